From an optimization exercise on the open Yosys and OpenROAD flow, aimed at small area, a short achievable clock period and few clock cycles per item; shortcuts taken in it are not production practice. In this exercise RTL edits were held to simulation tests only and were not proved equivalent to the original. The runs stand in the order in which they began. Some may have run side by side, so a run need not build on the results above it, and the first need not be the original design. Some runs may be left out. An edit can pass the tests and still lose a function that they never use.

<file path="flow/design.v">
`timescale 1ns / 1ps
module addkeyancon(data_in,k1,k,data_out);
 input[63:0] data_in,k1,k;
 output[63:0] data_out;
 assign data_out = data_in ^ k1 ^ k;
endmodule
`timescale 1ns / 1ps
module linear_mprime(data_in,data_out);
	input [63:0] data_in;
	output [63:0] data_out;
	wire [31:0] ims;
    		  assign ims[0] = data_in[59] ^ data_in[55];
		  assign ims[1] = data_in[54] ^ data_in[50];		  
		  assign ims[2] = data_in[61] ^ data_in[49];
		  assign ims[3] = data_in[60] ^ data_in[56];
        assign data_out[63] = ims[0] ^ data_in[51];
        assign data_out[62] = data_in[62] ^ ims[1];
        assign data_out[61] = data_in[57] ^ ims[2];
        assign data_out[60] = ims[3] ^ data_in[52];
        assign data_out[59] = data_in[63] ^ ims[0];
        assign data_out[58] = data_in[58] ^ ims[1];
        assign data_out[57] = data_in[53] ^ ims[2];
        assign data_out[56] = ims[3] ^ data_in[48];
		  assign ims[4] = data_in[63] ^ data_in[51];
		  assign ims[5] = data_in[62] ^ data_in[58];		  
		  assign ims[6] = data_in[57] ^ data_in[53];
		  assign ims[7] = data_in[52] ^ data_in[48];
        assign data_out[55] = data_in[59] ^ ims[4];
        assign data_out[54] = ims[5] ^ data_in[54];
        assign data_out[53] = ims[6] ^ data_in[49];
        assign data_out[52] = data_in[60] ^ ims[7];
        assign data_out[51] = data_in[55] ^ ims[4];
        assign data_out[50] = ims[5] ^ data_in[50];
        assign data_out[49] = data_in[61] ^ ims[6];
        assign data_out[48] = data_in[56] ^ ims[7];
		  assign ims[8] = data_in[47] ^ data_in[43];
		  assign ims[9] = data_in[42] ^ data_in[38];		  
		  assign ims[10] = data_in[37] ^ data_in[33];
		  assign ims[11] = data_in[44] ^ data_in[32];
        assign data_out[47] = ims[8] ^ data_in[39];
        assign data_out[46] = ims[9] ^ data_in[34];
        assign data_out[45] = data_in[45] ^ ims[10];
        assign data_out[44] = ims[11] ^ data_in[40];
        assign data_out[43] = ims[8] ^ data_in[35];
        assign data_out[42] = data_in[46] ^ ims[9];
        assign data_out[41] = data_in[41] ^ ims[10];
        assign data_out[40] = ims[11] ^ data_in[36];
		  assign ims[12] = data_in[39] ^ data_in[35];
		  assign ims[13] = data_in[46] ^ data_in[34];		  
		  assign ims[14] = data_in[45] ^ data_in[41];
		  assign ims[15] = data_in[40] ^ data_in[36];
		  assign data_out[39] = data_in[47] ^ ims[12];
        assign data_out[38] = ims[13] ^ data_in[42];
        assign data_out[37] = ims[14] ^ data_in[37];
        assign data_out[36] = ims[15] ^ data_in[32];
        assign data_out[35] = data_in[43] ^ ims[12];
        assign data_out[34] = ims[13] ^ data_in[38];
        assign data_out[33] = ims[14] ^ data_in[33];
        assign data_out[32] = data_in[44] ^ ims[15];
		  assign ims[16] = data_in[31] ^ data_in[27];
		  assign ims[17] = data_in[26] ^ data_in[22];		  
		  assign ims[18] = data_in[21] ^ data_in[17];
		  assign ims[19] = data_in[28] ^ data_in[16];
        assign data_out[31] = ims[16] ^ data_in[23];
        assign data_out[30] = ims[17] ^ data_in[18];
        assign data_out[29] = data_in[29] ^ ims[18];
        assign data_out[28] = ims[19] ^ data_in[24];
        assign data_out[27] = ims[16] ^ data_in[19];
        assign data_out[26] = data_in[30] ^ ims[17];
        assign data_out[25] = data_in[25] ^ ims[18];
        assign data_out[24] = ims[19] ^ data_in[20];
		  assign ims[20] = data_in[23] ^ data_in[19];
		  assign ims[21] = data_in[30] ^ data_in[18];		  
		  assign ims[22] = data_in[29] ^ data_in[25];
		  assign ims[23] = data_in[24] ^ data_in[20];
        assign data_out[23] = data_in[31] ^ ims[20];
        assign data_out[22] = ims[21] ^ data_in[26];
        assign data_out[21] = ims[22] ^ data_in[21];
        assign data_out[20] = ims[23] ^ data_in[16];
        assign data_out[19] = data_in[27] ^ ims[20];
        assign data_out[18] = ims[21] ^ data_in[22];
        assign data_out[17] = ims[22] ^ data_in[17];
        assign data_out[16] = data_in[28] ^ ims[23];
		  assign ims[24] = data_in[11] ^ data_in[7];
		  assign ims[25] = data_in[6]  ^ data_in[2];		  
		  assign ims[26] = data_in[13] ^ data_in[1];
		  assign ims[27] = data_in[12] ^ data_in[8];
        assign data_out[15] = ims[24] ^ data_in[3];
        assign data_out[14] = data_in[14] ^ ims[25];
        assign data_out[13] = ims[26] ^ data_in[9];
        assign data_out[12] = ims[27] ^ data_in[4];
        assign data_out[11] = data_in[15] ^ ims[24];
        assign data_out[10] = data_in[10] ^ ims[25];
        assign data_out[9]  = ims[26] ^ data_in[5];
        assign data_out[8]  = ims[27] ^ data_in[0];
		  assign ims[28] = data_in[15] ^ data_in[3];
		  assign ims[29] = data_in[14] ^ data_in[10];		  
		  assign ims[30] = data_in[9] ^ data_in[5];
		  assign ims[31] = data_in[4] ^ data_in[0];
        assign data_out[7]  = ims[28] ^ data_in[11];
        assign data_out[6]  = ims[29] ^ data_in[6];
        assign data_out[5]  = ims[30] ^ data_in[1];
        assign data_out[4]  = data_in[12] ^ ims[31];
        assign data_out[3]  = ims[28] ^ data_in[7];
        assign data_out[2]  = ims[29] ^ data_in[2];
        assign data_out[1]  = ims[30] ^ data_in[13];
        assign data_out[0]  = data_in[8] ^ ims[31];
endmodule
`timescale 1ns / 1ps
module linear_m(data_in,data_out);
	input [63:0] data_in;
	output [63:0] data_out;
	wire [63:0] mp;
   linear_mprime mp1(data_in, mp);
	assign data_out[63:60] = mp[63:60];
	assign data_out[59:56] = mp[43:40];
	assign data_out[55:52] = mp[23:20];
	assign data_out[51:48] = mp[3:0];
	assign data_out[47:44] = mp[47:44];
	assign data_out[43:40] = mp[27:24];
	assign data_out[39:36] = mp[7:4];
	assign data_out[35:32] = mp[51:48];
	assign data_out[31:28] = mp[31:28];
	assign data_out[27:24] = mp[11:8];
	assign data_out[23:20] = mp[55:52];
	assign data_out[19:16] = mp[35:32];
	assign data_out[15:12] = mp[15:12];
	assign data_out[11:8]  = mp[59:56];
	assign data_out[7:4]   = mp[39:36];
	assign data_out[3:0]   = mp[19:16];
endmodule
`timescale 1ns / 1ps
module linear_m_inv(data_in,data_out);
	input [63:0] data_in;
	output [63:0] data_out;
	wire [63:0] mp;
	assign mp[63:60] = data_in[63:60];
	assign mp[59:56] = data_in[11:8];
	assign mp[55:52] = data_in[23:20];
	assign mp[51:48] = data_in[35:32];
	assign mp[47:44] = data_in[47:44];
	assign mp[43:40] = data_in[59:56];
	assign mp[39:36] = data_in[7:4];
	assign mp[35:32] = data_in[19:16];
	assign mp[31:28] = data_in[31:28];
	assign mp[27:24] = data_in[43:40];
	assign mp[23:20] = data_in[55:52];
	assign mp[19:16] = data_in[3:0];
	assign mp[15:12] = data_in[15:12];
	assign mp[11:8]  = data_in[27:24];
	assign mp[7:4]   = data_in[39:36];
	assign mp[3:0]   = data_in[51:48];
	linear_mprime mp0(mp,data_out);
endmodule
`timescale 1ns / 1ps
module prince_core(data_in,key,rc,data_out);
	input[63:0] data_in,key,rc;
	output [63:0] data_out;
	wire [63:0] sb_out,m_out,m_out0,xor_out;
	sbox s1(data_in,sb_out);
	linear_m m_0(sb_out,m_out);
	addkeyancon akc1(m_out,key,rc,data_out);
endmodule
module prince_core1(data_in,key,rc,data_out);
	input[63:0] data_in,key,rc;
	output [63:0] data_out;
	wire [63:0] m_out,xor_out;
	addkeyancon akc2(data_in,key,rc,xor_out);
	linear_m_inv m_1(xor_out,m_out);
	invsbox s1(m_out,data_out);
endmodule
module sbox(data_in,data_out);
	input [63:0] data_in;
	output [63:0] data_out;
	function [3:0] sb;
		input [3:0] x;
		case (x)
			4'h0: sb = 4'd11; 4'h1: sb = 4'd15; 4'h2: sb = 4'd3;  4'h3: sb = 4'd2;
			4'h4: sb = 4'd10; 4'h5: sb = 4'd12; 4'h6: sb = 4'd9;  4'h7: sb = 4'd1;
			4'h8: sb = 4'd6;  4'h9: sb = 4'd7;  4'ha: sb = 4'd8;  4'hb: sb = 4'd0;
			4'hc: sb = 4'd14; 4'hd: sb = 4'd5;  4'he: sb = 4'd13; default: sb = 4'd4;
		endcase
	endfunction
	assign data_out={
	  sb(data_in[63:60]),sb(data_in[59:56]),sb(data_in[55:52]),sb(data_in[51:48]),
	  sb(data_in[47:44]),sb(data_in[43:40]),sb(data_in[39:36]),sb(data_in[35:32]),
	  sb(data_in[31:28]),sb(data_in[27:24]),sb(data_in[23:20]),sb(data_in[19:16]),
	  sb(data_in[15:12]),sb(data_in[11: 8]),sb(data_in[ 7: 4]),sb(data_in[ 3: 0])
	};
endmodule
module invsbox(data_in,data_out);
	input [63:0] data_in;
	output [63:0] data_out;
	function [3:0] isb;
		input [3:0] x;
		case (x)
			4'h0: isb = 4'd11; 4'h1: isb = 4'd7;  4'h2: isb = 4'd3;  4'h3: isb = 4'd2;
			4'h4: isb = 4'd15; 4'h5: isb = 4'd13; 4'h6: isb = 4'd8;  4'h7: isb = 4'd9;
			4'h8: isb = 4'd10; 4'h9: isb = 4'd6;  4'ha: isb = 4'd4;  4'hb: isb = 4'd0;
			4'hc: isb = 4'd5;  4'hd: isb = 4'd14; 4'he: isb = 4'd12; default: isb = 4'd1;
		endcase
	endfunction
	assign data_out={
	  isb(data_in[63:60]),isb(data_in[59:56]),isb(data_in[55:52]),isb(data_in[51:48]),
	  isb(data_in[47:44]),isb(data_in[43:40]),isb(data_in[39:36]),isb(data_in[35:32]),
	  isb(data_in[31:28]),isb(data_in[27:24]),isb(data_in[23:20]),isb(data_in[19:16]),
	  isb(data_in[15:12]),isb(data_in[11: 8]),isb(data_in[ 7: 4]),isb(data_in[ 3: 0])
	};
endmodule
`timescale 1ns / 1ps
module prince_top(plaintext,key,ciphertext);
	input [63:0] plaintext;
	input [127:0] key;
	output [63:0] ciphertext;	
	wire [63:0] m[0:11],m1,m2,subkey;
	wire [63:0] ai[1:5];
	assign ai[1]=64'h13198A2E03707344;
	assign ai[2]=64'hA4093822299F31D0;
	assign ai[3]=64'h082EFA98EC4E6C89;
	assign ai[4]=64'h452821E638D01377;
	assign ai[5]=64'hBE5466CF34E90C6C;
	addkeyancon akc1(plaintext,key[127:64],key[63:0],m[0]);
	prince_core p001(m[0],key[63:0],ai[1],m[1]);
	prince_core p011(m[1],key[63:0],ai[2],m[2]);
	prince_core p021(m[2],key[63:0],ai[3],m[3]);
	prince_core p031(m[3],key[63:0],ai[4],m[4]);
	prince_core p041(m[4],key[63:0],ai[5],m[5]);
	sbox s1(m[5],m1);
	linear_mprime mm1(m1,m2);
	invsbox ss1(m2,m[6]);
	getk11 k11(key[63:0],subkey);
	prince_core1 p101(m[6],subkey,ai[5],m[7]);	
	prince_core1 p111(m[7],subkey,ai[4],m[8]);	
	prince_core1 p121(m[8],subkey,ai[3],m[9]);
	prince_core1 p131(m[9],subkey,ai[2],m[10]);
	prince_core1 p141(m[10],subkey,ai[1],m[11]);
   addkeyancon akc31(m[11],subkey,{key[64],key[127:66],key[65]^ key[127]},ciphertext);	
endmodule
module getk11(key,wk);
   input  [63:0] key;
   output [63:0] wk;
	assign wk = {~key[63:62],key[61:56],~key[55],key[54],~key[53],
		key[52],~key[51:50],key[49:46],~key[45],key[44],
		~key[43],key[42:41],~key[40:39],key[38],~key[37:36],
		key[35],~key[34:30],key[29:28],~key[27],key[26:25],
		~key[24],key[23],~key[22:18],key[17:15],~key[14],
		key[13],~key[12],key[11:8],~key[7:6],key[5],
		~key[4:2],key[1],~key[0]};
endmodule
module prince_enc (
    input  wire         clk,
    input  wire         rst,         
    input  wire         in_valid,
    output wire         in_ready,
    input  wire [63:0]  plaintext,
    input  wire [127:0] key,         
    output reg          out_valid,
    output reg  [63:0]  ciphertext
);
    reg         v1;
    reg [63:0]  pt_r;
    reg [127:0] key_r;
    wire [63:0] ct;
    assign in_ready = 1'b1;
    always @(posedge clk) begin
        if (rst) begin
            v1        <= 1'b0;
            out_valid <= 1'b0;
        end else begin
            v1        <= in_valid;
            out_valid <= v1;
        end
    end
    always @(posedge clk) begin
        if (in_valid) begin
            pt_r  <= plaintext;
            key_r <= key;
        end
        if (v1)
            ciphertext <= ct;
    end
    prince_top u_prince (
        .plaintext  (pt_r),
        .key        (key_r),
        .ciphertext (ct)
    );
endmodule
</file>
<file path="flow/config.mk">
export PLATFORM = sky130hd
export DESIGN_NAME = prince_enc
export DESIGN_NICKNAME = prince_enc
export VERILOG_FILES = /design/flow/design.v
export SDC_FILE = /design/flow/constraint.sdc
export NUM_CORES = 4
export LEC_CHECK = 0
export CAP_MARGIN = 20
export CORE_MARGIN = 2
export CORE_UTILIZATION = 40
export PLACE_DENSITY = 0.6
export SLEW_MARGIN = 20
</file>
<file path="flow/run.sh">
#!/bin/bash
# synth_recipe.tcl (not shown) runs the flow's synth.tcl, then flattens the netlist and writes it again
# the make line also repeats each setting of config.mk as NAME=value (left out here)
make -C /OpenROAD-flow-scripts/flow DESIGN_CONFIG=/design/flow/config.mk WORK_HOME=/design/flow/orfs CLKGATE_MAP_FILE= SYNTH_SCRIPT=/design/flow/synth_recipe.tcl finish
</file>
<file path="flow/constraint.sdc">
create_clock -name core_clock -period 22.0 [get_ports {clk}]
set_input_delay 4.4000 -clock core_clock [delete_from_list [all_inputs] [get_ports {clk}]]
set_output_delay 4.4000 -clock core_clock [all_outputs]
set_load 0.01 [all_outputs]
</file>
==> impl_metrics.tcl, run 1 <==
set metrics [dict create \
    r2r_slack_ps 1100 \
    synth_ff_type "edfxtp_1" \
    synth_edf_count 256 \
    syn_area_per_cell_um2 9.53 \
    slew_violations 0 \
    start_util 0.404 \
    reg2reg_to "ciphertext[52]$_DFFE_PP_" \
    cts_tree "yes" \
    worst_path_largest_cell_delay_ps 830 \
    synth_common_cells "xnor2_1 (911), ha_1 (630), inv_1 (542), mux2i_1 (389), xor2_1 (369)" \
    rsz0062_at_grt "no" \
    synth.top_cell.area_share 0.126 \
    num_vias 53515 \
    synth_fp_nets 7461 \
    finalSetupViolCount 0 \
    drive_gt1_frac 0.0994 \
    synthTopCellsByArea "xnor2_1 (13%), ha_1 (12%), edfxtp_1 (12%), xnor3_1 (9.5%), mux2i_1 (6.2%)" \
    crit_top_cell "xnor2_1" \
    startpoint_type "flop" \
    grt_pass1_wl_mm 342 \
    clkTransAtPathRegs_ps 80 \
    coreArea_mm2 0.157 \
    drt_wl_total_mm 246 \
    vias_per_cell 5.91 \
    worstRegToRegCells 72 \
    htreeDepth 1 \
    fillers 14889 \
    cp_max_fo 7 \
    cp_slowest_cell "edfxtp_1" \
    gp_congestion 0.984 \
    finalCriticalPeriod_ps 20900 \
    critical_path_class "reg -> reg" \
    place_area_mm2 0.0692 \
    whs_endpoint "ciphertext[51]$_DFFE_PP_" \
    antenna_found_initial 11 \
    dr.pass1.iters 6 \
    cp-startpoint "key_r[23]$_DFFE_PP_" \
    synth_seq_cells 258 \
    hold_viol 0 \
    layout_setup_ws_ps 1100 \
    fin_area_mm2 0.0702 \
    ys_warn_count 4 \
    required_ps 22340 \
    drtAntennaViolNets 0 \
    hpwl_mm 199 \
    final_nets 7802 \
    status "complete, no violations" \
    yosysMostFrequentCell "xnor2_1" \
    wl_per_cell_um 27.1 \
    die_h_um 402 \
    worst_slew_pin_slew_ps 1190 \
    path_buf_inv 8 \
    min_period_over_period 0.950 \
    dieWidth_um 402 \
    maxCapViolCount 0 \
    grt.overflow.total 0 \
    grt_max_degree 90 \
    hp-start "v1$_SDFF_PP0_" \
    holdPathStages 0 \
    synth_top_area_cell "xnor2_1" \
    clockBufferDepth 3 \
    pre_cts_slack_ps 1380 \
    yosysSeqAreaShare 0.122 \
    max_freq_mhz 47.9 \
    drc_errors 0 \
    synthArstFlopShare 0 \
    cts_sinks 258 \
    grt_usage 0.291 \
    synthCells 6636 \
    die_area_mm2 0.161 \
    min_path_type "reg -> reg" \
    r2r-start "key_r[23]$_DFFE_PP_" \
    finClkSkew_ps 26.1 \
    ios 261 \
    root_buffer "clkbuf_16" \
    drtIter0Drc 5426 \
    area_growth_pct 10.9 \
    critPathTopFamily "XOR/XNOR gates" \
    rows 145 \
    insertion_delay_ps 610 \
    cts_buffers 26 \
    synthDistinctLibCells 145 \
    slew_headroom 0.200 \
    grt_pass1_vias 49267 \
    worstSetupEndpointType "flop" \
    setup_tns_ps 0 \
    ctsHoldBuffers 0 \
    port_buffers 259 \
    netlist_area_mm2 0.0633 \
    cp_data_arrival_time_ps 21240 \
]
[what timing repair did]
item / in CTS / in global routing
gates resized for setup: 0 / 9
endpoints found under the setup margin: 0 / 47
buffers inserted: 0 / 3
[final cells by class]
class | count | area (µm²) | area share
Multi-Input combinational cell | 5663 | 52800 | 0.752
Sequential cell | 258 | 7730 | 0.110
Timing Repair Buffer | 443 | 3990 | 0.0569
Tap cell | 2058 | 2570 | 0.0367
Inverter | 585 | 2200 | 0.0313
Clock buffer | 30 | 666 | 0.00949
Clock inverter | 16 | 190 | 0.00271
Antenna cell | 7 | 17.5 | 0.000250
[worst max-delay path by stage]
stage,slack [ps],cells past startpoint,end
2_1_floorplan,4290,77,ciphertext[16]$_DFFE_PP_
3_3_place_gp,1690,67,ciphertext[46]$_DFFE_PP_
3_5_place_dp,1380,74,ciphertext[52]$_DFFE_PP_
4_1_cts,1260,74,ciphertext[52]$_DFFE_PP_
5_1_grt,30,80,ciphertext[4]$_DFFE_PP_
6_report,1100,72,ciphertext[52]$_DFFE_PP_
[state kept, by name (all words and copies together) (netlist names)]
register and count:
ciphertext 64, v1 1, out_valid 1, pt_r 64, key_r 128
[routing by layer]
metal	vias to the layer above	share of wire	routed length (µm)	GRT usage
met5	-	0.00028	68	0
met2	2383	0.43	106000	0.454
li1	24662	-	-	-
met1	25917	0.41	99900	0.376
met3	543	0.080	19700	0.0378
met4	10	0.082	20100	0.198
[kinds of logic after synthesis]
logic type               count (synthesis)  share of synthesized area
other                                    1                  0.0000593
buffers and inverters                  715                     0.0441
AO/OA/AOI/OAI                         1420                      0.166
XOR/XNOR                              1740                      0.334
flip-flops                             258                      0.122
multiplexers                           533                     0.0929
AND/OR/NAND/NOR                       1339                      0.116
adder cells (fa/ha/maj)                630                      0.125
[placed cells by master (no fill, tap or decap), types with 79 or more instances in the layout]
master,instances
nor2_1,269
o211ai_1,126
edfxtp_1,256
xor2_1,367
mux2i_1,389
a21oi_1,235
buf_4,183
nand2_1,212
a211oi_1,115
nand3_1,134
nor3_1,113
clkdlybuf4s50_1,258
xnor3_1,267
inv_1,542
ha_1,630
o21ai_0,183
mux2_2,84
xnor2_2,79
and3_1,79
xnor2_1,908
[stage by stage]
step | hold WS (ps) | instances | utilization
floorplan | 640 | 6636 | -
global placement | 670 | 9004 | 0.442
detailed placement | 677 | 9004 | 0.442
CTS | 683 | 9050 | 0.448
global route | 699 | 9057 | 0.448
finish | 676 | 9060 | 0.448
Testbench counts, summed over its fixed seeds: cycles 2,064, items 2,048.
Power of run 1 is not shown: default switching activity piles up to over one toggle a cycle in this logic, so the estimate is an artifact.
## Run 2: large edit since run 1, in outline
flow/design.v: 287 -> 1563 lines; modules unchanged: 0
  prince_enc: edited, 38 -> 1563 lines, shown in part
  removed: addkeyancon, linear_mprime, linear_m, linear_m_inv, prince_core, prince_core1, sbox, invsbox, prince_top, getk11
  code outside the modules changed too, not shown
==> module prince_enc, changes in run 2, first 50 of 1582 lines <==
@@ -7,32 +7,1557 @@
     input  wire [127:0] key,         
-    output reg          out_valid,
-    output reg  [63:0]  ciphertext
+    output wire         out_valid,
+    output wire [63:0]  ciphertext
 );
-    reg         v1;
-    reg [63:0]  pt_r;
-    reg [127:0] key_r;
-    wire [63:0] ct;
     assign in_ready = 1'b1;
+    reg [3:0] vld;
     always @(posedge clk) begin
-        if (rst) begin
-            v1        <= 1'b0;
-            out_valid <= 1'b0;
-        end else begin
-            v1        <= in_valid;
-            out_valid <= v1;
-        end
+        if (rst) vld <= 4'b0;
+        else vld <= {vld[2:0], in_valid};
     end
+    assign out_valid = vld[3];
+    wire [63:0] s0;
+    assign s0 = plaintext ^ key[127:64] ^ key[63:0];
+    reg [63:0] st0;
+    reg [63:0] k0_0, k1_0;
     always @(posedge clk) begin
-        if (in_valid) begin
-            pt_r  <= plaintext;
-            key_r <= key;
-        end
-        if (v1)
-            ciphertext <= ct;
+        st0 <= s0;
+        k0_0 <= key[127:64];
+        k1_0 <= key[63:0];
     end
-    prince_top u_prince (
-        .plaintext  (pt_r),
-        .key        (key_r),
-        .ciphertext (ct)
-    );
+    wire [63:0] s1;
+    assign s1[60] = (~st0[60] & st0[61] & st0[62]) | (~st0[60] & st0[61] & ~st0[63]) | (st0[60] & ~st0[61] & st0[63]) | (~st0[61] & ~st0[62] & ~st0[63]) | (st0[61] & st0[62] & ~st0[63]);
+    assign s1[61] = (~st0[60] & ~st0[61]) | (~st0[61] & ~st0[62]) | (~st0[62] & ~st0[63]);
+    assign s1[62] = (st0[60] & ~st0[61]) | (~st0[61] & st0[63]) | (st0[62] & st0[63]);
+    assign s1[63] = (~st0[60] & st0[61] & st0[63]) | (~st0[60] & st0[62]) | (~st0[61] & ~st0[63]);
--- a/flow/config.mk
+++ b/flow/config.mk
@@ -7,6 +7,7 @@
 export LEC_CHECK = 0
+export ABC_CLOCK_PERIOD_IN_PS = 4500
 export CAP_MARGIN = 20
 export CORE_MARGIN = 2
-export CORE_UTILIZATION = 40
-export PLACE_DENSITY = 0.6
+export CORE_UTILIZATION = 55
+export PLACE_DENSITY = 0.7
 export SLEW_MARGIN = 20
==> run 2 against run 1 <==
Routed wire length is 27% lower. Core utilization is 18 points higher. Worst hold slack worse by 350 ps. Sequential share of layout area is 12 points higher. Clock-buffer cell count is 59 higher. Synthesized cell count is 16% lower. Register-to-register slack better by 14000 ps. Sequential cell count is 386 higher. Final area is 21% lower. Area after synthesis is 22% lower. Critical path type unchanged.
==> impl_metrics.tcl, run 2 <==
set metrics [dict create \
    synthCells 5603 \
    min_period_over_period 0.324 \
    wl_per_cell_um 25.3 \
    slew_headroom 0.243 \
    cts_buffers 68 \
    ios 261 \
    num_vias 42714 \
    root_buffer "clkbuf_16" \
    synth_edf_count 0 \
    clkTransAtPathRegs_ps 60 \
    startpoint_type "flop" \
    synth_common_cells "xnor2_1 (1388), dfxtp_1 (644), xor2_1 (579), nor2_1 (391), a21oi_1 (390)" \
    ctsHoldBuffers 0 \
    ys_warn_count 1 \
    cts_resized 0 \
    final_nets 6092 \
    synth_ff_type "dfxtp_1" \
    drt_wl_total_mm 180 \
    synthArstFlopShare 0 \
    grt_pass1_wl_mm 252 \
    final_cell_mix "xnor2_1 (1387), dfxtp_1 (644), xor2_1 (578)" \
    cts_sinks 644 \
    required_ps 22510 \
    place_area_mm2 0.0532 \
    layoutNonFillerInstCount 7115 \
    finalCoreUtilization 0.626 \
    setup_tns_ps 0 \
    vias_per_cell 6.00 \
    cts_tree "yes" \
    drtIter0Drc 4747 \
    htreeDepth 3 \
    grt_max_degree 16 \
    synthTopCellsByArea "dfxtp_1 (26%), xnor2_1 (25%), xor2_1 (10%), a21oi_1 (4.0%), nor2_1 (3.0%)" \
    start_util 0.556 \
    grt_usage 0.379 \
    grt_pass1_vias 37906 \
    finClkSkew_ps 33.7 \
    cp_data_arrival_time_ps 7640 \
    finalCriticalPeriod_ps 7140 \
    synthDistinctLibCells 124 \
    yosysSeqAreaShare 0.262 \
    yosysMostFrequentCell "xnor2_1" \
    gp_congestion 1.03 \
    clockBufferDepth 3 \
    netlist_area_mm2 0.0493 \
    min_path_type "reg -> reg" \
    synth_fp_nets 5798 \
    worst_slew_pin_slew_ps 1130 \
    status "complete, no violations" \
    die_area_mm2 0.0920 \
    maxCapViolCount 0 \
    cp_max_fo 11 \
    critical_path_class "reg -> reg" \
    port_buffers 259 \
    drc_errors 0 \
    coreArea_mm2 0.0886 \
    finalSetupViolCount 0 \
    rsz0062_at_grt "no" \
    max_freq_mhz 140 \
    syn_area_per_cell_um2 8.80 \
    area_growth_pct 12.6 \
    synth_top_area_cell "dfxtp_1" \
    dpl.cell_count 6992 \
    dieWidth_um 303 \
    hpwl_mm 149 \
    rows 109 \
    synth.top_cell.area_share 0.262 \
    grt.overflow.total 0 \
    hold_viol 0 \
    worstSetupEndpointType "flop" \
    drtAntennaViolNets 0 \
    dr.pass1.iters 6 \
    cts_setup_buffers 0 \
    layout_commonest_cell "xnor2_1" \
    fin_area_mm2 0.0555 \
    slew_violations 0 \
    drive_gt1_frac 0.0565 \
    synth_seq_cells 644 \
    die_h_um 303 \
    insertion_delay_ps 640 \
    antenna_found_initial 11 \
]
run 2: changes by cell type after synthesis, moves of 92 or more:
cell	delta
mux2i_1	-354
xor2_1	+210
dfxtp_1	+642
a21oi_1	+155
nor2_1	+122
ha_1	-630
nand2_1	+100
edfxtp_1	-256
o211ai_1	-96
o21ai_0	+92
xnor2_1	+477
inv_1	-427
xnor3_1	-224
run 2: logic make-up after synthesis:
logic type / count (synthesis) / synth area share
xor gates and xnor gates: 2113 / 0.406
AOI/OAI and AO/OA: 1417 / 0.189
adders and majority gates: 18 / 0.00368
other: 1 / 0.0000761
and+or+nand+nor: 1200 / 0.116
muxes: 49 / 0.0108
DFF: 644 / 0.262
buffers and inverters: 161 / 0.0126
run 2: cell type report:
type	count	area (µm²)
Multi-Input combinational cell	4798	35800
Fill cell	7777	33200
Sequential cell	644	12900
Timing Repair Buffer	270	2680
Clock buffer	89	1930
Tap cell	1165	1460
Inverter	115	432
Clock inverter	30	299
Antenna cell	4	10.0
run 2: worst paths after layout:
kind	from	end	slack [ps]	depth (start not counted)
min reg2reg	k0_1[8]$_DFF_P_	k0_2[8]$_DFF_P_	320	0
max	st1[37]$_DFF_P_	st2[27]$_DFF_P_	14860	19
max reg2reg	st1[37]$_DFF_P_	st2[27]$_DFF_P_	14860	19
min	k0_1[8]$_DFF_P_	k0_2[8]$_DFF_P_	320	0
run 2: critical path, stage by stage (launching register included):
cell,delay [ps]
dfxtp_1,450
a21oi_1,120
o22ai_2,270
xor2_1,540
xnor2_1,330
mux2i_1,330
mux2i_4,140
xnor2_2,350
xor2_1,680
a21oi_1,200
o31a_1,330
or4_1,580
a21o_1,290
nor4bb_1,150
o32ai_1,610
xnor2_1,320
xnor2_1,250
xor2_1,580
nor3_1,130
a311oi_1,340
run 2: stage by stage:
stage	setup slack (ps)	hold slack (ps)
floorplan	16470	310
global placement	15240	310
detailed placement	15120	312
CTS	15030	321
global route	14460	326
finish	14860	322
run 2: layer usage:
layer / routed length, µm / GRT usage
met2: 78600 / 0.591
met1: 72700 / 0.490
met3: 16500 / 0.0720
met5: 12 / 0
met4: 12400 / 0.216
Testbench counts for the RTL of run 2, summed over its fixed seeds: cycles 2,080, items 2,048.
Power of run 2 is left out for the same reason.
==> inputs of run 3 (changes only) <==
--- a/flow/design.v
+++ b/flow/design.v
@@ -19,74 +19,67 @@
     assign s0 = plaintext ^ key[127:64] ^ key[63:0];
-    reg [63:0] st0;
-    reg [63:0] k0_0, k1_0;
-    always @(posedge clk) begin
-        st0 <= s0;
-        k0_0 <= key[127:64];
-        k1_0 <= key[63:0];
-    end
     wire [63:0] s1;
-    assign s1[60] = (~st0[60] & st0[61] & st0[62]) | (~st0[60] & st0[61] & ~st0[63]) | (st0[60] & ~st0[61] & st0[63]) | (~st0[61] & ~st0[62] & ~st0[63]) | (st0[61] & st0[62] & ~st0[63]);
-    assign s1[61] = (~st0[60] & ~st0[61]) | (~st0[61] & ~st0[62]) | (~st0[62] & ~st0[63]);
-    assign s1[62] = (st0[60] & ~st0[61]) | (~st0[61] & st0[63]) | (st0[62] & st0[63]);
-    assign s1[63] = (~st0[60] & st0[61] & st0[63]) | (~st0[60] & st0[62]) | (~st0[61] & ~st0[63]);
-    assign s1[56] = (~st0[56] & st0[57] & st0[58]) | (~st0[56] & st0[57] & ~st0[59]) | (st0[56] & ~st0[57] & st0[59]) | (~st0[57] & ~st0[58] & ~st0[59]) | (st0[57] & st0[58] & ~st0[59]);
-    assign s1[57] = (~st0[56] & ~st0[57]) | (~st0[57] & ~st0[58]) | (~st0[58] & ~st0[59]);
-    assign s1[58] = (st0[56] & ~st0[57]) | (~st0[57] & st0[59]) | (st0[58] & st0[59]);
-    assign s1[59] = (~st0[56] & st0[57] & st0[59]) | (~st0[56] & st0[58]) | (~st0[57] & ~st0[59]);
-    assign s1[52] = (~st0[52] & st0[53] & st0[54]) | (~st0[52] & st0[53] & ~st0[55]) | (st0[52] & ~st0[53] & st0[55]) | (~st0[53] & ~st0[54] & ~st0[55]) | (st0[53] & st0[54] & ~st0[55]);
-    assign s1[53] = (~st0[52] & ~st0[53]) | (~st0[53] & ~st0[54]) | (~st0[54] & ~st0[55]);
-    assign s1[54] = (st0[52] & ~st0[53]) | (~st0[53] & st0[55]) | (st0[54] & st0[55]);
-    assign s1[55] = (~st0[52] & st0[53] & st0[55]) | (~st0[52] & st0[54]) | (~st0[53] & ~st0[55]);
-    assign s1[48] = (~st0[48] & st0[49] & st0[50]) | (~st0[48] & st0[49] & ~st0[51]) | (st0[48] & ~st0[49] & st0[51]) | (~st0[49] & ~st0[50] & ~st0[51]) | (st0[49] & st0[50] & ~st0[51]);
-    assign s1[49] = (~st0[48] & ~st0[49]) | (~st0[49] & ~st0[50]) | (~st0[50] & ~st0[51]);
-    assign s1[50] = (st0[48] & ~st0[49]) | (~st0[49] & st0[51]) | (st0[50] & st0[51]);
-    assign s1[51] = (~st0[48] & st0[49] & st0[51]) | (~st0[48] & st0[50]) | (~st0[49] & ~st0[51]);
-    assign s1[44] = (~st0[44] & st0[45] & st0[46]) | (~st0[44] & st0[45] & ~st0[47]) | (st0[44] & ~st0[45] & st0[47]) | (~st0[45] & ~st0[46] & ~st0[47]) | (st0[45] & st0[46] & ~st0[47]);
-    assign s1[45] = (~st0[44] & ~st0[45]) | (~st0[45] & ~st0[46]) | (~st0[46] & ~st0[47]);
-    assign s1[46] = (st0[44] & ~st0[45]) | (~st0[45] & st0[47]) | (st0[46] & st0[47]);
-    assign s1[47] = (~st0[44] & st0[45] & st0[47]) | (~st0[44] & st0[46]) | (~st0[45] & ~st0[47]);
-    assign s1[40] = (~st0[40] & st0[41] & st0[42]) | (~st0[40] & st0[41] & ~st0[43]) | (st0[40] & ~st0[41] & st0[43]) | (~st0[41] & ~st0[42] & ~st0[43]) | (st0[41] & st0[42] & ~st0[43]);
-    assign s1[41] = (~st0[40] & ~st0[41]) | (~st0[41] & ~st0[42]) | (~st0[42] & ~st0[43]);
-    assign s1[42] = (st0[40] & ~st0[41]) | (~st0[41] & st0[43]) | (st0[42] & st0[43]);
-    assign s1[43] = (~st0[40] & st0[41] & st0[43]) | (~st0[40] & st0[42]) | (~st0[41] & ~st0[43]);
-    assign s1[36] = (~st0[36] & st0[37] & st0[38]) | (~st0[36] & st0[37] & ~st0[39]) | (st0[36] & ~st0[37] & st0[39]) | (~st0[37] & ~st0[38] & ~st0[39]) | (st0[37] & st0[38] & ~st0[39]);
-    assign s1[37] = (~st0[36] & ~st0[37]) | (~st0[37] & ~st0[38]) | (~st0[38] & ~st0[39]);
-    assign s1[38] = (st0[36] & ~st0[37]) | (~st0[37] & st0[39]) | (st0[38] & st0[39]);
-    assign s1[39] = (~st0[36] & st0[37] & st0[39]) | (~st0[36] & st0[38]) | (~st0[37] & ~st0[39]);
-    assign s1[32] = (~st0[32] & st0[33] & st0[34]) | (~st0[32] & st0[33] & ~st0[35]) | (st0[32] & ~st0[33] & st0[35]) | (~st0[33] & ~st0[34] & ~st0[35]) | (st0[33] & st0[34] & ~st0[35]);
-    assign s1[33] = (~st0[32] & ~st0[33]) | (~st0[33] & ~st0[34]) | (~st0[34] & ~st0[35]);
-    assign s1[34] = (st0[32] & ~st0[33]) | (~st0[33] & st0[35]) | (st0[34] & st0[35]);
-    assign s1[35] = (~st0[32] & st0[33] & st0[35]) | (~st0[32] & st0[34]) | (~st0[33] & ~st0[35]);
-    assign s1[28] = (~st0[28] & st0[29] & st0[30]) | (~st0[28] & st0[29] & ~st0[31]) | (st0[28] & ~st0[29] & st0[31]) | (~st0[29] & ~st0[30] & ~st0[31]) | (st0[29] & st0[30] & ~st0[31]);
-    assign s1[29] = (~st0[28] & ~st0[29]) | (~st0[29] & ~st0[30]) | (~st0[30] & ~st0[31]);
-    assign s1[30] = (st0[28] & ~st0[29]) | (~st0[29] & st0[31]) | (st0[30] & st0[31]);
-    assign s1[31] = (~st0[28] & st0[29] & st0[31]) | (~st0[28] & st0[30]) | (~st0[29] & ~st0[31]);
-    assign s1[24] = (~st0[24] & st0[25] & st0[26]) | (~st0[24] & st0[25] & ~st0[27]) | (st0[24] & ~st0[25] & st0[27]) | (~st0[25] & ~st0[26] & ~st0[27]) | (st0[25] & st0[26] & ~st0[27]);
-    assign s1[25] = (~st0[24] & ~st0[25]) | (~st0[25] & ~st0[26]) | (~st0[26] & ~st0[27]);
-    assign s1[26] = (st0[24] & ~st0[25]) | (~st0[25] & st0[27]) | (st0[26] & st0[27]);
-    assign s1[27] = (~st0[24] & st0[25] & st0[27]) | (~st0[24] & st0[26]) | (~st0[25] & ~st0[27]);
-    assign s1[20] = (~st0[20] & st0[21] & st0[22]) | (~st0[20] & st0[21] & ~st0[23]) | (st0[20] & ~st0[21] & st0[23]) | (~st0[21] & ~st0[22] & ~st0[23]) | (st0[21] & st0[22] & ~st0[23]);
-    assign s1[21] = (~st0[20] & ~st0[21]) | (~st0[21] & ~st0[22]) | (~st0[22] & ~st0[23]);
-    assign s1[22] = (st0[20] & ~st0[21]) | (~st0[21] & st0[23]) | (st0[22] & st0[23]);
-    assign s1[23] = (~st0[20] & st0[21] & st0[23]) | (~st0[20] & st0[22]) | (~st0[21] & ~st0[23]);
-    assign s1[16] = (~st0[16] & st0[17] & st0[18]) | (~st0[16] & st0[17] & ~st0[19]) | (st0[16] & ~st0[17] & st0[19]) | (~st0[17] & ~st0[18] & ~st0[19]) | (st0[17] & st0[18] & ~st0[19]);
-    assign s1[17] = (~st0[16] & ~st0[17]) | (~st0[17] & ~st0[18]) | (~st0[18] & ~st0[19]);
-    assign s1[18] = (st0[16] & ~st0[17]) | (~st0[17] & st0[19]) | (st0[18] & st0[19]);
-    assign s1[19] = (~st0[16] & st0[17] & st0[19]) | (~st0[16] & st0[18]) | (~st0[17] & ~st0[19]);
-    assign s1[12] = (~st0[12] & st0[13] & st0[14]) | (~st0[12] & st0[13] & ~st0[15]) | (st0[12] & ~st0[13] & st0[15]) | (~st0[13] & ~st0[14] & ~st0[15]) | (st0[13] & st0[14] & ~st0[15]);
-    assign s1[13] = (~st0[12] & ~st0[13]) | (~st0[13] & ~st0[14]) | (~st0[14] & ~st0[15]);
-    assign s1[14] = (st0[12] & ~st0[13]) | (~st0[13] & st0[15]) | (st0[14] & st0[15]);
-    assign s1[15] = (~st0[12] & st0[13] & st0[15]) | (~st0[12] & st0[14]) | (~st0[13] & ~st0[15]);
-    assign s1[8] = (~st0[8] & st0[9] & st0[10]) | (~st0[8] & st0[9] & ~st0[11]) | (st0[8] & ~st0[9] & st0[11]) | (~st0[9] & ~st0[10] & ~st0[11]) | (st0[9] & st0[10] & ~st0[11]);
-    assign s1[9] = (~st0[8] & ~st0[9]) | (~st0[9] & ~st0[10]) | (~st0[10] & ~st0[11]);
-    assign s1[10] = (st0[8] & ~st0[9]) | (~st0[9] & st0[11]) | (st0[10] & st0[11]);
-    assign s1[11] = (~st0[8] & st0[9] & st0[11]) | (~st0[8] & st0[10]) | (~st0[9] & ~st0[11]);
-    assign s1[4] = (~st0[4] & st0[5] & st0[6]) | (~st0[4] & st0[5] & ~st0[7]) | (st0[4] & ~st0[5] & st0[7]) | (~st0[5] & ~st0[6] & ~st0[7]) | (st0[5] & st0[6] & ~st0[7]);
-    assign s1[5] = (~st0[4] & ~st0[5]) | (~st0[5] & ~st0[6]) | (~st0[6] & ~st0[7]);
-    assign s1[6] = (st0[4] & ~st0[5]) | (~st0[5] & st0[7]) | (st0[6] & st0[7]);
-    assign s1[7] = (~st0[4] & st0[5] & st0[7]) | (~st0[4] & st0[6]) | (~st0[5] & ~st0[7]);
-    assign s1[0] = (~st0[0] & st0[1] & st0[2]) | (~st0[0] & st0[1] & ~st0[3]) | (st0[0] & ~st0[1] & st0[3]) | (~st0[1] & ~st0[2] & ~st0[3]) | (st0[1] & st0[2] & ~st0[3]);
-    assign s1[1] = (~st0[0] & ~st0[1]) | (~st0[1] & ~st0[2]) | (~st0[2] & ~st0[3]);
-    assign s1[2] = (st0[0] & ~st0[1]) | (~st0[1] & st0[3]) | (st0[2] & st0[3]);
-    assign s1[3] = (~st0[0] & st0[1] & st0[3]) | (~st0[0] & st0[2]) | (~st0[1] & ~st0[3]);
+    assign s1[60] = (~s0[60] & s0[61] & s0[62]) | (~s0[60] & s0[61] & ~s0[63]) | (s0[60] & ~s0[61] & s0[63]) | (~s0[61] & ~s0[62] & ~s0[63]) | (s0[61] & s0[62] & ~s0[63]);
+    assign s1[61] = (~s0[60] & ~s0[61]) | (~s0[61] & ~s0[62]) | (~s0[62] & ~s0[63]);
+    assign s1[62] = (s0[60] & ~s0[61]) | (~s0[61] & s0[63]) | (s0[62] & s0[63]);
+    assign s1[63] = (~s0[60] & s0[61] & s0[63]) | (~s0[60] & s0[62]) | (~s0[61] & ~s0[63]);
+    assign s1[56] = (~s0[56] & s0[57] & s0[58]) | (~s0[56] & s0[57] & ~s0[59]) | (s0[56] & ~s0[57] & s0[59]) | (~s0[57] & ~s0[58] & ~s0[59]) | (s0[57] & s0[58] & ~s0[59]);
+    assign s1[57] = (~s0[56] & ~s0[57]) | (~s0[57] & ~s0[58]) | (~s0[58] & ~s0[59]);
+    assign s1[58] = (s0[56] & ~s0[57]) | (~s0[57] & s0[59]) | (s0[58] & s0[59]);
+    assign s1[59] = (~s0[56] & s0[57] & s0[59]) | (~s0[56] & s0[58]) | (~s0[57] & ~s0[59]);
+    assign s1[52] = (~s0[52] & s0[53] & s0[54]) | (~s0[52] & s0[53] & ~s0[55]) | (s0[52] & ~s0[53] & s0[55]) | (~s0[53] & ~s0[54] & ~s0[55]) | (s0[53] & s0[54] & ~s0[55]);
+    assign s1[53] = (~s0[52] & ~s0[53]) | (~s0[53] & ~s0[54]) | (~s0[54] & ~s0[55]);
+    assign s1[54] = (s0[52] & ~s0[53]) | (~s0[53] & s0[55]) | (s0[54] & s0[55]);
+    assign s1[55] = (~s0[52] & s0[53] & s0[55]) | (~s0[52] & s0[54]) | (~s0[53] & ~s0[55]);
+    assign s1[48] = (~s0[48] & s0[49] & s0[50]) | (~s0[48] & s0[49] & ~s0[51]) | (s0[48] & ~s0[49] & s0[51]) | (~s0[49] & ~s0[50] & ~s0[51]) | (s0[49] & s0[50] & ~s0[51]);
+    assign s1[49] = (~s0[48] & ~s0[49]) | (~s0[49] & ~s0[50]) | (~s0[50] & ~s0[51]);
+    assign s1[50] = (s0[48] & ~s0[49]) | (~s0[49] & s0[51]) | (s0[50] & s0[51]);
+    assign s1[51] = (~s0[48] & s0[49] & s0[51]) | (~s0[48] & s0[50]) | (~s0[49] & ~s0[51]);
+    assign s1[44] = (~s0[44] & s0[45] & s0[46]) | (~s0[44] & s0[45] & ~s0[47]) | (s0[44] & ~s0[45] & s0[47]) | (~s0[45] & ~s0[46] & ~s0[47]) | (s0[45] & s0[46] & ~s0[47]);
+    assign s1[45] = (~s0[44] & ~s0[45]) | (~s0[45] & ~s0[46]) | (~s0[46] & ~s0[47]);
+    assign s1[46] = (s0[44] & ~s0[45]) | (~s0[45] & s0[47]) | (s0[46] & s0[47]);
+    assign s1[47] = (~s0[44] & s0[45] & s0[47]) | (~s0[44] & s0[46]) | (~s0[45] & ~s0[47]);
+    assign s1[40] = (~s0[40] & s0[41] & s0[42]) | (~s0[40] & s0[41] & ~s0[43]) | (s0[40] & ~s0[41] & s0[43]) | (~s0[41] & ~s0[42] & ~s0[43]) | (s0[41] & s0[42] & ~s0[43]);
+    assign s1[41] = (~s0[40] & ~s0[41]) | (~s0[41] & ~s0[42]) | (~s0[42] & ~s0[43]);
+    assign s1[42] = (s0[40] & ~s0[41]) | (~s0[41] & s0[43]) | (s0[42] & s0[43]);
+    assign s1[43] = (~s0[40] & s0[41] & s0[43]) | (~s0[40] & s0[42]) | (~s0[41] & ~s0[43]);
+    assign s1[36] = (~s0[36] & s0[37] & s0[38]) | (~s0[36] & s0[37] & ~s0[39]) | (s0[36] & ~s0[37] & s0[39]) | (~s0[37] & ~s0[38] & ~s0[39]) | (s0[37] & s0[38] & ~s0[39]);
+    assign s1[37] = (~s0[36] & ~s0[37]) | (~s0[37] & ~s0[38]) | (~s0[38] & ~s0[39]);
+    assign s1[38] = (s0[36] & ~s0[37]) | (~s0[37] & s0[39]) | (s0[38] & s0[39]);
+    assign s1[39] = (~s0[36] & s0[37] & s0[39]) | (~s0[36] & s0[38]) | (~s0[37] & ~s0[39]);
+    assign s1[32] = (~s0[32] & s0[33] & s0[34]) | (~s0[32] & s0[33] & ~s0[35]) | (s0[32] & ~s0[33] & s0[35]) | (~s0[33] & ~s0[34] & ~s0[35]) | (s0[33] & s0[34] & ~s0[35]);
+    assign s1[33] = (~s0[32] & ~s0[33]) | (~s0[33] & ~s0[34]) | (~s0[34] & ~s0[35]);
+    assign s1[34] = (s0[32] & ~s0[33]) | (~s0[33] & s0[35]) | (s0[34] & s0[35]);
+    assign s1[35] = (~s0[32] & s0[33] & s0[35]) | (~s0[32] & s0[34]) | (~s0[33] & ~s0[35]);
+    assign s1[28] = (~s0[28] & s0[29] & s0[30]) | (~s0[28] & s0[29] & ~s0[31]) | (s0[28] & ~s0[29] & s0[31]) | (~s0[29] & ~s0[30] & ~s0[31]) | (s0[29] & s0[30] & ~s0[31]);
+    assign s1[29] = (~s0[28] & ~s0[29]) | (~s0[29] & ~s0[30]) | (~s0[30] & ~s0[31]);
+    assign s1[30] = (s0[28] & ~s0[29]) | (~s0[29] & s0[31]) | (s0[30] & s0[31]);
+    assign s1[31] = (~s0[28] & s0[29] & s0[31]) | (~s0[28] & s0[30]) | (~s0[29] & ~s0[31]);
+    assign s1[24] = (~s0[24] & s0[25] & s0[26]) | (~s0[24] & s0[25] & ~s0[27]) | (s0[24] & ~s0[25] & s0[27]) | (~s0[25] & ~s0[26] & ~s0[27]) | (s0[25] & s0[26] & ~s0[27]);
+    assign s1[25] = (~s0[24] & ~s0[25]) | (~s0[25] & ~s0[26]) | (~s0[26] & ~s0[27]);
+    assign s1[26] = (s0[24] & ~s0[25]) | (~s0[25] & s0[27]) | (s0[26] & s0[27]);
+    assign s1[27] = (~s0[24] & s0[25] & s0[27]) | (~s0[24] & s0[26]) | (~s0[25] & ~s0[27]);
+    assign s1[20] = (~s0[20] & s0[21] & s0[22]) | (~s0[20] & s0[21] & ~s0[23]) | (s0[20] & ~s0[21] & s0[23]) | (~s0[21] & ~s0[22] & ~s0[23]) | (s0[21] & s0[22] & ~s0[23]);
+    assign s1[21] = (~s0[20] & ~s0[21]) | (~s0[21] & ~s0[22]) | (~s0[22] & ~s0[23]);
+    assign s1[22] = (s0[20] & ~s0[21]) | (~s0[21] & s0[23]) | (s0[22] & s0[23]);
+    assign s1[23] = (~s0[20] & s0[21] & s0[23]) | (~s0[20] & s0[22]) | (~s0[21] & ~s0[23]);
+    assign s1[16] = (~s0[16] & s0[17] & s0[18]) | (~s0[16] & s0[17] & ~s0[19]) | (s0[16] & ~s0[17] & s0[19]) | (~s0[17] & ~s0[18] & ~s0[19]) | (s0[17] & s0[18] & ~s0[19]);
+    assign s1[17] = (~s0[16] & ~s0[17]) | (~s0[17] & ~s0[18]) | (~s0[18] & ~s0[19]);
+    assign s1[18] = (s0[16] & ~s0[17]) | (~s0[17] & s0[19]) | (s0[18] & s0[19]);
+    assign s1[19] = (~s0[16] & s0[17] & s0[19]) | (~s0[16] & s0[18]) | (~s0[17] & ~s0[19]);
+    assign s1[12] = (~s0[12] & s0[13] & s0[14]) | (~s0[12] & s0[13] & ~s0[15]) | (s0[12] & ~s0[13] & s0[15]) | (~s0[13] & ~s0[14] & ~s0[15]) | (s0[13] & s0[14] & ~s0[15]);
+    assign s1[13] = (~s0[12] & ~s0[13]) | (~s0[13] & ~s0[14]) | (~s0[14] & ~s0[15]);
+    assign s1[14] = (s0[12] & ~s0[13]) | (~s0[13] & s0[15]) | (s0[14] & s0[15]);
+    assign s1[15] = (~s0[12] & s0[13] & s0[15]) | (~s0[12] & s0[14]) | (~s0[13] & ~s0[15]);
+    assign s1[8] = (~s0[8] & s0[9] & s0[10]) | (~s0[8] & s0[9] & ~s0[11]) | (s0[8] & ~s0[9] & s0[11]) | (~s0[9] & ~s0[10] & ~s0[11]) | (s0[9] & s0[10] & ~s0[11]);
+    assign s1[9] = (~s0[8] & ~s0[9]) | (~s0[9] & ~s0[10]) | (~s0[10] & ~s0[11]);
+    assign s1[10] = (s0[8] & ~s0[9]) | (~s0[9] & s0[11]) | (s0[10] & s0[11]);
+    assign s1[11] = (~s0[8] & s0[9] & s0[11]) | (~s0[8] & s0[10]) | (~s0[9] & ~s0[11]);
+    assign s1[4] = (~s0[4] & s0[5] & s0[6]) | (~s0[4] & s0[5] & ~s0[7]) | (s0[4] & ~s0[5] & s0[7]) | (~s0[5] & ~s0[6] & ~s0[7]) | (s0[5] & s0[6] & ~s0[7]);
+    assign s1[5] = (~s0[4] & ~s0[5]) | (~s0[5] & ~s0[6]) | (~s0[6] & ~s0[7]);
+    assign s1[6] = (s0[4] & ~s0[5]) | (~s0[5] & s0[7]) | (s0[6] & s0[7]);
+    assign s1[7] = (~s0[4] & s0[5] & s0[7]) | (~s0[4] & s0[6]) | (~s0[5] & ~s0[7]);
+    assign s1[0] = (~s0[0] & s0[1] & s0[2]) | (~s0[0] & s0[1] & ~s0[3]) | (s0[0] & ~s0[1] & s0[3]) | (~s0[1] & ~s0[2] & ~s0[3]) | (s0[1] & s0[2] & ~s0[3]);
+    assign s1[1] = (~s0[0] & ~s0[1]) | (~s0[1] & ~s0[2]) | (~s0[2] & ~s0[3]);
+    assign s1[2] = (s0[0] & ~s0[1]) | (~s0[1] & s0[3]) | (s0[2] & s0[3]);
+    assign s1[3] = (~s0[0] & s0[1] & s0[3]) | (~s0[0] & s0[2]) | (~s0[1] & ~s0[3]);
     wire [63:0] s2;
@@ -156,4 +149,11 @@
     assign s2[0] = s1[28] ^ s1[24] ^ s1[20];
+    reg [63:0] st0;
+    reg [63:0] k0_0, k1_0;
+    always @(posedge clk) begin
+        st0 <= s2;
+        k0_0 <= key[127:64];
+        k1_0 <= key[63:0];
+    end
     wire [63:0] s3;
-    assign s3 = s2 ^ k1_0 ^ 64'h13198a2e03707344;
+    assign s3 = st0 ^ k1_0 ^ 64'h13198a2e03707344;
     wire [63:0] s4;
@@ -554,2 +554,67 @@
     assign s12 = s11 ^ k1_0 ^ 64'h452821e638d01377;
+    wire [63:0] s13;
+    assign s13[60] = (~s12[60] & s12[61] & s12[62]) | (~s12[60] & s12[61] & ~s12[63]) | (s12[60] & ~s12[61] & s12[63]) | (~s12[61] & ~s12[62] & ~s12[63]) | (s12[61] & s12[62] & ~s12[63]);
+    assign s13[61] = (~s12[60] & ~s12[61]) | (~s12[61] & ~s12[62]) | (~s12[62] & ~s12[63]);
+    assign s13[62] = (s12[60] & ~s12[61]) | (~s12[61] & s12[63]) | (s12[62] & s12[63]);
+    assign s13[63] = (~s12[60] & s12[61] & s12[63]) | (~s12[60] & s12[62]) | (~s12[61] & ~s12[63]);
+    assign s13[56] = (~s12[56] & s12[57] & s12[58]) | (~s12[56] & s12[57] & ~s12[59]) | (s12[56] & ~s12[57] & s12[59]) | (~s12[57] & ~s12[58] & ~s12[59]) | (s12[57] & s12[58] & ~s12[59]);
+    assign s13[57] = (~s12[56] & ~s12[57]) | (~s12[57] & ~s12[58]) | (~s12[58] & ~s12[59]);
+    assign s13[58] = (s12[56] & ~s12[57]) | (~s12[57] & s12[59]) | (s12[58] & s12[59]);
+    assign s13[59] = (~s12[56] & s12[57] & s12[59]) | (~s12[56] & s12[58]) | (~s12[57] & ~s12[59]);
+    assign s13[52] = (~s12[52] & s12[53] & s12[54]) | (~s12[52] & s12[53] & ~s12[55]) | (s12[52] & ~s12[53] & s12[55]) | (~s12[53] & ~s12[54] & ~s12[55]) | (s12[53] & s12[54] & ~s12[55]);
+    assign s13[53] = (~s12[52] & ~s12[53]) | (~s12[53] & ~s12[54]) | (~s12[54] & ~s12[55]);
+    assign s13[54] = (s12[52] & ~s12[53]) | (~s12[53] & s12[55]) | (s12[54] & s12[55]);
+    assign s13[55] = (~s12[52] & s12[53] & s12[55]) | (~s12[52] & s12[54]) | (~s12[53] & ~s12[55]);
+    assign s13[48] = (~s12[48] & s12[49] & s12[50]) | (~s12[48] & s12[49] & ~s12[51]) | (s12[48] & ~s12[49] & s12[51]) | (~s12[49] & ~s12[50] & ~s12[51]) | (s12[49] & s12[50] & ~s12[51]);
+    assign s13[49] = (~s12[48] & ~s12[49]) | (~s12[49] & ~s12[50]) | (~s12[50] & ~s12[51]);
+    assign s13[50] = (s12[48] & ~s12[49]) | (~s12[49] & s12[51]) | (s12[50] & s12[51]);
+    assign s13[51] = (~s12[48] & s12[49] & s12[51]) | (~s12[48] & s12[50]) | (~s12[49] & ~s12[51]);
+    assign s13[44] = (~s12[44] & s12[45] & s12[46]) | (~s12[44] & s12[45] & ~s12[47]) | (s12[44] & ~s12[45] & s12[47]) | (~s12[45] & ~s12[46] & ~s12[47]) | (s12[45] & s12[46] & ~s12[47]);
+    assign s13[45] = (~s12[44] & ~s12[45]) | (~s12[45] & ~s12[46]) | (~s12[46] & ~s12[47]);
+    assign s13[46] = (s12[44] & ~s12[45]) | (~s12[45] & s12[47]) | (s12[46] & s12[47]);
+    assign s13[47] = (~s12[44] & s12[45] & s12[47]) | (~s12[44] & s12[46]) | (~s12[45] & ~s12[47]);
+    assign s13[40] = (~s12[40] & s12[41] & s12[42]) | (~s12[40] & s12[41] & ~s12[43]) | (s12[40] & ~s12[41] & s12[43]) | (~s12[41] & ~s12[42] & ~s12[43]) | (s12[41] & s12[42] & ~s12[43]);
+    assign s13[41] = (~s12[40] & ~s12[41]) | (~s12[41] & ~s12[42]) | (~s12[42] & ~s12[43]);
+    assign s13[42] = (s12[40] & ~s12[41]) | (~s12[41] & s12[43]) | (s12[42] & s12[43]);
+    assign s13[43] = (~s12[40] & s12[41] & s12[43]) | (~s12[40] & s12[42]) | (~s12[41] & ~s12[43]);
+    assign s13[36] = (~s12[36] & s12[37] & s12[38]) | (~s12[36] & s12[37] & ~s12[39]) | (s12[36] & ~s12[37] & s12[39]) | (~s12[37] & ~s12[38] & ~s12[39]) | (s12[37] & s12[38] & ~s12[39]);
+    assign s13[37] = (~s12[36] & ~s12[37]) | (~s12[37] & ~s12[38]) | (~s12[38] & ~s12[39]);
+    assign s13[38] = (s12[36] & ~s12[37]) | (~s12[37] & s12[39]) | (s12[38] & s12[39]);
+    assign s13[39] = (~s12[36] & s12[37] & s12[39]) | (~s12[36] & s12[38]) | (~s12[37] & ~s12[39]);
+    assign s13[32] = (~s12[32] & s12[33] & s12[34]) | (~s12[32] & s12[33] & ~s12[35]) | (s12[32] & ~s12[33] & s12[35]) | (~s12[33] & ~s12[34] & ~s12[35]) | (s12[33] & s12[34] & ~s12[35]);
+    assign s13[33] = (~s12[32] & ~s12[33]) | (~s12[33] & ~s12[34]) | (~s12[34] & ~s12[35]);
+    assign s13[34] = (s12[32] & ~s12[33]) | (~s12[33] & s12[35]) | (s12[34] & s12[35]);
+    assign s13[35] = (~s12[32] & s12[33] & s12[35]) | (~s12[32] & s12[34]) | (~s12[33] & ~s12[35]);
+    assign s13[28] = (~s12[28] & s12[29] & s12[30]) | (~s12[28] & s12[29] & ~s12[31]) | (s12[28] & ~s12[29] & s12[31]) | (~s12[29] & ~s12[30] & ~s12[31]) | (s12[29] & s12[30] & ~s12[31]);
+    assign s13[29] = (~s12[28] & ~s12[29]) | (~s12[29] & ~s12[30]) | (~s12[30] & ~s12[31]);
+    assign s13[30] = (s12[28] & ~s12[29]) | (~s12[29] & s12[31]) | (s12[30] & s12[31]);
+    assign s13[31] = (~s12[28] & s12[29] & s12[31]) | (~s12[28] & s12[30]) | (~s12[29] & ~s12[31]);
+    assign s13[24] = (~s12[24] & s12[25] & s12[26]) | (~s12[24] & s12[25] & ~s12[27]) | (s12[24] & ~s12[25] & s12[27]) | (~s12[25] & ~s12[26] & ~s12[27]) | (s12[25] & s12[26] & ~s12[27]);
+    assign s13[25] = (~s12[24] & ~s12[25]) | (~s12[25] & ~s12[26]) | (~s12[26] & ~s12[27]);
+    assign s13[26] = (s12[24] & ~s12[25]) | (~s12[25] & s12[27]) | (s12[26] & s12[27]);
+    assign s13[27] = (~s12[24] & s12[25] & s12[27]) | (~s12[24] & s12[26]) | (~s12[25] & ~s12[27]);
+    assign s13[20] = (~s12[20] & s12[21] & s12[22]) | (~s12[20] & s12[21] & ~s12[23]) | (s12[20] & ~s12[21] & s12[23]) | (~s12[21] & ~s12[22] & ~s12[23]) | (s12[21] & s12[22] & ~s12[23]);
+    assign s13[21] = (~s12[20] & ~s12[21]) | (~s12[21] & ~s12[22]) | (~s12[22] & ~s12[23]);
+    assign s13[22] = (s12[20] & ~s12[21]) | (~s12[21] & s12[23]) | (s12[22] & s12[23]);
+    assign s13[23] = (~s12[20] & s12[21] & s12[23]) | (~s12[20] & s12[22]) | (~s12[21] & ~s12[23]);
+    assign s13[16] = (~s12[16] & s12[17] & s12[18]) | (~s12[16] & s12[17] & ~s12[19]) | (s12[16] & ~s12[17] & s12[19]) | (~s12[17] & ~s12[18] & ~s12[19]) | (s12[17] & s12[18] & ~s12[19]);
+    assign s13[17] = (~s12[16] & ~s12[17]) | (~s12[17] & ~s12[18]) | (~s12[18] & ~s12[19]);
+    assign s13[18] = (s12[16] & ~s12[17]) | (~s12[17] & s12[19]) | (s12[18] & s12[19]);
+    assign s13[19] = (~s12[16] & s12[17] & s12[19]) | (~s12[16] & s12[18]) | (~s12[17] & ~s12[19]);
+    assign s13[12] = (~s12[12] & s12[13] & s12[14]) | (~s12[12] & s12[13] & ~s12[15]) | (s12[12] & ~s12[13] & s12[15]) | (~s12[13] & ~s12[14] & ~s12[15]) | (s12[13] & s12[14] & ~s12[15]);
+    assign s13[13] = (~s12[12] & ~s12[13]) | (~s12[13] & ~s12[14]) | (~s12[14] & ~s12[15]);
+    assign s13[14] = (s12[12] & ~s12[13]) | (~s12[13] & s12[15]) | (s12[14] & s12[15]);
+    assign s13[15] = (~s12[12] & s12[13] & s12[15]) | (~s12[12] & s12[14]) | (~s12[13] & ~s12[15]);
+    assign s13[8] = (~s12[8] & s12[9] & s12[10]) | (~s12[8] & s12[9] & ~s12[11]) | (s12[8] & ~s12[9] & s12[11]) | (~s12[9] & ~s12[10] & ~s12[11]) | (s12[9] & s12[10] & ~s12[11]);
+    assign s13[9] = (~s12[8] & ~s12[9]) | (~s12[9] & ~s12[10]) | (~s12[10] & ~s12[11]);
+    assign s13[10] = (s12[8] & ~s12[9]) | (~s12[9] & s12[11]) | (s12[10] & s12[11]);
+    assign s13[11] = (~s12[8] & s12[9] & s12[11]) | (~s12[8] & s12[10]) | (~s12[9] & ~s12[11]);
+    assign s13[4] = (~s12[4] & s12[5] & s12[6]) | (~s12[4] & s12[5] & ~s12[7]) | (s12[4] & ~s12[5] & s12[7]) | (~s12[5] & ~s12[6] & ~s12[7]) | (s12[5] & s12[6] & ~s12[7]);
+    assign s13[5] = (~s12[4] & ~s12[5]) | (~s12[5] & ~s12[6]) | (~s12[6] & ~s12[7]);
+    assign s13[6] = (s12[4] & ~s12[5]) | (~s12[5] & s12[7]) | (s12[6] & s12[7]);
+    assign s13[7] = (~s12[4] & s12[5] & s12[7]) | (~s12[4] & s12[6]) | (~s12[5] & ~s12[7]);
+    assign s13[0] = (~s12[0] & s12[1] & s12[2]) | (~s12[0] & s12[1] & ~s12[3]) | (s12[0] & ~s12[1] & s12[3]) | (~s12[1] & ~s12[2] & ~s12[3]) | (s12[1] & s12[2] & ~s12[3]);
+    assign s13[1] = (~s12[0] & ~s12[1]) | (~s12[1] & ~s12[2]) | (~s12[2] & ~s12[3]);
+    assign s13[2] = (s12[0] & ~s12[1]) | (~s12[1] & s12[3]) | (s12[2] & s12[3]);
+    assign s13[3] = (~s12[0] & s12[1] & s12[3]) | (~s12[0] & s12[2]) | (~s12[1] & ~s12[3]);
     reg [63:0] st1;
@@ -557,3 +622,3 @@
     always @(posedge clk) begin
-        st1 <= s12;
+        st1 <= s13;
         k0_1 <= k0_0;
@@ -561,132 +626,67 @@
     end
-    wire [63:0] s13;
-    assign s13[60] = (~st1[60] & st1[61] & st1[62]) | (~st1[60] & st1[61] & ~st1[63]) | (st1[60] & ~st1[61] & st1[63]) | (~st1[61] & ~st1[62] & ~st1[63]) | (st1[61] & st1[62] & ~st1[63]);
-    assign s13[61] = (~st1[60] & ~st1[61]) | (~st1[61] & ~st1[62]) | (~st1[62] & ~st1[63]);
-    assign s13[62] = (st1[60] & ~st1[61]) | (~st1[61] & st1[63]) | (st1[62] & st1[63]);
-    assign s13[63] = (~st1[60] & st1[61] & st1[63]) | (~st1[60] & st1[62]) | (~st1[61] & ~st1[63]);
-    assign s13[56] = (~st1[56] & st1[57] & st1[58]) | (~st1[56] & st1[57] & ~st1[59]) | (st1[56] & ~st1[57] & st1[59]) | (~st1[57] & ~st1[58] & ~st1[59]) | (st1[57] & st1[58] & ~st1[59]);
-    assign s13[57] = (~st1[56] & ~st1[57]) | (~st1[57] & ~st1[58]) | (~st1[58] & ~st1[59]);
-    assign s13[58] = (st1[56] & ~st1[57]) | (~st1[57] & st1[59]) | (st1[58] & st1[59]);
-    assign s13[59] = (~st1[56] & st1[57] & st1[59]) | (~st1[56] & st1[58]) | (~st1[57] & ~st1[59]);
-    assign s13[52] = (~st1[52] & st1[53] & st1[54]) | (~st1[52] & st1[53] & ~st1[55]) | (st1[52] & ~st1[53] & st1[55]) | (~st1[53] & ~st1[54] & ~st1[55]) | (st1[53] & st1[54] & ~st1[55]);
-    assign s13[53] = (~st1[52] & ~st1[53]) | (~st1[53] & ~st1[54]) | (~st1[54] & ~st1[55]);
-    assign s13[54] = (st1[52] & ~st1[53]) | (~st1[53] & st1[55]) | (st1[54] & st1[55]);
-    assign s13[55] = (~st1[52] & st1[53] & st1[55]) | (~st1[52] & st1[54]) | (~st1[53] & ~st1[55]);
-    assign s13[48] = (~st1[48] & st1[49] & st1[50]) | (~st1[48] & st1[49] & ~st1[51]) | (st1[48] & ~st1[49] & st1[51]) | (~st1[49] & ~st1[50] & ~st1[51]) | (st1[49] & st1[50] & ~st1[51]);
-    assign s13[49] = (~st1[48] & ~st1[49]) | (~st1[49] & ~st1[50]) | (~st1[50] & ~st1[51]);
-    assign s13[50] = (st1[48] & ~st1[49]) | (~st1[49] & st1[51]) | (st1[50] & st1[51]);
-    assign s13[51] = (~st1[48] & st1[49] & st1[51]) | (~st1[48] & st1[50]) | (~st1[49] & ~st1[51]);
-    assign s13[44] = (~st1[44] & st1[45] & st1[46]) | (~st1[44] & st1[45] & ~st1[47]) | (st1[44] & ~st1[45] & st1[47]) | (~st1[45] & ~st1[46] & ~st1[47]) | (st1[45] & st1[46] & ~st1[47]);
-    assign s13[45] = (~st1[44] & ~st1[45]) | (~st1[45] & ~st1[46]) | (~st1[46] & ~st1[47]);
-    assign s13[46] = (st1[44] & ~st1[45]) | (~st1[45] & st1[47]) | (st1[46] & st1[47]);
-    assign s13[47] = (~st1[44] & st1[45] & st1[47]) | (~st1[44] & st1[46]) | (~st1[45] & ~st1[47]);
-    assign s13[40] = (~st1[40] & st1[41] & st1[42]) | (~st1[40] & st1[41] & ~st1[43]) | (st1[40] & ~st1[41] & st1[43]) | (~st1[41] & ~st1[42] & ~st1[43]) | (st1[41] & st1[42] & ~st1[43]);
-    assign s13[41] = (~st1[40] & ~st1[41]) | (~st1[41] & ~st1[42]) | (~st1[42] & ~st1[43]);
-    assign s13[42] = (st1[40] & ~st1[41]) | (~st1[41] & st1[43]) | (st1[42] & st1[43]);
-    assign s13[43] = (~st1[40] & st1[41] & st1[43]) | (~st1[40] & st1[42]) | (~st1[41] & ~st1[43]);
-    assign s13[36] = (~st1[36] & st1[37] & st1[38]) | (~st1[36] & st1[37] & ~st1[39]) | (st1[36] & ~st1[37] & st1[39]) | (~st1[37] & ~st1[38] & ~st1[39]) | (st1[37] & st1[38] & ~st1[39]);
-    assign s13[37] = (~st1[36] & ~st1[37]) | (~st1[37] & ~st1[38]) | (~st1[38] & ~st1[39]);
-    assign s13[38] = (st1[36] & ~st1[37]) | (~st1[37] & st1[39]) | (st1[38] & st1[39]);
-    assign s13[39] = (~st1[36] & st1[37] & st1[39]) | (~st1[36] & st1[38]) | (~st1[37] & ~st1[39]);
-    assign s13[32] = (~st1[32] & st1[33] & st1[34]) | (~st1[32] & st1[33] & ~st1[35]) | (st1[32] & ~st1[33] & st1[35]) | (~st1[33] & ~st1[34] & ~st1[35]) | (st1[33] & st1[34] & ~st1[35]);
-    assign s13[33] = (~st1[32] & ~st1[33]) | (~st1[33] & ~st1[34]) | (~st1[34] & ~st1[35]);
-    assign s13[34] = (st1[32] & ~st1[33]) | (~st1[33] & st1[35]) | (st1[34] & st1[35]);
-    assign s13[35] = (~st1[32] & st1[33] & st1[35]) | (~st1[32] & st1[34]) | (~st1[33] & ~st1[35]);
-    assign s13[28] = (~st1[28] & st1[29] & st1[30]) | (~st1[28] & st1[29] & ~st1[31]) | (st1[28] & ~st1[29] & st1[31]) | (~st1[29] & ~st1[30] & ~st1[31]) | (st1[29] & st1[30] & ~st1[31]);
-    assign s13[29] = (~st1[28] & ~st1[29]) | (~st1[29] & ~st1[30]) | (~st1[30] & ~st1[31]);
-    assign s13[30] = (st1[28] & ~st1[29]) | (~st1[29] & st1[31]) | (st1[30] & st1[31]);
-    assign s13[31] = (~st1[28] & st1[29] & st1[31]) | (~st1[28] & st1[30]) | (~st1[29] & ~st1[31]);
-    assign s13[24] = (~st1[24] & st1[25] & st1[26]) | (~st1[24] & st1[25] & ~st1[27]) | (st1[24] & ~st1[25] & st1[27]) | (~st1[25] & ~st1[26] & ~st1[27]) | (st1[25] & st1[26] & ~st1[27]);
-    assign s13[25] = (~st1[24] & ~st1[25]) | (~st1[25] & ~st1[26]) | (~st1[26] & ~st1[27]);
-    assign s13[26] = (st1[24] & ~st1[25]) | (~st1[25] & st1[27]) | (st1[26] & st1[27]);
-    assign s13[27] = (~st1[24] & st1[25] & st1[27]) | (~st1[24] & st1[26]) | (~st1[25] & ~st1[27]);
-    assign s13[20] = (~st1[20] & st1[21] & st1[22]) | (~st1[20] & st1[21] & ~st1[23]) | (st1[20] & ~st1[21] & st1[23]) | (~st1[21] & ~st1[22] & ~st1[23]) | (st1[21] & st1[22] & ~st1[23]);
-    assign s13[21] = (~st1[20] & ~st1[21]) | (~st1[21] & ~st1[22]) | (~st1[22] & ~st1[23]);
-    assign s13[22] = (st1[20] & ~st1[21]) | (~st1[21] & st1[23]) | (st1[22] & st1[23]);
-    assign s13[23] = (~st1[20] & st1[21] & st1[23]) | (~st1[20] & st1[22]) | (~st1[21] & ~st1[23]);
-    assign s13[16] = (~st1[16] & st1[17] & st1[18]) | (~st1[16] & st1[17] & ~st1[19]) | (st1[16] & ~st1[17] & st1[19]) | (~st1[17] & ~st1[18] & ~st1[19]) | (st1[17] & st1[18] & ~st1[19]);
-    assign s13[17] = (~st1[16] & ~st1[17]) | (~st1[17] & ~st1[18]) | (~st1[18] & ~st1[19]);
-    assign s13[18] = (st1[16] & ~st1[17]) | (~st1[17] & st1[19]) | (st1[18] & st1[19]);
-    assign s13[19] = (~st1[16] & st1[17] & st1[19]) | (~st1[16] & st1[18]) | (~st1[17] & ~st1[19]);
-    assign s13[12] = (~st1[12] & st1[13] & st1[14]) | (~st1[12] & st1[13] & ~st1[15]) | (st1[12] & ~st1[13] & st1[15]) | (~st1[13] & ~st1[14] & ~st1[15]) | (st1[13] & st1[14] & ~st1[15]);
-    assign s13[13] = (~st1[12] & ~st1[13]) | (~st1[13] & ~st1[14]) | (~st1[14] & ~st1[15]);
-    assign s13[14] = (st1[12] & ~st1[13]) | (~st1[13] & st1[15]) | (st1[14] & st1[15]);
-    assign s13[15] = (~st1[12] & st1[13] & st1[15]) | (~st1[12] & st1[14]) | (~st1[13] & ~st1[15]);
-    assign s13[8] = (~st1[8] & st1[9] & st1[10]) | (~st1[8] & st1[9] & ~st1[11]) | (st1[8] & ~st1[9] & st1[11]) | (~st1[9] & ~st1[10] & ~st1[11]) | (st1[9] & st1[10] & ~st1[11]);
-    assign s13[9] = (~st1[8] & ~st1[9]) | (~st1[9] & ~st1[10]) | (~st1[10] & ~st1[11]);
-    assign s13[10] = (st1[8] & ~st1[9]) | (~st1[9] & st1[11]) | (st1[10] & st1[11]);
-    assign s13[11] = (~st1[8] & st1[9] & st1[11]) | (~st1[8] & st1[10]) | (~st1[9] & ~st1[11]);
-    assign s13[4] = (~st1[4] & st1[5] & st1[6]) | (~st1[4] & st1[5] & ~st1[7]) | (st1[4] & ~st1[5] & st1[7]) | (~st1[5] & ~st1[6] & ~st1[7]) | (st1[5] & st1[6] & ~st1[7]);
-    assign s13[5] = (~st1[4] & ~st1[5]) | (~st1[5] & ~st1[6]) | (~st1[6] & ~st1[7]);
-    assign s13[6] = (st1[4] & ~st1[5]) | (~st1[5] & st1[7]) | (st1[6] & st1[7]);
-    assign s13[7] = (~st1[4] & st1[5] & st1[7]) | (~st1[4] & st1[6]) | (~st1[5] & ~st1[7]);
-    assign s13[0] = (~st1[0] & st1[1] & st1[2]) | (~st1[0] & st1[1] & ~st1[3]) | (st1[0] & ~st1[1] & st1[3]) | (~st1[1] & ~st1[2] & ~st1[3]) | (st1[1] & st1[2] & ~st1[3]);
-    assign s13[1] = (~st1[0] & ~st1[1]) | (~st1[1] & ~st1[2]) | (~st1[2] & ~st1[3]);
-    assign s13[2] = (st1[0] & ~st1[1]) | (~st1[1] & st1[3]) | (st1[2] & st1[3]);
-    assign s13[3] = (~st1[0] & st1[1] & st1[3]) | (~st1[0] & st1[2]) | (~st1[1] & ~st1[3]);
     wire [63:0] s14;
-    assign s14[63] = s13[59] ^ s13[55] ^ s13[51];
-    assign s14[62] = s13[62] ^ s13[54] ^ s13[50];
-    assign s14[61] = s13[61] ^ s13[57] ^ s13[49];
-    assign s14[60] = s13[60] ^ s13[56] ^ s13[52];
-    assign s14[59] = s13[47] ^ s13[43] ^ s13[35];
-    assign s14[58] = s13[46] ^ s13[42] ^ s13[38];
-    assign s14[57] = s13[41] ^ s13[37] ^ s13[33];
-    assign s14[56] = s13[44] ^ s13[36] ^ s13[32];
-    assign s14[55] = s13[31] ^ s13[23] ^ s13[19];
-    assign s14[54] = s13[30] ^ s13[26] ^ s13[18];
-    assign s14[53] = s13[29] ^ s13[25] ^ s13[21];
-    assign s14[52] = s13[24] ^ s13[20] ^ s13[16];
-    assign s14[51] = s13[15] ^ s13[7] ^ s13[3];
-    assign s14[50] = s13[14] ^ s13[10] ^ s13[2];
-    assign s14[49] = s13[13] ^ s13[9] ^ s13[5];
-    assign s14[48] = s13[8] ^ s13[4] ^ s13[0];
-    assign s14[47] = s13[47] ^ s13[43] ^ s13[39];
-    assign s14[46] = s13[42] ^ s13[38] ^ s13[34];
-    assign s14[45] = s13[45] ^ s13[37] ^ s13[33];
-    assign s14[44] = s13[44] ^ s13[40] ^ s13[32];
-    assign s14[43] = s13[31] ^ s13[27] ^ s13[19];
-    assign s14[42] = s13[30] ^ s13[26] ^ s13[22];
-    assign s14[41] = s13[25] ^ s13[21] ^ s13[17];
-    assign s14[40] = s13[28] ^ s13[20] ^ s13[16];
-    assign s14[39] = s13[15] ^ s13[11] ^ s13[3];
-    assign s14[38] = s13[14] ^ s13[10] ^ s13[6];
-    assign s14[37] = s13[9] ^ s13[5] ^ s13[1];
-    assign s14[36] = s13[12] ^ s13[4] ^ s13[0];
-    assign s14[35] = s13[63] ^ s13[55] ^ s13[51];
-    assign s14[34] = s13[62] ^ s13[58] ^ s13[50];
-    assign s14[33] = s13[61] ^ s13[57] ^ s13[53];
-    assign s14[32] = s13[56] ^ s13[52] ^ s13[48];
-    assign s14[31] = s13[31] ^ s13[27] ^ s13[23];
-    assign s14[30] = s13[26] ^ s13[22] ^ s13[18];
-    assign s14[29] = s13[29] ^ s13[21] ^ s13[17];
-    assign s14[28] = s13[28] ^ s13[24] ^ s13[16];
-    assign s14[27] = s13[15] ^ s13[11] ^ s13[7];
-    assign s14[26] = s13[10] ^ s13[6] ^ s13[2];
-    assign s14[25] = s13[13] ^ s13[5] ^ s13[1];
-    assign s14[24] = s13[12] ^ s13[8] ^ s13[0];
-    assign s14[23] = s13[63] ^ s13[59] ^ s13[51];
-    assign s14[22] = s13[62] ^ s13[58] ^ s13[54];
-    assign s14[21] = s13[57] ^ s13[53] ^ s13[49];
-    assign s14[20] = s13[60] ^ s13[52] ^ s13[48];
-    assign s14[19] = s13[43] ^ s13[39] ^ s13[35];
-    assign s14[18] = s13[46] ^ s13[38] ^ s13[34];
-    assign s14[17] = s13[45] ^ s13[41] ^ s13[33];
-    assign s14[16] = s13[44] ^ s13[40] ^ s13[36];
-    assign s14[15] = s13[11] ^ s13[7] ^ s13[3];
-    assign s14[14] = s13[14] ^ s13[6] ^ s13[2];
-    assign s14[13] = s13[13] ^ s13[9] ^ s13[1];
-    assign s14[12] = s13[12] ^ s13[8] ^ s13[4];
-    assign s14[11] = s13[63] ^ s13[59] ^ s13[55];
-    assign s14[10] = s13[58] ^ s13[54] ^ s13[50];
-    assign s14[9] = s13[61] ^ s13[53] ^ s13[49];
-    assign s14[8] = s13[60] ^ s13[56] ^ s13[48];
-    assign s14[7] = s13[47] ^ s13[39] ^ s13[35];
-    assign s14[6] = s13[46] ^ s13[42] ^ s13[34];
-    assign s14[5] = s13[45] ^ s13[41] ^ s13[37];
-    assign s14[4] = s13[40] ^ s13[36] ^ s13[32];
-    assign s14[3] = s13[27] ^ s13[23] ^ s13[19];
-    assign s14[2] = s13[30] ^ s13[22] ^ s13[18];
-    assign s14[1] = s13[29] ^ s13[25] ^ s13[17];
-    assign s14[0] = s13[28] ^ s13[24] ^ s13[20];
+    assign s14[63] = st1[59] ^ st1[55] ^ st1[51];
+    assign s14[62] = st1[62] ^ st1[54] ^ st1[50];
+    assign s14[61] = st1[61] ^ st1[57] ^ st1[49];
+    assign s14[60] = st1[60] ^ st1[56] ^ st1[52];
+    assign s14[59] = st1[47] ^ st1[43] ^ st1[35];
+    assign s14[58] = st1[46] ^ st1[42] ^ st1[38];
+    assign s14[57] = st1[41] ^ st1[37] ^ st1[33];
+    assign s14[56] = st1[44] ^ st1[36] ^ st1[32];
+    assign s14[55] = st1[31] ^ st1[23] ^ st1[19];
+    assign s14[54] = st1[30] ^ st1[26] ^ st1[18];
+    assign s14[53] = st1[29] ^ st1[25] ^ st1[21];
+    assign s14[52] = st1[24] ^ st1[20] ^ st1[16];
+    assign s14[51] = st1[15] ^ st1[7] ^ st1[3];
+    assign s14[50] = st1[14] ^ st1[10] ^ st1[2];
+    assign s14[49] = st1[13] ^ st1[9] ^ st1[5];
+    assign s14[48] = st1[8] ^ st1[4] ^ st1[0];
+    assign s14[47] = st1[47] ^ st1[43] ^ st1[39];
+    assign s14[46] = st1[42] ^ st1[38] ^ st1[34];
+    assign s14[45] = st1[45] ^ st1[37] ^ st1[33];
+    assign s14[44] = st1[44] ^ st1[40] ^ st1[32];
+    assign s14[43] = st1[31] ^ st1[27] ^ st1[19];
+    assign s14[42] = st1[30] ^ st1[26] ^ st1[22];
+    assign s14[41] = st1[25] ^ st1[21] ^ st1[17];
+    assign s14[40] = st1[28] ^ st1[20] ^ st1[16];
+    assign s14[39] = st1[15] ^ st1[11] ^ st1[3];
+    assign s14[38] = st1[14] ^ st1[10] ^ st1[6];
+    assign s14[37] = st1[9] ^ st1[5] ^ st1[1];
+    assign s14[36] = st1[12] ^ st1[4] ^ st1[0];
+    assign s14[35] = st1[63] ^ st1[55] ^ st1[51];
+    assign s14[34] = st1[62] ^ st1[58] ^ st1[50];
+    assign s14[33] = st1[61] ^ st1[57] ^ st1[53];
+    assign s14[32] = st1[56] ^ st1[52] ^ st1[48];
+    assign s14[31] = st1[31] ^ st1[27] ^ st1[23];
+    assign s14[30] = st1[26] ^ st1[22] ^ st1[18];
+    assign s14[29] = st1[29] ^ st1[21] ^ st1[17];
+    assign s14[28] = st1[28] ^ st1[24] ^ st1[16];
+    assign s14[27] = st1[15] ^ st1[11] ^ st1[7];
+    assign s14[26] = st1[10] ^ st1[6] ^ st1[2];
+    assign s14[25] = st1[13] ^ st1[5] ^ st1[1];
+    assign s14[24] = st1[12] ^ st1[8] ^ st1[0];
+    assign s14[23] = st1[63] ^ st1[59] ^ st1[51];
+    assign s14[22] = st1[62] ^ st1[58] ^ st1[54];
+    assign s14[21] = st1[57] ^ st1[53] ^ st1[49];
+    assign s14[20] = st1[60] ^ st1[52] ^ st1[48];
+    assign s14[19] = st1[43] ^ st1[39] ^ st1[35];
+    assign s14[18] = st1[46] ^ st1[38] ^ st1[34];
+    assign s14[17] = st1[45] ^ st1[41] ^ st1[33];
+    assign s14[16] = st1[44] ^ st1[40] ^ st1[36];
+    assign s14[15] = st1[11] ^ st1[7] ^ st1[3];
+    assign s14[14] = st1[14] ^ st1[6] ^ st1[2];
+    assign s14[13] = st1[13] ^ st1[9] ^ st1[1];
+    assign s14[12] = st1[12] ^ st1[8] ^ st1[4];
+    assign s14[11] = st1[63] ^ st1[59] ^ st1[55];
+    assign s14[10] = st1[58] ^ st1[54] ^ st1[50];
+    assign s14[9] = st1[61] ^ st1[53] ^ st1[49];
+    assign s14[8] = st1[60] ^ st1[56] ^ st1[48];
+    assign s14[7] = st1[47] ^ st1[39] ^ st1[35];
+    assign s14[6] = st1[46] ^ st1[42] ^ st1[34];
+    assign s14[5] = st1[45] ^ st1[41] ^ st1[37];
+    assign s14[4] = st1[40] ^ st1[36] ^ st1[32];
+    assign s14[3] = st1[27] ^ st1[23] ^ st1[19];
+    assign s14[2] = st1[30] ^ st1[22] ^ st1[18];
+    assign s14[1] = st1[29] ^ st1[25] ^ st1[17];
+    assign s14[0] = st1[28] ^ st1[24] ^ st1[20];
     wire [63:0] s15;
@@ -1087,67 +1087,2 @@
     assign s23[0] = s22[24] ^ s22[36] ^ s22[48];
-    wire [63:0] s24;
-    assign s24[60] = (~s23[60] & ~s23[61] & s23[62]) | (~s23[60] & ~s23[62] & ~s23[63]) | (s23[60] & s23[61] & s23[62]) | (~s23[61] & ~s23[63]);
-    assign s24[61] = (~s23[60] & ~s23[61] & ~s23[63]) | (s23[60] & ~s23[61] & s23[63]) | (~s23[61] & ~s23[62]) | (~s23[62] & ~s23[63]);
-    assign s24[62] = (~s23[60] & s23[61] & s23[63]) | (s23[60] & ~s23[61]) | (~s23[61] & s23[62]);
-    assign s24[63] = (~s23[60] & ~s23[61] & ~s23[62]) | (~s23[60] & s23[61] & s23[62]) | (s23[60] & ~s23[61] & s23[62]) | (s23[62] & ~s23[63]);
-    assign s24[56] = (~s23[56] & ~s23[57] & s23[58]) | (~s23[56] & ~s23[58] & ~s23[59]) | (s23[56] & s23[57] & s23[58]) | (~s23[57] & ~s23[59]);
-    assign s24[57] = (~s23[56] & ~s23[57] & ~s23[59]) | (s23[56] & ~s23[57] & s23[59]) | (~s23[57] & ~s23[58]) | (~s23[58] & ~s23[59]);
-    assign s24[58] = (~s23[56] & s23[57] & s23[59]) | (s23[56] & ~s23[57]) | (~s23[57] & s23[58]);
-    assign s24[59] = (~s23[56] & ~s23[57] & ~s23[58]) | (~s23[56] & s23[57] & s23[58]) | (s23[56] & ~s23[57] & s23[58]) | (s23[58] & ~s23[59]);
-    assign s24[52] = (~s23[52] & ~s23[53] & s23[54]) | (~s23[52] & ~s23[54] & ~s23[55]) | (s23[52] & s23[53] & s23[54]) | (~s23[53] & ~s23[55]);
-    assign s24[53] = (~s23[52] & ~s23[53] & ~s23[55]) | (s23[52] & ~s23[53] & s23[55]) | (~s23[53] & ~s23[54]) | (~s23[54] & ~s23[55]);
-    assign s24[54] = (~s23[52] & s23[53] & s23[55]) | (s23[52] & ~s23[53]) | (~s23[53] & s23[54]);
-    assign s24[55] = (~s23[52] & ~s23[53] & ~s23[54]) | (~s23[52] & s23[53] & s23[54]) | (s23[52] & ~s23[53] & s23[54]) | (s23[54] & ~s23[55]);
-    assign s24[48] = (~s23[48] & ~s23[49] & s23[50]) | (~s23[48] & ~s23[50] & ~s23[51]) | (s23[48] & s23[49] & s23[50]) | (~s23[49] & ~s23[51]);
-    assign s24[49] = (~s23[48] & ~s23[49] & ~s23[51]) | (s23[48] & ~s23[49] & s23[51]) | (~s23[49] & ~s23[50]) | (~s23[50] & ~s23[51]);
-    assign s24[50] = (~s23[48] & s23[49] & s23[51]) | (s23[48] & ~s23[49]) | (~s23[49] & s23[50]);
-    assign s24[51] = (~s23[48] & ~s23[49] & ~s23[50]) | (~s23[48] & s23[49] & s23[50]) | (s23[48] & ~s23[49] & s23[50]) | (s23[50] & ~s23[51]);
-    assign s24[44] = (~s23[44] & ~s23[45] & s23[46]) | (~s23[44] & ~s23[46] & ~s23[47]) | (s23[44] & s23[45] & s23[46]) | (~s23[45] & ~s23[47]);
-    assign s24[45] = (~s23[44] & ~s23[45] & ~s23[47]) | (s23[44] & ~s23[45] & s23[47]) | (~s23[45] & ~s23[46]) | (~s23[46] & ~s23[47]);
-    assign s24[46] = (~s23[44] & s23[45] & s23[47]) | (s23[44] & ~s23[45]) | (~s23[45] & s23[46]);
-    assign s24[47] = (~s23[44] & ~s23[45] & ~s23[46]) | (~s23[44] & s23[45] & s23[46]) | (s23[44] & ~s23[45] & s23[46]) | (s23[46] & ~s23[47]);
-    assign s24[40] = (~s23[40] & ~s23[41] & s23[42]) | (~s23[40] & ~s23[42] & ~s23[43]) | (s23[40] & s23[41] & s23[42]) | (~s23[41] & ~s23[43]);
-    assign s24[41] = (~s23[40] & ~s23[41] & ~s23[43]) | (s23[40] & ~s23[41] & s23[43]) | (~s23[41] & ~s23[42]) | (~s23[42] & ~s23[43]);
-    assign s24[42] = (~s23[40] & s23[41] & s23[43]) | (s23[40] & ~s23[41]) | (~s23[41] & s23[42]);
-    assign s24[43] = (~s23[40] & ~s23[41] & ~s23[42]) | (~s23[40] & s23[41] & s23[42]) | (s23[40] & ~s23[41] & s23[42]) | (s23[42] & ~s23[43]);
-    assign s24[36] = (~s23[36] & ~s23[37] & s23[38]) | (~s23[36] & ~s23[38] & ~s23[39]) | (s23[36] & s23[37] & s23[38]) | (~s23[37] & ~s23[39]);
-    assign s24[37] = (~s23[36] & ~s23[37] & ~s23[39]) | (s23[36] & ~s23[37] & s23[39]) | (~s23[37] & ~s23[38]) | (~s23[38] & ~s23[39]);
-    assign s24[38] = (~s23[36] & s23[37] & s23[39]) | (s23[36] & ~s23[37]) | (~s23[37] & s23[38]);
-    assign s24[39] = (~s23[36] & ~s23[37] & ~s23[38]) | (~s23[36] & s23[37] & s23[38]) | (s23[36] & ~s23[37] & s23[38]) | (s23[38] & ~s23[39]);
-    assign s24[32] = (~s23[32] & ~s23[33] & s23[34]) | (~s23[32] & ~s23[34] & ~s23[35]) | (s23[32] & s23[33] & s23[34]) | (~s23[33] & ~s23[35]);
-    assign s24[33] = (~s23[32] & ~s23[33] & ~s23[35]) | (s23[32] & ~s23[33] & s23[35]) | (~s23[33] & ~s23[34]) | (~s23[34] & ~s23[35]);
-    assign s24[34] = (~s23[32] & s23[33] & s23[35]) | (s23[32] & ~s23[33]) | (~s23[33] & s23[34]);
-    assign s24[35] = (~s23[32] & ~s23[33] & ~s23[34]) | (~s23[32] & s23[33] & s23[34]) | (s23[32] & ~s23[33] & s23[34]) | (s23[34] & ~s23[35]);
-    assign s24[28] = (~s23[28] & ~s23[29] & s23[30]) | (~s23[28] & ~s23[30] & ~s23[31]) | (s23[28] & s23[29] & s23[30]) | (~s23[29] & ~s23[31]);
-    assign s24[29] = (~s23[28] & ~s23[29] & ~s23[31]) | (s23[28] & ~s23[29] & s23[31]) | (~s23[29] & ~s23[30]) | (~s23[30] & ~s23[31]);
-    assign s24[30] = (~s23[28] & s23[29] & s23[31]) | (s23[28] & ~s23[29]) | (~s23[29] & s23[30]);
-    assign s24[31] = (~s23[28] & ~s23[29] & ~s23[30]) | (~s23[28] & s23[29] & s23[30]) | (s23[28] & ~s23[29] & s23[30]) | (s23[30] & ~s23[31]);
-    assign s24[24] = (~s23[24] & ~s23[25] & s23[26]) | (~s23[24] & ~s23[26] & ~s23[27]) | (s23[24] & s23[25] & s23[26]) | (~s23[25] & ~s23[27]);
-    assign s24[25] = (~s23[24] & ~s23[25] & ~s23[27]) | (s23[24] & ~s23[25] & s23[27]) | (~s23[25] & ~s23[26]) | (~s23[26] & ~s23[27]);
-    assign s24[26] = (~s23[24] & s23[25] & s23[27]) | (s23[24] & ~s23[25]) | (~s23[25] & s23[26]);
-    assign s24[27] = (~s23[24] & ~s23[25] & ~s23[26]) | (~s23[24] & s23[25] & s23[26]) | (s23[24] & ~s23[25] & s23[26]) | (s23[26] & ~s23[27]);
-    assign s24[20] = (~s23[20] & ~s23[21] & s23[22]) | (~s23[20] & ~s23[22] & ~s23[23]) | (s23[20] & s23[21] & s23[22]) | (~s23[21] & ~s23[23]);
-    assign s24[21] = (~s23[20] & ~s23[21] & ~s23[23]) | (s23[20] & ~s23[21] & s23[23]) | (~s23[21] & ~s23[22]) | (~s23[22] & ~s23[23]);
-    assign s24[22] = (~s23[20] & s23[21] & s23[23]) | (s23[20] & ~s23[21]) | (~s23[21] & s23[22]);
-    assign s24[23] = (~s23[20] & ~s23[21] & ~s23[22]) | (~s23[20] & s23[21] & s23[22]) | (s23[20] & ~s23[21] & s23[22]) | (s23[22] & ~s23[23]);
-    assign s24[16] = (~s23[16] & ~s23[17] & s23[18]) | (~s23[16] & ~s23[18] & ~s23[19]) | (s23[16] & s23[17] & s23[18]) | (~s23[17] & ~s23[19]);
-    assign s24[17] = (~s23[16] & ~s23[17] & ~s23[19]) | (s23[16] & ~s23[17] & s23[19]) | (~s23[17] & ~s23[18]) | (~s23[18] & ~s23[19]);
-    assign s24[18] = (~s23[16] & s23[17] & s23[19]) | (s23[16] & ~s23[17]) | (~s23[17] & s23[18]);
-    assign s24[19] = (~s23[16] & ~s23[17] & ~s23[18]) | (~s23[16] & s23[17] & s23[18]) | (s23[16] & ~s23[17] & s23[18]) | (s23[18] & ~s23[19]);
-    assign s24[12] = (~s23[12] & ~s23[13] & s23[14]) | (~s23[12] & ~s23[14] & ~s23[15]) | (s23[12] & s23[13] & s23[14]) | (~s23[13] & ~s23[15]);
-    assign s24[13] = (~s23[12] & ~s23[13] & ~s23[15]) | (s23[12] & ~s23[13] & s23[15]) | (~s23[13] & ~s23[14]) | (~s23[14] & ~s23[15]);
-    assign s24[14] = (~s23[12] & s23[13] & s23[15]) | (s23[12] & ~s23[13]) | (~s23[13] & s23[14]);
-    assign s24[15] = (~s23[12] & ~s23[13] & ~s23[14]) | (~s23[12] & s23[13] & s23[14]) | (s23[12] & ~s23[13] & s23[14]) | (s23[14] & ~s23[15]);
-    assign s24[8] = (~s23[8] & ~s23[9] & s23[10]) | (~s23[8] & ~s23[10] & ~s23[11]) | (s23[8] & s23[9] & s23[10]) | (~s23[9] & ~s23[11]);
-    assign s24[9] = (~s23[8] & ~s23[9] & ~s23[11]) | (s23[8] & ~s23[9] & s23[11]) | (~s23[9] & ~s23[10]) | (~s23[10] & ~s23[11]);
-    assign s24[10] = (~s23[8] & s23[9] & s23[11]) | (s23[8] & ~s23[9]) | (~s23[9] & s23[10]);
-    assign s24[11] = (~s23[8] & ~s23[9] & ~s23[10]) | (~s23[8] & s23[9] & s23[10]) | (s23[8] & ~s23[9] & s23[10]) | (s23[10] & ~s23[11]);
-    assign s24[4] = (~s23[4] & ~s23[5] & s23[6]) | (~s23[4] & ~s23[6] & ~s23[7]) | (s23[4] & s23[5] & s23[6]) | (~s23[5] & ~s23[7]);
-    assign s24[5] = (~s23[4] & ~s23[5] & ~s23[7]) | (s23[4] & ~s23[5] & s23[7]) | (~s23[5] & ~s23[6]) | (~s23[6] & ~s23[7]);
-    assign s24[6] = (~s23[4] & s23[5] & s23[7]) | (s23[4] & ~s23[5]) | (~s23[5] & s23[6]);
-    assign s24[7] = (~s23[4] & ~s23[5] & ~s23[6]) | (~s23[4] & s23[5] & s23[6]) | (s23[4] & ~s23[5] & s23[6]) | (s23[6] & ~s23[7]);
-    assign s24[0] = (~s23[0] & ~s23[1] & s23[2]) | (~s23[0] & ~s23[2] & ~s23[3]) | (s23[0] & s23[1] & s23[2]) | (~s23[1] & ~s23[3]);
-    assign s24[1] = (~s23[0] & ~s23[1] & ~s23[3]) | (s23[0] & ~s23[1] & s23[3]) | (~s23[1] & ~s23[2]) | (~s23[2] & ~s23[3]);
-    assign s24[2] = (~s23[0] & s23[1] & s23[3]) | (s23[0] & ~s23[1]) | (~s23[1] & s23[2]);
-    assign s24[3] = (~s23[0] & ~s23[1] & ~s23[2]) | (~s23[0] & s23[1] & s23[2]) | (s23[0] & ~s23[1] & s23[2]) | (s23[2] & ~s23[3]);
     reg [63:0] st2;
@@ -1155,3 +1090,3 @@
     always @(posedge clk) begin
-        st2 <= s24;
+        st2 <= s23;
         k0_2 <= k0_1;
@@ -1159,4 +1094,69 @@
     end
+    wire [63:0] s24;
+    assign s24[60] = (~st2[60] & ~st2[61] & st2[62]) | (~st2[60] & ~st2[62] & ~st2[63]) | (st2[60] & st2[61] & st2[62]) | (~st2[61] & ~st2[63]);
+    assign s24[61] = (~st2[60] & ~st2[61] & ~st2[63]) | (st2[60] & ~st2[61] & st2[63]) | (~st2[61] & ~st2[62]) | (~st2[62] & ~st2[63]);
+    assign s24[62] = (~st2[60] & st2[61] & st2[63]) | (st2[60] & ~st2[61]) | (~st2[61] & st2[62]);
+    assign s24[63] = (~st2[60] & ~st2[61] & ~st2[62]) | (~st2[60] & st2[61] & st2[62]) | (st2[60] & ~st2[61] & st2[62]) | (st2[62] & ~st2[63]);
+    assign s24[56] = (~st2[56] & ~st2[57] & st2[58]) | (~st2[56] & ~st2[58] & ~st2[59]) | (st2[56] & st2[57] & st2[58]) | (~st2[57] & ~st2[59]);
+    assign s24[57] = (~st2[56] & ~st2[57] & ~st2[59]) | (st2[56] & ~st2[57] & st2[59]) | (~st2[57] & ~st2[58]) | (~st2[58] & ~st2[59]);
+    assign s24[58] = (~st2[56] & st2[57] & st2[59]) | (st2[56] & ~st2[57]) | (~st2[57] & st2[58]);
+    assign s24[59] = (~st2[56] & ~st2[57] & ~st2[58]) | (~st2[56] & st2[57] & st2[58]) | (st2[56] & ~st2[57] & st2[58]) | (st2[58] & ~st2[59]);
+    assign s24[52] = (~st2[52] & ~st2[53] & st2[54]) | (~st2[52] & ~st2[54] & ~st2[55]) | (st2[52] & st2[53] & st2[54]) | (~st2[53] & ~st2[55]);
+    assign s24[53] = (~st2[52] & ~st2[53] & ~st2[55]) | (st2[52] & ~st2[53] & st2[55]) | (~st2[53] & ~st2[54]) | (~st2[54] & ~st2[55]);
+    assign s24[54] = (~st2[52] & st2[53] & st2[55]) | (st2[52] & ~st2[53]) | (~st2[53] & st2[54]);
+    assign s24[55] = (~st2[52] & ~st2[53] & ~st2[54]) | (~st2[52] & st2[53] & st2[54]) | (st2[52] & ~st2[53] & st2[54]) | (st2[54] & ~st2[55]);
+    assign s24[48] = (~st2[48] & ~st2[49] & st2[50]) | (~st2[48] & ~st2[50] & ~st2[51]) | (st2[48] & st2[49] & st2[50]) | (~st2[49] & ~st2[51]);
+    assign s24[49] = (~st2[48] & ~st2[49] & ~st2[51]) | (st2[48] & ~st2[49] & st2[51]) | (~st2[49] & ~st2[50]) | (~st2[50] & ~st2[51]);
+    assign s24[50] = (~st2[48] & st2[49] & st2[51]) | (st2[48] & ~st2[49]) | (~st2[49] & st2[50]);
+    assign s24[51] = (~st2[48] & ~st2[49] & ~st2[50]) | (~st2[48] & st2[49] & st2[50]) | (st2[48] & ~st2[49] & st2[50]) | (st2[50] & ~st2[51]);
+    assign s24[44] = (~st2[44] & ~st2[45] & st2[46]) | (~st2[44] & ~st2[46] & ~st2[47]) | (st2[44] & st2[45] & st2[46]) | (~st2[45] & ~st2[47]);
+    assign s24[45] = (~st2[44] & ~st2[45] & ~st2[47]) | (st2[44] & ~st2[45] & st2[47]) | (~st2[45] & ~st2[46]) | (~st2[46] & ~st2[47]);
+    assign s24[46] = (~st2[44] & st2[45] & st2[47]) | (st2[44] & ~st2[45]) | (~st2[45] & st2[46]);
+    assign s24[47] = (~st2[44] & ~st2[45] & ~st2[46]) | (~st2[44] & st2[45] & st2[46]) | (st2[44] & ~st2[45] & st2[46]) | (st2[46] & ~st2[47]);
+    assign s24[40] = (~st2[40] & ~st2[41] & st2[42]) | (~st2[40] & ~st2[42] & ~st2[43]) | (st2[40] & st2[41] & st2[42]) | (~st2[41] & ~st2[43]);
+    assign s24[41] = (~st2[40] & ~st2[41] & ~st2[43]) | (st2[40] & ~st2[41] & st2[43]) | (~st2[41] & ~st2[42]) | (~st2[42] & ~st2[43]);
+    assign s24[42] = (~st2[40] & st2[41] & st2[43]) | (st2[40] & ~st2[41]) | (~st2[41] & st2[42]);
+    assign s24[43] = (~st2[40] & ~st2[41] & ~st2[42]) | (~st2[40] & st2[41] & st2[42]) | (st2[40] & ~st2[41] & st2[42]) | (st2[42] & ~st2[43]);
+    assign s24[36] = (~st2[36] & ~st2[37] & st2[38]) | (~st2[36] & ~st2[38] & ~st2[39]) | (st2[36] & st2[37] & st2[38]) | (~st2[37] & ~st2[39]);
+    assign s24[37] = (~st2[36] & ~st2[37] & ~st2[39]) | (st2[36] & ~st2[37] & st2[39]) | (~st2[37] & ~st2[38]) | (~st2[38] & ~st2[39]);
+    assign s24[38] = (~st2[36] & st2[37] & st2[39]) | (st2[36] & ~st2[37]) | (~st2[37] & st2[38]);
+    assign s24[39] = (~st2[36] & ~st2[37] & ~st2[38]) | (~st2[36] & st2[37] & st2[38]) | (st2[36] & ~st2[37] & st2[38]) | (st2[38] & ~st2[39]);
+    assign s24[32] = (~st2[32] & ~st2[33] & st2[34]) | (~st2[32] & ~st2[34] & ~st2[35]) | (st2[32] & st2[33] & st2[34]) | (~st2[33] & ~st2[35]);
+    assign s24[33] = (~st2[32] & ~st2[33] & ~st2[35]) | (st2[32] & ~st2[33] & st2[35]) | (~st2[33] & ~st2[34]) | (~st2[34] & ~st2[35]);
+    assign s24[34] = (~st2[32] & st2[33] & st2[35]) | (st2[32] & ~st2[33]) | (~st2[33] & st2[34]);
+    assign s24[35] = (~st2[32] & ~st2[33] & ~st2[34]) | (~st2[32] & st2[33] & st2[34]) | (st2[32] & ~st2[33] & st2[34]) | (st2[34] & ~st2[35]);
+    assign s24[28] = (~st2[28] & ~st2[29] & st2[30]) | (~st2[28] & ~st2[30] & ~st2[31]) | (st2[28] & st2[29] & st2[30]) | (~st2[29] & ~st2[31]);
+    assign s24[29] = (~st2[28] & ~st2[29] & ~st2[31]) | (st2[28] & ~st2[29] & st2[31]) | (~st2[29] & ~st2[30]) | (~st2[30] & ~st2[31]);
+    assign s24[30] = (~st2[28] & st2[29] & st2[31]) | (st2[28] & ~st2[29]) | (~st2[29] & st2[30]);
+    assign s24[31] = (~st2[28] & ~st2[29] & ~st2[30]) | (~st2[28] & st2[29] & st2[30]) | (st2[28] & ~st2[29] & st2[30]) | (st2[30] & ~st2[31]);
+    assign s24[24] = (~st2[24] & ~st2[25] & st2[26]) | (~st2[24] & ~st2[26] & ~st2[27]) | (st2[24] & st2[25] & st2[26]) | (~st2[25] & ~st2[27]);
+    assign s24[25] = (~st2[24] & ~st2[25] & ~st2[27]) | (st2[24] & ~st2[25] & st2[27]) | (~st2[25] & ~st2[26]) | (~st2[26] & ~st2[27]);
+    assign s24[26] = (~st2[24] & st2[25] & st2[27]) | (st2[24] & ~st2[25]) | (~st2[25] & st2[26]);
+    assign s24[27] = (~st2[24] & ~st2[25] & ~st2[26]) | (~st2[24] & st2[25] & st2[26]) | (st2[24] & ~st2[25] & st2[26]) | (st2[26] & ~st2[27]);
+    assign s24[20] = (~st2[20] & ~st2[21] & st2[22]) | (~st2[20] & ~st2[22] & ~st2[23]) | (st2[20] & st2[21] & st2[22]) | (~st2[21] & ~st2[23]);
+    assign s24[21] = (~st2[20] & ~st2[21] & ~st2[23]) | (st2[20] & ~st2[21] & st2[23]) | (~st2[21] & ~st2[22]) | (~st2[22] & ~st2[23]);
+    assign s24[22] = (~st2[20] & st2[21] & st2[23]) | (st2[20] & ~st2[21]) | (~st2[21] & st2[22]);
+    assign s24[23] = (~st2[20] & ~st2[21] & ~st2[22]) | (~st2[20] & st2[21] & st2[22]) | (st2[20] & ~st2[21] & st2[22]) | (st2[22] & ~st2[23]);
+    assign s24[16] = (~st2[16] & ~st2[17] & st2[18]) | (~st2[16] & ~st2[18] & ~st2[19]) | (st2[16] & st2[17] & st2[18]) | (~st2[17] & ~st2[19]);
+    assign s24[17] = (~st2[16] & ~st2[17] & ~st2[19]) | (st2[16] & ~st2[17] & st2[19]) | (~st2[17] & ~st2[18]) | (~st2[18] & ~st2[19]);
+    assign s24[18] = (~st2[16] & st2[17] & st2[19]) | (st2[16] & ~st2[17]) | (~st2[17] & st2[18]);
+    assign s24[19] = (~st2[16] & ~st2[17] & ~st2[18]) | (~st2[16] & st2[17] & st2[18]) | (st2[16] & ~st2[17] & st2[18]) | (st2[18] & ~st2[19]);
+    assign s24[12] = (~st2[12] & ~st2[13] & st2[14]) | (~st2[12] & ~st2[14] & ~st2[15]) | (st2[12] & st2[13] & st2[14]) | (~st2[13] & ~st2[15]);
+    assign s24[13] = (~st2[12] & ~st2[13] & ~st2[15]) | (st2[12] & ~st2[13] & st2[15]) | (~st2[13] & ~st2[14]) | (~st2[14] & ~st2[15]);
+    assign s24[14] = (~st2[12] & st2[13] & st2[15]) | (st2[12] & ~st2[13]) | (~st2[13] & st2[14]);
+    assign s24[15] = (~st2[12] & ~st2[13] & ~st2[14]) | (~st2[12] & st2[13] & st2[14]) | (st2[12] & ~st2[13] & st2[14]) | (st2[14] & ~st2[15]);
+    assign s24[8] = (~st2[8] & ~st2[9] & st2[10]) | (~st2[8] & ~st2[10] & ~st2[11]) | (st2[8] & st2[9] & st2[10]) | (~st2[9] & ~st2[11]);
+    assign s24[9] = (~st2[8] & ~st2[9] & ~st2[11]) | (st2[8] & ~st2[9] & st2[11]) | (~st2[9] & ~st2[10]) | (~st2[10] & ~st2[11]);
+    assign s24[10] = (~st2[8] & st2[9] & st2[11]) | (st2[8] & ~st2[9]) | (~st2[9] & st2[10]);
+    assign s24[11] = (~st2[8] & ~st2[9] & ~st2[10]) | (~st2[8] & st2[9] & st2[10]) | (st2[8] & ~st2[9] & st2[10]) | (st2[10] & ~st2[11]);
+    assign s24[4] = (~st2[4] & ~st2[5] & st2[6]) | (~st2[4] & ~st2[6] & ~st2[7]) | (st2[4] & st2[5] & st2[6]) | (~st2[5] & ~st2[7]);
+    assign s24[5] = (~st2[4] & ~st2[5] & ~st2[7]) | (st2[4] & ~st2[5] & st2[7]) | (~st2[5] & ~st2[6]) | (~st2[6] & ~st2[7]);
+    assign s24[6] = (~st2[4] & st2[5] & st2[7]) | (st2[4] & ~st2[5]) | (~st2[5] & st2[6]);
+    assign s24[7] = (~st2[4] & ~st2[5] & ~st2[6]) | (~st2[4] & st2[5] & st2[6]) | (st2[4] & ~st2[5] & st2[6]) | (st2[6] & ~st2[7]);
+    assign s24[0] = (~st2[0] & ~st2[1] & st2[2]) | (~st2[0] & ~st2[2] & ~st2[3]) | (st2[0] & st2[1] & st2[2]) | (~st2[1] & ~st2[3]);
+    assign s24[1] = (~st2[0] & ~st2[1] & ~st2[3]) | (st2[0] & ~st2[1] & st2[3]) | (~st2[1] & ~st2[2]) | (~st2[2] & ~st2[3]);
+    assign s24[2] = (~st2[0] & st2[1] & st2[3]) | (st2[0] & ~st2[1]) | (~st2[1] & st2[2]);
+    assign s24[3] = (~st2[0] & ~st2[1] & ~st2[2]) | (~st2[0] & st2[1] & st2[2]) | (st2[0] & ~st2[1] & st2[2]) | (st2[2] & ~st2[3]);
     wire [63:0] s25;
-    assign s25 = st2 ^ k1_2 ^ 64'hc882d32f25323c54;
+    assign s25 = s24 ^ k1_2 ^ 64'hc882d32f25323c54;
     wire [63:0] s26;
--- a/flow/config.mk
+++ b/flow/config.mk
@@ -7,7 +7,6 @@
 export LEC_CHECK = 0
-export ABC_CLOCK_PERIOD_IN_PS = 4500
 export CAP_MARGIN = 20
 export CORE_MARGIN = 2
-export CORE_UTILIZATION = 55
-export PLACE_DENSITY = 0.7
+export CORE_UTILIZATION = 60
+export PLACE_DENSITY = 0.72
 export SLEW_MARGIN = 20
==> run 3 against run 2 <==
Area after synthesis is 0.14% higher. Worst hold slack worse by 0.50 ps. Final area hardly changed. Clock-buffer cell count is 2 lower. Highest routed layer is now met4. Fmax is 6.2% higher. Final cell count is 7.1% lower. Sequential cell count stayed put. Via count is 9.9% lower. First-iteration DRC count is 36% lower. Core utilization is 5.3 points higher.
==> impl_metrics.tcl, run 3 <==
set metrics [dict create \
    final_cell_mix "xnor2_1 (1253), xor2_1 (672), dfxtp_1 (644)" \
    dr.pass1.iters 7 \
    synthTopCellsByArea "dfxtp_1 (26%), xnor2_1 (22%), xor2_1 (12%), xnor3_1 (5.2%), a21oi_1 (3.2%)" \
    synth_top_area_cell "dfxtp_1" \
    worst_slew_pin_slew_ps 1160 \
    cp_max_fo 7 \
    setup_tns_ps 0 \
    grt.overflow.total 0 \
    antenna_found_initial 3 \
    htreeDepth 3 \
    maxCapViolCount 0 \
    cts_tree "yes" \
    multi_input_area_mm2 0.0357 \
    grt_pass1_wl_mm 237 \
    slew_violations 0 \
    dieWidth_um 291 \
    ctsHoldBuffers 0 \
    synth_common_cells "xnor2_1 (1253), xor2_1 (672), dfxtp_1 (644), a21oi_1 (313), nand2_1 (248)" \
    status "complete, no violations" \
    die_area_mm2 0.0846 \
    finalCoreUtilization 0.679 \
    synth_edf_count 0 \
    seqCellArea_mm2 0.0129 \
    layout_commonest_cell "xnor2_1" \
    synth_top_family_by_area "XOR/XNOR gates" \
    synth_ff_type "dfxtp_1" \
    startpoint_type "flop" \
    fillers 6671 \
    die_h_um 291 \
    ios 261 \
    grt_pass1_vias 35902 \
    clockBufferDepth 3 \
    num_vias 38480 \
    vias_per_cell 5.82 \
    cts_buffers 70 \
    syn_area_per_cell_um2 9.47 \
    cp_data_arrival_time_ps 7170 \
    synthDistinctLibCells 106 \
    grt_max_degree 18 \
    drive_gt1_frac 0.0671 \
    synthArstFlopShare 0 \
    synth_mux_area_frac 0.0222 \
    ys_warn_count 1 \
    cts_sinks 644 \
    finClkSkew_ps 38.0 \
    cp-startpoint "k1_0[7]$_DFF_P_" \
    insertion_delay_ps 630 \
    rows 105 \
    port_buffers 259 \
    synth_fp_nets 5406 \
    hp-start "k0_1[53]$_DFF_P_" \
    coreArea_mm2 0.0817 \
    wl_per_cell_um 25.5 \
    min_period_over_period 0.306 \
    drc_errors 0 \
    yosys.area_share.simple 0.0779 \
    hold_viol 0 \
    r2r-start "k1_0[7]$_DFF_P_" \
    critical_path_class "reg -> reg" \
    start_util 0.604 \
    clkTransAtPathRegs_ps 70 \
    required_ps 22440 \
    yosysMostFrequentCell "xnor2_1" \
    synthCells 5211 \
    grt_usage 0.386 \
    cts_setup_buffers 0 \
    rsz0062_at_grt "no" \
    finalSetupViolCount 0 \
    yosysSeqAreaShare 0.261 \
    final_nets 5680 \
    synth_compound_area_frac 0.160 \
    hpwl_mm 141 \
    netlist_area_mm2 0.0494 \
    slew_headroom 0.219 \
    drt_wl_total_mm 169 \
    cts_resized 0 \
    gp_congestion 1.01 \
    drtIter0Drc 3048 \
    root_buffer "clkbuf_16" \
    worstSetupEndpointType "flop" \
    synth_seq_cells 644 \
    synthAdderAreaFrac 0.00735 \
    area_growth_pct 12.4 \
    synth-xor-area-share 0.455 \
    synth.top_cell.area_share 0.261 \
    finalCriticalPeriod_ps 6720 \
    max_freq_mhz 149 \
    min_path_type "reg -> reg" \
    drtAntennaViolNets 0 \
]
-- run 3: cell types whose count changed after synthesis, sizes merged, moves of 41 or more --
cell | previous run | this run
a21oi | 393 | 320
mux2i | 37 | 90
a22oi | 75 | 116
nand2 | 314 | 249
xnor3 | 45 | 126
xnor2 | 1448 | 1348
xor2 | 615 | 704
nor2 | 393 | 245
-- run 3: final cells by class --
type | instances | share of cell area
Antenna cell | 3 | 0.000135
Clock inverter | 40 | 0.00913
Sequential cell | 644 | 0.232
Clock buffer | 87 | 0.0349
Multi-Input combinational cell | 4379 | 0.643
Tap cell | 1070 | 0.0241
Timing Repair Buffer | 265 | 0.0475
Inverter | 125 | 0.00846
-- run 3: stage by stage --
| stage | hold slack [ps] | setup WS (ps) | cells | area (µm²) |
|---|---|---|---|---|
| after floorplan | 310 | 16040 | 5211 | 49400 |
| after global placement | 311 | 15360 | 6483 | 53000 |
| after detailed placement | 312 | 15340 | 6483 | 53000 |
| after CTS | 323 | 15610 | 6610 | 55500 |
| after global routing | 329 | 15180 | 6610 | 55500 |
| final | 322 | 15280 | 6613 | 55500 |
-- run 3: cells by family after synthesis --
| group | after synthesis |
|---|---|
| flops | 644 |
| mux | 105 |
| simple gates | 817 |
| buf+inv | 188 |
| fa+ha+maj | 36 |
| xor+xnor | 2205 |
| compound gates | 1215 |
| other cells | 1 |
-- run 3: worst paths after layout --
check	slack [ps]	depth (start not counted)	endpoint
min	320	0	k0_2[53]$_DFF_P_
max reg2reg	15280	17	st1[40]$_DFF_P_
min reg2reg	320	0	k0_2[53]$_DFF_P_
max	15280	17	st1[40]$_DFF_P_
-- run 3: worst max-delay path, stage by stage (launching register included) --
cell and delay [ps]:
dfxtp_1 850, xor2_1 270, a21o_1 240, a22oi_1 680, xor2_1 230, xnor2_1 860, mux2i_1 170, mux2i_1 410
xor2_1 310, xor2_1 290, xnor2_1 180, o21ai_0 200, o21ai_0 240, xnor2_1 250, xnor2_1 540, or2_2 220
a21oi_1 60, a211oi_1 500
-- run 3: layer usage --
metal	track usage	wire length, µm	up-vias
li1	-	-	18348
met1	0.443	64800	18264
met2	0.651	78900	1384
met3	0.0428	8610	484
met4	0.320	16600	0
met5	0	0	-
Testbench counts for the RTL of run 3, summed over its fixed seeds: cycles 2,080, items 2,048.
Power of run 3 is left out for the same reason.
--- run 4: outline of the changes from run 3 ---
flow/design.v: 1563 -> 1570 lines; modules unchanged: 0
  prince_enc: edited, 1563 -> 1570 lines, shown in part
==> module prince_enc, changes in run 4, first 32 of 767 lines <==
@@ -11,75 +11,82 @@
     assign in_ready = 1'b1;
-    reg [3:0] vld;
+    reg [4:0] vld;
     always @(posedge clk) begin
-        if (rst) vld <= 4'b0;
-        else vld <= {vld[2:0], in_valid};
+        if (rst) vld <= 5'b0;
+        else vld <= {vld[3:0], in_valid};
     end
-    assign out_valid = vld[3];
+    assign out_valid = vld[4];
     wire [63:0] s0;
     assign s0 = plaintext ^ key[127:64] ^ key[63:0];
+    reg [63:0] st0;
+    reg [63:0] k0_0, k1_0;
+    always @(posedge clk) begin
+        st0 <= s0;
+        k0_0 <= key[127:64];
+        k1_0 <= key[63:0];
+    end
     wire [63:0] s1;
-    assign s1[60] = (~s0[60] & s0[61] & s0[62]) | (~s0[60] & s0[61] & ~s0[63]) | (s0[60] & ~s0[61] & s0[63]) | (~s0[61] & ~s0[62] & ~s0[63]) | (s0[61] & s0[62] & ~s0[63]);
-    assign s1[61] = (~s0[60] & ~s0[61]) | (~s0[61] & ~s0[62]) | (~s0[62] & ~s0[63]);
-    assign s1[62] = (s0[60] & ~s0[61]) | (~s0[61] & s0[63]) | (s0[62] & s0[63]);
-    assign s1[63] = (~s0[60] & s0[61] & s0[63]) | (~s0[60] & s0[62]) | (~s0[61] & ~s0[63]);
-    assign s1[56] = (~s0[56] & s0[57] & s0[58]) | (~s0[56] & s0[57] & ~s0[59]) | (s0[56] & ~s0[57] & s0[59]) | (~s0[57] & ~s0[58] & ~s0[59]) | (s0[57] & s0[58] & ~s0[59]);
-    assign s1[57] = (~s0[56] & ~s0[57]) | (~s0[57] & ~s0[58]) | (~s0[58] & ~s0[59]);
-    assign s1[58] = (s0[56] & ~s0[57]) | (~s0[57] & s0[59]) | (s0[58] & s0[59]);
-    assign s1[59] = (~s0[56] & s0[57] & s0[59]) | (~s0[56] & s0[58]) | (~s0[57] & ~s0[59]);
-    assign s1[52] = (~s0[52] & s0[53] & s0[54]) | (~s0[52] & s0[53] & ~s0[55]) | (s0[52] & ~s0[53] & s0[55]) | (~s0[53] & ~s0[54] & ~s0[55]) | (s0[53] & s0[54] & ~s0[55]);
-    assign s1[53] = (~s0[52] & ~s0[53]) | (~s0[53] & ~s0[54]) | (~s0[54] & ~s0[55]);
==> run 4 against run 3 <==
Final cell count rose by 4.3%. Still clean on timing, DRC and antenna. Fmax rose by 13%. Non-clock buffer count fell by 6. Core utilization rose by 0.27 points. Sequential share of layout area rose by 5.2 points.
==> impl_metrics.tcl, run 4 <==
set metrics [dict create \
    gp_congestion 0.996 \
    cts_buffers 83 \
    die_area_mm2 0.0894 \
    synth_ff_type "dfxtp_1" \
    cp-startpoint "st4[48]$_DFF_P_" \
    cp_slowest_cell "clkdlybuf4s50_1" \
    rsz0062_at_grt "no" \
    synth_common_cells "xnor2_1 (1384), dfxtp_1 (837), xor2_1 (574), a21oi_1 (318), nor2_1 (285)" \
    cp_max_fo 1 \
    htreeDepth 3 \
    clkTransAtPathRegs_ps 60 \
    worstRegToRegCells 13 \
    port_buffers 259 \
    drt_wl_total_mm 168 \
    ios 261 \
    setup_tns_ps 0 \
    synth.top_cell.area_share 0.321 \
    num_vias 39863 \
    finClkSkew_ps 89.5 \
    cts_tree "yes" \
    final_cell_mix "xnor2_1 (1383), dfxtp_1 (837), xor2_1 (574)" \
    reg2reg_to "st2[39]$_DFF_P_" \
    cts_sinks 837 \
    pre_cts_slack_ps 16160 \
    holdWs_ps 303 \
    grt.overflow.total 0 \
    cts_setup_buffers 0 \
    antenna_found_initial 10 \
    layout_setup_ws_ps 16070 \
    final_nets 5869 \
    coreArea_mm2 0.0865 \
    area_growth_pct 12.9 \
    yosysMostFrequentCell "xnor2_1" \
    synthArstFlopShare 0 \
    synthCells 5367 \
    synth_fp_nets 5562 \
    synth_top_area_cell "dfxtp_1" \
    cp.depth 1 \
    critPathTopFamily "buffers and inverters" \
    synth_edf_count 0 \
    path_buf_inv 1 \
    drtAntennaViolNets 0 \
    critical_path_class "reg -> out" \
    insertion_delay_ps 680 \
    ctsHoldBuffers 0 \
    synthDistinctLibCells 105 \
    r2r_slack_ps 16680 \
    hpwl_mm 140 \
    max_freq_mhz 169 \
    drc_errors 0 \
    min_period_over_period 0.269 \
    clockBufferDepth 3 \
    syn_area_per_cell_um2 9.73 \
    cp_data_arrival_time_ps 1530 \
    drive_gt1_frac 0.0530 \
    status "complete, no violations" \
    crit_path_cell_trace "clkdlybuf4s50_1" \
    die_h_um 299 \
    rows 108 \
    r2r-start "k1_1[39]$_DFF_P_" \
    wl_per_cell_um 24.4 \
    slew_headroom 0.278 \
    grt_pass1_wl_mm 239 \
    netlist_area_mm2 0.0522 \
    layout_commonest_cell "xnor2_1" \
    dr.pass1.iters 6 \
    hold_viol 0 \
    maxCapViolCount 0 \
    grt_usage 0.366 \
    root_buffer "clkbuf_16" \
    startpoint_type "flop" \
    slew_violations 0 \
    min_path_type "reg -> reg" \
    finalCriticalPeriod_ps 5930 \
    synthTopCellsByArea "dfxtp_1 (32%), xnor2_1 (23%), xor2_1 (9.6%), xnor3_1 (4.7%), a21oi_1 (3.0%)" \
    finalSetupViolCount 0 \
    layoutNonFillerInstCount 6896 \
    grt_pass1_vias 36430 \
    worstSetupEndpointType "output pin" \
    dieWidth_um 299 \
    drtIter0Drc 3835 \
    dpl.cell_count 6744 \
    yosysSeqAreaShare 0.321 \
    synth_seq_cells 837 \
    required_ps 17600 \
    vias_per_cell 5.78 \
    cts_resized 0 \
    worst_path_largest_cell_delay_ps 550 \
    ys_warn_count 1 \
    grt_max_degree 16 \
    setup.worst_path.end "ciphertext[48]" \
    start_util 0.604 \
    worst_slew_pin_slew_ps 1070 \
]
## run 4: cells by family (layout without fill, tap and decap cells)
logic type               count (synthesis)  after routing  share of synthesized area
AO/OA/AOI/OAI                         1231           1231                      0.151
XOR/XNOR                              2191           2191                      0.421
adder cells (fa/ha/maj)                 27             27                    0.00520
buffers and inverters                  157            525                     0.0121
flip-flops                             837            837                      0.321
multiplexers                            70             70                     0.0138
other                                    1              7                  0.0000718
AND/OR/NAND/NOR                        853            853                     0.0762
## run 4: layout make-up
class | count | area (µm²)
antenna | 6 | 15.0
clock buffer | 114 | 2360
clock inverter | 32 | 492
fill | 6894 | 27500
inverter | 120 | 450
multi-input combinational | 4373 | 34800
sequential | 837 | 16800
tap | 1155 | 1450
timing repair buffer | 259 | 2590
## run 4: layer usage
layer  share of wire  routed length [µm]  global-route usage
met5        0.000071                  12                   0
met2            0.46               77400               0.604
met4           0.057                9650               0.181
met1            0.41               68900               0.472
met3           0.073               12200              0.0512
## run 4: how the worst min path moves through the flow
stage / cells after the start / slack, ps / to / from
after global placement: 0 / 310 / k0_2[26]$_DFF_P_ / k0_1[26]$_DFF_P_
after detailed placement: 0 / 310 / k0_1[50]$_DFF_P_ / k0_0[50]$_DFF_P_
after floorplan: 0 / 310 / k0_1[0]$_DFF_P_ / k0_0[0]$_DFF_P_
after global routing: 0 / 310 / k0_2[10]$_DFF_P_ / k0_1[10]$_DFF_P_
final: 0 / 300 / k0_2[10]$_DFF_P_ / k0_1[10]$_DFF_P_
after CTS: 0 / 290 / k0_2[10]$_DFF_P_ / k0_1[10]$_DFF_P_
## run 4: per-stage QoR
stage	instance area, µm²	util
final	58900	0.682
after global placement	56100	0.648
after global routing	58900	0.681
after detailed placement	56100	0.648
after CTS	58900	0.681
after floorplan	52200	-
Testbench counts for the RTL of run 4, summed over its fixed seeds: cycles 2,088, items 2,048.
Power of run 4 is left out for the same reason.
==> inputs of run 5 (changes only) <==
==> flow/flow/run.sh (new file) <==
#!/bin/bash
# Standard ORFS layout; repair_timing aims for 16.4 ns of setup slack so the
# flow sizes the critical paths instead of stopping at the 22 ns constraint.
set -euo pipefail
bash standard.sh SETUP_SLACK_MARGIN=16.4 finish > standard_finish.log 2>&1
==> flow/standard.sh (new file) <==
#!/bin/bash
# synth_recipe.tcl (not shown) runs the flow's synth.tcl, then flattens the netlist and writes it again
# the make line also repeats each setting of config.mk as NAME=value (left out here)
make -C /OpenROAD-flow-scripts/flow DESIGN_CONFIG=/design/flow/config.mk WORK_HOME=/design/flow/orfs CLKGATE_MAP_FILE= SYNTH_SCRIPT=/design/flow/synth_recipe.tcl "${@:-finish}"
removed: flow/run.sh
==> run 5 against run 4 <==
Worst hold slack better by 2.4 ps. Synthesized cell count stayed put. Critical path depth is the same. Sequential cell count unchanged. Sequential share of layout area is 0.13 points higher. Final cell count is essentially flat.
==> impl_metrics.tcl, run 5 <==
set metrics [dict create \
    insertion_delay_ps 690 \
    critical_path_class "reg -> out" \
    critPathTopFamily "flip-flops" \
    grt_usage 0.367 \
    vias_per_cell 5.76 \
    ios 261 \
    synthArstFlopShare 0 \
    die_h_um 299 \
    min_period_over_period 0.253 \
    ctsHoldBuffers 0 \
    crit_path_cell_trace "clkdlybuf4s15_2" \
    grt_pass1_vias 36430 \
    pre_cts_slack_ps 16160 \
    yosysSeqAreaShare 0.321 \
    rsz0062_at_grt "no" \
    cp_data_arrival_time_ps 1170 \
    setup_tns_ps 0 \
    required_ps 17600 \
    grt_pass1_wl_mm 239 \
    port_buffers 259 \
    cp_slowest_cell "dfxtp_1" \
    yosysMostFrequentCell "xnor2_1" \
    wl_per_cell_um 24.4 \
    grt_max_degree 16 \
    max_freq_mhz 180 \
    synth_ff_type "dfxtp_1" \
    drive_gt1_frac 0.0643 \
    final_nets 5869 \
    cts_tree "yes" \
    worst_path_largest_cell_delay_ps 310 \
    start_util 0.604 \
    antenna_found_initial 11 \
    min_path_type "reg -> reg" \
    finalSetupViolCount 0 \
    cp_max_fo 1 \
    hold_viol 0 \
    drt_wl_total_mm 168 \
    dieWidth_um 299 \
    synth.top_cell.area_share 0.321 \
    syn_area_per_cell_um2 9.73 \
    drc_errors 0 \
    num_vias 39722 \
    path_buf_inv 1 \
    maxCapViolCount 0 \
    layout_commonest_cell "xnor2_1" \
    synth_fp_nets 5562 \
    netlist_area_mm2 0.0522 \
    gp_congestion 0.996 \
    root_buffer "clkbuf_16" \
    finalCriticalPeriod_ps 5570 \
    worst_slew_pin_slew_ps 1120 \
    clockBufferDepth 3 \
    drtAntennaViolNets 0 \
    dr.pass1.iters 6 \
    synth_edf_count 0 \
    synthTopCellsByArea "dfxtp_1 (32%), xnor2_1 (23%), xor2_1 (9.6%), xnor3_1 (4.7%), a21oi_1 (3.0%)" \
    synthCells 5367 \
    finClkSkew_ps 94.1 \
    hpwl_mm 140 \
    layout_setup_ws_ps 16430 \
    synth_common_cells "xnor2_1 (1384), dfxtp_1 (837), xor2_1 (574), a21oi_1 (318), nor2_1 (285)" \
    cts_sinks 837 \
    finalCoreUtilization 0.679 \
    slew_violations 0 \
    final_cell_mix "xnor2_1 (1383), dfxtp_1 (837), xor2_1 (574)" \
    synthDistinctLibCells 105 \
    ys_warn_count 1 \
    die_area_mm2 0.0894 \
    synth_seq_cells 837 \
    synth_top_area_cell "dfxtp_1" \
    slew_headroom 0.242 \
    rows 108 \
    htreeDepth 3 \
    worstSetupEndpointType "output pin" \
    grt.overflow.total 0 \
    drtIter0Drc 3739 \
    status "complete, no violations" \
    startpoint_type "flop" \
    clkTransAtPathRegs_ps 60 \
    coreArea_mm2 0.0865 \
    area_growth_pct 12.4 \
    cts_buffers 83 \
]
## run 5: changes by cell type in the layout (fill, tap and decap cells not counted), sizes merged
cell           delta
buf              +49
clkbuf            +5
clkdlybuf4s15    +11
clkdlybuf4s50    -65
diode             -2
## run 5: cell families (layout without fill, tap and decap cells)
family / count (synthesis) / count (layout) / synth area share
buffers and inverters: 157 / 525 / 0.0121
DFF: 837 / 837 / 0.321
AOI/OAI and AO/OA: 1231 / 1231 / 0.151
adders and majority gates: 27 / 27 / 0.00520
and+or+nand+nor: 853 / 853 / 0.0762
muxes: 70 / 70 / 0.0138
xor gates and xnor gates: 2191 / 2191 / 0.421
other: 1 / 5 / 0.0000718
## run 5: layer usage
metal  part of all wire  vias to the layer above  global-route usage
li1                   -                    18881                   -
met1               0.41                    18841               0.473
met2               0.46                     1590               0.604
met3              0.068                      408              0.0511
met4              0.057                        2               0.181
met5           0.000071                        -                   0
## run 5: final cells by class
cell class / instances / area (µm²)
multi-input cells: 4373 / 34800
fillers: 6932 / 27800
flip-flops and latches: 837 / 16800
clock buffers: 114 / 2360
repair buffers: 259 / 2340
well taps: 1155 / 1450
clock inverters: 32 / 492
inverters: 120 / 450
diodes: 4 / 10.0
## run 5: repair_timing
action | 4_1_cts | 5_1_grt
setup buffers | 0 | 0
hold endpoints to repair | 0 | 0
resized for setup | 216 | 28
endpoints found under the setup margin | 65 | 28
## run 5: worst reg2reg max path, stage by stage, from the launching register on
cell,delay [ps]
dfxtp_1,720
xor2_1,500
a21oi_1,90
a21oi_1,390
xnor2_1,200
xnor2_1,300
mux2_2,370
a221oi_1,750
xnor2_1,270
xnor2_1,560
inv_1,120
a22oi_1,380
xor2_1,290
xnor2_1,190
## run 5: through the flow
stage | hold WS, ps | cell area (µm²) | instances
global placement | 310 | 56100 | 6744
finish | 306 | 58700 | 6894
CTS | 294 | 58800 | 6890
floorplan | 310 | 52200 | 5367
detailed placement | 312 | 56100 | 6744
global route | 307 | 58700 | 6891
## run 5: path summary, 6_finish.rpt
| kind | startpoint | to | slack (ps) | depth (start not counted) |
|---|---|---|---|---|
| max | st4[22]$_DFF_P_ | ciphertext[22] | 16430 | 1 |
| min | k0_1[10]$_DFF_P_ | k0_2[10]$_DFF_P_ | 310 | 0 |
| max reg2reg | k1_1[45]$_DFF_P_ | st2[39]$_DFF_P_ | 16740 | 13 |
| min reg2reg | k0_1[10]$_DFF_P_ | k0_2[10]$_DFF_P_ | 310 | 0 |
Power of run 5 is left out for the same reason.
==> inputs of run 6 (changes only) <==
==> flow/flow/run.sh (replaced) <==
#!/bin/bash
# Standard ORFS layout; repair_timing aims for 16.8 ns of setup slack so the
# flow sizes the critical paths instead of stopping at the 22 ns constraint.
set -euo pipefail
bash standard.sh SETUP_SLACK_MARGIN=16.8 finish > standard_finish.log 2>&1
==> run 6 against run 5 <==
Critical path depth did not move. Critical path type unchanged. Highest routed layer unchanged. First-iteration DRC count shrank 1.4%. Routed wire length is 0.17% higher. Largest cell class unchanged. Final area increased by 0.32%. Sequential cell count did not move.
==> impl_metrics.tcl, run 6 <==
set metrics [dict create \
    slew_violations 0 \
    insertion_delay_ps 680 \
    synthArstFlopShare 0 \
    synth_top_family_by_area "XOR/XNOR gates" \
    gp_congestion 0.996 \
    min_path_type "reg -> reg" \
    layout_commonest_cell "xnor2_1" \
    yosysMostFrequentCell "xnor2_1" \
    grt.overflow.total 0 \
    grt_pass1_wl_mm 239 \
    ctsHoldBuffers 0 \
    critical_path_class "reg -> out" \
    drtIter0Drc 3685 \
    hpwl_mm 140 \
    ys_warn_count 1 \
    grt_max_degree 16 \
    drive_gt1_frac 0.0713 \
    setup_tns_ps 0 \
    path_buf_inv 1 \
    final_cell_mix "xnor2_1 (1377), dfxtp_1 (808), xor2_1 (573)" \
    status "complete, no violations" \
    htreeDepth 3 \
    synth_fp_nets 5562 \
    final_nets 5869 \
    drc_errors 0 \
    wl_per_cell_um 24.5 \
    finalSetupViolCount 0 \
    dieWidth_um 299 \
    port_buffers 259 \
    ios 261 \
    rows 108 \
    synth_ff_type "dfxtp_1" \
    cts_setup_buffers 0 \
    critPathTopFamily "flip-flops" \
    maxCapViolCount 0 \
    synthAdderAreaFrac 0.00520 \
    rsz0062_at_grt "yes" \
    grt_pass1_vias 36459 \
    cts_sinks 837 \
    cts_buffers 83 \
    cp_data_arrival_time_ps 1090 \
    grt_usage 0.367 \
    area_growth_pct 12.7 \
    coreArea_mm2 0.0865 \
    synth_mux_area_frac 0.0138 \
    netlist_area_mm2 0.0522 \
    yosys.area_share.simple 0.0762 \
    finalCriticalPeriod_ps 5490 \
    drtAntennaViolNets 0 \
    synth_top_area_cell "dfxtp_1" \
    clockBufferDepth 3 \
    fillers 6908 \
    required_ps 17600 \
    synth-xor-area-share 0.421 \
    cp_max_fo 1 \
    cts_tree "yes" \
    dr.pass1.iters 6 \
    cp_slowest_cell "dfxtp_2" \
    die_area_mm2 0.0894 \
    synth_compound_area_frac 0.151 \
    synth.top_cell.area_share 0.321 \
    max_freq_mhz 182 \
    finClkSkew_ps 90.1 \
    antenna_found_initial 9 \
    yosysSeqAreaShare 0.321 \
    synth_seq_cells 837 \
    vias_per_cell 5.78 \
    startpoint_type "flop" \
    synth_edf_count 0 \
    slew_headroom 0.311 \
    worstSetupEndpointType "output pin" \
    hold_viol 0 \
    die_h_um 299 \
    start_util 0.604 \
    root_buffer "clkbuf_16" \
    syn_area_per_cell_um2 9.73 \
    clkTransAtPathRegs_ps 70 \
    worst_path_largest_cell_delay_ps 320 \
    worst_slew_pin_slew_ps 1020 \
    synthDistinctLibCells 105 \
    synth_common_cells "xnor2_1 (1384), dfxtp_1 (837), xor2_1 (574), a21oi_1 (318), nor2_1 (285)" \
    synthTopCellsByArea "dfxtp_1 (32%), xnor2_1 (23%), xor2_1 (9.6%), xnor3_1 (4.7%), a21oi_1 (3.0%)" \
    min_period_over_period 0.249 \
    synthCells 5367 \
    drt_wl_total_mm 169 \
    num_vias 39844 \
    crit_path_cell_trace "buf_6" \
]
[run 6: cell counts after synthesis]
Identical to the previous run, type by type.
[run 6: path summary, 6_finish.rpt]
kind / to / slack [ps] / startpoint / cells after the start
worst max-delay path: ciphertext[62] / 16510 / st4[62]$_DFF_P_ / 1
worst min-delay path: k0_2[10]$_DFF_P_ / 300 / k0_1[10]$_DFF_P_ / 0
worst max register to register: st2[49]$_DFF_P_ / 16850 / k1_1[4]$_DFF_P_ / 14
worst min register to register: k0_2[10]$_DFF_P_ / 300 / k0_1[10]$_DFF_P_ / 0
[run 6: area by class of cell]
cell class,instances,area (µm²),area share
timing repair buffer,259,2420,0.0411
multi-input combinational,4373,34900,0.593
clock inverter,32,492,0.00835
clock buffer,114,2360,0.0400
sequential,837,16800,0.285
tap,1155,1450,0.0245
inverter,120,450,0.00765
antenna,4,10.0,0.000170
[run 6: routing by layer]
metal,wire (µm),track usage,vias up,share of wire
li1,-,-,18866,-
met1,68800,0.473,18987,0.41
met2,77800,0.605,1603,0.46
met3,12500,0.0518,386,0.074
met5,12,0,-,0.000071
met4,9490,0.179,2,0.056
[run 6: per-stage QoR]
| step | util | hold slack, ps | setup WS, ps | cell area (µm²) | instances |
|---|---|---|---|---|---|
| detailed placement | 0.648 | 312 | 16160 | 56100 | 6744 |
| CTS | 0.679 | 294 | 16490 | 58700 | 6890 |
| global placement | 0.648 | 310 | 16160 | 56100 | 6744 |
| global route | 0.681 | 307 | 16480 | 58900 | 6891 |
| floorplan | - | 310 | 17250 | 52200 | 5367 |
| finish | 0.681 | 305 | 16510 | 58900 | 6894 |
[run 6: repair_timing]
item,4_1_cts,5_1_grt
setup endpoints to repair,65,115
gates resized for setup,284,44
pin swaps,0,0
gates cloned,0,0
[run 6: kinds of logic after synthesis]
family                   Yosys count
AO/OA/AOI/OAI                   1231
AND/OR/NAND/NOR                  853
flip-flops                       837
XOR/XNOR                        2191
multiplexers                      70
other                              1
adder cells (fa/ha/maj)           27
buffers and inverters            157
Power of run 6 is left out for the same reason.
==> inputs of run 7 (changes only) <==
==> flow/flow/run.sh (replaced) <==
#!/bin/bash
# Standard ORFS layout with two changes: repair_timing aims for 16.8 ns of setup
# slack (so the flow sizes the critical paths instead of stopping at the 22 ns
# constraint), and ports are buffered with buf_1 (repair upsizes where needed).
set -euo pipefail
bash standard.sh SETUP_SLACK_MARGIN=16.8 "BUFFER_PORTS_ARGS=-buffer_cell sky130_fd_sc_hd__buf_1" finish > standard_finish.log 2>&1
==> run 7 against run 6 <==
Clock-buffer cell count unchanged. Largest cell class unchanged. First-iteration DRC count increased by 12%. Register-to-register slack improved by 100 ps. Sequential share of layout area increased by 0.56 points. Global-route usage decreased by 0.16 points. Critical path depth unchanged. Area after synthesis unchanged. Routed wire length about the same. Synthesized cell count unchanged. Die area unchanged. Worst hold slack got worse by 47 ps. Still clean. Sequential cell count unchanged.
==> impl_metrics.tcl, run 7 <==
set metrics [dict create \
    gp_congestion 1.02 \
    grt_max_degree 17 \
    maxCapViolCount 0 \
    cp_max_fo 1 \
    grt.overflow.total 0 \
    htreeDepth 3 \
    clkTransAtPathRegs_ps 60 \
    r2r_slack_ps 16950 \
    synth_fp_nets 5562 \
    grt_usage 0.365 \
    cts_resized 79 \
    synthArstFlopShare 0 \
    finalSetupViolCount 0 \
    setup_tns_ps 0 \
    grt_pass1_wl_mm 238 \
    drtIter0Drc 4130 \
    finClkSkew_ps 75.4 \
    required_ps 17600 \
    fin_area_mm2 0.0577 \
    worstSetupEndpointType "output pin" \
    min_period_over_period 0.252 \
    num_vias 40195 \
    root_buffer "clkbuf_16" \
    synth_top_area_cell "dfxtp_1" \
    reg2reg_to "st2[24]$_DFF_P_" \
    drt_wl_total_mm 169 \
    die_h_um 299 \
    cts_setup_buffers 0 \
    insertion_delay_ps 720 \
    wl_per_cell_um 24.4 \
    dieWidth_um 299 \
    start_util 0.604 \
    grt_pass1_vias 36582 \
    slew_violations 0 \
    rsz0062_at_grt "yes" \
    hp-start "k0_2[46]$_DFF_P_" \
    drtAntennaViolNets 0 \
    port_buffers 259 \
    critical_path_class "reg -> out" \
    worstRegToRegCells 14 \
    min_path_type "reg -> reg" \
    synthDistinctLibCells 105 \
    final_nets 5870 \
    final_cell_mix "xnor2_1 (1381), dfxtp_1 (809), xor2_1 (573)" \
    synth.top_cell.area_share 0.321 \
    worst_slew_pin_slew_ps 1130 \
    vias_per_cell 5.83 \
    layout_commonest_cell "xnor2_1" \
    startpoint_type "flop" \
    dr.pass1.iters 7 \
    slew_headroom 0.241 \
    rows 108 \
    drive_gt1_frac 0.0718 \
    finalCoreUtilization 0.668 \
    yosysSeqAreaShare 0.321 \
    synthCells 5367 \
    ctsHoldBuffers 0 \
    netlist_area_mm2 0.0522 \
    die_area_mm2 0.0894 \
    critPathTopFamily "flip-flops" \
    holdPathStages 0 \
    cts_buffers 84 \
    place_area_mm2 0.0545 \
    r2r-start "k1_1[4]$_DFF_P_" \
    hpwl_mm 139 \
    finalCriticalPeriod_ps 5550 \
    ios 261 \
    hold_viol 0 \
    worst_path_largest_cell_delay_ps 320 \
    path_buf_inv 1 \
    synth_ff_type "dfxtp_1" \
    antenna_found_initial 11 \
    clockBufferDepth 3 \
    coreArea_mm2 0.0865 \
    whs_endpoint "k0_3[46]$_DFF_P_" \
    cp_slowest_cell "dfxtp_2" \
    cts_sinks 837 \
    synth_seq_cells 837 \
    cp_data_arrival_time_ps 1150 \
    status "complete, no violations" \
    holdWs_ps 257 \
    yosysMostFrequentCell "xnor2_1" \
    synth_common_cells "xnor2_1 (1384), dfxtp_1 (837), xor2_1 (574), a21oi_1 (318), nor2_1 (285)" \
    syn_area_per_cell_um2 9.73 \
    cts_tree "yes" \
    ys_warn_count 1 \
    crit_path_cell_trace "buf_6" \
    synth_edf_count 0 \
    drc_errors 0 \
    area_growth_pct 10.6 \
    synthTopCellsByArea "dfxtp_1 (32%), xnor2_1 (23%), xor2_1 (9.6%), xnor3_1 (4.7%), a21oi_1 (3.0%)" \
    max_freq_mhz 180 \
]
==> run 7: worst register-to-register path, delay by kind of cell (launching register included) <==
kind,cells,cell delay [ps]
AND/OR/NAND/NOR,2,290
AO/OA/AOI/OAI,5,1340
XOR/XNOR,7,2490
flip-flops,1,760
==> run 7: cell type report <==
class | count | area [µm²]
diodes | 3 | 7.51
inverters | 120 | 450
multi-input cells | 4373 | 34900
flip-flops and latches | 837 | 16800
repair buffers | 259 | 1220
clock buffers | 114 | 2380
well taps | 1155 | 1450
fillers | 6905 | 28700
clock inverters | 39 | 564
==> run 7: through the flow <==
| stage | std cells | worst slack, ps |
|---|---|---|
| floorplan | 5367 | 17250 |
| global placement | 6744 | 16750 |
| detailed placement | 6744 | 16710 |
| CTS | 6897 | 16420 |
| global route | 6897 | 16410 |
| finish | 6900 | 16450 |
==> run 7: worst max path at each step <==
stage / start / endpoint / slack, ps / cells after the start
after detailed placement: key[8] / st0[8]$_DFF_P_ / 16710 / 3
after floorplan: plaintext[0] / st0[0]$_DFF_P_ / 17250 / 2
final: st4[62]$_DFF_P_ / ciphertext[62] / 16450 / 1
after global routing: st4[59]$_DFF_P_ / ciphertext[59] / 16410 / 1
after CTS: st4[48]$_DFF_P_ / ciphertext[48] / 16420 / 1
after global placement: plaintext[4] / st0[4]$_DFF_P_ / 16750 / 3
==> run 7: kinds of logic (layout without fill, tap and decap cells) <==
| group | Yosys count | in the layout | share of synthesized area |
|---|---|---|---|
| AOI/OAI and AO/OA | 1231 | 1231 | 0.151 |
| xor gates and xnor gates | 2191 | 2191 | 0.421 |
| adders and majority gates | 27 | 27 | 0.00520 |
| buffers and inverters | 157 | 532 | 0.0121 |
| DFF | 837 | 837 | 0.321 |
| muxes | 70 | 70 | 0.0138 |
| other | 1 | 4 | 0.0000718 |
| and+or+nand+nor | 853 | 853 | 0.0762 |
==> run 7: layer usage <==
layer / global-route usage / up-vias / wire length (µm)
li1: - / 18889 / -
met1: 0.468 / 19074 / 67000
met3: 0.0546 / 446 / 14000
met5: 0 / - / 0
met2: 0.596 / 1786 / 77300
met4: 0.194 / 0 / 10300
Power of run 7 is left out for the same reason.
==> inputs of run 8 (changes only) <==
--- a/flow/config.mk
+++ b/flow/config.mk
@@ -10,2 +10,3 @@
 export CORE_UTILIZATION = 60
+export CTS_BUF_LIST = sky130_fd_sc_hd__clkbuf_8
 export PLACE_DENSITY = 0.72
==> run 8 against run 7 <==
Critical path depth stayed put. First-iteration DRC count is 3.4% lower. Final area is 0.13% lower. Routed wire length is 0.15% lower. Register-to-register slack hardly changed.
==> impl_metrics.tcl, run 8 <==
set metrics [dict create \
    status "complete, no violations" \
    min_period_over_period 0.259 \
    worstRegToRegCells 13 \
    slew_headroom 0.217 \
    synthCells 5367 \
    cp_slowest_cell "dfxtp_2" \
    critical_path_class "reg -> out" \
    port_buffers 259 \
    critPathTopFamily "flip-flops" \
    path_buf_inv 1 \
    final_nets 5918 \
    yosysMostFrequentCell "xnor2_1" \
    coreArea_mm2 0.0865 \
    num_vias 40344 \
    synth_ff_type "dfxtp_1" \
    drc_errors 0 \
    cts_tree "yes" \
    whs_endpoint "k0_3[47]$_DFF_P_" \
    grt.overflow.total 0 \
    rsz0062_at_grt "yes" \
    syn_area_per_cell_um2 9.73 \
    root_buffer "clkbuf_8" \
    cp_data_arrival_time_ps 1310 \
    clkTransAtPathRegs_ps 70 \
    synthTopCellsByArea "dfxtp_1 (32%), xnor2_1 (23%), xor2_1 (9.6%), xnor3_1 (4.7%), a21oi_1 (3.0%)" \
    clockBufferDepth 3 \
    grt_usage 0.366 \
    r2r_slack_ps 16950 \
    drtIter0Drc 3988 \
    rows 108 \
    drt_wl_total_mm 168 \
    ios 261 \
    place_area_mm2 0.0545 \
    ys_warn_count 1 \
    synth_common_cells "xnor2_1 (1384), dfxtp_1 (837), xor2_1 (574), a21oi_1 (318), nor2_1 (285)" \
    synth_fp_nets 5562 \
    min_path_type "reg -> reg" \
    cts_buffers 132 \
    pre_cts_slack_ps 16710 \
    yosysSeqAreaShare 0.321 \
    die_h_um 299 \
    wl_per_cell_um 24.1 \
    setup_tns_ps 0 \
    layout_setup_ws_ps 16290 \
    cts_resized 82 \
    hp-start "k0_2[47]$_DFF_P_" \
    synthArstFlopShare 0 \
    hold_viol 0 \
    crit_path_cell_trace "buf_6" \
    area_growth_pct 10.4 \
    layout_commonest_cell "xnor2_1" \
    dr.pass1.iters 6 \
    final_cell_mix "xnor2_1 (1382), dfxtp_1 (808), xor2_1 (573)" \
    hpwl_mm 139 \
    startpoint_type "flop" \
    die_area_mm2 0.0894 \
    dieWidth_um 299 \
    layoutNonFillerInstCount 6974 \
    synth.top_cell.area_share 0.321 \
    start_util 0.604 \
    insertion_delay_ps 860 \
    cp-startpoint "st4[55]$_DFF_P_" \
    dpl.cell_count 6744 \
    netlist_area_mm2 0.0522 \
    holdPathStages 0 \
    gp_congestion 1.02 \
    grt_pass1_wl_mm 238 \
    synth_edf_count 0 \
    finalCriticalPeriod_ps 5710 \
    worst_slew_pin_slew_ps 1160 \
    worst_path_largest_cell_delay_ps 360 \
    synth_top_area_cell "dfxtp_1" \
    finalSetupViolCount 0 \
    cts_setup_buffers 0 \
    vias_per_cell 5.78 \
    ctsHoldBuffers 0 \
    finClkSkew_ps 60.3 \
    synth_seq_cells 837 \
    maxCapViolCount 0 \
    grt_pass1_vias 36820 \
    cts_sinks 837 \
    drtAntennaViolNets 0 \
    required_ps 17600 \
    htreeDepth 4 \
    reg2reg_to "st2[27]$_DFF_P_" \
    cp_max_fo 1 \
    r2r-start "k1_1[6]$_DFF_P_" \
    synthDistinctLibCells 105 \
    worstSetupEndpointType "output pin" \
    slew_violations 0 \
    drive_gt1_frac 0.0800 \
    grt_max_degree 17 \
    max_freq_mhz 175 \
    antenna_found_initial 13 \
    fin_area_mm2 0.0577 \
]
## run 8: cell types whose count changed in the layout (fill, tap and decap cells not counted), moves of 2 or more
cell / delta
inv_1: +29
inv_6: -4
inv_16: +4
clkbuf_1: -13
inv_12: +5
clkbuf_8: +140
clkinvlp_4: -3
bufinv_16: +2
clkbuf_16: -84
clkinv_4: -4
clkinv_16: -4
diode_2: +4
## run 8: metal layers
layer | track usage | share of wire | up-vias
met1 | 0.468 | 0.40 | 19158
met4 | 0.185 | 0.055 | 6
met5 | 0 | 0.00026 | -
li1 | - | - | 18986
met2 | 0.599 | 0.46 | 1764
met3 | 0.0586 | 0.082 | 430
## run 8: how the worst max path moves through the flow
stage | end | cells past startpoint | slack [ps]
3_5_place_dp | st0[8]$_DFF_P_ | 3 | 16710
5_1_grt | ciphertext[55] | 1 | 16250
4_1_cts | ciphertext[55] | 1 | 16240
3_3_place_gp | st0[4]$_DFF_P_ | 3 | 16750
2_1_floorplan | st0[0]$_DFF_P_ | 2 | 17250
6_report | ciphertext[55] | 1 | 16290
## run 8: layout make-up
type	instances	area, µm²
multi-input combinational	4373	34900
fill	6907	28800
sequential	837	16800
clock buffer	157	2160
tap	1155	1450
timing repair buffer	259	1230
clock inverter	66	709
inverter	120	450
antenna	7	17.5
## run 8: cell families (layout without fill, tap and decap cells)
| logic type | count (synthesis) | after routing | share of synthesized area |
|---|---|---|---|
| AND/OR/NAND/NOR | 853 | 853 | 0.0762 |
| AO/OA/AOI/OAI | 1231 | 1231 | 0.151 |
| adder cells (fa/ha/maj) | 27 | 27 | 0.00520 |
| other | 1 | 8 | 0.0000718 |
| flip-flops | 837 | 837 | 0.321 |
| XOR/XNOR | 2191 | 2191 | 0.421 |
| multiplexers | 70 | 70 | 0.0138 |
| buffers and inverters | 157 | 602 | 0.0121 |
## run 8: through the flow
stage | utilization | hold WS, ps
finish | 0.667 | 306
global route | 0.667 | 318
CTS | 0.664 | 314
detailed placement | 0.630 | 312
global placement | 0.630 | 310
floorplan | - | 310
Power of run 8 is left out for the same reason.
==> inputs of run 9 (changes only) <==
==> flow/design.v: back to that of run 3 <==
==> flow/flow/run.sh (replaced) <==
#!/bin/bash
# Standard ORFS layout with two changes: repair_timing aims for 16.6 ns of setup
# slack (so the flow sizes the critical paths instead of stopping at the 22 ns
# constraint), and ports are buffered with buf_1 (repair upsizes where needed).
set -euo pipefail
bash standard.sh SETUP_SLACK_MARGIN=16.6 "BUFFER_PORTS_ARGS=-buffer_cell sky130_fd_sc_hd__buf_1" finish > standard_finish.log 2>&1
--- a/flow/config.mk
+++ b/flow/config.mk
@@ -10,3 +10,2 @@
 export CORE_UTILIZATION = 60
-export CTS_BUF_LIST = sky130_fd_sc_hd__clkbuf_8
 export PLACE_DENSITY = 0.72
==> run 9 against run 8 <==
Still clean on timing, DRC and antenna. Register-to-register slack got worse by 350 ps. Die area decreased by 5.4%. Routed wire length increased by 1.6%. Setup slack improved by 220 ps. Largest cell class unchanged.
==> impl_metrics.tcl, run 9 <==
set metrics [dict create \
    status "complete, no violations" \
    insertion_delay_ps 650 \
    setup_tns_ps 0 \
    dr.pass1.iters 8 \
    synth.top_cell.area_share 0.261 \
    clkTransAtPathRegs_ps 60 \
    dieWidth_um 291 \
    pre_cts_slack_ps 15700 \
    coreArea_mm2 0.0817 \
    synth_top_area_cell "dfxtp_1" \
    vias_per_cell 5.90 \
    min_path_type "reg -> reg" \
    cts_tree "yes" \
    cts_buffers 68 \
    synth_ff_type "dfxtp_1" \
    netlist_area_mm2 0.0494 \
    cp_slowest_cell "dfxtp_2" \
    holdWs_ps 315 \
    start_util 0.604 \
    yosysSeqAreaShare 0.261 \
    clockBufferDepth 3 \
    maxCapViolCount 0 \
    rows 105 \
    grt_pass1_wl_mm 239 \
    grt.overflow.total 0 \
    cp_data_arrival_time_ps 1090 \
    drtAntennaViolNets 0 \
    final_nets 5763 \
    slew_violations 0 \
    critical_path_class "reg -> out" \
    worstSetupEndpointType "output pin" \
    wl_per_cell_um 25.5 \
    required_ps 17600 \
    min_period_over_period 0.249 \
    yosysMostFrequentCell "xnor2_1" \
    max_freq_mhz 182 \
    crit_path_cell_trace "buf_6" \
    num_vias 39469 \
    gp_congestion 1.07 \
    finalCriticalPeriod_ps 5490 \
    drive_gt1_frac 0.216 \
    area_growth_pct 20.9 \
    port_buffers 259 \
    drt_wl_total_mm 171 \
    drtIter0Drc 3353 \
    ctsHoldBuffers 0 \
    synthTopCellsByArea "dfxtp_1 (26%), xnor2_1 (22%), xor2_1 (12%), xnor3_1 (5.2%), a21oi_1 (3.2%)" \
    drc_errors 0 \
    grt_max_degree 17 \
    critPathTopFamily "flip-flops" \
    ios 261 \
    r2r_slack_ps 16600 \
    htreeDepth 3 \
    synthCells 5211 \
    slew_headroom 0.385 \
    grt_usage 0.386 \
    synth_edf_count 0 \
    synthArstFlopShare 0 \
    finClkSkew_ps 20.2 \
    finalSetupViolCount 0 \
    synth_fp_nets 5406 \
    cts_sinks 644 \
    synthDistinctLibCells 106 \
    synth_common_cells "xnor2_1 (1253), xor2_1 (672), dfxtp_1 (644), a21oi_1 (313), nand2_1 (248)" \
    cp_max_fo 1 \
    die_area_mm2 0.0846 \
    worst_slew_pin_slew_ps 922 \
    fillers 5923 \
    layout_setup_ws_ps 16510 \
    hpwl_mm 137 \
    startpoint_type "flop" \
    die_h_um 291 \
    rsz0062_at_grt "yes" \
    layout_commonest_cell "xnor2_1" \
    worst_path_largest_cell_delay_ps 330 \
    ys_warn_count 1 \
    antenna_found_initial 6 \
    hold_viol 0 \
    root_buffer "clkbuf_16" \
    path_buf_inv 1 \
    syn_area_per_cell_um2 9.47 \
    synth_seq_cells 644 \
    final_cell_mix "xnor2_1 (971), dfxtp_1 (557), xor2_1 (512)" \
    grt_pass1_vias 36714 \
]
[run 9: cell count changes after synthesis, sizes merged, moves of 18 or more]
cell	previous run	this run
xnor2	1437	1348
dfxtp	837	644
mux2i	59	90
nor2	286	245
nor2b	41	60
a211o	25	7
nand2b	107	86
xor2	608	704
[run 9: kinds of logic after synthesis]
family          share of synthesized area
compound gates                      0.160
xor+xnor                            0.455
fa+ha+maj                         0.00735
buf+inv                            0.0157
flops                               0.261
mux                                0.0222
other cells                     0.0000760
simple gates                       0.0779
[run 9: final timing paths]
| check | start | end | cells past startpoint |
|---|---|---|---|
| worst max register to register | k1_1[60]$_DFF_P_ | st2[38]$_DFF_P_ | 16 |
| worst min register to register | k0_0[36]$_DFF_P_ | k0_1[36]$_DFF_P_ | 0 |
| worst max-delay path | st3[63]$_DFF_P_ | ciphertext[63] | 1 |
| worst min-delay path | k0_0[36]$_DFF_P_ | k0_1[36]$_DFF_P_ | 0 |
[run 9: final cells by class]
| cell class | instances | area [µm²] | share of cell area |
|---|---|---|---|
| Antenna cell | 3 | 7.51 | 0.000126 |
| Tap cell | 1070 | 1340 | 0.0224 |
| Sequential cell | 644 | 13000 | 0.218 |
| Multi-Input combinational cell | 4380 | 40500 | 0.678 |
| Timing Repair Buffer | 349 | 1970 | 0.0330 |
| Clock inverter | 40 | 557 | 0.00933 |
| Clock buffer | 83 | 1850 | 0.0310 |
| Inverter | 125 | 469 | 0.00786 |
[run 9: repair_timing]
item,in CTS,in global routing
setup endpoints to repair,254,287
gates resized for setup,231,448
gates cloned,0,1
setup buffers,14,75
pin swaps,6,62
[run 9: layer usage]
layer | routed length, µm | share of wire | GRT usage
met1 | 62200 | 0.36 | 0.442
met2 | 78300 | 0.46 | 0.633
met5 | 0 | 0 | 0
met3 | 11100 | 0.065 | 0.0551
met4 | 19300 | 0.11 | 0.341
[run 9: metrics by stage]
| stage | utilization | cell area, µm² | cells |
|---|---|---|---|
| after floorplan | - | 50900 | 5211 |
| after global placement | 0.647 | 52900 | 6478 |
| after detailed placement | 0.647 | 52900 | 6478 |
| after CTS | 0.690 | 56400 | 6615 |
| after global routing | 0.730 | 59700 | 6691 |
| final | 0.730 | 59700 | 6694 |
Testbench counts for the RTL of run 9, summed over its fixed seeds: cycles 2,080, items 2,048.
Power of run 9 is left out for the same reason.
==> inputs of run 10 (changes only) <==
==> flow/design.v: back to that of run 4 <==
==> flow/flow/run.sh (replaced) <==
#!/bin/bash
# Own layout flow: the standard flow, with three changes.
#  1. After the standard synthesis, the combinational logic is re-mapped for
#     area by ABC (flow/resynth.ys.in); registers keep their names and cells.
#  2. repair_timing aims for MARGIN ns of setup slack, so the flow sizes the
#     critical paths instead of stopping at the 22 ns constraint.
#  3. Ports are buffered with buf_1 (repair upsizes where needed).
set -euo pipefail
MARGIN=16.8
VARS=(SETUP_SLACK_MARGIN=$MARGIN "BUFFER_PORTS_ARGS=-buffer_cell sky130_fd_sc_hd__buf_1")
bash standard.sh "${VARS[@]}" synth > standard_synth.log 2>&1
R=orfs/results/${FLOW_PLATFORM:-sky130hd}/prince_enc/base
LIB=$FLOW_HOME/platforms/sky130hd/lib/sky130_fd_sc_hd__tt_025C_1v80.lib
YOSYS=$(command -v yosys || echo "$FLOW_HOME/../tools/install/yosys/bin/yosys")
cp $R/1_2_yosys.v standard_1_2_yosys.v
printf 'set_driving_cell sky130_fd_sc_hd__buf_1\nset_load 5\n' > resynth.constr
sed -e "s#@LIB@#$LIB#g" -e "s#@IN@#standard_1_2_yosys.v#" -e "s#@TOP@#${FLOW_TOP:-prince_enc}#" \
    -e "s#@CONSTR@#resynth.constr#" -e "s#@D@#5000#" -e "s#@OUT@#resynth.v#" flow/resynth.ys.in > resynth.ys
"$YOSYS" -l resynth.log -q resynth.ys > /dev/null 2>&1
cp resynth.v $R/1_2_yosys.v
rm -f $R/1_synth.odb $R/1_synth.sdc
bash standard.sh "${VARS[@]}" finish > standard_finish.log 2>&1
==> flow/flow/resynth.ys.in (new file) <==
# Re-map the combinational logic of the standard synthesis netlist for area
# with ABC; flip-flops and tie cells are kept as they are (same instances,
# same names and cell types).
read_liberty -overwrite -ignore_miss_func @LIB@
read_verilog @IN@
hierarchy -top @TOP@
setattr -mod -set keep_hierarchy 1 sky130_fd_sc_hd__df* sky130_fd_sc_hd__conb_1
flatten
opt_clean -purge
abc -liberty @LIB@ -dont_use sky130_fd_sc_hd__probe_p_8 -dont_use sky130_fd_sc_hd__probec_p_8 -dont_use *lpflow* -constr @CONSTR@ -D @D@ -script "+strash; &get -n; &st; &syn2; &dch -f; &nf -R 1000; &put; topo; stime -c"
opt_clean -purge
blackbox sky130_fd_sc_hd__df* sky130_fd_sc_hd__conb_1
stat -liberty @LIB@
write_verilog -noattr -nohex -nodec @OUT@
==> run 10 against run 9 <==
Still clean on timing, DRC and antenna. Non-clock buffer count shrank 86. Die area shrank 4.4%. Area after synthesis shrank 4.4%. Clock-buffer cell count grew 31. Final area shrank 11%. Routed wire length shrank 7.8%. Sequential share of layout area grew 9.9 points. Largest cell class unchanged.
==> impl_metrics.tcl, run 10 <==
set metrics [dict create \
    grt_max_degree 17 \
    ios 261 \
    startpoint_type "flop" \
    critical_path_class "reg -> out" \
    port_buffers 259 \
    rows 102 \
    cp_data_arrival_time_ps 1120 \
    drt_wl_total_mm 158 \
    status "complete, no violations" \
    ctsHoldBuffers 0 \
    cp-startpoint "vld[4]$_SDFF_PP0_" \
    setup.worst_path.end "out_valid" \
    slew_violations 0 \
    finalSetupViolCount 0 \
    root_buffer "clkbuf_16" \
    clkTransAtPathRegs_ps 70 \
    die_area_mm2 0.0808 \
    worstRegToRegCells 16 \
    layout_commonest_cell "xnor2_1" \
    maxCapViolCount 0 \
    antenna_found_initial 13 \
    worstSetupEndpointType "output pin" \
    vias_per_cell 5.70 \
    dr.pass1.iters 8 \
    wl_per_cell_um 23.2 \
    htreeDepth 3 \
    max_freq_mhz 181 \
    worst_slew_pin_slew_ps 935 \
    drtAntennaViolNets 0 \
    coreArea_mm2 0.0776 \
    fillers 6398 \
    cp_slowest_cell "dfxtp_2" \
    finalCriticalPeriod_ps 5520 \
    layout_setup_ws_ps 16480 \
    grt_pass1_wl_mm 224 \
    insertion_delay_ps 690 \
    path_buf_inv 1 \
    cts_tree "yes" \
    rsz0062_at_grt "yes" \
    area_growth_pct 12.4 \
    clockBufferDepth 3 \
    slew_headroom 0.370 \
    pre_cts_slack_ps 16940 \
    r2r-start "k1_1[61]$_DFF_P_" \
    drive_gt1_frac 0.0470 \
    worst_path_largest_cell_delay_ps 320 \
    final_cell_mix "xnor2_1 (1321), dfxtp_1 (810), xor2_1 (702)" \
    drtIter0Drc 3476 \
    final_nets 5869 \
    cp.depth 1 \
    grt_pass1_vias 35885 \
    hp-start "k0_1[18]$_DFF_P_" \
    reg2reg_to "st2[4]$_DFF_P_" \
    hpwl_mm 130 \
    die_h_um 284 \
    cp_max_fo 1 \
    ys_warn_count 1 \
    netlist_area_mm2 0.0472 \
    min_path_type "reg -> reg" \
    critPathTopFamily "flip-flops" \
    drc_errors 0 \
    gp_congestion 1.04 \
    synth_fp_nets 5516 \
    cts_sinks 837 \
    num_vias 38667 \
    dieWidth_um 284 \
    finClkSkew_ps 46.3 \
    required_ps 17600 \
    grt.overflow.total 0 \
    synthCells 5321 \
    min_period_over_period 0.251 \
    crit_path_cell_trace "buf_6" \
    syn_area_per_cell_um2 8.86 \
    grt_usage 0.377 \
    setup_tns_ps 0 \
    cts_buffers 88 \
    hold_viol 0 \
    start_util 0.608 \
    holdPathStages 0 \
    r2r_slack_ps 16990 \
]
==> run 10: cell count changes in the layout (fill, tap and decap cells not counted), sizes merged, moves of 33 or more <==
cell and delta:
inv -128, maj3 -33, a21oi +63, o21ai +57, nor2 +231, buf -75, o22ai +38, clkinv +158
nand2 +91, xnor3 -127, mux2i -59, dfxtp +193, a22oi -35
==> run 10: how the worst min path moves through the flow <==
stage | slack (ps) | endpoint
finish | 300 | k0_2[18]$_DFF_P_
floorplan | 310 | k0_1[0]$_DFF_P_
global placement | 310 | k0_2[34]$_DFF_P_
detailed placement | 310 | k0_1[43]$_DFF_P_
CTS | 290 | k0_2[18]$_DFF_P_
global route | 300 | k0_2[18]$_DFF_P_
==> run 10: per-layer routing <==
layer / up-vias / share of wire / track usage / wire (µm)
met5: - / 0.000044 / 0 / 7
met4: 2 / 0.092 / 0.296 / 14400
met3: 532 / 0.072 / 0.0527 / 11300
met2: 1668 / 0.46 / 0.628 / 72600
met1: 17988 / 0.38 / 0.436 / 59300
li1: 18477 / - / - / -
==> run 10: final cells by class <==
cell class	instances	area (µm²)	area share
Multi-Input combinational cell	4333	30000	0.566
Sequential cell	837	16800	0.317
Clock buffer	114	2460	0.0464
Tap cell	1040	1300	0.0245
Timing Repair Buffer	263	1250	0.0236
Clock inverter	43	596	0.0112
Inverter	151	567	0.0107
Antenna cell	7	17.5	0.000330
==> run 10: timing repair <==
| action | CTS | global route |
|---|---|---|
| pin swaps | 0 | 1 |
| buffers inserted | 0 | 4 |
| setup endpoints to repair | 65 | 148 |
| gates resized for setup | 80 | 69 |
==> run 10: per-stage QoR <==
| stage | area (µm²) | hold WS, ps | instances | utilization |
|---|---|---|---|---|
| after global routing | 53000 | 300 | 6781 | 0.683 |
| after floorplan | 47200 | 310 | 5321 | - |
| final | 53000 | 298 | 6788 | 0.683 |
| after global placement | 49400 | 311 | 6620 | 0.637 |
| after detailed placement | 49400 | 312 | 6620 | 0.637 |
| after CTS | 52600 | 291 | 6777 | 0.678 |
Testbench counts for the RTL of run 10, summed over its fixed seeds: cycles 2,088, items 2,048.
Power of run 10 is left out for the same reason.
==> inputs of run 11 (changes only) <==
--- a/flow/config.mk
+++ b/flow/config.mk
@@ -9,4 +9,4 @@
 export CORE_MARGIN = 2
-export CORE_UTILIZATION = 60
-export PLACE_DENSITY = 0.72
+export CORE_UTILIZATION = 70
+export PLACE_DENSITY = 0.8
 export SLEW_MARGIN = 20
==> run 11 against run 10 <==
Via count rose by 2.7%. Clock-buffer cell count fell by 16. Die area fell by 14%. Routed wire length rose by 1.4%. Fmax fell by 0.26%. Critical path depth did not move. Setup slack got worse by 15 ps. Area after synthesis did not move. First-iteration DRC count rose by 14%. Core utilization rose by 10 points. Critical path type unchanged.
==> impl_metrics.tcl, run 11 <==
set metrics [dict create \
    status "complete, no violations" \
    insertion_delay_ps 690 \
    required_ps 17600 \
    r2r-start "st2[25]$_DFF_P_" \
    gp_congestion 1.06 \
    netlist_area_mm2 0.0472 \
    port_buffers 259 \
    syn_area_per_cell_um2 8.86 \
    start_util 0.705 \
    ys_warn_count 1 \
    path_buf_inv 1 \
    synthCells 5321 \
    ios 261 \
    rsz0062_at_grt "yes" \
    grt_max_degree 18 \
    min_path_type "reg -> reg" \
    slew_headroom 0.225 \
    worst_path_largest_cell_delay_ps 330 \
    cp_max_fo 1 \
    cp_slowest_cell "dfxtp_2" \
    final_nets 5864 \
    drive_gt1_frac 0.0486 \
    clockBufferDepth 3 \
    wl_per_cell_um 24.2 \
    cts_buffers 82 \
    crit_path_cell_trace "buf_6" \
    worst_slew_pin_slew_ps 1150 \
    min_period_over_period 0.251 \
    die_area_mm2 0.0695 \
    maxCapViolCount 0 \
    finClkSkew_ps 49.7 \
    drtIter0Drc 3962 \
    final_cell_mix "xnor2_1 (1306), dfxtp_1 (821), xor2_1 (696)" \
    grt_pass1_wl_mm 229 \
    root_buffer "clkbuf_16" \
    finalSetupViolCount 0 \
    slew_violations 0 \
    area_growth_pct 11.8 \
    r2r_slack_ps 16910 \
    critPathTopFamily "flip-flops" \
    drt_wl_total_mm 160 \
    reg2reg_to "st3[27]$_DFF_P_" \
    worstSetupEndpointType "output pin" \
    cts_sinks 837 \
    holdPathStages 0 \
    finalCriticalPeriod_ps 5530 \
    layout_commonest_cell "xnor2_1" \
    dieWidth_um 264 \
    critical_path_class "reg -> out" \
    antenna_found_initial 11 \
    die_h_um 264 \
    grt.overflow.total 0 \
    drtAntennaViolNets 0 \
    grt_pass1_vias 37623 \
    dr.pass1.iters 7 \
    max_freq_mhz 181 \
    whs_endpoint "k0_2[2]$_DFF_P_" \
    htreeDepth 3 \
    num_vias 39700 \
    fillers 4664 \
    hp-start "k0_1[2]$_DFF_P_" \
    drc_errors 0 \
    setup_tns_ps 0 \
    synth_fp_nets 5516 \
    rows 95 \
    worstRegToRegCells 17 \
    coreArea_mm2 0.0669 \
    clkTransAtPathRegs_ps 70 \
    vias_per_cell 6.01 \
    cp.depth 1 \
    startpoint_type "flop" \
    hold_viol 0 \
    cts_tree "yes" \
    grt_usage 0.445 \
    hpwl_mm 128 \
    cp_data_arrival_time_ps 1130 \
    ctsHoldBuffers 0 \
]
-- run 11: through the flow --
stage / instance area, µm² / hold WS (ps) / cells / utilization / setup WS (ps)
after floorplan: 47200 / 310 / 5321 / - / 17250
after global placement: 49200 / 310 / 6453 / 0.735 / 17060
after detailed placement: 49200 / 312 / 6453 / 0.736 / 16980
after CTS: 52200 / 293 / 6604 / 0.780 / 16460
after global routing: 52700 / 303 / 6609 / 0.788 / 16460
final: 52700 / 305 / 6610 / 0.788 / 16470
-- run 11: worst max-delay path by stage --
stage	startpoint	slack [ps]	endpoint
floorplan	key[0]	17250	st0[0]$_DFF_P_
global placement	key[11]	17060	st0[11]$_DFF_P_
detailed placement	st2[0]$_DFF_P_	16980	st3[11]$_DFF_P_
CTS	st4[13]$_DFF_P_	16460	ciphertext[13]
global route	st4[11]$_DFF_P_	16460	ciphertext[11]
finish	st4[13]$_DFF_P_	16470	ciphertext[13]
-- run 11: per-layer routing --
layer  global-route usage  part of all wire
met1                0.488              0.35
met2                0.724              0.45
met3               0.0861             0.084
met4                0.422              0.11
met5                    0                 0
-- run 11: repair_timing --
action | CTS | global route
buffers inserted | 0 | 5
pin swaps | 0 | 3
endpoints found under the setup margin | 65 | 124
gates resized for setup | 73 | 76
-- run 11: area by class of cell --
class	instances	area [µm²]	share of cell area
antenna	1	2.50	0.0000475
clock buffer	98	2180	0.0414
tap	873	1090	0.0207
clock inverter	53	713	0.0135
sequential	837	16800	0.318
inverter	151	567	0.0107
timing repair buffer	264	1190	0.0226
multi-input combinational	4333	30200	0.573
Power of run 11 is left out for the same reason.
==> inputs of run 12 (changes only) <==
--- a/flow/config.mk
+++ b/flow/config.mk
@@ -9,4 +9,6 @@
 export CORE_MARGIN = 2
-export CORE_UTILIZATION = 70
-export PLACE_DENSITY = 0.8
+export CORE_UTILIZATION = 60
+export CTS_CLUSTER_DIAMETER = 60
+export CTS_CLUSTER_SIZE = 30
+export PLACE_DENSITY = 0.72
 export SLEW_MARGIN = 20
==> run 12 against run 11 <==
Die area up 16%. Clock skew shrank 13 ps. Final area decreased by 0.18%. Non-clock buffer count down 1. First-iteration DRC count fell by 13%. Largest cell class unchanged. Via count is 2.8% lower.
==> impl_metrics.tcl, run 12 <==
set metrics [dict create \
    layout_setup_ws_ps 16480 \
    slew_headroom 0.348 \
    worst_slew_pin_slew_ps 971 \
    required_ps 17600 \
    fillers 6446 \
    wl_per_cell_um 23.2 \
    root_buffer "clkbuf_16" \
    cp_max_fo 1 \
    synthCells 5321 \
    htreeDepth 3 \
    worst_path_largest_cell_delay_ps 320 \
    grt_pass1_vias 35459 \
    drtIter0Drc 3430 \
    clkTransAtPathRegs_ps 100 \
    dr.pass1.iters 6 \
    grt_max_degree 31 \
    syn_area_per_cell_um2 8.86 \
    clockBufferDepth 3 \
    gp_congestion 1.04 \
    vias_per_cell 5.72 \
    coreArea_mm2 0.0776 \
    dieWidth_um 284 \
    ctsHoldBuffers 0 \
    insertion_delay_ps 670 \
    antenna_found_initial 9 \
    maxCapViolCount 0 \
    cts_buffers 66 \
    place_area_mm2 0.0494 \
    drive_gt1_frac 0.0419 \
    setup_tns_ps 0 \
    final_nets 5847 \
    critPathTopFamily "flip-flops" \
    layoutNonFillerInstCount 6753 \
    slew_violations 0 \
    cts_tree "yes" \
    cts_sinks 837 \
    critical_path_class "reg -> out" \
    dpl.cell_count 6620 \
    worstSetupEndpointType "output pin" \
    max_freq_mhz 181 \
    drt_wl_total_mm 157 \
    crit_path_cell_trace "buf_2" \
    start_util 0.608 \
    finalSetupViolCount 0 \
    finalCriticalPeriod_ps 5520 \
    num_vias 38598 \
    startpoint_type "flop" \
    die_area_mm2 0.0808 \
    rsz0062_at_grt "yes" \
    status "complete, no violations" \
    die_h_um 284 \
    min_period_over_period 0.251 \
    pre_cts_slack_ps 16940 \
    ios 261 \
    port_buffers 259 \
    grt_usage 0.374 \
    netlist_area_mm2 0.0472 \
    fin_area_mm2 0.0526 \
    finClkSkew_ps 36.3 \
    synth_fp_nets 5516 \
    hold_viol 0 \
    grt.overflow.total 0 \
    min_path_type "reg -> reg" \
    drc_errors 0 \
    layout_commonest_cell "xnor2_1" \
    final_cell_mix "xnor2_1 (1319), dfxtp_1 (813), xor2_1 (703)" \
    path_buf_inv 1 \
    area_growth_pct 11.6 \
    r2r_slack_ps 16920 \
    hpwl_mm 130 \
    cp_data_arrival_time_ps 1120 \
    rows 102 \
    drtAntennaViolNets 0 \
    grt_pass1_wl_mm 223 \
    ys_warn_count 1 \
    cp_slowest_cell "dfxtp_1" \
]
## run 12: through the flow
stage / util / hold slack, ps
2_1_floorplan: - / 310
3_3_place_gp: 0.637 / 311
3_5_place_dp: 0.637 / 312
4_1_cts: 0.673 / 331
5_1_grt: 0.678 / 333
6_report: 0.678 / 327
## run 12: repair_timing
item | 4_1_cts | 5_1_grt
setup endpoints to repair | 65 | 141
pin swaps | 0 | 1
gates resized for setup | 77 | 66
setup buffers | 0 | 4
endpoints found under the hold margin | 0 | 0
## run 12: final timing paths
kind / depth (start not counted) / from / end
max reg2reg: 14 / k1_1[2]$_DFF_P_ / st2[5]$_DFF_P_
min: 0 / k0_1[45]$_DFF_P_ / k0_2[45]$_DFF_P_
min reg2reg: 0 / k0_1[45]$_DFF_P_ / k0_2[45]$_DFF_P_
max: 1 / st4[46]$_DFF_P_ / ciphertext[46]
## run 12: cell type report
type	count	area [µm²]	area share
Tap cell	1040	1300	0.0247
Multi-Input combinational cell	4333	30000	0.571
Clock buffer	70	1700	0.0323
Antenna cell	8	20.0	0.000380
Timing Repair Buffer	263	1230	0.0234
Inverter	151	567	0.0108
Sequential cell	837	16800	0.319
Clock inverter	51	996	0.0189
## run 12: metal layers
metal,share of wire,track usage
met3,0.065,0.0502
met1,0.38,0.435
met5,0.000045,0
met2,0.46,0.627
met4,0.091,0.286
Power of run 12 is left out for the same reason.
==> inputs of run 13 (changes only) <==
==> flow/design.v: back to that of run 3 <==
--- a/flow/flow/run.sh
+++ b/flow/flow/run.sh
@@ -8,3 +8,3 @@
 set -euo pipefail
-MARGIN=16.8
+MARGIN=16.45
 VARS=(SETUP_SLACK_MARGIN=$MARGIN "BUFFER_PORTS_ARGS=-buffer_cell sky130_fd_sc_hd__buf_1")
==> run 13 against run 12 <==
Clock-buffer cell count is 21 lower. Largest cell class unchanged. Final cell count decreased by 3.5%. Core utilization increased by 6.9 points. Still clean. Highest routed layer is now met4.
==> impl_metrics.tcl, run 13 <==
set metrics [dict create \
    critical_path_class "reg -> reg" \
    finalSetupViolCount 0 \
    dr.pass1.iters 8 \
    netlist_area_mm2 0.0434 \
    grt_pass1_wl_mm 212 \
    worstSetupEndpointType "flop" \
    layout_commonest_cell "xnor2_1" \
    drtAntennaViolNets 0 \
    min_period_over_period 0.285 \
    whs_endpoint "k0_2[62]$_DFF_P_" \
    die_h_um 273 \
    vias_per_cell 5.91 \
    hpwl_mm 124 \
    drt_wl_total_mm 161 \
    rows 98 \
    crit_top_cell "xnor2_2" \
    final_nets 5728 \
    cts_tree "yes" \
    ys_warn_count 1 \
    hp-start "k0_1[62]$_DFF_P_" \
    reg2reg_to "st3[25]$_DFF_P_" \
    gp_congestion 1.02 \
    start_util 0.606 \
    max_freq_mhz 159 \
    worstRegToRegCells 20 \
    fillers 5225 \
    grt_max_degree 31 \
    crit_path_cell_trace "o21ai_0 > mux2i_1 > xor2_2 > xnor2_2 > xnor2_2 > nor2b_1 > nor3_1 > nor2_1 > xnor2_2 > xor2_1 > xnor2_1 > nor2_1 > nor3_1 > a21oi_1 > xnor2_2 > xor2_2 > clkinv_1 > o21ai_0 > mux2i_2 > xnor2_1" \
    r2r-start "st2[57]$_DFF_P_" \
    synthCells 5121 \
    rsz0062_at_grt "yes" \
    cp_slowest_cell "mux2i_2" \
    holdPathStages 0 \
    dpl.cell_count 6338 \
    worst_slew_pin_slew_ps 1030 \
    grt_usage 0.388 \
    area_growth_pct 23.2 \
    syn_area_per_cell_um2 8.48 \
    drc_errors 0 \
    required_ps 22480 \
    num_vias 38550 \
    coreArea_mm2 0.0716 \
    slew_violations 0 \
    hold_viol 0 \
    drive_gt1_frac 0.167 \
    insertion_delay_ps 680 \
    min_path_type "reg -> reg" \
    startpoint_type "flop" \
    clockBufferDepth 3 \
    r2r_slack_ps 15730 \
    cts_buffers 47 \
    finalCriticalPeriod_ps 6270 \
    synth_fp_nets 5316 \
    cp-startpoint "st2[57]$_DFF_P_" \
    final_cell_mix "xnor2_1 (954), xor2_1 (592), dfxtp_1 (589)" \
    maxCapViolCount 0 \
    grt_pass1_vias 33985 \
    grt.overflow.total 0 \
    port_buffers 259 \
    finClkSkew_ps 46.3 \
    wl_per_cell_um 24.7 \
    drtIter0Drc 3923 \
    setup_tns_ps 0 \
    ios 261 \
    layoutNonFillerInstCount 6520 \
    die_area_mm2 0.0745 \
    slew_headroom 0.296 \
    htreeDepth 2 \
    root_buffer "clkbuf_16" \
    status "complete, no violations" \
    worst_path_largest_cell_delay_ps 830 \
    antenna_found_initial 6 \
    cp_data_arrival_time_ps 6750 \
    dieWidth_um 273 \
    cts_sinks 644 \
    clkTransAtPathRegs_ps 110 \
    cp_max_fo 7 \
]
==> run 13: what timing repair did <==
item | 4_1_cts | 5_1_grt
buffers inserted | 2 | 94
cloned | 0 | 0
pin swaps | 3 | 55
setup endpoints to repair | 155 | 221
gates resized for setup | 177 | 506
hold buffers | 0 | 0
hold endpoints to repair | 0 | 0
==> run 13: worst max path at each step <==
stage / endpoint / slack, ps / cells past startpoint
2_1_floorplan: st0[40]$_DFF_P_ / 16300 / 7
3_3_place_gp: st0[28]$_DFF_P_ / 15700 / 7
3_5_place_dp: st0[28]$_DFF_P_ / 15670 / 7
4_1_cts: st3[15]$_DFF_P_ / 16330 / 22
5_1_grt: st3[25]$_DFF_P_ / 15520 / 21
6_report: st3[25]$_DFF_P_ / 15730 / 20
==> run 13: area by class of cell <==
type                    count  area, µm²  share of cell area
inverters                 162        621              0.0116
flip-flops and latches    644      13000               0.242
clock buffers              49       1190              0.0223
diodes                      2       5.00           0.0000935
well taps                 950       1190              0.0222
multi-input cells        4315      34900               0.653
repair buffers            363       1920              0.0360
clock inverters            35        673              0.0126
==> run 13: routing by layer <==
layer  vias to the layer above  part of all wire  GRT usage
met5                         -                 0          0
met4                         0             0.095      0.283
met3                       695             0.094     0.0551
met2                      1862              0.45      0.641
met1                     18255              0.36      0.461
li1                      17738                 -          -
==> run 13: critical path, delay by kind of cell (launching register included) <==
family / cells / cell delay (ps)
simple gates: 5 / 1040
flops: 1 / 460
compound gates: 3 / 360
buf+inv: 1 / 150
xor+xnor: 9 / 2870
mux: 2 / 1190
==> run 13: per-stage QoR <==
| stage | util | hold slack (ps) | area [µm²] | setup slack [ps] |
|---|---|---|---|---|
| floorplan | - | 310 | 44500 | 16300 |
| global placement | 0.652 | 310 | 46700 | 15700 |
| detailed placement | 0.652 | 312 | 46700 | 15670 |
| CTS | 0.690 | 314 | 49400 | 16330 |
| global route | 0.747 | 304 | 53500 | 15520 |
| finish | 0.747 | 303 | 53500 | 15730 |
Testbench counts for the RTL of run 13, summed over its fixed seeds: cycles 2,080, items 2,048.
Power of run 13 is left out for the same reason.
==> inputs of run 14 (changes only) <==
==> flow/design.v: back to that of run 4 <==
--- a/flow/flow/run.sh
+++ b/flow/flow/run.sh
@@ -8,3 +8,3 @@
 set -euo pipefail
-MARGIN=16.45
+MARGIN=16.6
 VARS=(SETUP_SLACK_MARGIN=$MARGIN "BUFFER_PORTS_ARGS=-buffer_cell sky130_fd_sc_hd__buf_1")
==> run 14 against run 13 <==
Via count fell by 0.27%. Non-clock buffer count fell by 104. Critical path depth fell by 19. Die area rose by 8.5%. First-iteration DRC count fell by 8.5%. Critical endpoint is now ciphertext[16].
==> impl_metrics.tcl, run 14 <==
set metrics [dict create \
    ctsHoldBuffers 0 \
    cts_tree "yes" \
    vias_per_cell 5.70 \
    final_nets 5843 \
    min_period_over_period 0.251 \
    holdWs_ps 327 \
    r2r_slack_ps 16900 \
    cts_sinks 837 \
    cts_buffers 66 \
    grt_pass1_wl_mm 223 \
    critPathTopFamily "flip-flops" \
    dr.pass1.iters 6 \
    reg2reg_to "st3[39]$_DFF_P_" \
    place_area_mm2 0.0494 \
    hpwl_mm 130 \
    coreArea_mm2 0.0776 \
    path_buf_inv 1 \
    worst_path_largest_cell_delay_ps 330 \
    ios 261 \
    min_path_type "reg -> reg" \
    required_ps 17600 \
    synthCells 5321 \
    drive_gt1_frac 0.0372 \
    finalCriticalPeriod_ps 5520 \
    insertion_delay_ps 670 \
    fillers 6485 \
    cp_max_fo 1 \
    grt.overflow.total 0 \
    clockBufferDepth 3 \
    wl_met3_mm 10.6 \
    area_growth_pct 11.2 \
    dieWidth_um 284 \
    startpoint_type "flop" \
    finalSetupViolCount 0 \
    start_util 0.608 \
    status "complete, no violations" \
    cp_data_arrival_time_ps 1120 \
    num_vias 38445 \
    rows 102 \
    grt_max_degree 31 \
    top_layer "met5" \
    cp_slowest_cell "dfxtp_1" \
    r2r-start "st2[24]$_DFF_P_" \
    route.met2.wl_mm 71.9 \
    final_cell_mix "xnor2_1 (1330), dfxtp_1 (813), xor2_1 (712)" \
    wl_per_cell_um 23.2 \
    syn_area_per_cell_um2 8.86 \
    cp-startpoint "st4[16]$_DFF_P_" \
    worstRegToRegCells 19 \
    cp.depth 1 \
    slew_violations 0 \
    die_area_mm2 0.0808 \
    drtAntennaViolNets 0 \
    setup.worst_path.end "ciphertext[16]" \
    setup_tns_ps 0 \
    drc_errors 0 \
    synth_fp_nets 5516 \
    drt_wl_total_mm 156 \
    critical_path_class "reg -> out" \
    wl_met1_mm 59.5 \
    hold_viol 0 \
    htreeDepth 3 \
    port_buffers 259 \
    die_h_um 284 \
    slew_headroom 0.323 \
    layout_commonest_cell "xnor2_1" \
    rsz0062_at_grt "yes" \
    maxCapViolCount 0 \
    fin_area_mm2 0.0524 \
    antenna_found_initial 9 \
    max_freq_mhz 181 \
    finClkSkew_ps 32.5 \
    root_buffer "clkbuf_16" \
    worst_slew_pin_slew_ps 1010 \
    worstSetupEndpointType "output pin" \
    netlist_area_mm2 0.0472 \
    ys_warn_count 1 \
    grt_usage 0.374 \
    grt_pass1_vias 35459 \
    crit_path_cell_trace "buf_2" \
    gp_congestion 1.04 \
    clkTransAtPathRegs_ps 100 \
    drtIter0Drc 3589 \
]
## run 14: worst min-delay path by stage
stage	start	slack [ps]	end	depth (start not counted)
detailed placement	k0_0[43]$_DFF_P_	310	k0_1[43]$_DFF_P_	0
global placement	k0_1[34]$_DFF_P_	310	k0_2[34]$_DFF_P_	0
CTS	k0_0[51]$_DFF_P_	330	k0_1[51]$_DFF_P_	0
finish	k0_1[45]$_DFF_P_	330	k0_2[45]$_DFF_P_	0
global route	k0_1[45]$_DFF_P_	330	k0_2[45]$_DFF_P_	0
floorplan	k0_0[0]$_DFF_P_	310	k0_1[0]$_DFF_P_	0
## run 14: worst reg2reg max path, stage by stage, from the launching register on
cell and delay [ps]:
dfxtp_1 360, nor2_1 180, nor2_1 50, o21ai_0 190, o21ai_0 150, xor2_1 410, xnor2_1 240, xor2_1 360
nor2b_1 330, nor2_1 90, o22ai_1 250, xor2_1 500, xor2_1 360, xor2_1 440, nand2b_1 180, a21oi_1 60
o21ai_0 220, xor2_1 280, xnor2_1 210, xor2_1 190
## run 14: routing by layer
| metal | global-route usage | vias to the layer above |
|---|---|---|
| li1 | - | 18406 |
| met1 | 0.435 | 17936 |
| met2 | 0.627 | 1581 |
| met3 | 0.0502 | 520 |
| met4 | 0.286 | 2 |
| met5 | 0 | - |
## run 14: cell type report
cell class | instances | area [µm²] | share of cell area
timing repair buffer | 259 | 1200 | 0.0230
antenna | 3 | 7.51 | 0.000143
inverter | 151 | 567 | 0.0108
tap | 1040 | 1300 | 0.0248
sequential | 837 | 16800 | 0.320
multi-input combinational | 4333 | 29900 | 0.570
clock buffer | 70 | 1700 | 0.0324
clock inverter | 51 | 996 | 0.0190
## run 14: stage by stage
step	util	cells	worst slack, ps
finish	0.676	6744	16480
global route	0.675	6741	16450
CTS	0.673	6741	16460
detailed placement	0.637	6620	16940
global placement	0.637	6620	17000
floorplan	-	5321	17250
## run 14: repair_timing
action                     CTS  global route
resized for setup           77            40
setup buffers                0             0
setup endpoints to repair   65            89
Testbench counts for the RTL of run 14, summed over its fixed seeds: cycles 2,088, items 2,048.
Power of run 14 is left out for the same reason.

==> separate check: timing with driven ports <==
No port has a modelled driver above. Below, the same layouts with a new extraction and two added sets of constraints. Step 1 (the two cells are an assumption about what drives the block):
set clk [get_ports {clk}]
set_driving_cell -lib_cell sky130_fd_sc_hd__clkbuf_16 $clk
set_driving_cell -lib_cell sky130_fd_sc_hd__buf_2 [delete_from_list [all_inputs] $clk]
Step 2 also shifts input and output timing later by t, the mid clock arrival at the registers, as if the neighbouring blocks saw the same clock. Three values: ideal ports, drivers, drivers and shift; two values: the first two.
run | t (ns) | slack for setup (ns) | worst hold slack (ns) | pins driven straight from the clock port
run 1 | 0.664 | 1.102 / 1.102 / 1.102 | 0.676 / 0.676 / 0.676 | 1
run 2 | 0.700 | 14.861 / 14.861 / 14.861 | 0.322 / 0.322 / 0.322 | 1
run 3 | 0.684 | 15.277 / 15.277 / 15.239 | 0.322 / 0.322 / 0.322 | 1
run 4 | 0.710 | 16.072 / 16.001 / 16.241 | 0.303 / 0.303 / 0.303 | 1
run 5 | 0.709 | 16.429 / 16.359 / 16.248 | 0.306 / 0.306 / 0.306 | 1
run 6 | 0.709 | 16.514 / 16.444 / 16.246 | 0.305 / 0.305 / 0.305 | 1
run 7 | 0.750 | 16.451 / 16.381 / 16.727 | 0.257 / 0.257 / 0.257 | 1
run 8 | 0.891 | 16.294 / 16.228 / 16.674 | 0.306 / 0.306 / 0.306 | 1
run 9 | 0.710 | 16.512 / 16.440 / 15.943 | 0.315 / 0.315 / 0.315 | 1
run 10 | 0.740 | 16.484 / 16.412 / 16.986 | 0.298 / 0.298 / 0.298 | 1
run 11 | 0.738 | 16.469 / 16.398 / 16.914 | 0.305 / 0.305 / 0.305 | 1
run 12 | 0.731 | 16.483 / 16.409 / 16.917 | 0.327 / 0.327 / 0.327 | 1
run 13 | 0.724 | 15.728 / 15.728 / 15.728 | 0.303 / 0.303 / 0.303 | 1
run 14 | 0.728 | 16.483 / 16.408 / 16.900 | 0.327 / 0.327 / 0.327 | 1
After both steps setup and hold are still met in every run listed. For run 9, which loses most, drivers alone change the setup slack by -0.072 ns; drivers and shift together by -0.569 ns.
